Source: an optimization exercise on an open RTL-to-GDS flow (aim: a short achievable clock period and few clock cycles). Production flows keep margins and buffers that such runs may drop. Where RTL was checked, it was by simulation tests only, not by an equivalence proof against the original. Runs are listed by start time; runs that overlapped did not see each other's results, and the first one shown may already differ from the original design. Some runs may be left out. An edit can pass the tests and still lose a function that they never use. Function not checked in runs 3 and 4: the RTL went through the layout flow alone. Power figures rest on the tool's default switching activity, not on a simulated workload.

$ cat design.v
module multiply(
    input clk, rstn,
    input [31:0] a, b,
    output [31:0] c
);
    assign c = a *b;
endmodule
module ALU (
  input [5:0]  ALU_Control,
  input [31:0] operand_A,
  input [31:0] operand_B,
  output reg [31:0] ALU_result
);
always @(*) begin
  case (ALU_Control)
    (6'b000000)  : ALU_result <= operand_A + operand_B;
    (6'b000001)  : ALU_result <= operand_A - operand_B;
    (6'b001000)   : ALU_result <= operand_A | operand_B;
    (6'b000101)  : ALU_result <= operand_A ^ operand_B;
    (6'b001001)  : ALU_result <= operand_A & operand_B;
    (6'b000010)  : ALU_result <= operand_A << operand_B[4:0];
    (6'b000110)  : ALU_result <= operand_A >> operand_B[4:0];
    (6'b000111)  : ALU_result <= $signed(operand_A) >>> operand_B[4:0];
    (6'b011111)  : ALU_result <= operand_A;
    (6'b111111) : ALU_result <= operand_A;
    (6'b000011)  : ALU_result <= ({31'b0,$signed(operand_A)<$signed(operand_B)});
    (6'b000100) : ALU_result <= ({31'b0,$unsigned(operand_A)<$unsigned(operand_B)});
    (6'b101010)  : ALU_result <= operand_A + operand_B;
    default: ALU_result <= 32'b0; 
  endcase
end	  
endmodule
module mini_decoder (
    input [31:0] instruction,
    input [31:0] PC,
    output reg[31:0]PC_predict
);
 wire [6:0]opcode;
 wire[12:0] sb_imm_orig;
 wire[31:0] sb_imm_32;
 wire jump_flag;
 wire branch_flag;
 reg[31:0] imm;
 reg branch_loop;
wire[20:0] uj_imm;
wire[31:0] uj_imm_32;
assign opcode=instruction[6:0]; 
assign uj_imm = {instruction[31], instruction[19:12], instruction[20], instruction[30:21], 1'b0};
assign uj_imm_32 = { {11{uj_imm[20]}}, uj_imm};
assign sb_imm_orig = {instruction[31], instruction[7], instruction[30:25], instruction[11:8], 1'b0};
assign sb_imm_32 = { {19{sb_imm_orig[12]}}, sb_imm_orig}; 
assign jump_flag =(opcode==7'b1101111);
assign branch_flag = (opcode==7'b1100011);
always @(*) begin
    if (jump_flag) begin
      imm=uj_imm_32;
    end
    else if (branch_flag)begin
      imm=sb_imm_32;
    end
    else begin
      imm=32'b0;
    end
    if (sb_imm_32[31]==1'b1) begin
      branch_loop=1'b1;  
    end
    else begin
      branch_loop=1'b0;   
    end
    if (branch_flag && branch_loop || jump_flag) begin
        PC_predict=PC+imm;
    end
    else begin
        PC_predict=PC+4;
    end
end
endmodule
module branch_unit (
    input [5:0]ALU_Control,
    input [31:0] operand_A,
    input [31:0] operand_B,
    output reg branch_result
);
always @(*) begin
     case (ALU_Control)
        (6'b001110) : branch_result <=  ($unsigned(operand_A)<$unsigned(operand_B));
        (6'b001101)  : branch_result <= ($signed(operand_A)>=$signed(operand_B));
        (6'b001111) : branch_result <= ($unsigned(operand_A)>=$unsigned(operand_B));
        (6'b001010)  : branch_result <= (operand_A == operand_B);
        (6'b001011)  : branch_result <= (operand_A != operand_B);
        (6'b001100)  : branch_result <= ($signed(operand_A)<$signed(operand_B));
    default: branch_result<= 1'b0;
 endcase  
end
endmodule
module decoder (
  input [31:0] instruction,
  output [4:0] read_sel1,                    
  output [4:0] read_sel2,                    
  output [4:0] rd,                           
  output reg[31:0] imm32                       
);
wire [6:0] opcode;
wire [2:0] funct3;
wire[6:0]  s_imm_msb;
wire[4:0]  s_imm_lsb;
wire[19:0] u_imm;
wire[11:0] i_imm_orig;
wire[20:0] uj_imm;
wire[11:0] s_imm_orig;
wire[12:0] sb_imm_orig;
wire[4:0] shamt;
wire[31:0] sb_imm_32;
wire[31:0] u_imm_32;
wire[31:0] i_imm_32;
wire[31:0] s_imm_32;
wire[31:0] uj_imm_32;  
wire[31:0] shamt_32;
assign opcode = instruction[6:0];
assign funct3 = instruction[14:12];
assign read_sel2  = instruction[24:20];
assign read_sel1  = instruction[19:15];
assign rd = instruction[11:7]; 
assign s_imm_msb = instruction[31:25];
assign s_imm_lsb = instruction[11:7];
assign s_imm_orig = {s_imm_msb, s_imm_lsb};
assign s_imm_32 = { {20{s_imm_orig[11]}},s_imm_orig};  
assign i_imm_orig = instruction[31:20];
assign i_imm_32 = { {20{i_imm_orig[11]}}, i_imm_orig};  
assign u_imm = instruction[31:12];
assign u_imm_32 = {u_imm, 12'b000000000000}; 
assign sb_imm_orig = {instruction[31], instruction[7], instruction[30:25], instruction[11:8], 1'b0};
assign sb_imm_32 = { {19{sb_imm_orig[12]}}, sb_imm_orig}; 
assign shamt = instruction[24:20];
assign shamt_32 = {27'b000000000000000000000000000, shamt};
always @(*) begin
    case (opcode)
        7'b0010011: begin
            if (funct3 == 3'b001 || funct3 == 3'b101) begin
                imm32 = shamt_32;  
            end else begin
                imm32 = i_imm_32;  
            end
        end
        7'b0000011: imm32 = i_imm_32;  
        7'b0100011: imm32 = s_imm_32;  
        7'b1100011: imm32 = sb_imm_32;  
        7'b1100111: imm32 = i_imm_32;  
        7'b0010111: imm32 = u_imm_32;  
        7'b0110111: imm32 = u_imm_32;  
        default: imm32 = 0;  
    endcase
end
endmodule
module decode_stage(
    input clk,
    input rstn,
    input stall_all,    
    input [5:0]ALU_Control,
    input branch_op,
    input [31:0]PC,
    input [31:0]instruction,
    input wrEN_WB,
    input [4:0]Rd_WB,  
    input [31:0]RWrdata_WB,   
    input [4:0] Rd_Exec,
    input mem_wEn_Exec,
    input [4:0] Rd_Mem,
    input mem_wEn_Mem,
    input [31:0] Data_mem_Mem,
    input [31:0] ALU_output_Mem,
    input [6:0]opcode_Mem,   
    input [6:0]opcode_Exec,
    input [6:0]opcode_WB,
    output [31:0]Rdata1,
    output [31:0]Rdata2,
    output [31:0] imm32,     
    output [4:0] Rd_Dec,       
    output reg[1:0] forward_select_A_Dec,  
    output reg[1:0] forward_select_B_Dec,
    output reg npc_control,
    output reg [31:0]jump_target_PC,     
    output reg wait_signal_c  
);
reg [31:0]operand_A,operand_B;
wire[4:0] Rsrc1,Rsrc2;
reg [4:0] Rdst_in;
reg [31:0] RWrdata;
reg wrEn;
reg wait_signal;
reg [1:0] forward_select_A,forward_select_A_c;
reg [1:0] forward_select_B,forward_select_B_c;
reg jump_flag,branch_jump_flag;
reg [1:0]predict_result;
decoder decoder_unit (
      .instruction(instruction),  
      .read_sel1(Rsrc1),      
      .read_sel2(Rsrc2),       
      .rd(Rd_Dec), 
      .imm32(imm32)            
   );
RegFile RF(
        .AddrA(Rsrc1), 
        .DataOutA(Rdata1), 
	      .AddrB(Rsrc2), 
        .DataOutB(Rdata2), 
	      .AddrW(Rdst_in), 
        .DataInW(RWrdata), 
        .WenW(wrEn),   
        .CLK(clk)
        );  
branch_unit branch_unit(
  .ALU_Control(ALU_Control),
  .operand_A(operand_A),
  .operand_B(operand_B),
  .branch_result(branch_result)
);
always @(*) begin
  Rdst_in=Rd_WB;
  RWrdata=RWrdata_WB;
  wrEn=wrEN_WB;
end 
always @(posedge clk or negedge rstn) begin
  if (!rstn) begin
    wait_signal<=1'b0;
    forward_select_A<=2'b00;
    forward_select_B<=2'b00;
  end
  else if (!stall_all) begin
    wait_signal<=wait_signal_c;
    forward_select_A<=forward_select_A_c;
    forward_select_B<=forward_select_B_c;
  end
end
always @(*) begin
    forward_select_A_c=2'b00;
    forward_select_B_c=2'b00;
    wait_signal_c=1'b0;
    operand_A=32'b0;
    operand_B=32'b0;
    jump_target_PC=32'b0;
    jump_flag=1'b0; 
    branch_jump_flag=1'b0;
    npc_control=1'b0;
    forward_select_A_Dec=2'b0;
    forward_select_B_Dec=2'b0;
    predict_result=2'b0;
  if (branch_op==1'b1 || ALU_Control==6'b111111)  begin  
    if (wait_signal==1'b0) begin 
      if (Rd_Exec!= 5'b0 && Rd_Exec==Rsrc1 && mem_wEn_Exec==1'b1 && opcode_Exec!=7'b1100011 ) begin  
          wait_signal_c=1'b1;
          forward_select_A_c=2'b10;  
      end
      else if (Rd_Mem!=5'b0 && Rd_Mem==Rsrc1 && mem_wEn_Mem==1'b1 && opcode_Mem!=7'b1100011) begin  
            wait_signal_c=1'b1;
            forward_select_A_c=2'b01;    
      end
      else if (Rd_WB!=5'b0 && Rd_WB==Rsrc1 && wrEN_WB==1'b0 && opcode_WB!=7'b1100011 && opcode_WB!=7'b0100011) begin
            wait_signal_c=1'b1;
            forward_select_A_c=2'b11;
      end
      else begin
        operand_A=Rdata1;
      end
      if (Rd_Exec!= 5'b0 && Rd_Exec==Rsrc2 && mem_wEn_Exec==1'b1 && opcode_Exec!=7'b1100011 ) begin
          wait_signal_c=1'b1;
          forward_select_B_c=2'b10;  
      end
      else if (Rd_Mem!=5'b0 && Rd_Mem==Rsrc2 && mem_wEn_Mem==1'b1 && opcode_Mem!=7'b1100011 ) begin
            wait_signal_c=1'b1;
            forward_select_B_c=2'b01;
      end
      else if (Rd_WB!=5'b0 && Rd_WB==Rsrc2 && wrEN_WB==1'b0 && opcode_WB!=7'b1100011 && opcode_WB!=7'b0100011) begin
            wait_signal_c=1'b1;
            forward_select_B_c=2'b11;
      end
      else begin
        operand_B=Rdata2;
      end
    end
    else if (wait_signal==1'b1)begin  
      wait_signal_c=1'b0;
      if (forward_select_A==2'b11) begin
          operand_A=Rdata1;
      end
      else if(forward_select_A==2'b01) begin   
          operand_A=RWrdata_WB;   
      end
      else if (forward_select_A==2'b10) begin  
        if(opcode_Mem==7'b0000011)
          operand_A=Data_mem_Mem;    
        else
          operand_A=ALU_output_Mem;    
      end
      else begin
        operand_A=Rdata1;     
      end
      if (forward_select_B==2'b11) begin
          operand_B=Rdata2;
      end
      else if(forward_select_B==2'b01) begin   
          operand_B=RWrdata_WB;   
      end
      else if (forward_select_B==2'b10) begin  
        if(opcode_Mem==7'b0000011)
          operand_B=Data_mem_Mem;    
        else
          operand_B=ALU_output_Mem;    
      end
      else begin
        operand_B=Rdata2;      
      end
    end
    if (wait_signal_c==1'b0) begin 
      if (imm32[31]==1'b1) begin   
        if (branch_result==1'b1) begin   
          predict_result=2'b11; 
        end
        else if (branch_result==1'b0) begin  
          predict_result=2'b01;
        end
      end
      else if (imm32[31]==1'b0) begin   
        if (branch_result==1'b1) begin   
          predict_result=2'b10;
        end
        else if (branch_result==1'b0) begin  
            predict_result=2'b11; 
        end
      end
      else begin
        predict_result=2'b0;
      end
      if (ALU_Control == 6'b111111) begin   
        jump_target_PC=operand_A+imm32;
        branch_jump_flag=1'b0;
        jump_flag=1'b1;
      end
      else if (branch_op==1'b1) begin     
        if (predict_result==2'b01) begin
          jump_target_PC=PC+4;
          branch_jump_flag=1'b1;
        end
        else if (predict_result==2'b10) begin
          jump_target_PC=PC + imm32;
          branch_jump_flag=1'b1;
        end
        else begin
          jump_target_PC=32'b0;  
          branch_jump_flag=1'b0;
        end
        jump_flag=1'b0;
      end
      else begin
        jump_target_PC=32'b0;
        jump_flag=1'b0;
        branch_jump_flag=1'b0;
      end
      if (jump_flag||branch_jump_flag) begin    
          npc_control=1'b1;
      end
      else begin
          npc_control=1'b0; 
      end
    end
  end
  else begin 
    if (Rd_Exec!= 5'b0 && Rd_Exec==Rsrc1 && mem_wEn_Exec==1'b1 && opcode_Exec!=7'b1100011)  begin 
            forward_select_A_Dec=2'b10;  
    end
    else if (Rd_Mem!=5'b0 && Rd_Mem==Rsrc1 && mem_wEn_Mem==1'b1 && opcode_Mem!=7'b1100011 ) begin  
            forward_select_A_Dec=2'b01;   
    end
    else 
      forward_select_A_Dec=2'b00;   
    if (Rd_Exec!= 5'b0 && Rd_Exec==Rsrc2 && mem_wEn_Exec==1'b1 && opcode_Exec!=7'b1100011) begin
            forward_select_B_Dec=2'b10;    
    end
    else if (Rd_Mem!=5'b0 && Rd_Mem==Rsrc2 && mem_wEn_Mem==1'b1 && opcode_Mem!=7'b1100011) begin  
          forward_select_B_Dec=2'b01;    
    end
    else 
      forward_select_B_Dec=2'b00;     
  end
end
endmodule
module execution(
  input [1:0] op_A_sel,
  input op_B_sel,
  input [5:0]ALU_Control,
  input [31:0] Rdata1,  
  input [31:0] Rdata2_in,  
  input [31:0] imm32,
  input [31:0] PC, 
  input [1:0] forward_select_A,
  input [1:0] forward_select_B,
  input [31:0]instruction_Exec,
  input [31:0]RWrdata_WB,
  input [31:0]Data_mem_Mem,
  input [31:0] ALU_output_Mem,
  input [6:0]opcode_Mem,
  output reg[31:0]Rdata2_out,
  output [6:0] opcode_Exec,
  output [31:0] ALU_result
);
reg [31:0] operand_A;  
reg [31:0] operand_B;   
  wire [31:0] mul_result;
  wire [31:0] ALU_result_temp;
assign opcode_Exec = instruction_Exec[6:0];
ALU ALU_inst (
  .ALU_Control(ALU_Control),  
  .operand_A(operand_A),      
  .operand_B(operand_B),      
  .ALU_result(ALU_result_temp)     
);
multiply mul_inst (
  .a(operand_A),
  .b(operand_B),
  .c(mul_result)
);
assign ALU_result = (ALU_Control == 6'b110011)? mul_result : ALU_result_temp;
always @(*) begin
  if(forward_select_A==2'b01 && op_A_sel==2'b00) begin
    operand_A=RWrdata_WB;   
  end
  else if (forward_select_A==2'b10 && op_A_sel==2'b00) begin
    if(opcode_Mem==7'b0000011)
      operand_A=Data_mem_Mem;    
    else
      operand_A=ALU_output_Mem;    
  end
  else begin
    case (op_A_sel)
      2'b00: operand_A=Rdata1;
      2'b01: operand_A=PC;   
      2'b10:  operand_A=PC + 32'd4;  
      2'b11: operand_A=32'b0; 
      default: operand_A=32'b0; 
    endcase
  end
  if (op_B_sel==1'b1) begin
      operand_B=imm32;
  end 
  else begin
    if(forward_select_B==2'b01) begin
      operand_B=RWrdata_WB;  
    end
    else if (forward_select_B==2'b10) begin
      if (opcode_Mem==7'b0000011)
        operand_B=Data_mem_Mem;
      else 
        operand_B=ALU_output_Mem;
    end
    else begin
        operand_B=Rdata2_in;
    end
  end
  if(ALU_Control==6'b101010) begin
     if(forward_select_B==2'b01) begin
      Rdata2_out=RWrdata_WB;  
    end
    else if (forward_select_B==2'b10) begin
      if (opcode_Mem==7'b0000011)
        Rdata2_out=Data_mem_Mem;
      else 
        Rdata2_out=ALU_output_Mem;
    end
    else begin
        Rdata2_out=Rdata2_in;
    end
  end
  else begin
    Rdata2_out=32'b0;
  end
end
endmodule
module ifetch(
    input npc_control,
    input IF_stall,
    input [31:0] branch_pc,   
    input rst,
    input clk,
    input [31:0] imem_rdata,
    output [31:0] instruction,
    output [31:0]PC,
    output halt
);
    reg [31:0] PC_in;
    wire [31:0]PC_out;
    wire [31:0]InstWord;
    wire [6:0]opcode;
   assign InstWord = imem_rdata;
    mini_decoder mini_decoder(
        .instruction(InstWord),
        .PC(PC_in),
        .PC_predict(PC_out)
    );
   assign PC=PC_in;   
    always @ (negedge clk)begin
        if (!rst) begin
            PC_in <= 32'b0;
        end
        else if (npc_control) begin
            PC_in <= (IF_stall)?PC:branch_pc;  
        end
        else begin
            PC_in <= (IF_stall)?PC:PC_out;
        end
    end
    assign instruction=InstWord;
    assign opcode = InstWord[6:0];
    assign halt = !((opcode == 7'b0110011)||(opcode == 7'b0010011)||(opcode == 7'b0100011)||(opcode == 7'b0000011)
   ||(opcode == 7'b1100011)||(opcode == 7'b1100111) ||(opcode == 7'b1101111)||(opcode == 7'b0010111)||(opcode == 7'b0110111));
endmodule
module mem_access(
    input clk,
    input mem_wEn,          
    input load_extend_sign,  
    input branch_op,       
    input [1:0]MemSize,
    input [31:0] instruction_Mem,
    input [31:0] imm32,
    input [31:0] Rdata2,
    input [31:0]ALU_result,  
    input [31:0] dmem_rdata,
    output [31:0] dmem_addr,
    output [31:0] dmem_wdata,
    output [1:0] dmem_size,
    output dmem_we,
    output [31:0]DataWord,
    output [6:0] opcode_Mem
);
assign opcode_Mem = instruction_Mem[6:0];
assign dmem_addr = ALU_result;
assign dmem_wdata = Rdata2;
assign dmem_size = MemSize;
assign dmem_we = !mem_wEn;
DataMem DMEM(
    .Addr(ALU_result), 
    .Size(MemSize), 
    .load_extend_sign(load_extend_sign),
    .RData(dmem_rdata), 
    .DataOut(DataWord)
    );
endmodule
module DataMem(Addr, Size, load_extend_sign, RData, DataOut);
   input [31:0] Addr;
   input [1:0] 	Size; 
   input load_extend_sign;  
   input [31:0] RData;   
   output reg[31:0] DataOut;
   wire [7:0] ByteB;
   wire [15:0] HalfB;
   assign ByteB = RData[8*Addr[1:0] +: 8];
   assign HalfB = Addr[1] ? RData[31:16] : RData[15:0];
always @ (*) begin
    if (Size == 2'b00 && load_extend_sign == 1'b1) begin
        DataOut = {{24{ByteB[7]}}, ByteB};
    end else if (Size == 2'b00 && load_extend_sign == 1'b0) begin
        DataOut = {24'b0, ByteB};
    end else if (Size == 2'b01 && load_extend_sign == 1'b1) begin
        DataOut = {{16{HalfB[15]}}, HalfB};
    end else if (Size == 2'b01 && load_extend_sign == 1'b0) begin
        DataOut = {16'b0, HalfB};
    end else begin
        DataOut = RData;
    end
end
endmodule  
module RegFile(AddrA, DataOutA,
	       AddrB, DataOutB,
	       AddrW, DataInW, WenW, CLK);
   input [4:0] AddrA, AddrB, AddrW;
   output [31:0] DataOutA, DataOutB;
   reg [31:0] DataOutA, DataOutB;   
   input [31:0]  DataInW;
   input 	 WenW, CLK;
   reg [31:0] 	 Mem[0:31];
   always @ * begin
      DataOutA = (AddrA == 0) ? 32'h00000000 : Mem[AddrA];
      DataOutB = (AddrB == 0) ? 32'h00000000 : Mem[AddrB]; 
   end
   always @ (negedge CLK) begin
     if (!WenW) begin
       Mem[AddrW] <= DataInW;
     end
      Mem[0] <= 0;  
   end
endmodule  
module write_back(
    input wb_sel,
    input [31:0] ALU_result,
    input [31:0]DataWord,
    input [31:0]instruction_WB,
    output [31:0]RWrdata,
    output [6:0] opcode_WB
);
assign RWrdata = (wb_sel)? DataWord:ALU_result;  
assign opcode_WB = instruction_WB[6:0];
endmodule
module control  (
  input [31:0] instruction,
  output reg wEn,    
  output reg [1:0] op_A_sel,                  
  output reg op_B_sel,                       
  output reg [5:0] ALU_Control,               
  output reg branch_op,                        
  output reg mem_wEn,
  output reg [1:0]MemSize,
  output reg load_extend_sign,
  output reg wb_sel
);
wire [6:0] opcode;
wire [6:0] funct7;
wire [2:0] funct3;
assign opcode = instruction[6:0];
assign funct7 = instruction[31:25];
assign funct3 = instruction[14:12];
always @(*) begin 
  wEn <= 1;
  op_A_sel <= 2'b00;
  op_B_sel <= 0;
  ALU_Control <= 6'b000000;
  branch_op <= 0;
  mem_wEn <= 1;
  MemSize <= 2'b00;
  load_extend_sign <= 1'b0;
  wb_sel <= 0;
  case (opcode) 
    7'b0110011: begin  
    branch_op <= 0;
    mem_wEn <= 1;
    op_A_sel <= 2'b00;  
    op_B_sel <= 0;  
    wb_sel <= 0;  
    wEn <= 0;
        case (funct3)
              3'b000 : begin
                  if (funct7 == 7'b0000000) begin 
                          ALU_Control <= 6'b000000;
                  end else if (funct7==7'b0100000) begin
                          ALU_Control <= 6'b000001;      
                  end else if (funct7==7'b0000001) begin
                          ALU_Control <= 6'b110011;
                  end
              end
              3'b001: ALU_Control<=6'b000010;  
              3'b010: ALU_Control<=6'b000011; 
              3'b011: ALU_Control<=6'b000100; 
              3'b100: ALU_Control<=6'b000101; 
              3'b101: begin
                  if(funct7==7'b0000000)begin
                      ALU_Control<=6'b000110;  
                  end
                  else if (funct7==7'b0100000) begin
                      ALU_Control<=6'b000111;  
                  end
              end
              3'b110:ALU_Control<=6'b001000; 
              3'b111:ALU_Control<=6'b001001; 
              default: ALU_Control<=6'b000000;
        endcase
    end 		  
  7'b0010011: begin  
    branch_op <= 0;
    mem_wEn <= 1;
    op_A_sel <= 2'b00; 
    op_B_sel <= 1;  
    wb_sel <= 0;
    wEn <= 0;
        case (funct3)
          3'b000: ALU_Control <= 6'b000000;
          3'b001:ALU_Control <=6'b000010;
          3'b010: ALU_Control<=6'b000011;
          3'b011: ALU_Control<=6'b000100;
          3'b100: ALU_Control<=6'b000101;
          3'b101: begin
              if (funct7 == 7'b0000000) begin 
              ALU_Control <= 6'b000110;  
              end else if(funct7==7'b0100000) begin 
              ALU_Control <= 6'b000111;  
              end
          end
          3'b110: ALU_Control <= 6'b001000;
          3'b111: ALU_Control <= 6'b001001;
          default: ALU_Control<=6'b000000;
        endcase
  end
      7'b0000011: begin  
    branch_op <= 0;
    mem_wEn <= 1;  
    op_A_sel <= 2'b00;
    op_B_sel <= 1;
    wb_sel <= 1;
    wEn <= 0;   
    ALU_Control <= 6'b000000;
    case (funct3)
      3'b000 :begin MemSize<=2'b00; load_extend_sign<= 1'b1; end 
      3'b001 : begin MemSize<=2'b01; load_extend_sign<= 1'b1; end  
      3'b010 : begin MemSize<= 2'b10; load_extend_sign<=1'b1; end 
      3'b100:begin MemSize<=2'b00;load_extend_sign<= 1'b0; end 
      3'b101:begin MemSize<=2'b01;load_extend_sign<= 1'b0; end 
      default: begin MemSize<=2'b00;load_extend_sign<= 1'b0; end
    endcase
  end 
      7'b0100011: begin  
    branch_op <= 0;
    mem_wEn <= 0;  
    op_A_sel <= 2'b00;  
    op_B_sel <= 1;   
    wb_sel <= 0;
    wEn <= 1;
    ALU_Control <= 6'b101010;
    case (funct3)
      3'b000: MemSize<=2'b00;  
      3'b001: MemSize<=2'b01;  
      3'b010: MemSize<=2'b10;  
      default: MemSize<=2'b11;
    endcase
  end
      7'b1100011 : begin  
      branch_op <= 1;    
      mem_wEn <= 1;
      op_A_sel <= 2'b00;   
      op_B_sel <= 0;   
      wb_sel <= 0;
      wEn <= 1;
      case (funct3)
          3'b000 : ALU_Control<=6'b001010;
          3'b001: ALU_Control<=6'b001011;
          3'b100: ALU_Control<=6'b001100;
          3'b101 : ALU_Control<=6'b001101;
          3'b110 : ALU_Control<=6'b001110;
          3'b111: ALU_Control<=6'b001111;
      endcase
  end
  7'b1100111: begin  
    branch_op <= 0;
    mem_wEn <= 1;
    op_A_sel <= 2'b10;  
    op_B_sel <= 0;   
    wb_sel <= 0;
    wEn <= 0;
    ALU_Control <= 6'b111111;  
  end
  7'b1101111: begin  
    branch_op <= 0;
    mem_wEn <= 1;
    op_A_sel <= 2'b10;   
    op_B_sel <= 0;  
    wb_sel <= 0;
    wEn <= 0;
    ALU_Control <= 6'b011111;  
  end
  7'b0010111: begin  
    mem_wEn <= 1;
    op_A_sel <= 2'b01;  
    op_B_sel <= 1;  
    wb_sel <= 0;
    wEn <= 0;
    ALU_Control <=6'b000000;   
  end
  7'b0110111 : begin  
    branch_op <= 0;
    mem_wEn <= 1;
    op_A_sel <= 2'b11;  
    op_B_sel <= 1;      
    wb_sel <= 0;
    wEn <= 0;
    ALU_Control <= 6'b000000;  
  end
  endcase 
end	 
endmodule
module pipeline_top (
    input clk, rstn,
    output reg halt_out,
    output [31:0] imem_addr,
    input [31:0] imem_rdata,
    output [31:0] dmem_addr,
    output [31:0] dmem_wdata,
    output [1:0] dmem_size,
    output dmem_we,
    input [31:0] dmem_rdata
);
wire stall_all, stall_IF, stall_Dec, stall_Exec;   
wire flush_all, flush_IF, flush_Dec;  
wire wait_signal_Dec;   
wire IF_stall;  
wire [31:0] PC_IF,PC_Dec_out;
reg [31:0] PC_Dec_in,PC_Exec_in;
wire [31:0] Instruction_IF; 
reg [31:0] Instruction_Dec,Instruction_Exec,Instruction_Mem,Instruction_WB;
wire [31:0]Imm_Dec;
reg [31:0] Imm_Mem,Imm_Exec;   
wire [31:0]A_Dec,B_Dec;
reg [31:0] A_Exec;   
reg [31:0] B_Exec;   
wire [31:0]Rdata1_Dec;
reg [31:0] Rdata1_Exec;
wire [31:0]Rdata2_Dec,Rdata2_Exec_out;
reg [31:0] Rdata2_Exec_in,Rdata2_Mem;
wire [4:0]Rd_Dec;
reg [4:0] Rd_Exec,Rd_Mem,Rd_WB;  
wire [31:0]ALU_output_Exec;
reg [31:0] ALU_output_Mem, ALU_output_WB;
wire [31:0]Data_mem_Mem;
reg  [31:0]  Data_mem_WB;
wire [31:0] RWrdata_WB;
wire wrEn_Dec;
reg wrEn_Exec,wrEn_Mem,wrEN_WB;
wire [1:0]op_A_sel_Dec;
reg [1:0]op_A_sel_Exec;
wire op_B_sel_Dec;
reg op_B_sel_Exec;
wire [5:0]ALU_Control_Dec;
reg [5:0]ALU_Control_Exec;
wire branch_op_Dec;
reg branch_op_Exec,branch_op_Mem;
wire mem_wEn_Dec;
reg mem_wEn_Exec,mem_wEn_Mem;
wire [1:0] MemSize_Dec;
reg [1:0]MemSize_Exec,MemSize_Mem;
wire load_extend_sign_Dec;
reg load_extend_sign_Exec,load_extend_sign_Mem;
wire wb_sel_Dec;
reg wb_sel_Exec,wb_sel_Mem,wb_sel_WB;
wire [6:0] opcode_Exec,opcode_Mem,opcode_WB;
wire npc_control_Dec;   
wire [1:0]forward_select_A_Dec,forward_select_B_Dec;
reg [1:0] forward_select_A_Exec,forward_select_B_Exec;
wire halt_IF;
reg halt_Dec,halt_Exec,halt_Mem,halt_WB;
wire stall_hazard_if, stall_hazard_dec, stall_hazard_ex;
assign stall_IF=stall_Dec||halt_IF||stall_hazard_if;
assign stall_Dec=wait_signal_Dec||stall_hazard_dec;   
assign imem_addr = PC_IF;
assign stall_Exec = stall_hazard_ex;
assign IF_stall=stall_IF||stall_all;
ifetch IF (
    .clk(clk),
    .rst(rstn),    
    .IF_stall(IF_stall),
    .imem_rdata(imem_rdata),
    .branch_pc(PC_Dec_out),    
    .npc_control(npc_control_Dec), 
    .instruction(Instruction_IF), 
    .PC (PC_IF),
    .halt(halt_IF)
    );
control Control(
    .instruction(Instruction_Dec),
    .wEn(wrEn_Dec),
    .op_A_sel(op_A_sel_Dec),
    .op_B_sel(op_B_sel_Dec),
    .ALU_Control(ALU_Control_Dec),
    .branch_op(branch_op_Dec),
    .mem_wEn(mem_wEn_Dec),
    .MemSize(MemSize_Dec),
    .load_extend_sign(load_extend_sign_Dec),
    .wb_sel(wb_sel_Dec)
);
decode_stage Dec (
    .clk(clk),
    .rstn(rstn),
    .stall_all(stall_all),
    .ALU_Control(ALU_Control_Dec),
    .branch_op(branch_op_Dec),
    .PC(PC_Dec_in),
    .instruction(Instruction_Dec),
    .wrEN_WB(wrEN_WB),
    .Rd_WB(Rd_WB),    
    .RWrdata_WB(RWrdata_WB),
    .Rd_Exec(Rd_Exec),
    .mem_wEn_Exec(mem_wEn_Exec),
    .Rd_Mem(Rd_Mem),
    .mem_wEn_Mem(mem_wEn_Mem),
    .Data_mem_Mem(Data_mem_Mem),
    .ALU_output_Mem(ALU_output_Mem),
    .opcode_Mem(opcode_Mem),
    .opcode_Exec(opcode_Exec),
    .opcode_WB(opcode_WB),
    .Rdata1(Rdata1_Dec),
    .Rdata2(Rdata2_Dec),
    .imm32(Imm_Dec),
    .Rd_Dec(Rd_Dec),
    .forward_select_A_Dec(forward_select_A_Dec),
    .forward_select_B_Dec(forward_select_B_Dec),
    .npc_control(npc_control_Dec),
    .jump_target_PC(PC_Dec_out),
    .wait_signal_c(wait_signal_Dec)
);
execution Exec (
    .op_A_sel(op_A_sel_Exec),
    .op_B_sel(op_B_sel_Exec),
    .ALU_Control(ALU_Control_Exec),
    .Rdata1(Rdata1_Exec),
    .Rdata2_in(Rdata2_Exec_in),
    .imm32(Imm_Exec),
    .PC(PC_Exec_in),
    .forward_select_A(forward_select_A_Exec),
    .forward_select_B(forward_select_B_Exec),
    .instruction_Exec(Instruction_Exec),
    .RWrdata_WB(RWrdata_WB),
    .Data_mem_Mem(Data_mem_Mem),
    .ALU_output_Mem(ALU_output_Mem),
    .opcode_Mem(opcode_Mem),
    .Rdata2_out(Rdata2_Exec_out),
    .ALU_result(ALU_output_Exec),
    .opcode_Exec(opcode_Exec)
    );
mem_access Mem(
    .clk(clk),
    .mem_wEn(mem_wEn_Mem),
    .load_extend_sign(load_extend_sign_Mem),
    .branch_op(branch_op_Mem),
    .MemSize(MemSize_Mem),
    .instruction_Mem(Instruction_Mem),
    .imm32(Imm_Mem),
    .Rdata2(Rdata2_Mem),
    .ALU_result(ALU_output_Mem),
    .dmem_rdata(dmem_rdata),
    .dmem_addr(dmem_addr),
    .dmem_wdata(dmem_wdata),
    .dmem_size(dmem_size),
    .dmem_we(dmem_we),
    .DataWord(Data_mem_Mem),
    .opcode_Mem(opcode_Mem)
);
assign stall_all = 1'b0;
assign stall_hazard_dec = 1'b0;
assign stall_hazard_if = 1'b0;
assign stall_hazard_ex = 1'b0;
write_back WB(
    .wb_sel(wb_sel_WB),
    .ALU_result(ALU_output_WB),
    .DataWord(Data_mem_WB),
    .instruction_WB(Instruction_WB),
    .RWrdata(RWrdata_WB),
    .opcode_WB(opcode_WB)
);
always @(posedge clk or negedge rstn) begin 
    if (!rstn) begin
        halt_Dec<=1'b0;
        halt_Exec<=1'b0;
        halt_Mem<=1'b0;
        halt_WB<=1'b0;
        halt_out<=1'b0;
        wrEn_Exec<=1'b1;
        wrEn_Mem<=1'b1;
        wrEN_WB<=1'b1;
        ALU_Control_Exec<=6'b0;
        branch_op_Exec<=1'b0;
        branch_op_Mem<=1'b0;
        mem_wEn_Exec<=1'b1;
        mem_wEn_Mem<=1'b1;
        MemSize_Exec<=2'b0;
        MemSize_Mem<=2'b0;
        load_extend_sign_Exec<=1'b0;
        load_extend_sign_Mem<=1'b0;
        wb_sel_Exec<=1'b0;
        wb_sel_Mem<=1'b0;
        wb_sel_WB<=1'b0;
        PC_Dec_in <= 32'b0;
        Instruction_Dec <= 32'b0;
        Instruction_Exec<=32'b0;
        Instruction_Mem<=32'b0;
        Instruction_WB<=32'b0;
        PC_Exec_in <= 32'b0;
        A_Exec <= 32'b0;
        Rdata1_Exec<=32'b0;
        Rdata2_Exec_in<=32'b0;
        B_Exec <= 32'b0;
        Imm_Exec <= 32'b0;
        Rd_Exec <= 32'b0;
        op_A_sel_Exec<=2'b0;
        op_B_sel_Exec<=1'b0;
        forward_select_A_Exec<=2'b0;
        forward_select_B_Exec<=2'b0;
        ALU_output_Mem <= 32'b0;
        Rdata2_Mem<=32'b0;
        Rd_Mem<=32'b0;   
        Data_mem_WB <= 32'b0;
        ALU_output_WB <= 32'b0;
        Rd_WB<=32'b0;   
    end
    else begin
        halt_Dec<=halt_IF;
        halt_Exec<=halt_Dec;
        halt_Mem<=halt_Exec;
        halt_WB<=halt_Mem;
        halt_out<=halt_WB;
        wrEn_Exec<=(stall_all | stall_Dec)? wrEn_Exec : wrEn_Dec;
        ALU_Control_Exec<=(stall_all | stall_Dec)? ALU_Control_Exec : ALU_Control_Dec;
        branch_op_Exec<=(stall_all | stall_Dec)? branch_op_Exec : branch_op_Dec;
        mem_wEn_Exec<=(stall_all | stall_Dec)? mem_wEn_Exec : mem_wEn_Dec;
        MemSize_Exec<=(stall_all | stall_Dec)? MemSize_Exec : MemSize_Dec;
        load_extend_sign_Exec<=(stall_all | stall_Dec)? load_extend_sign_Exec : load_extend_sign_Dec;
        wb_sel_Exec<=(stall_all | stall_Dec)? wb_sel_Exec : wb_sel_Dec;
        op_A_sel_Exec<=(stall_all | stall_Dec)?op_A_sel_Exec:op_A_sel_Dec;
        op_B_sel_Exec<=(stall_all | stall_Dec)?op_B_sel_Exec:op_B_sel_Dec;
        PC_Exec_in<=(stall_all | stall_Dec)?PC_Exec_in:PC_Dec_in;
        forward_select_A_Exec<=(stall_all | stall_Dec)?forward_select_A_Exec:forward_select_A_Dec;
        forward_select_B_Exec<=(stall_all | stall_Dec)? forward_select_B_Exec:forward_select_B_Dec;
        wrEn_Mem<=(stall_all | stall_Exec)? wrEn_Mem : wrEn_Exec;  
        branch_op_Mem<=(stall_all | stall_Exec)? branch_op_Mem : branch_op_Exec;
        mem_wEn_Mem<=(stall_all | stall_Exec)? mem_wEn_Mem : mem_wEn_Exec;
        MemSize_Mem<=(stall_all | stall_Exec)? MemSize_Mem : MemSize_Exec;
        load_extend_sign_Mem<=(stall_all | stall_Exec)? load_extend_sign_Mem : load_extend_sign_Exec;
        wb_sel_Mem<=(stall_all | stall_Exec)? wb_sel_Mem : wb_sel_Exec;
        wb_sel_WB<=(stall_all)? wb_sel_WB : wb_sel_Mem;
        wrEn_Mem<=(stall_all)? wrEn_Mem : wrEn_Exec;  
        PC_Dec_in <= (stall_all | stall_IF)? PC_Dec_in : PC_IF;
        Instruction_Dec <= (stall_all | stall_IF)? Instruction_Dec : Instruction_IF;
        PC_Exec_in <= (stall_all | stall_Dec)? PC_Exec_in : PC_Dec_in;
        A_Exec <= (stall_all | stall_Dec)? A_Exec : A_Dec;
        B_Exec <= (stall_all | stall_Dec)? B_Exec : B_Dec;
        Rdata1_Exec<= (stall_all | stall_Dec)? Rdata1_Exec : Rdata1_Dec;
        Rdata2_Exec_in<= (stall_all | stall_Dec)? Rdata2_Exec_in : Rdata2_Dec;
        Imm_Exec <= (stall_all | stall_Dec)? Imm_Exec : Imm_Dec;
        Rd_Exec <= (stall_all | stall_Dec)? Rd_Exec : Rd_Dec;
        Instruction_Exec<=(stall_all | stall_Dec)?Instruction_Exec:Instruction_Dec;
        if (!stall_all && stall_Dec) begin
            wrEn_Exec<=1'b1;
            mem_wEn_Exec<=1'b1;
            Rd_Exec<=5'b0;
            Instruction_Exec<=32'b0;
            forward_select_A_Exec<=2'b00;
            forward_select_B_Exec<=2'b00;
        end
        ALU_output_Mem <= (stall_all | stall_Exec)? ALU_output_Mem : ALU_output_Exec;
        Rdata2_Mem<= (stall_all | stall_Exec)? Rdata2_Mem : Rdata2_Exec_out;
        Rd_Mem<= (stall_all | stall_Exec)? Rd_Mem : Rd_Exec;   
        Instruction_Mem<=(stall_all | stall_Exec)? Instruction_Mem:Instruction_Exec;
        Data_mem_WB <= (stall_all)? Data_mem_WB : Data_mem_Mem;
        ALU_output_WB <= (stall_all)? ALU_output_WB : ALU_output_Mem;
        Rd_WB<= (stall_all)? Rd_WB : Rd_Mem;  
        wrEN_WB<= (stall_all)? wrEN_WB : wrEn_Mem;
        Instruction_WB<=(stall_all)? Instruction_WB:Instruction_Mem;
    end
end
endmodule
$ cat run.sh
#!/bin/bash
# synth_recipe.tcl (not shown) runs the flow's synth.tcl, then flattens the netlist and writes it again
# the make line also repeats each setting of config.mk as NAME=value (left out here)
make -C /OpenROAD-flow-scripts/flow DESIGN_CONFIG=/design/flow/config.mk WORK_HOME=/design/flow/orfs CLKGATE_MAP_FILE= SYNTH_SCRIPT=/design/flow/synth_recipe.tcl finish
$ cat config.mk
export PLATFORM = sky130hd
export DESIGN_NAME = pipeline_top
export DESIGN_NICKNAME = pipeline_top
export VERILOG_FILES = /design/flow/design.v
export SDC_FILE = /design/flow/constraint.sdc
export NUM_CORES = 4
export LEC_CHECK = 0
export CAP_MARGIN = 20
export CORE_MARGIN = 2
export CORE_UTILIZATION = 40
export SLEW_MARGIN = 20
$ cat constraint.sdc
create_clock -name core_clock -period 30.0 [get_ports {clk}]
set_input_delay 6.0000 -clock core_clock [delete_from_list [all_inputs] [get_ports {clk}]]
set_output_delay 6.0000 -clock core_clock [all_outputs]
set_load 0.01 [all_outputs]
==> impl_metrics.yaml, run 1 <==
setup_path:
  r2r-end: "IF.PC_in[30]"
  worstPathArrival_ns: 13.58
  critPathKind: "in2reg"
  crit_family: "compound AO/OA/AOI/OAI gates"
  r2r-start: "Instruction_Dec[16]"
  critPathMostFrequentCell: "o21a_1"
  r2r_cells: 30
  cp_num_buf_inv: 2
  cpPeakStageDelay_ns: 0.82
  crit_slowest_cell: "a21boi_0"
  r2r_setup_slack_ns: 5.25
  crit_fanout: 12
  critical_path.endpoint_type: "flop"
  worstPathRequired_ns: 15.66
  critPathLaunchType: "input pin"
layout:
  multiInputGateArea_um2: 53400
  nets: 10400
  areaGrowthSynthToFinish_pct: 16.0
  seqCellArea_um2: 40300
  final_cells: 12900
  n_fill_cell: 22300
  drive_gt1_share_pct: 14.6
grt:
  antenna_found_initial: 23
  grt_max_degree: 138
  grt_pass1_wl_mm: 594
  grt-ovfl-total: 0
  grt_usage_pct: 33.7
  grt_pass1_vias: 81300
clocking:
  path_clk_slew_ns: 0.06
  cts_tree: "built"
  hold_buffers: 0
  cts_root_buf: "clkbuf_16"
  cts_resized: 0
  h-tree-depth: 4
  numCtsBuffers: 164
  post_cts_buffers: 0
  cts.sinks: 1416
  clkLatencyLatePin_ns: 0.84
  clockBufferDepth: 3
yosys:
  ys_async_sr_fraction_pct: 27.7
  synthFlopType: "edfxtp_1"
  ys_top_cells_by_area: "edfxtp_1 (31%), mux4_2 (13%), dfrtp_1 (9.9%)"
  yosysTopAreaCellShare_pct: 30.5
  yosysSeqAreaShare_pct: 41.2
  synth.distinct_cells: 128
  yosysWarningCount: 12
  ys_ff_latch: 1416
  syn_inst: 8513
  synth_area_um2: 97600
  post-synth-top-area-cell: "edfxtp_1"
  synth_edf_count: 992
  synth.avg_cell_area_um2: 11.5
floorplan:
  num_rows: 181
  initial_core_util_pct: 40.2
  core-area_um2: 243000
  io_pins: 166
  die_x_um: 498
  chipHeight_um: 498
  dieArea_um2: 248000
placed_design:
  io_buffers: 165
  place_ws_ns: 1.54
  place.gp.congestion: 1.01
  dp.cells: 11600
  dp_hpwl_mm: 299
timing:
  slew_headroom_pct: 15.0
  hold_viol_final: 0
  fin_skew_ns: 0.0961
  post-route-worst-setup-slack_ns: 2.08
  timing.setup.tns_ns: 0
  finalSetupViolations: 0
  rsz0062_at_grt: "no"
  tightest_slew_ns: 1.27
  slew_viol_final: 0
routing:
  wl_per_cell_um: 32.9
  via_per_inst: 6.15
  drtPass1Iterations: 6
  drt_iter0_drc: 8609
  postRouteAntennaNets: 0
  drc_errors: 0
  wirelength_mm: 424
  vias: 79300
worst_hold_path:
  hold_path.class: "reg2reg"
  hold-path-endpoint: "wrEn_Mem"
  min-delay-start: "wrEn_Exec"
  hold_depth: 0
flow_run:
  drv_cap: 0
outcome:
  status: "no timing/DRC/antenna violations"
-- final cells by class --
type / count / area share, %
inverter: 564 / 1.88
clock inverter: 1136 / 4.68
timing repair buffer: 419 / 3.24
clock buffer: 186 / 3.86
multi-input combinational: 5967 / 47.2
sequential: 1416 / 35.6
antenna: 10 / 0.0221
tap: 3202 / 3.54
-- cell families (layout without fill, tap and decap cells) --
group,Yosys count,in the layout,synth area share (%)
AO/OA/AOI/OAI,1720,1720,11.7
buffers and inverters,1130,2305,4.53
flip-flops,1416,1416,41.2
multiplexers,867,867,16.5
AND/OR/NAND/NOR,2357,2357,10.6
XOR/XNOR,254,254,2.38
adder cells (fa/ha/maj),769,769,13.0
other,0,10,0
-- registers in the layout (all words and copies together), names as in the netlist, 5 cells and up --
signal and flops:
PC_Exec_in 32, ALU_output_Mem 32, Instruction_Dec 32, ALU_Control_Exec 6
Instruction_Mem 7, Rdata2_Mem 32, Instruction_WB 6, ALU_output_WB 32
Data_mem_WB 32, Instruction_Exec 7, IF.PC_in 32, Imm_Exec 32
Rd_WB 5, Rd_Exec 5, Rdata2_Exec_in 32, Rd_Mem 5
Rdata1_Exec 32, PC_Dec_in 32, Dec.RF.Mem 992
-- layout by cell type (no fill, tap or decap), types with 38 or more instances in the layout --
cell type and count:
dfrtp_1 375, mux4_2 583, and2_1 70, clkbuf_16 169, a211oi_1 67, clkdlybuf4s50_1 164, o211ai_1 60, nor2b_1 38
o21ai_0 405, inv_1 1580, fa_1 413, xor2_1 73, ha_1 354, a221oi_1 57, o221ai_1 47, a31oi_1 46
nor3_1 103, a21oi_1 399, mux2i_1 177, mux2_2 98, o22ai_1 86, nand2b_1 55, buf_4 245, nor2_1 714
nand3_1 98, a22o_1 48, xnor2_1 172, edfxtp_1 992, o21a_1 41, nand2_1 975, a21o_1 106, a22oi_1 53
nand4_1 60
-- how the worst max path moves through the flow --
| stage | slack [ns] | start | to | cells past startpoint |
|---|---|---|---|---|
| 5_1_grt | 1.76 | dmem_rdata[15] | IF.PC_in[30] | 32 |
| 2_1_floorplan | 3.51 | dmem_rdata[25] | IF.PC_in[30] | 30 |
| 3_5_place_dp | 1.54 | dmem_rdata[24] | IF.PC_in[30] | 31 |
| 3_3_place_gp | 1.54 | dmem_rdata[24] | IF.PC_in[30] | 31 |
| 6_report | 2.08 | dmem_rdata[24] | IF.PC_in[30] | 31 |
| 4_1_cts | 2.30 | dmem_rdata[24] | IF.PC_in[30] | 31 |
-- metal layers --
metal	global-route usage, %	routed length (µm)	up-vias
li1	-	-	33400
met1	39.3	154000	40600
met2	55.9	206000	4285
met3	6.79	32200	1018
met4	23.1	32400	16
met5	0	100	-
-- synthesized netlist by cell type, types with 106 or more instances --
cell type and number:
mux4_2 583, a21o_1 106, inv_1 539, o21ai_0 410, mux2i_1 181, buf_1 108, nor2_1 750, a21oi_1 403
ha_1 354, fa_1 413, xnor2_1 173, nand2_1 977, clkbuf_1 374, dfrtp_1 387, edfxtp_1 992, nor3_1 107
-- metrics by stage --
step	hold slack, ns	utilization (%)	area [µm²]
4_1_cts	0.332	46.6	113000
3_3_place_gp	0.332	42.6	103000
3_5_place_dp	0.336	42.6	103000
2_1_floorplan	0.331	-	97600
5_1_grt	0.328	46.6	113000
6_report	0.336	46.6	113000
Testbench counts, summed over its fixed seeds: cycles 43,507.
Power of run 1 is left out: the tool's default activity adds up to more than one toggle a clock period on the data nets, which glitch-free logic cannot reach.
## Run 2: large edit since run 1, in outline
design.v: 1043 -> 1384 lines; modules unchanged: 0
  mul_tree: new, 946 lines, shown in part
  mul_final: new, 200 lines
  pipeline_top: edited, 268 -> 238 lines
  removed: multiply, ALU, mini_decoder, branch_unit, decoder, decode_stage, execution, ifetch, mem_access, DataMem, RegFile, write_back, control
==> module mul_tree as of run 2, first 4 of 946 lines <==
module mul_tree (
  input [31:0] a, b,
  output [127:0] rows
);
==> module mul_final as of run 2 <==
module mul_final (
  input [127:0] rows,
  output [31:0] p
);
  wire t1, t2, t3, t4, t5, t6, t7, t8, t9, t10, t11, t12, t13, t14, t15, t16, t17, t18, t19, t20, t21, t22, t23, t24, t25, t26, t27, t28, t29, t30, t31, t32, t33, t34, t35, t36, t37, t38, t39, t40, t41, t42, t43, t44, t45, t46, t47, t48, t49, t50, t51, t52, t53, t54, t55, t56, t57, t58, t59, t60, t61, t62, t63, t64, t65, t66, t67, t68, t69, t70, t71, t72, t73, t74, t75, t76, t77, t78, t79, t80, t81, t82, t83, t84, t85, t86, t87, t88, t89, t90, t91, t92, t93, t94, t95, t96, t97, t98, t99, t100, t101, t102, t103, t104, t105, t106, t107, t108, t109, t110, t111, t112, t113, t114, t115, t116, t117, t118, t119, t120, t121, t122, t123, t124, t125, t126, t127, t128;
  assign t1 = rows[0] ^ rows[32];
  assign t2 = rows[0] & rows[32];
  assign t3 = rows[1] ^ rows[33] ^ rows[65];
  assign t4 = (rows[1] & rows[33]) | (rows[1] & rows[65]) | (rows[33] & rows[65]);
  assign t5 = rows[2] ^ rows[34] ^ rows[66];
  assign t6 = (rows[2] & rows[34]) | (rows[2] & rows[66]) | (rows[34] & rows[66]);
  assign t7 = rows[3] ^ rows[35] ^ rows[67];
  assign t8 = (rows[3] & rows[35]) | (rows[3] & rows[67]) | (rows[35] & rows[67]);
  assign t9 = rows[4] ^ rows[36] ^ rows[68];
  assign t10 = (rows[4] & rows[36]) | (rows[4] & rows[68]) | (rows[36] & rows[68]);
  assign t11 = rows[5] ^ rows[37] ^ rows[69];
  assign t12 = (rows[5] & rows[37]) | (rows[5] & rows[69]) | (rows[37] & rows[69]);
  assign t13 = rows[6] ^ rows[38] ^ rows[70];
  assign t14 = (rows[6] & rows[38]) | (rows[6] & rows[70]) | (rows[38] & rows[70]);
  assign t15 = rows[7] ^ rows[39] ^ rows[71];
  assign t16 = (rows[7] & rows[39]) | (rows[7] & rows[71]) | (rows[39] & rows[71]);
  assign t17 = rows[8] ^ rows[40] ^ rows[72];
  assign t18 = (rows[8] & rows[40]) | (rows[8] & rows[72]) | (rows[40] & rows[72]);
  assign t19 = rows[9] ^ rows[41] ^ rows[73];
  assign t20 = (rows[9] & rows[41]) | (rows[9] & rows[73]) | (rows[41] & rows[73]);
  assign t21 = rows[10] ^ rows[42] ^ rows[74];
  assign t22 = (rows[10] & rows[42]) | (rows[10] & rows[74]) | (rows[42] & rows[74]);
  assign t23 = rows[11] ^ rows[43] ^ rows[75];
  assign t24 = (rows[11] & rows[43]) | (rows[11] & rows[75]) | (rows[43] & rows[75]);
  assign t25 = rows[12] ^ rows[44] ^ rows[76];
  assign t26 = (rows[12] & rows[44]) | (rows[12] & rows[76]) | (rows[44] & rows[76]);
  assign t27 = rows[13] ^ rows[45] ^ rows[77];
  assign t28 = (rows[13] & rows[45]) | (rows[13] & rows[77]) | (rows[45] & rows[77]);
  assign t29 = rows[14] ^ rows[46] ^ rows[78];
  assign t30 = (rows[14] & rows[46]) | (rows[14] & rows[78]) | (rows[46] & rows[78]);
  assign t31 = rows[15] ^ rows[47] ^ rows[79];
  assign t32 = (rows[15] & rows[47]) | (rows[15] & rows[79]) | (rows[47] & rows[79]);
  assign t33 = rows[16] ^ rows[48] ^ rows[80];
  assign t34 = (rows[16] & rows[48]) | (rows[16] & rows[80]) | (rows[48] & rows[80]);
  assign t35 = rows[17] ^ rows[49] ^ rows[81];
  assign t36 = (rows[17] & rows[49]) | (rows[17] & rows[81]) | (rows[49] & rows[81]);
  assign t37 = rows[18] ^ rows[50] ^ rows[82];
  assign t38 = (rows[18] & rows[50]) | (rows[18] & rows[82]) | (rows[50] & rows[82]);
  assign t39 = rows[19] ^ rows[51] ^ rows[83];
  assign t40 = (rows[19] & rows[51]) | (rows[19] & rows[83]) | (rows[51] & rows[83]);
  assign t41 = rows[20] ^ rows[52] ^ rows[84];
  assign t42 = (rows[20] & rows[52]) | (rows[20] & rows[84]) | (rows[52] & rows[84]);
  assign t43 = rows[21] ^ rows[53] ^ rows[85];
  assign t44 = (rows[21] & rows[53]) | (rows[21] & rows[85]) | (rows[53] & rows[85]);
  assign t45 = rows[22] ^ rows[54] ^ rows[86];
  assign t46 = (rows[22] & rows[54]) | (rows[22] & rows[86]) | (rows[54] & rows[86]);
  assign t47 = rows[23] ^ rows[55] ^ rows[87];
  assign t48 = (rows[23] & rows[55]) | (rows[23] & rows[87]) | (rows[55] & rows[87]);
  assign t49 = rows[24] ^ rows[56] ^ rows[88];
  assign t50 = (rows[24] & rows[56]) | (rows[24] & rows[88]) | (rows[56] & rows[88]);
  assign t51 = rows[25] ^ rows[57] ^ rows[89];
  assign t52 = (rows[25] & rows[57]) | (rows[25] & rows[89]) | (rows[57] & rows[89]);
  assign t53 = rows[26] ^ rows[58] ^ rows[90];
  assign t54 = (rows[26] & rows[58]) | (rows[26] & rows[90]) | (rows[58] & rows[90]);
  assign t55 = rows[27] ^ rows[59] ^ rows[91];
  assign t56 = (rows[27] & rows[59]) | (rows[27] & rows[91]) | (rows[59] & rows[91]);
  assign t57 = rows[28] ^ rows[60] ^ rows[92];
  assign t58 = (rows[28] & rows[60]) | (rows[28] & rows[92]) | (rows[60] & rows[92]);
  assign t59 = rows[29] ^ rows[61] ^ rows[93];
  assign t60 = (rows[29] & rows[61]) | (rows[29] & rows[93]) | (rows[61] & rows[93]);
  assign t61 = rows[30] ^ rows[62] ^ rows[94];
  assign t62 = (rows[30] & rows[62]) | (rows[30] & rows[94]) | (rows[62] & rows[94]);
  assign t63 = rows[31] ^ rows[63] ^ rows[95];
  assign t64 = (rows[31] & rows[63]) | (rows[31] & rows[95]) | (rows[63] & rows[95]);
  assign t65 = t1 ^ rows[64];
  assign t66 = t1 & rows[64];
  assign t67 = t3 ^ rows[97] ^ t2;
  assign t68 = (t3 & rows[97]) | (t3 & t2) | (rows[97] & t2);
  assign t69 = t5 ^ rows[98] ^ t4;
  assign t70 = (t5 & rows[98]) | (t5 & t4) | (rows[98] & t4);
  assign t71 = t7 ^ rows[99] ^ t6;
  assign t72 = (t7 & rows[99]) | (t7 & t6) | (rows[99] & t6);
  assign t73 = t9 ^ rows[100] ^ t8;
  assign t74 = (t9 & rows[100]) | (t9 & t8) | (rows[100] & t8);
  assign t75 = t11 ^ rows[101] ^ t10;
  assign t76 = (t11 & rows[101]) | (t11 & t10) | (rows[101] & t10);
  assign t77 = t13 ^ rows[102] ^ t12;
  assign t78 = (t13 & rows[102]) | (t13 & t12) | (rows[102] & t12);
  assign t79 = t15 ^ rows[103] ^ t14;
  assign t80 = (t15 & rows[103]) | (t15 & t14) | (rows[103] & t14);
  assign t81 = t17 ^ rows[104] ^ t16;
  assign t82 = (t17 & rows[104]) | (t17 & t16) | (rows[104] & t16);
  assign t83 = t19 ^ rows[105] ^ t18;
  assign t84 = (t19 & rows[105]) | (t19 & t18) | (rows[105] & t18);
  assign t85 = t21 ^ rows[106] ^ t20;
  assign t86 = (t21 & rows[106]) | (t21 & t20) | (rows[106] & t20);
  assign t87 = t23 ^ rows[107] ^ t22;
  assign t88 = (t23 & rows[107]) | (t23 & t22) | (rows[107] & t22);
  assign t89 = t25 ^ rows[108] ^ t24;
  assign t90 = (t25 & rows[108]) | (t25 & t24) | (rows[108] & t24);
  assign t91 = t27 ^ rows[109] ^ t26;
  assign t92 = (t27 & rows[109]) | (t27 & t26) | (rows[109] & t26);
  assign t93 = t29 ^ rows[110] ^ t28;
  assign t94 = (t29 & rows[110]) | (t29 & t28) | (rows[110] & t28);
  assign t95 = t31 ^ rows[111] ^ t30;
  assign t96 = (t31 & rows[111]) | (t31 & t30) | (rows[111] & t30);
  assign t97 = t33 ^ rows[112] ^ t32;
  assign t98 = (t33 & rows[112]) | (t33 & t32) | (rows[112] & t32);
  assign t99 = t35 ^ rows[113] ^ t34;
  assign t100 = (t35 & rows[113]) | (t35 & t34) | (rows[113] & t34);
  assign t101 = t37 ^ rows[114] ^ t36;
  assign t102 = (t37 & rows[114]) | (t37 & t36) | (rows[114] & t36);
  assign t103 = t39 ^ rows[115] ^ t38;
  assign t104 = (t39 & rows[115]) | (t39 & t38) | (rows[115] & t38);
  assign t105 = t41 ^ rows[116] ^ t40;
  assign t106 = (t41 & rows[116]) | (t41 & t40) | (rows[116] & t40);
  assign t107 = t43 ^ rows[117] ^ t42;
  assign t108 = (t43 & rows[117]) | (t43 & t42) | (rows[117] & t42);
  assign t109 = t45 ^ rows[118] ^ t44;
  assign t110 = (t45 & rows[118]) | (t45 & t44) | (rows[118] & t44);
  assign t111 = t47 ^ rows[119] ^ t46;
  assign t112 = (t47 & rows[119]) | (t47 & t46) | (rows[119] & t46);
  assign t113 = t49 ^ rows[120] ^ t48;
  assign t114 = (t49 & rows[120]) | (t49 & t48) | (rows[120] & t48);
  assign t115 = t51 ^ rows[121] ^ t50;
  assign t116 = (t51 & rows[121]) | (t51 & t50) | (rows[121] & t50);
  assign t117 = t53 ^ rows[122] ^ t52;
  assign t118 = (t53 & rows[122]) | (t53 & t52) | (rows[122] & t52);
  assign t119 = t55 ^ rows[123] ^ t54;
  assign t120 = (t55 & rows[123]) | (t55 & t54) | (rows[123] & t54);
  assign t121 = t57 ^ rows[124] ^ t56;
  assign t122 = (t57 & rows[124]) | (t57 & t56) | (rows[124] & t56);
  assign t123 = t59 ^ rows[125] ^ t58;
  assign t124 = (t59 & rows[125]) | (t59 & t58) | (rows[125] & t58);
  assign t125 = t61 ^ rows[126] ^ t60;
  assign t126 = (t61 & rows[126]) | (t61 & t60) | (rows[126] & t60);
  assign t127 = t63 ^ rows[127] ^ t62;
  assign t128 = (t63 & rows[127]) | (t63 & t62) | (rows[127] & t62);
  wire [31:0] x, y;
  assign x[0] = t65;
  assign y[0] = rows[96];
  assign x[1] = t67;
  assign y[1] = t66;
  assign x[2] = t69;
  assign y[2] = t68;
  assign x[3] = t71;
  assign y[3] = t70;
  assign x[4] = t73;
  assign y[4] = t72;
  assign x[5] = t75;
  assign y[5] = t74;
  assign x[6] = t77;
  assign y[6] = t76;
  assign x[7] = t79;
  assign y[7] = t78;
  assign x[8] = t81;
  assign y[8] = t80;
  assign x[9] = t83;
  assign y[9] = t82;
  assign x[10] = t85;
  assign y[10] = t84;
  assign x[11] = t87;
  assign y[11] = t86;
  assign x[12] = t89;
  assign y[12] = t88;
  assign x[13] = t91;
  assign y[13] = t90;
  assign x[14] = t93;
  assign y[14] = t92;
  assign x[15] = t95;
  assign y[15] = t94;
  assign x[16] = t97;
  assign y[16] = t96;
  assign x[17] = t99;
  assign y[17] = t98;
  assign x[18] = t101;
  assign y[18] = t100;
  assign x[19] = t103;
  assign y[19] = t102;
  assign x[20] = t105;
  assign y[20] = t104;
  assign x[21] = t107;
  assign y[21] = t106;
  assign x[22] = t109;
  assign y[22] = t108;
  assign x[23] = t111;
  assign y[23] = t110;
  assign x[24] = t113;
  assign y[24] = t112;
  assign x[25] = t115;
  assign y[25] = t114;
  assign x[26] = t117;
  assign y[26] = t116;
  assign x[27] = t119;
  assign y[27] = t118;
  assign x[28] = t121;
  assign y[28] = t120;
  assign x[29] = t123;
  assign y[29] = t122;
  assign x[30] = t125;
  assign y[30] = t124;
  assign x[31] = t127;
  assign y[31] = t126;
  assign p = x + y;
endmodule
==> module pipeline_top as of run 2 <==
module pipeline_top (
    input clk, rstn,
    output reg halt_out,
    output [31:0] imem_addr,
    input [31:0] imem_rdata,
    output [31:0] dmem_addr,
    output [31:0] dmem_wdata,
    output [1:0] dmem_size,
    output dmem_we,
    input [31:0] dmem_rdata
);
reg  [9:0]  pc_f;
reg         v_d;
reg  [31:0] ir_d;
reg  [9:0]  pc_d;
reg         v_e, wr_e, ld_e, st_e, mul_e, br_e, halt_e;
reg  [4:0]  rd_e;
reg  [31:0] a_e, b_e, imm_e, res_d_e;
reg         fa_m_e, fa_w_e, fb_m_e, fb_w_e;
reg         bimm_e;           
reg         use_res_d_e;      
reg         sub_e, sra_e;
reg  [2:0]  f3_e;             
reg  [2:0]  bf3_e;            
reg         chk_e;            
reg         pred_e;           
reg  [9:0]  alt_e;            
reg         wr_m, ld_m, mul_m, we_m;
reg  [4:0]  rd_m;
reg  [31:0] res_m, sd_m;
reg  [2:0]  f3_m;
reg  [127:0] rows_m;
reg         wr_w, ld_w;
reg  [4:0]  rd_w;
reg  [31:0] res_w, ld_raw_w;
reg  [2:0]  f3_w;
reg  [1:0]  al_w;
reg  [31:0] rf [1:31];
reg         stopped;          
reg  [31:0] ld_val_w;
always @(*) begin
    case (f3_w[1:0])
        2'b00: begin
            case (al_w)
                2'd0: ld_val_w[7:0] = ld_raw_w[7:0];
                2'd1: ld_val_w[7:0] = ld_raw_w[15:8];
                2'd2: ld_val_w[7:0] = ld_raw_w[23:16];
                default: ld_val_w[7:0] = ld_raw_w[31:24];
            endcase
            ld_val_w[31:8] = {24{~f3_w[2] & ld_val_w[7]}};
        end
        2'b01: begin
            ld_val_w[15:0] = al_w[1] ? ld_raw_w[31:16] : ld_raw_w[15:0];
            ld_val_w[31:16] = {16{~f3_w[2] & ld_val_w[15]}};
        end
        default: ld_val_w = ld_raw_w;
    endcase
end
wire [31:0] wb_w = ld_w ? ld_val_w : res_w;
always @(posedge clk) begin
    if (wr_w) rf[rd_w] <= wb_w;
end
wire [6:0] op_d = ir_d[6:0];
wire [2:0] f3_d = ir_d[14:12];
wire [4:0] rs1_d = ir_d[19:15];
wire [4:0] rs2_d = ir_d[24:20];
wire [4:0] rd_d = ir_d[11:7];
wire is_op_d    = op_d == 7'b0110011;
wire is_opi_d   = op_d == 7'b0010011;
wire is_st_d    = op_d == 7'b0100011;
wire is_ld_d    = op_d == 7'b0000011;
wire is_br_d    = op_d == 7'b1100011;
wire is_jalr_d  = op_d == 7'b1100111;
wire is_jal_d   = op_d == 7'b1101111;
wire is_auipc_d = op_d == 7'b0010111;
wire is_lui_d   = op_d == 7'b0110111;
wire is_halt_d  = ~(is_op_d | is_opi_d | is_st_d | is_ld_d | is_br_d | is_jalr_d |
                    is_jal_d | is_auipc_d | is_lui_d);
wire is_mul_d   = is_op_d & ir_d[25];
wire use1_d = is_op_d | is_opi_d | is_st_d | is_ld_d | is_br_d | is_jalr_d;
wire use2_d = is_op_d | is_st_d | is_br_d;
wire wr_d   = (is_op_d | is_opi_d | is_ld_d | is_jalr_d | is_jal_d | is_auipc_d | is_lui_d) &
              (rd_d != 5'd0);
wire [31:0] immI = {{20{ir_d[31]}}, ir_d[31:20]};
wire [31:0] immS = {{20{ir_d[31]}}, ir_d[31:25], ir_d[11:7]};
wire [31:0] immU = {ir_d[31:12], 12'b0};
wire e_wr_now = v_e & wr_e;
wire m_late   = ld_m | mul_m;               
wire m1_e = e_wr_now & (rd_e == rs1_d);
wire m2_e = e_wr_now & (rd_e == rs2_d);
wire m1_m = wr_m & (rd_m == rs1_d);
wire m2_m = wr_m & (rd_m == rs2_d);
wire m1_w = wr_w & (rd_w == rs1_d);
wire m2_w = wr_w & (rd_w == rs2_d);
wire [31:0] rf1 = (rs1_d == 5'd0) ? 32'b0 : rf[rs1_d];
wire [31:0] rf2 = (rs2_d == 5'd0) ? 32'b0 : rf[rs2_d];
wire [31:0] a_d = (m1_m & ~m_late) ? res_m : m1_w ? wb_w : rf1;
wire [31:0] b_d = (m2_m & ~m_late) ? res_m : m2_w ? wb_w : rf2;
wire rdy1_d = ~m1_e & ~(m1_m & m_late);
wire rdy2_d = ~m2_e & ~(m2_m & m_late);
wire lu_stall = v_e & wr_e & (ld_e | mul_e) & ((use1_d & m1_e) | (use2_d & m2_e));
wire eq_d  = a_d == b_d;
wire lt_d  = $signed(a_d) < $signed(b_d);
wire ltu_d = a_d < b_d;
wire cond_d = f3_d[2] ? ((f3_d[1] ? ltu_d : lt_d) ^ f3_d[0]) : (eq_d ^ f3_d[0]);
wire [9:0] pc1_d   = pc_d + 10'd1;
wire [9:0] brtgt_d = pc_d + {ir_d[7], ir_d[30:25], ir_d[11:9]};
wire [9:0] jtgt_d  = pc_d + {ir_d[19:12], ir_d[20], ir_d[30:22]};
wire [11:0] jrsum_d = a_d[11:0] + ir_d[31:20];
wire [9:0] jrtgt_d = jrsum_d[11:2];
wire br_rdy_d  = rdy1_d & rdy2_d;
wire br_pred_d = ir_d[31];                          
wire br_take_d = br_rdy_d ? cond_d : br_pred_d;
wire jr_wait_d = is_jalr_d & ~rdy1_d;
wire e_mis;
wire d_ok      = v_d & ~e_mis & ~stopped;
wire d_stall   = d_ok & (lu_stall | jr_wait_d);
wire d_go      = d_ok & ~d_stall;              
wire d_redir   = d_go & ((is_br_d & br_take_d) | is_jal_d | is_jalr_d);
wire [9:0] d_tgt = is_jalr_d ? jrtgt_d : is_jal_d ? jtgt_d : brtgt_d;
wire d_halt    = d_go & is_halt_d;
wire [31:0] a_x = fa_m_e ? res_m : fa_w_e ? wb_w : a_e;
wire [31:0] b_x = fb_m_e ? res_m : fb_w_e ? wb_w : b_e;
wire [31:0] bo_x = bimm_e ? imm_e : b_x;
wire [31:0] sum_x = a_x + (sub_e ? ~bo_x : bo_x) + {31'b0, sub_e};
wire        lt_x  = $signed(a_x) < $signed(bo_x);
wire        ltu_x = a_x < bo_x;
wire [31:0] sll_x = a_x << bo_x[4:0];
wire [31:0] srl_x = $signed({sra_e & a_x[31], a_x}) >>> bo_x[4:0];
reg  [31:0] alu_x;
always @(*) begin
    case (f3_e)
        3'd0: alu_x = sum_x;
        3'd1: alu_x = sll_x;
        3'd2: alu_x = {31'b0, lt_x};
        3'd3: alu_x = {31'b0, ltu_x};
        3'd4: alu_x = a_x ^ bo_x;
        3'd5: alu_x = srl_x;
        3'd6: alu_x = a_x | bo_x;
        default: alu_x = a_x & bo_x;
    endcase
end
wire [31:0] res_x = use_res_d_e ? res_d_e : alu_x;
wire eq_x  = a_x == b_x;
wire blt_x = $signed(a_x) < $signed(b_x);
wire bltu_x = a_x < b_x;
wire cond_x = bf3_e[2] ? ((bf3_e[1] ? bltu_x : blt_x) ^ bf3_e[0]) : (eq_x ^ bf3_e[0]);
assign e_mis = v_e & chk_e & (cond_x != pred_e);
wire [127:0] rows_x;
mul_tree MT (.a(a_x), .b(b_x), .rows(rows_x));
wire [31:0] prod_m;
mul_final MF (.rows(rows_m), .p(prod_m));
assign dmem_addr  = res_m;
assign dmem_wdata = sd_m;
assign dmem_size  = f3_m[1:0];
assign dmem_we    = we_m;
assign imem_addr  = {20'b0, pc_f, 2'b00};
always @(posedge clk or negedge rstn) begin
    if (!rstn) begin
        pc_f <= 10'd0;
        v_d <= 1'b0;
        ir_d <= 32'b0;
        pc_d <= 10'd0;
        v_e <= 1'b0; wr_e <= 1'b0; ld_e <= 1'b0; st_e <= 1'b0; mul_e <= 1'b0;
        br_e <= 1'b0; halt_e <= 1'b0; chk_e <= 1'b0; pred_e <= 1'b0;
        rd_e <= 5'd0;
        fa_m_e <= 1'b0; fa_w_e <= 1'b0; fb_m_e <= 1'b0; fb_w_e <= 1'b0;
        wr_m <= 1'b0; ld_m <= 1'b0; mul_m <= 1'b0; we_m <= 1'b0; rd_m <= 5'd0;
        wr_w <= 1'b0; ld_w <= 1'b0; rd_w <= 5'd0;
        stopped <= 1'b0;
        halt_out <= 1'b0;
    end else begin
        if (e_mis) begin
            pc_f <= alt_e;
            v_d <= 1'b0;
        end else if (stopped | d_halt) begin
            v_d <= 1'b0;
        end else if (d_stall) begin
        end else if (d_redir) begin
            pc_f <= d_tgt;
            v_d <= 1'b0;
        end else begin
            pc_f <= pc_f + 10'd1;
            ir_d <= imem_rdata;
            pc_d <= pc_f;
            v_d <= 1'b1;
        end
        if (d_halt) stopped <= 1'b1;
        v_e    <= d_go;
        wr_e   <= d_go & wr_d;
        ld_e   <= d_go & is_ld_d;
        st_e   <= d_go & is_st_d;
        mul_e  <= d_go & is_mul_d;
        br_e   <= d_go & is_br_d;
        halt_e <= d_go & is_halt_d;
        chk_e  <= d_go & is_br_d & ~br_rdy_d;
        pred_e <= br_pred_d;
        rd_e   <= rd_d;
        fa_m_e <= d_go & use1_d & m1_e;
        fa_w_e <= d_go & use1_d & ~m1_e & m1_m & m_late;
        fb_m_e <= d_go & use2_d & m2_e;
        fb_w_e <= d_go & use2_d & ~m2_e & m2_m & m_late;
        wr_m  <= v_e & wr_e;
        ld_m  <= v_e & ld_e;
        mul_m <= v_e & mul_e;
        we_m  <= v_e & st_e;
        rd_m  <= rd_e;
        wr_w <= wr_m;
        ld_w <= ld_m;
        rd_w <= rd_m;
        halt_out <= halt_out | (v_e & halt_e) |
                    (d_halt & ~(v_e & st_e));
    end
end
always @(posedge clk) begin
    a_e <= a_d;
    b_e <= b_d;
    imm_e <= is_st_d ? immS : immI;
    res_d_e <= is_lui_d ? immU :
               is_auipc_d ? {ir_d[31:12], pc_d, 2'b00} :
               {20'b0, pc1_d, 2'b00};
    use_res_d_e <= is_lui_d | is_auipc_d | is_jal_d | is_jalr_d;
    bimm_e <= ~(is_op_d | is_br_d);
    sub_e <= is_op_d & ir_d[30] & (f3_d == 3'd0);
    sra_e <= ir_d[30];
    f3_e <= (is_ld_d | is_st_d) ? 3'd0 : f3_d;
    bf3_e <= f3_d;
    alt_e <= br_pred_d ? pc1_d : brtgt_d;
    res_m <= res_x;
    sd_m <= b_x;
    f3_m <= bf3_e;
    rows_m <= rows_x;
    res_w <= mul_m ? prod_m : res_m;
    ld_raw_w <= dmem_rdata;
    f3_w <= f3_m;
    al_w <= res_m[1:0];
end
endmodule
==> run 2 against run 1 <==
  * Still clean
  * Synthesized cell count is 15% lower
  * Clock skew shrank 0.037 ns
  * Setup slack improved by 19 ns
  * Sequential cell count increased by 47
  * Sequential share of layout area increased by 4.7 points
  * Design area is 13% lower
  * Global-route usage shrank 3.9 points
  * Routed wire length is 21% lower
  * Utilization is 1.3 points lower
  * Worst hold slack improved by 0.015 ns
  * Largest cell class unchanged
==> impl_metrics.yaml, run 2 <==
grt:
  grt-ovfl-total: 0
  grt_pass1_wl_mm: 476
  antenna_found_initial: 12
  grt_usage_pct: 29.8
  grt_max_degree: 99
  grt_pass1_vias: 64500
timing:
  slew_headroom_pct: 20.8
  rsz0062_at_grt: "no"
  post-route-worst-setup-slack_ns: 20.74
  fin_skew_ns: 0.0591
  period_needed_ns: 9.26
  tightest_slew_ns: 1.19
  finalSetupViolations: 0
  timing.setup.tns_ns: 0
  hold_viol_final: 0
  slew_viol_final: 0
  fin_crit_sh_pct: 30.9
  max_freq_mhz: 108
setup_path:
  critPathLaunchType: "flop"
  crit_fanout: 39
  r2r_cells: 24
  path_cells: "buf_4, buf_4, buf_4, buf_4, mux4_2, a21oi_1, a31oi_1, nor2_1, nor3_1, a21oi_1, o21ai_0, ha_1, and4_1, nand4bb_1, or4_1, a211o_1, nor4bb_1, a211o_1, mux2_4, nor3_4, nor3_2, nor2_4, buf_4, mux2_1"
  critPathKind: "reg2reg"
  cpPeakStageDelay_ns: 0.77
  critPathMostFrequentCell: "buf_4"
  critical_path.endpoint_type: "flop"
  r2r_setup_slack_ns: 20.74
  worstPathRequired_ns: 30.69
  worstPathArrival_ns: 9.95
  crit_slowest_cell: "buf_4"
layout:
  largestRegisters: "rf x992, rows_m x122"
  multiInputGateArea_um2: 44600
  n_fill_cell: 19500
  seqCellArea_um2: 39700
  top_register: "rf"
  final_util_pct: 45.3
  mostFrequentLayoutCells: "edfxtp_1 (992), nor2_1 (747), inv_1 (516)"
  final_design_area_no_fill_um2: 98500
  drive_gt1_share_pct: 16.1
  nets: 8098
  final_common_cell: "edfxtp_1"
  areaGrowthSynthToFinish_pct: 12.3
  largest_register_ffs: 992
clocking:
  clkLatencyLatePin_ns: 0.86
  h-tree-depth: 4
  cts.sinks: 1463
  clockBufferDepth: 3
  cts_resized: 0
  hold_buffers: 0
  numCtsBuffers: 163
  cts_tree: "built"
  cts_root_buf: "clkbuf_16"
  post_cts_buffers: 0
  path_clk_slew_ns: 0.06
routing:
  drc_errors: 0
  drt_iter0_drc: 8102
  postRouteAntennaNets: 0
  wirelength_mm: 337
  drtPass1Iterations: 6
  vias: 64600
  wl_per_cell_um: 32.6
  via_per_inst: 6.26
yosys:
  yosysMostFrequentCell: "edfxtp_1"
  post-synth-top-area-cell: "edfxtp_1"
  synthFlopType: "edfxtp_1"
  yosys-top-cells-count: "edfxtp_1 (992), nor2_1 (791), inv_1 (517), mux4_2 (429), nand2_1 (428)"
  yosysSeqAreaShare_pct: 45.2
  yosysWarningCount: 1
  syn_inst: 7273
  synth_area_um2: 87800
  ys_async_sr_fraction_pct: 6.02
  synth_edf_count: 992
  synth.distinct_cells: 99
  ys_ff_latch: 1463
  yosysTopAreaCellShare_pct: 33.9
  ys_top_cells_by_area: "edfxtp_1 (34%), mux4_2 (11%), fa_1 (9.4%)"
  synth.avg_cell_area_um2: 12.1
floorplan:
  dieArea_um2: 223000
  chipHeight_um: 472
  die_x_um: 472
  io_pins: 166
  initial_core_util_pct: 40.3
  core-area_um2: 218000
  num_rows: 171
worst_hold_path:
  hold_path.class: "reg2reg"
  hold_depth: 0
placed_design:
  place_ws_ns: 20.69
  io_buffers: 143
  place.gp.congestion: 1.03
  placed_area_um2: 93100
  dp_hpwl_mm: 224
flow_run:
  drv_cap: 0
outcome:
  status: "no timing/DRC/antenna violations"
run 2: changes by cell type after synthesis, sizes merged, moves of 115 or more:
cell,before,now
dfrtp,387,88
dfxtp,32,383
mux2i,182,307
mux4,584,429
nand2,977,428
o21ai,429,314
run 2: logic make-up after synthesis:
kind of cell	Yosys count	share of synthesized area, %
xor gates and xnor gates	200	2.03
and+or+nand+nor	1629	8.03
AOI/OAI and AO/OA	1348	9.94
adders and majority gates	700	13.5
other	1	0.00427
DFF	1463	45.2
buffers and inverters	1042	4.80
muxes	890	16.5
run 2: final cells by class:
type                       instances  area share [%]
clock buffer                     201            4.41
tap                             2854            3.62
clock inverter                    95            1.07
antenna                            7          0.0178
timing repair buffer             379            3.29
multi-input combinational       4789            45.3
sequential                      1463            40.3
inverter                         536            2.04
run 2: path summary, 6_finish.rpt:
| kind | startpoint | end |
|---|---|---|
| worst min register to register | f3_m[1] | f3_w[1] |
| worst max register to register | ir_d[15] | pc_d[4] |
| max in group asynchronous | rstn | ir_d[15] |
| worst max-delay path | ir_d[15] | pc_d[4] |
| min in group asynchronous | rstn | pc_d[8] |
| worst min-delay path | f3_m[1] | f3_w[1] |
run 2: worst max-delay path: cells and delay by family, from the launching register on:
kind	cells	cell delay (ns)
buffers and inverters	5	2.99
and+or+nand+nor	9	2.26
AOI/OAI and AO/OA	6	1.36
muxes	3	1.31
DFF	1	0.76
adders and majority gates	1	0.36
run 2: metal layers:
layer / global-route usage [%] / wire length [µm] / part of all wire (%) / vias to the layer above
li1: - / - / - / 26600
met1: 37.6 / 125000 / 37 / 33000
met2: 46.6 / 154000 / 46 / 4029
met3: 6.55 / 33400 / 9.9 / 996
met4: 18.4 / 24700 / 7.3 / 10
met5: 0 / 69 / 0.020 / -
run 2: per-stage QoR:
step	std cells	hold slack, ns
floorplan	7294	0.310
global placement	10000	0.340
detailed placement	10000	0.339
CTS	10300	0.353
global route	10300	0.370
finish	10300	0.351
Testbench counts for the RTL of run 2, summed over its fixed seeds: cycles 45,736.
Power of run 2 is not shown: the default activity estimate is doubtful for this run.
==> run 3, diff against run 2 <==
--- a/design.v
+++ b/design.v
@@ -1156,55 +1156,73 @@
     input [31:0] dmem_rdata
 );
-reg  [9:0]  pc_f;
+reg  [9:0]  pc_f;             
+reg  [9:0]  ia_f;             
 reg         v_d;
 reg  [31:0] ir_d;
 reg  [9:0]  pc_d;
-reg         v_e, wr_e, ld_e, st_e, mul_e, br_e, halt_e;
+reg         pt_d;             
+reg  [31:1] sel1_d, sel2_d;   
+reg         v_e, wr_e, ld_e, st_e, mul_e, halt_e;
 reg  [4:0]  rd_e;
 reg  [31:0] a_e, b_e, imm_e, res_d_e;
-reg         fa_m_e, fa_w_e, fb_m_e, fb_w_e;
+reg         fa_w_e, fb_w_e;   
 reg         bimm_e;           
-reg         use_res_d_e;      
+reg         early_e;          
 reg         sub_e, sra_e;
+reg         add_e;            
 reg  [2:0]  f3_e;             
-reg  [2:0]  bf3_e;            
+reg  [2:0]  mf3_e;            
 reg         chk_e;            
 reg         pred_e;           
 reg  [9:0]  alt_e;            
-reg         wr_m, ld_m, mul_m, we_m;
+reg         wr_m, ld_m, mul_m;
+reg         we_m;             
 reg  [4:0]  rd_m;
-reg  [31:0] res_m, sd_m;
+reg  [31:0] res_m;
+reg  [31:0] da_m;             
+reg  [31:0] sd_m;             
+reg  [1:0]  ds_m;             
 reg  [2:0]  f3_m;
 reg  [127:0] rows_m;
-reg         wr_w, ld_w;
+reg         wr_w;
 reg  [4:0]  rd_w;
-reg  [31:0] res_w, ld_raw_w;
-reg  [2:0]  f3_w;
-reg  [1:0]  al_w;
+reg  [31:0] res_w;
 reg  [31:0] rf [1:31];
 reg         stopped;          
-reg  [31:0] ld_val_w;
-always @(*) begin
-    case (f3_w[1:0])
-        2'b00: begin
-            case (al_w)
-                2'd0: ld_val_w[7:0] = ld_raw_w[7:0];
-                2'd1: ld_val_w[7:0] = ld_raw_w[15:8];
-                2'd2: ld_val_w[7:0] = ld_raw_w[23:16];
-                default: ld_val_w[7:0] = ld_raw_w[31:24];
-            endcase
-            ld_val_w[31:8] = {24{~f3_w[2] & ld_val_w[7]}};
-        end
-        2'b01: begin
-            ld_val_w[15:0] = al_w[1] ? ld_raw_w[31:16] : ld_raw_w[15:0];
-            ld_val_w[31:16] = {16{~f3_w[2] & ld_val_w[15]}};
-        end
-        default: ld_val_w = ld_raw_w;
-    endcase
-end
-wire [31:0] wb_w = ld_w ? ld_val_w : res_w;
+integer r, k;
+wire [31:0] wb_w = res_w;
 always @(posedge clk) begin
     if (wr_w) rf[rd_w] <= wb_w;
 end
+wire [31:0] a_x = fa_w_e ? wb_w : a_e;
+wire [31:0] b_x = fb_w_e ? wb_w : b_e;
+wire [31:0] bo_x = bimm_e ? imm_e : b_x;
+wire [31:0] q_x = sub_e ? ~bo_x : bo_x;     
+wire [31:0] sum_x = a_x + q_x + {31'b0, sub_e};
+wire        lt_x  = $signed(a_x) < $signed(bo_x);
+wire        ltu_x = a_x < bo_x;
+wire [31:0] sll_x = a_x << bo_x[4:0];
+wire [31:0] srl_x = $signed({sra_e & a_x[31], a_x}) >>> bo_x[4:0];
+reg  [31:0] alu_x;
+always @(*) begin
+    case (f3_e)
+        3'd0: alu_x = sum_x;
+        3'd1: alu_x = sll_x;
+        3'd2: alu_x = {31'b0, lt_x};
+        3'd3: alu_x = {31'b0, ltu_x};
+        3'd4: alu_x = a_x ^ bo_x;
+        3'd5: alu_x = srl_x;
+        3'd6: alu_x = a_x | bo_x;
+        default: alu_x = a_x & bo_x;
+    endcase
+end
+wire [31:0] res_x = early_e ? res_d_e : alu_x;
+wire eq_x   = a_x == b_x;
+wire blt_x  = $signed(a_x) < $signed(b_x);
+wire bltu_x = a_x < b_x;
+wire cond_x = mf3_e[2] ? ((mf3_e[1] ? bltu_x : blt_x) ^ mf3_e[0]) : (eq_x ^ mf3_e[0]);
+wire e_mis  = v_e & chk_e & (cond_x != pred_e);
+wire [127:0] rows_x;
+mul_tree MT (.a(a_x), .b(b_x), .rows(rows_x));
 wire [6:0] op_d = ir_d[6:0];
 wire [2:0] f3_d = ir_d[14:12];
@@ -1231,105 +1249,127 @@
 wire [31:0] immS = {{20{ir_d[31]}}, ir_d[31:25], ir_d[11:7]};
 wire [31:0] immU = {ir_d[31:12], 12'b0};
-wire e_wr_now = v_e & wr_e;
-wire m_late   = ld_m | mul_m;               
-wire m1_e = e_wr_now & (rd_e == rs1_d);
-wire m2_e = e_wr_now & (rd_e == rs2_d);
+wire m_late = ld_m | mul_m;                 
+wire e_slow = ~early_e;                     
+wire m1_e = v_e & wr_e & (rd_e == rs1_d);
+wire m2_e = v_e & wr_e & (rd_e == rs2_d);
 wire m1_m = wr_m & (rd_m == rs1_d);
 wire m2_m = wr_m & (rd_m == rs2_d);
 wire m1_w = wr_w & (rd_w == rs1_d);
 wire m2_w = wr_w & (rd_w == rs2_d);
-wire [31:0] rf1 = (rs1_d == 5'd0) ? 32'b0 : rf[rs1_d];
-wire [31:0] rf2 = (rs2_d == 5'd0) ? 32'b0 : rf[rs2_d];
-wire [31:0] a_d = (m1_m & ~m_late) ? res_m : m1_w ? wb_w : rf1;
-wire [31:0] b_d = (m2_m & ~m_late) ? res_m : m2_w ? wb_w : rf2;
-wire rdy1_d = ~m1_e & ~(m1_m & m_late);
-wire rdy2_d = ~m2_e & ~(m2_m & m_late);
-wire lu_stall = v_e & wr_e & (ld_e | mul_e) & ((use1_d & m1_e) | (use2_d & m2_e));
-wire eq_d  = a_d == b_d;
-wire lt_d  = $signed(a_d) < $signed(b_d);
-wire ltu_d = a_d < b_d;
+reg  [31:0] rf1, rf2;
+always @(*) begin
+    rf1 = 32'b0;
+    rf2 = 32'b0;
+    for (r = 1; r < 32; r = r + 1) begin
+        rf1 = rf1 | (rf[r] & {32{sel1_d[r]}});
+        rf2 = rf2 | (rf[r] & {32{sel2_d[r]}});
+    end
+end
+wire [31:0] f1_d = m1_e ? res_d_e : m1_m ? res_m : m1_w ? wb_w : rf1;
+wire [31:0] f2_d = m2_e ? res_d_e : m2_m ? res_m : m2_w ? wb_w : rf2;
+wire ok1_d = ~(m1_e & e_slow) & ~(~m1_e & m1_m & m_late);
+wire ok2_d = ~(m2_e & e_slow) & ~(~m2_e & m2_m & m_late);
+wire [31:0] a_d = (m1_e & e_slow) ? res_x : f1_d;
+wire [31:0] b_d = (m2_e & e_slow) ? res_x : f2_d;
+wire d_wait = (use1_d & m1_e & (ld_e | mul_e)) | (use2_d & m2_e & (ld_e | mul_e)) |
+              (is_jalr_d & ~ok1_d);
+wire eq_d  = f1_d == f2_d;
+wire lt_d  = $signed(f1_d) < $signed(f2_d);
+wire ltu_d = f1_d < f2_d;
 wire cond_d = f3_d[2] ? ((f3_d[1] ? ltu_d : lt_d) ^ f3_d[0]) : (eq_d ^ f3_d[0]);
+wire        s1_d = m1_e & e_slow & ~m2_e;    
+wire        s2_d = m2_e & e_slow & ~m1_e;
+wire [31:0] so_d = s1_d ? f2_d : f1_d;      
+wire [31:0] sx_d = a_x ^ q_x ^ so_d;        
+wire [31:0] sm_d = (a_x & q_x) | (a_x & sx_d) | (q_x & sx_d);
+wire        seq_d = (sx_d[0] == sub_e) & (sx_d[31:1] == sm_d[30:0]);
+wire        sok_d = (s1_d | s2_d) & add_e & ~f3_d[2];
+wire rs_same_d = rs1_d == rs2_d;
+wire br_fast_d = (ok1_d & ok2_d) | sok_d | rs_same_d;
+wire br_cond_d = rs_same_d ? (f3_d[2] ? f3_d[0] : ~f3_d[0]) :
+                 (ok1_d & ok2_d) ? cond_d : (seq_d ^ f3_d[0]);
+wire br_pred_d = ir_d[31];                          
+wire br_take_d = br_fast_d ? br_cond_d : br_pred_d;
 wire [9:0] pc1_d   = pc_d + 10'd1;
 wire [9:0] brtgt_d = pc_d + {ir_d[7], ir_d[30:25], ir_d[11:9]};
 wire [9:0] jtgt_d  = pc_d + {ir_d[19:12], ir_d[20], ir_d[30:22]};
-wire [11:0] jrsum_d = a_d[11:0] + ir_d[31:20];
+wire [11:0] jrsum_d = f1_d[11:0] + ir_d[31:20];
 wire [9:0] jrtgt_d = jrsum_d[11:2];
-wire br_rdy_d  = rdy1_d & rdy2_d;
-wire br_pred_d = ir_d[31];                          
-wire br_take_d = br_rdy_d ? cond_d : br_pred_d;
-wire jr_wait_d = is_jalr_d & ~rdy1_d;
-wire e_mis;
-wire d_ok      = v_d & ~e_mis & ~stopped;
-wire d_stall   = d_ok & (lu_stall | jr_wait_d);
-wire d_go      = d_ok & ~d_stall;              
-wire d_redir   = d_go & ((is_br_d & br_take_d) | is_jal_d | is_jalr_d);
-wire [9:0] d_tgt = is_jalr_d ? jrtgt_d : is_jal_d ? jtgt_d : brtgt_d;
-wire d_halt    = d_go & is_halt_d;
-wire [31:0] a_x = fa_m_e ? res_m : fa_w_e ? wb_w : a_e;
-wire [31:0] b_x = fb_m_e ? res_m : fb_w_e ? wb_w : b_e;
-wire [31:0] bo_x = bimm_e ? imm_e : b_x;
-wire [31:0] sum_x = a_x + (sub_e ? ~bo_x : bo_x) + {31'b0, sub_e};
-wire        lt_x  = $signed(a_x) < $signed(bo_x);
-wire        ltu_x = a_x < bo_x;
-wire [31:0] sll_x = a_x << bo_x[4:0];
-wire [31:0] srl_x = $signed({sra_e & a_x[31], a_x}) >>> bo_x[4:0];
-reg  [31:0] alu_x;
+wire take_d = is_jal_d | is_jalr_d | (is_br_d & br_take_d);
+wire d_ok    = v_d & ~e_mis & ~stopped;
+wire d_stall = v_d & ~stopped & d_wait;         
+wire d_go    = d_ok & ~d_wait;                  
+wire d_redir = d_go & (is_jalr_d | (take_d ^ pt_d));
+wire d_halt  = d_go & is_halt_d;
+wire d_end   = v_d & ~stopped & ~d_wait & is_halt_d;    
+wire [6:0] op_f  = imem_rdata[6:0];
+wire       jal_f = op_f == 7'b1101111;
+wire       bb_f  = (op_f == 7'b1100011) & imem_rdata[31];
+wire [9:0] jt_f  = pc_f + {imem_rdata[19:12], imem_rdata[20], imem_rdata[30:22]};
+wire [9:0] bt_f  = pc_f + {imem_rdata[7], imem_rdata[30:25], imem_rdata[11:9]};
+wire       pt_f  = jal_f | bb_f;
+wire [31:0] prod_m;
+mul_final MF (.rows(rows_m), .p(prod_m));
+reg  [31:0] ld_val_m;
 always @(*) begin
-    case (f3_e)
-        3'd0: alu_x = sum_x;
-        3'd1: alu_x = sll_x;
-        3'd2: alu_x = {31'b0, lt_x};
-        3'd3: alu_x = {31'b0, ltu_x};
-        3'd4: alu_x = a_x ^ bo_x;
-        3'd5: alu_x = srl_x;
-        3'd6: alu_x = a_x | bo_x;
-        default: alu_x = a_x & bo_x;
+    case (f3_m[1:0])
+        2'b00: begin
+            case (res_m[1:0])
+                2'd0: ld_val_m[7:0] = dmem_rdata[7:0];
+                2'd1: ld_val_m[7:0] = dmem_rdata[15:8];
+                2'd2: ld_val_m[7:0] = dmem_rdata[23:16];
+                default: ld_val_m[7:0] = dmem_rdata[31:24];
+            endcase
+            ld_val_m[31:8] = {24{~f3_m[2] & ld_val_m[7]}};
+        end
+        2'b01: begin
+            ld_val_m[15:0] = res_m[1] ? dmem_rdata[31:16] : dmem_rdata[15:0];
+            ld_val_m[31:16] = {16{~f3_m[2] & ld_val_m[15]}};
+        end
+        default: ld_val_m = dmem_rdata;
     endcase
 end
-wire [31:0] res_x = use_res_d_e ? res_d_e : alu_x;
-wire eq_x  = a_x == b_x;
-wire blt_x = $signed(a_x) < $signed(b_x);
-wire bltu_x = a_x < b_x;
-wire cond_x = bf3_e[2] ? ((bf3_e[1] ? bltu_x : blt_x) ^ bf3_e[0]) : (eq_x ^ bf3_e[0]);
-assign e_mis = v_e & chk_e & (cond_x != pred_e);
-wire [127:0] rows_x;
-mul_tree MT (.a(a_x), .b(b_x), .rows(rows_x));
-wire [31:0] prod_m;
-mul_final MF (.rows(rows_m), .p(prod_m));
-assign dmem_addr  = res_m;
+assign dmem_addr  = da_m;
 assign dmem_wdata = sd_m;
-assign dmem_size  = f3_m[1:0];
+assign dmem_size  = ds_m;
 assign dmem_we    = we_m;
-assign imem_addr  = {20'b0, pc_f, 2'b00};
+assign imem_addr  = {20'b0, ia_f, 2'b00};
+wire       f_hold = d_stall | stopped | d_end;
+wire [9:0] pc_seq = jal_f ? jt_f : bb_f ? bt_f : pc_f + 10'd1;
+wire [9:0] br_t_nxt = pt_d ? pc_seq : brtgt_d;
+wire [9:0] br_n_nxt = pt_d ? pc1_d : pc_seq;
+wire [9:0] oth_nxt = (v_d & is_jalr_d) ? jrtgt_d : (v_d & is_jal_d & ~pt_d) ? jtgt_d : pc_seq;
+wire [9:0] pc_nxt = e_mis ? alt_e : (v_d & is_br_d) ? (br_take_d ? br_t_nxt : br_n_nxt) : oth_nxt;
 always @(posedge clk or negedge rstn) begin
     if (!rstn) begin
         pc_f <= 10'd0;
+        ia_f <= 10'd0;
         v_d <= 1'b0;
         ir_d <= 32'b0;
         pc_d <= 10'd0;
+        pt_d <= 1'b0;
+        sel1_d <= 31'b0;
+        sel2_d <= 31'b0;
         v_e <= 1'b0; wr_e <= 1'b0; ld_e <= 1'b0; st_e <= 1'b0; mul_e <= 1'b0;
-        br_e <= 1'b0; halt_e <= 1'b0; chk_e <= 1'b0; pred_e <= 1'b0;
+        halt_e <= 1'b0; chk_e <= 1'b0;
         rd_e <= 5'd0;
-        fa_m_e <= 1'b0; fa_w_e <= 1'b0; fb_m_e <= 1'b0; fb_w_e <= 1'b0;
+        fa_w_e <= 1'b0; fb_w_e <= 1'b0;
         wr_m <= 1'b0; ld_m <= 1'b0; mul_m <= 1'b0; we_m <= 1'b0; rd_m <= 5'd0;
-        wr_w <= 1'b0; ld_w <= 1'b0; rd_w <= 5'd0;
+        wr_w <= 1'b0; rd_w <= 5'd0;
         stopped <= 1'b0;
         halt_out <= 1'b0;
     end else begin
-        if (e_mis) begin
-            pc_f <= alt_e;
-            v_d <= 1'b0;
-        end else if (stopped | d_halt) begin
-            v_d <= 1'b0;
-        end else if (d_stall) begin
-        end else if (d_redir) begin
-            pc_f <= d_tgt;
-            v_d <= 1'b0;
-        end else begin
-            pc_f <= pc_f + 10'd1;
+        if (e_mis | ~f_hold) pc_f <= pc_nxt;
+        if (e_mis | ~d_stall) ia_f <= pc_nxt;
+        if (~f_hold) begin
             ir_d <= imem_rdata;
             pc_d <= pc_f;
-            v_d <= 1'b1;
+            pt_d <= pt_f;
+            for (r = 1; r < 32; r = r + 1) begin
+                sel1_d[r] <= imem_rdata[19:15] == r;
+                sel2_d[r] <= imem_rdata[24:20] == r;
+            end
         end
+        v_d <= e_mis ? 1'b0 : f_hold ? (v_d & ~stopped & ~d_end) : ~d_redir;
         if (d_halt) stopped <= 1'b1;
         v_e    <= d_go;
@@ -1338,12 +1378,8 @@
         st_e   <= d_go & is_st_d;
         mul_e  <= d_go & is_mul_d;
-        br_e   <= d_go & is_br_d;
         halt_e <= d_go & is_halt_d;
-        chk_e  <= d_go & is_br_d & ~br_rdy_d;
-        pred_e <= br_pred_d;
+        chk_e  <= d_go & is_br_d & ~br_fast_d;
         rd_e   <= rd_d;
-        fa_m_e <= d_go & use1_d & m1_e;
         fa_w_e <= d_go & use1_d & ~m1_e & m1_m & m_late;
-        fb_m_e <= d_go & use2_d & m2_e;
         fb_w_e <= d_go & use2_d & ~m2_e & m2_m & m_late;
         wr_m  <= v_e & wr_e;
@@ -1353,5 +1389,4 @@
         rd_m  <= rd_e;
         wr_w <= wr_m;
-        ld_w <= ld_m;
         rd_w <= rd_m;
         halt_out <= halt_out | (v_e & halt_e) |
@@ -1365,20 +1400,23 @@
     res_d_e <= is_lui_d ? immU :
                is_auipc_d ? {ir_d[31:12], pc_d, 2'b00} :
-               {20'b0, pc1_d, 2'b00};
-    use_res_d_e <= is_lui_d | is_auipc_d | is_jal_d | is_jalr_d;
-    bimm_e <= ~(is_op_d | is_br_d);
+               {19'b0, pc_d + 11'd1, 2'b00};
+    early_e <= is_lui_d | is_auipc_d | is_jal_d | is_jalr_d;
+    bimm_e <= ~is_op_d;
     sub_e <= is_op_d & ir_d[30] & (f3_d == 3'd0);
+    add_e <= (is_op_d | is_opi_d) & (f3_d == 3'd0) & ~is_mul_d;
     sra_e <= ir_d[30];
     f3_e <= (is_ld_d | is_st_d) ? 3'd0 : f3_d;
-    bf3_e <= f3_d;
+    mf3_e <= f3_d;
+    pred_e <= br_pred_d;
     alt_e <= br_pred_d ? pc1_d : brtgt_d;
     res_m <= res_x;
-    sd_m <= b_x;
-    f3_m <= bf3_e;
+    if (v_e & (ld_e | st_e)) da_m <= res_x;
+    if (v_e & st_e) begin
+        sd_m <= b_x;
+        ds_m <= mf3_e[1:0];
+    end
+    f3_m <= mf3_e;
     rows_m <= rows_x;
-    res_w <= mul_m ? prod_m : res_m;
-    ld_raw_w <= dmem_rdata;
-    f3_w <= f3_m;
-    al_w <= res_m[1:0];
+    res_w <= ld_m ? ld_val_m : mul_m ? prod_m : res_m;
 end
 endmodule
==> flow/run.sh (new file) <==
#!/bin/bash
# The standard layout, with fast buffers (instead of the default pick, a delay
# cell) on the input and output ports. make's output goes to make.log here.
set -euo pipefail
bash standard.sh finish "BUFFER_PORTS_ARGS=-buffer_cell sky130_fd_sc_hd__buf_4" > make.log 2>&1
==> standard.sh (new file) <==
#!/bin/bash
# synth_recipe.tcl (not shown) runs the flow's synth.tcl, then flattens the netlist and writes it again
# the make line also repeats each setting of config.mk as NAME=value (left out here)
make -C /OpenROAD-flow-scripts/flow DESIGN_CONFIG=/design/flow/config.mk WORK_HOME=/design/flow/orfs CLKGATE_MAP_FILE= SYNTH_SCRIPT=/design/flow/synth_recipe.tcl "${@:-finish}"
removed: run.sh
==> run 3 against run 2 <==
  * Routed wire length is 28% higher
  * Cell count rose by 6.7%
  * Critical path type is now in2reg
  * Worst hold slack gained 0.084 ns
  * Global-route usage grew 7.8 points
  * First-iteration DRC count rose by 96%
  * Critical path depth down 5
  * Utilization rose by 0.25 points
  * Synthesized cell count rose by 8.7%
  * Largest cell class unchanged
  * Design area grew 0.35%
  * Highest routed layer unchanged
  * Maximum frequency is 7.2% higher
  * Area after synthesis is 0.38% lower
  * Non-clock buffer count rose by 74
==> impl_metrics.yaml, run 3 <==
yosys:
  syn_inst: 7903
  synth_area_um2: 87400
  synth.area.mux_share_pct: 2.75
  synth_edf_count: 1058
  yosys.area_share.simple_pct: 10.2
  yosys-top-cells-count: "edfxtp_1 (1058), nor2_1 (799), nand2_1 (567), inv_1 (498), fa_1 (444)"
  synthFlopType: "edfxtp_1"
  ys_top_cells_by_area: "edfxtp_1 (36%), fa_1 (10%), dfxtp_1 (7.2%)"
  synth.distinct_cells: 96
  synth_xor_area_share_pct: 2.44
  post-synth-top-area-cell: "edfxtp_1"
  ys_async_sr_fraction_pct: 10.3
  ys_ff_latch: 1530
  synth-compound-area-share_pct: 17.5
  yosysWarningCount: 1
  synth_top_family_by_area: "compound AO/OA/AOI/OAI gates"
  synth.avg_cell_area_um2: 11.1
  yosysMostFrequentCell: "edfxtp_1"
  yosysTopAreaCellShare_pct: 36.3
  synthAdderAreaFrac_pct: 14.4
  yosysSeqAreaShare_pct: 48.0
layout:
  nets: 8808
  final_design_area_no_fill_um2: 98900
  drive_gt1_share_pct: 11.7
  largest_register_ffs: 992
  largestRegisters: "rf x992, rows_m x122"
  top_register: "rf"
  final_util_pct: 45.5
  final_cells: 11000
  final_common_cell: "edfxtp_1"
  mostFrequentLayoutCells: "edfxtp_1 (1058), nor2_1 (765), nand2_1 (566)"
  areaGrowthSynthToFinish_pct: 13.1
clocking:
  clockBufferDepth: 3
  cts_root_buf: "clkbuf_16"
  cts_tree: "built"
  cts.sinks: 1530
  clkLatencyLatePin_ns: 0.88
  hold_buffers: 0
  numCtsBuffers: 167
  path_clk_slew_ns: 0.06
  h-tree-depth: 4
  cts_resized: 0
  post_cts_buffers: 0
grt:
  grt_usage_pct: 37.6
  gr-usage-met1_pct: 49.8
  grt_pass1_vias: 73100
  grt_max_degree: 133
  antenna_found_initial: 21
  use_met3_pct: 16.0
  grt_busiest_layer: "met2"
  use_met2_pct: 50.3
  grt-ovfl-total: 0
  grt_pass1_wl_mm: 583
setup_path:
  critPathMostFrequentCell: "a21oi_1"
  crit_family: "compound AO/OA/AOI/OAI gates"
  r2r_cells: 20
  path_cells: "buf_4, nor2b_1, nand4_1, nand2b_1, ha_1, fa_1, a21oi_1, nor2_1, nor2_1, o21bai_1, a21oi_1, o21bai_1, a21oi_1, xnor2_1, mux2_2, nand2_1, o211ai_1, nand4b_1, o31ai_1"
  worstPathRequired_ns: 30.75
  cpPeakStageDelay_ns: 0.45
  critPathLaunchType: "input pin"
  critPathKind: "in2reg"
  critical_path_depth: 19
  crit_fanout: 5
  worstPathArrival_ns: 9.39
  critical_path.endpoint_type: "flop"
  crit_slowest_cell: "fa_1"
  cp_num_buf_inv: 1
timing:
  rsz0062_at_grt: "no"
  hold_ws_ns: 0.435
  slew_headroom_pct: 11.1
  hold_viol_final: 0
  slew_viol_final: 0
  max_freq_mhz: 116
  finalSetupViolations: 0
  post-route-worst-setup-slack_ns: 21.36
  period_needed_ns: 8.64
  timing.setup.tns_ns: 0
  tightest_slew_ns: 1.32
  fin_crit_sh_pct: 28.8
  fin_skew_ns: 0.0781
floorplan:
  io_pins: 166
  dieArea_um2: 222000
  die_x_um: 472
  chipHeight_um: 472
  initial_core_util_pct: 40.3
  core-area_um2: 217000
  num_rows: 171
worst_hold_path:
  hold_depth: 0
  hold_path.class: "reg2reg"
placed_design:
  io_buffers: 143
  place_ws_ns: 20.51
  dp.cells: 10700
  dp_hpwl_mm: 271
  place.gp.congestion: 1.03
  placed_area_um2: 93100
routing:
  wirelength_mm: 431
  wl_per_cell_um: 39.1
  drc_errors: 0
  vias: 76800
  drtPass1Iterations: 12
  drt_iter0_drc: 15900
  postRouteAntennaNets: 0
  via_per_inst: 6.97
flow_run:
  drv_cap: 0
pwr:
  power_density_nw_per_um2: 112
  p_total_mw: 11.1
  power_leakage_nw: 37.9
  ir_drop_v: 0.0000876
outcome:
  status: "no timing/DRC/antenna violations"
[run 3: cell types whose count changed after synthesis, moves of 73 or more]
cell      delta
mux2_2      -82
a21oi_1     -73
clkbuf_1    +87
a221oi_1   +205
mux4_2     -429
nand2_1    +139
nand4_1    +129
mux2i_1    -109
a22o_1     +237
a22oi_1    +352
[run 3: final timing paths]
check / startpoint / endpoint / slack, ns
setup / recovery: imem_rdata[4] / pc_f[8] / 21.36
hold / removal: rd_m[3] / rd_w[3] / 0.44
setup reg to reg: fb_w_e / da_m[30] / 21.39
hold reg to reg: rd_m[3] / rd_w[3] / 0.44
max in group asynchronous: rstn / sel1_d[30] / 22.96
min in group asynchronous: rstn / ia_f[6] / 5.06
[run 3: kinds of logic after synthesis]
family,count (synthesis)
buffers and inverters,1050
DFF,1530
muxes,233
and+or+nand+nor,1994
other,1
xor gates and xnor gates,244
AOI/OAI and AO/OA,2111
adders and majority gates,740
[run 3: worst register-to-register path: cells and delay by family (launching register included)]
family,cells,cell delay (ns)
buf+inv,4,1.81
mux,2,0.58
flops,1,0.86
simple gates,4,1.63
compound gates,9,3.12
fa+ha+maj,1,0.29
[run 3: layout make-up]
class                           count  area, µm²
Fill cell                       19900     118000
Multi-Input combinational cell   5344      42100
Sequential cell                  1530      42100
Clock buffer                      217       4500
Tap cell                         2854       3570
Timing Repair Buffer              453       3410
Inverter                          507       1900
Clock inverter                     99       1250
Antenna cell                       10       25.0
[run 3: report_power, final]
group / internal, mW / total, mW / switching (mW)
logic: 2.08 / 5.97 / 3.89
clock network: 1.23 / 2.18 / 0.949
registers: 2.70 / 2.95 / 0.248
total: 6.01 / 11.1 / 5.08
[run 3: routing by layer]
metal,up-vias,share of wire [%]
met5,-,0.038
met3,1817,18
met1,37700,36
met4,16,7.9
met2,7856,38
li1,29400,-
==> run 4, diff against run 3 <==
--- a/design.v
+++ b/design.v
@@ -1,7 +1,7 @@
 module mul_tree (
   input [31:0] a, b,
-  output [127:0] rows
+  output [191:0] rows
 );
-  wire t1, t2, t3, t4, t5, t6, t7, t8, t9, t10, t11, t12, t13, t14, t15, t16, t17, t18, t19, t20, t21, t22, t23, t24, t25, t26, t27, t28, t29, t30, t31, t32, t33, t34, t35, t36, t37, t38, t39, t40, t41, t42, t43, t44, t45, t46, t47, t48, t49, t50, t51, t52, t53, t54, t55, t56, t57, t58, t59, t60, t61, t62, t63, t64, t65, t66, t67, t68, t69, t70, t71, t72, t73, t74, t75, t76, t77, t78, t79, t80, t81, t82, t83, t84, t85, t86, t87, t88, t89, t90, t91, t92, t93, t94, t95, t96, t97, t98, t99, t100, t101, t102, t103, t104, t105, t106, t107, t108, t109, t110, t111, t112, t113, t114, t115, t116, t117, t118, t119, t120, t121, t122, t123, t124, t125, t126, t127, t128, t129, t130, t131, t132, t133, t134, t135, t136, t137, t138, t139, t140, t141, t142, t143, t144, t145, t146, t147, t148, t149, t150, t151, t152, t153, t154, t155, t156, t157, t158, t159, t160, t161, t162, t163, t164, t165, t166, t167, t168, t169, t170, t171, t172, t173, t174, t175, t176, t177, t178, t179, t180, t181, t182, t183, t184, t185, t186, t187, t188, t189, t190, t191, t192, t193, t194, t195, t196, t197, t198, t199, t200, t201, t202, t203, t204, t205, t206, t207, t208, t209, t210, t211, t212, t213, t214, t215, t216, t217, t218, t219, t220, t221, t222, t223, t224, t225, t226, t227, t228, t229, t230, t231, t232, t233, t234, t235, t236, t237, t238, t239, t240, t241, t242, t243, t244, t245, t246, t247, t248, t249, t250, t251, t252, t253, t254, t255, t256, t257, t258, t259, t260, t261, t262, t263, t264, t265, t266, t267, t268, t269, t270, t271, t272, t273, t274, t275, t276, t277, t278, t279, t280, t281, t282, t283, t284, t285, t286, t287, t288, t289, t290, t291, t292, t293, t294, t295, t296, t297, t298, t299, t300, t301, t302, t303, t304, t305, t306, t307, t308, t309, t310, t311, t312, t313, t314, t315, t316, t317, t318, t319, t320, t321, t322, t323, t324, t325, t326, t327, t328, t329, t330, t331, t332, t333, t334, t335, t336, t337, t338, t339, t340, t341, t342, t343, t344, t345, t346, t347, t348, t349, t350, t351, t352, t353, t354, t355, t356, t357, t358, t359, t360, t361, t362, t363, t364, t365, t366, t367, t368, t369, t370, t371, t372, t373, t374, t375, t376, t377, t378, t379, t380, t381, t382, t383, t384, t385, t386, t387, t388, t389, t390, t391, t392, t393, t394, t395, t396, t397, t398, t399, t400, t401, t402, t403, t404, t405, t406, t407, t408, t409, t410, t411, t412, t413, t414, t415, t416, t417, t418, t419, t420, t421, t422, t423, t424, t425, t426, t427, t428, t429, t430, t431, t432, t433, t434, t435, t436, t437, t438, t439, t440, t441, t442, t443, t444, t445, t446, t447, t448, t449, t450, t451, t452, t453, t454, t455, t456, t457, t458, t459, t460, t461, t462, t463, t464, t465, t466, t467, t468, t469, t470, t471, t472, t473, t474, t475, t476, t477, t478, t479, t480, t481, t482, t483, t484, t485, t486, t487, t488, t489, t490, t491, t492, t493, t494, t495, t496, t497, t498, t499, t500, t501, t502, t503, t504, t505, t506, t507, t508, t509, t510, t511, t512, t513, t514, t515, t516, t517, t518, t519, t520, t521, t522, t523, t524, t525, t526, t527, t528, t529, t530, t531, t532, t533, t534, t535, t536, t537, t538, t539, t540, t541, t542, t543, t544, t545, t546, t547, t548, t549, t550, t551, t552, t553, t554, t555, t556, t557, t558, t559, t560, t561, t562, t563, t564, t565, t566, t567, t568, t569, t570, t571, t572, t573, t574, t575, t576, t577, t578, t579, t580, t581, t582, t583, t584, t585, t586, t587, t588, t589, t590, t591, t592, t593, t594, t595, t596, t597, t598, t599, t600, t601, t602, t603, t604, t605, t606, t607, t608, t609, t610, t611, t612, t613, t614, t615, t616, t617, t618, t619, t620, t621, t622, t623, t624, t625, t626, t627, t628, t629, t630, t631, t632, t633, t634, t635, t636, t637, t638, t639, t640, t641, t642, t643, t644, t645, t646, t647, t648, t649, t650, t651, t652, t653, t654, t655, t656, t657, t658, t659, t660, t661, t662, t663, t664, t665, t666, t667, t668, t669, t670, t671, t672, t673, t674, t675, t676, t677, t678, t679, t680, t681, t682, t683, t684, t685, t686, t687, t688, t689, t690, t691, t692, t693, t694, t695, t696, t697, t698, t699, t700, t701, t702, t703, t704, t705, t706, t707, t708, t709, t710, t711, t712, t713, t714, t715, t716, t717, t718, t719, t720, t721, t722, t723, t724, t725, t726, t727, t728, t729, t730, t731, t732, t733, t734, t735, t736, t737, t738, t739, t740, t741, t742, t743, t744, t745, t746, t747, t748, t749, t750, t751, t752, t753, t754, t755, t756, t757, t758, t759, t760, t761, t762, t763, t764, t765, t766, t767, t768, t769, t770, t771, t772, t773, t774, t775, t776, t777, t778, t779, t780, t781, t782, t783, t784, t785, t786, t787, t788, t789, t790, t791, t792, t793, t794, t795, t796, t797, t798, t799, t800, t801, t802, t803, t804, t805, t806, t807, t808, t809, t810, t811, t812;
+  wire t1, t2, t3, t4, t5, t6, t7, t8, t9, t10, t11, t12, t13, t14, t15, t16, t17, t18, t19, t20, t21, t22, t23, t24, t25, t26, t27, t28, t29, t30, t31, t32, t33, t34, t35, t36, t37, t38, t39, t40, t41, t42, t43, t44, t45, t46, t47, t48, t49, t50, t51, t52, t53, t54, t55, t56, t57, t58, t59, t60, t61, t62, t63, t64, t65, t66, t67, t68, t69, t70, t71, t72, t73, t74, t75, t76, t77, t78, t79, t80, t81, t82, t83, t84, t85, t86, t87, t88, t89, t90, t91, t92, t93, t94, t95, t96, t97, t98, t99, t100, t101, t102, t103, t104, t105, t106, t107, t108, t109, t110, t111, t112, t113, t114, t115, t116, t117, t118, t119, t120, t121, t122, t123, t124, t125, t126, t127, t128, t129, t130, t131, t132, t133, t134, t135, t136, t137, t138, t139, t140, t141, t142, t143, t144, t145, t146, t147, t148, t149, t150, t151, t152, t153, t154, t155, t156, t157, t158, t159, t160, t161, t162, t163, t164, t165, t166, t167, t168, t169, t170, t171, t172, t173, t174, t175, t176, t177, t178, t179, t180, t181, t182, t183, t184, t185, t186, t187, t188, t189, t190, t191, t192, t193, t194, t195, t196, t197, t198, t199, t200, t201, t202, t203, t204, t205, t206, t207, t208, t209, t210, t211, t212, t213, t214, t215, t216, t217, t218, t219, t220, t221, t222, t223, t224, t225, t226, t227, t228, t229, t230, t231, t232, t233, t234, t235, t236, t237, t238, t239, t240, t241, t242, t243, t244, t245, t246, t247, t248, t249, t250, t251, t252, t253, t254, t255, t256, t257, t258, t259, t260, t261, t262, t263, t264, t265, t266, t267, t268, t269, t270, t271, t272, t273, t274, t275, t276, t277, t278, t279, t280, t281, t282, t283, t284, t285, t286, t287, t288, t289, t290, t291, t292, t293, t294, t295, t296, t297, t298, t299, t300, t301, t302, t303, t304, t305, t306, t307, t308, t309, t310, t311, t312, t313, t314, t315, t316, t317, t318, t319, t320, t321, t322, t323, t324, t325, t326, t327, t328, t329, t330, t331, t332, t333, t334, t335, t336, t337, t338, t339, t340, t341, t342, t343, t344, t345, t346, t347, t348, t349, t350, t351, t352, t353, t354, t355, t356, t357, t358, t359, t360, t361, t362, t363, t364, t365, t366, t367, t368, t369, t370, t371, t372, t373, t374, t375, t376, t377, t378, t379, t380, t381, t382, t383, t384, t385, t386, t387, t388, t389, t390, t391, t392, t393, t394, t395, t396, t397, t398, t399, t400, t401, t402, t403, t404, t405, t406, t407, t408, t409, t410, t411, t412, t413, t414, t415, t416, t417, t418, t419, t420, t421, t422, t423, t424, t425, t426, t427, t428, t429, t430, t431, t432, t433, t434, t435, t436, t437, t438, t439, t440, t441, t442, t443, t444, t445, t446, t447, t448, t449, t450, t451, t452, t453, t454, t455, t456, t457, t458, t459, t460, t461, t462, t463, t464, t465, t466, t467, t468, t469, t470, t471, t472, t473, t474, t475, t476, t477, t478, t479, t480, t481, t482, t483, t484, t485, t486, t487, t488, t489, t490, t491, t492, t493, t494, t495, t496, t497, t498, t499, t500, t501, t502, t503, t504, t505, t506, t507, t508, t509, t510, t511, t512, t513, t514, t515, t516, t517, t518, t519, t520, t521, t522, t523, t524, t525, t526, t527, t528, t529, t530, t531, t532, t533, t534, t535, t536, t537, t538, t539, t540, t541, t542, t543, t544, t545, t546, t547, t548, t549, t550, t551, t552, t553, t554, t555, t556, t557, t558, t559, t560, t561, t562, t563, t564, t565, t566, t567, t568, t569, t570, t571, t572, t573, t574, t575, t576, t577, t578, t579, t580, t581, t582, t583, t584, t585, t586, t587, t588, t589, t590, t591, t592, t593, t594, t595, t596, t597, t598, t599, t600, t601, t602, t603, t604, t605, t606, t607, t608, t609, t610, t611, t612, t613, t614, t615, t616, t617, t618, t619, t620, t621, t622, t623, t624, t625, t626, t627, t628, t629, t630, t631, t632, t633, t634, t635, t636, t637, t638, t639, t640, t641, t642, t643, t644, t645, t646, t647, t648, t649, t650, t651, t652, t653, t654, t655, t656, t657, t658, t659, t660, t661, t662, t663, t664, t665, t666, t667, t668, t669, t670, t671, t672, t673, t674, t675, t676, t677, t678, t679, t680, t681, t682, t683, t684, t685, t686, t687, t688, t689, t690, t691, t692, t693, t694, t695, t696, t697, t698, t699, t700, t701, t702;
   assign t1 = (a[28] & b[0]) ^ (a[27] & b[1]);
   assign t2 = (a[28] & b[0]) & (a[27] & b[1]);
@@ -706,441 +706,521 @@
   assign t701 = t540 ^ t542 ^ t544;
   assign t702 = (t540 & t542) | (t540 & t544) | (t542 & t544);
-  assign t703 = (a[4] & b[0]) ^ (a[3] & b[1]);
-  assign t704 = (a[4] & b[0]) & (a[3] & b[1]);
-  assign t705 = (a[5] & b[0]) ^ (a[4] & b[1]) ^ (a[3] & b[2]);
-  assign t706 = ((a[5] & b[0]) & (a[4] & b[1])) | ((a[5] & b[0]) & (a[3] & b[2])) | ((a[4] & b[1]) & (a[3] & b[2]));
-  assign t707 = (a[2] & b[3]) ^ (a[1] & b[4]);
-  assign t708 = (a[2] & b[3]) & (a[1] & b[4]);
-  assign t709 = t553 ^ (a[4] & b[2]) ^ (a[3] & b[3]);
-  assign t710 = (t553 & (a[4] & b[2])) | (t553 & (a[3] & b[3])) | ((a[4] & b[2]) & (a[3] & b[3]));
-  assign t711 = (a[2] & b[4]) ^ (a[1] & b[5]) ^ (a[0] & b[6]);
-  assign t712 = ((a[2] & b[4]) & (a[1] & b[5])) | ((a[2] & b[4]) & (a[0] & b[6])) | ((a[1] & b[5]) & (a[0] & b[6]));
-  assign t713 = t555 ^ t557 ^ (a[2] & b[5]);
-  assign t714 = (t555 & t557) | (t555 & (a[2] & b[5])) | (t557 & (a[2] & b[5]));
-  assign t715 = (a[1] & b[6]) ^ (a[0] & b[7]) ^ t554;
-  assign t716 = ((a[1] & b[6]) & (a[0] & b[7])) | ((a[1] & b[6]) & t554) | ((a[0] & b[7]) & t554);
-  assign t717 = t559 ^ t561 ^ t563;
-  assign t718 = (t559 & t561) | (t559 & t563) | (t561 & t563);
-  assign t719 = (a[0] & b[8]) ^ t556 ^ t558;
-  assign t720 = ((a[0] & b[8]) & t556) | ((a[0] & b[8]) & t558) | (t556 & t558);
-  assign t721 = t565 ^ t567 ^ t569;
-  assign t722 = (t565 & t567) | (t565 & t569) | (t567 & t569);
-  assign t723 = t560 ^ t562 ^ t564;
-  assign t724 = (t560 & t562) | (t560 & t564) | (t562 & t564);
-  assign t725 = t571 ^ t573 ^ t575;
-  assign t726 = (t571 & t573) | (t571 & t575) | (t573 & t575);
-  assign t727 = t566 ^ t568 ^ t570;
-  assign t728 = (t566 & t568) | (t566 & t570) | (t568 & t570);
-  assign t729 = t577 ^ t579 ^ t581;
-  assign t730 = (t577 & t579) | (t577 & t581) | (t579 & t581);
-  assign t731 = t572 ^ t574 ^ t576;
-  assign t732 = (t572 & t574) | (t572 & t576) | (t574 & t576);
-  assign t733 = t583 ^ t585 ^ t587;
-  assign t734 = (t583 & t585) | (t583 & t587) | (t585 & t587);
-  assign t735 = t578 ^ t580 ^ t582;
-  assign t736 = (t578 & t580) | (t578 & t582) | (t580 & t582);
-  assign t737 = t589 ^ t591 ^ t593;
-  assign t738 = (t589 & t591) | (t589 & t593) | (t591 & t593);
-  assign t739 = t584 ^ t586 ^ t588;
-  assign t740 = (t584 & t586) | (t584 & t588) | (t586 & t588);
-  assign t741 = t595 ^ t597 ^ t599;
-  assign t742 = (t595 & t597) | (t595 & t599) | (t597 & t599);
-  assign t743 = t590 ^ t592 ^ t594;
-  assign t744 = (t590 & t592) | (t590 & t594) | (t592 & t594);
-  assign t745 = t601 ^ t603 ^ t605;
-  assign t746 = (t601 & t603) | (t601 & t605) | (t603 & t605);
-  assign t747 = t596 ^ t598 ^ t600;
-  assign t748 = (t596 & t598) | (t596 & t600) | (t598 & t600);
-  assign t749 = t607 ^ t609 ^ t611;
-  assign t750 = (t607 & t609) | (t607 & t611) | (t609 & t611);
-  assign t751 = t602 ^ t604 ^ t606;
-  assign t752 = (t602 & t604) | (t602 & t606) | (t604 & t606);
-  assign t753 = t613 ^ t615 ^ t617;
-  assign t754 = (t613 & t615) | (t613 & t617) | (t615 & t617);
-  assign t755 = t608 ^ t610 ^ t612;
-  assign t756 = (t608 & t610) | (t608 & t612) | (t610 & t612);
-  assign t757 = t619 ^ t621 ^ t623;
-  assign t758 = (t619 & t621) | (t619 & t623) | (t621 & t623);
-  assign t759 = t614 ^ t616 ^ t618;
-  assign t760 = (t614 & t616) | (t614 & t618) | (t616 & t618);
-  assign t761 = t625 ^ t627 ^ t629;
-  assign t762 = (t625 & t627) | (t625 & t629) | (t627 & t629);
-  assign t763 = t620 ^ t622 ^ t624;
-  assign t764 = (t620 & t622) | (t620 & t624) | (t622 & t624);
-  assign t765 = t631 ^ t633 ^ t635;
-  assign t766 = (t631 & t633) | (t631 & t635) | (t633 & t635);
-  assign t767 = t626 ^ t628 ^ t630;
-  assign t768 = (t626 & t628) | (t626 & t630) | (t628 & t630);
-  assign t769 = t637 ^ t639 ^ t641;
-  assign t770 = (t637 & t639) | (t637 & t641) | (t639 & t641);
-  assign t771 = t632 ^ t634 ^ t636;
-  assign t772 = (t632 & t634) | (t632 & t636) | (t634 & t636);
-  assign t773 = t643 ^ t645 ^ t647;
-  assign t774 = (t643 & t645) | (t643 & t647) | (t645 & t647);
-  assign t775 = t638 ^ t640 ^ t642;
-  assign t776 = (t638 & t640) | (t638 & t642) | (t640 & t642);
-  assign t777 = t649 ^ t651 ^ t653;
-  assign t778 = (t649 & t651) | (t649 & t653) | (t651 & t653);
-  assign t779 = t644 ^ t646 ^ t648;
-  assign t780 = (t644 & t646) | (t644 & t648) | (t646 & t648);
-  assign t781 = t655 ^ t657 ^ t659;
-  assign t782 = (t655 & t657) | (t655 & t659) | (t657 & t659);
-  assign t783 = t650 ^ t652 ^ t654;
-  assign t784 = (t650 & t652) | (t650 & t654) | (t652 & t654);
-  assign t785 = t661 ^ t663 ^ t665;
-  assign t786 = (t661 & t663) | (t661 & t665) | (t663 & t665);
-  assign t787 = t656 ^ t658 ^ t660;
-  assign t788 = (t656 & t658) | (t656 & t660) | (t658 & t660);
-  assign t789 = t667 ^ t669 ^ t671;
-  assign t790 = (t667 & t669) | (t667 & t671) | (t669 & t671);
-  assign t791 = t662 ^ t664 ^ t666;
-  assign t792 = (t662 & t664) | (t662 & t666) | (t664 & t666);
-  assign t793 = t673 ^ t675 ^ t677;
-  assign t794 = (t673 & t675) | (t673 & t677) | (t675 & t677);
-  assign t795 = t668 ^ t670 ^ t672;
-  assign t796 = (t668 & t670) | (t668 & t672) | (t670 & t672);
-  assign t797 = t679 ^ t681 ^ t683;
-  assign t798 = (t679 & t681) | (t679 & t683) | (t681 & t683);
-  assign t799 = t674 ^ t676 ^ t678;
-  assign t800 = (t674 & t676) | (t674 & t678) | (t676 & t678);
-  assign t801 = t685 ^ t687 ^ t689;
-  assign t802 = (t685 & t687) | (t685 & t689) | (t687 & t689);
-  assign t803 = t680 ^ t682 ^ t684;
-  assign t804 = (t680 & t682) | (t680 & t684) | (t682 & t684);
-  assign t805 = t691 ^ t693 ^ t695;
-  assign t806 = (t691 & t693) | (t691 & t695) | (t693 & t695);
-  assign t807 = t686 ^ t688 ^ t690;
-  assign t808 = (t686 & t688) | (t686 & t690) | (t688 & t690);
-  assign t809 = t697 ^ t699 ^ t701;
-  assign t810 = (t697 & t699) | (t697 & t701) | (t699 & t701);
-  assign t811 = t692 ^ t694 ^ t696;
-  assign t812 = (t692 & t694) | (t692 & t696) | (t694 & t696);
   assign rows[0] = (a[0] & b[0]);
   assign rows[1] = (a[1] & b[0]);
   assign rows[2] = (a[2] & b[0]);
   assign rows[3] = (a[3] & b[0]);
-  assign rows[4] = t703;
-  assign rows[5] = t705;
-  assign rows[6] = t709;
-  assign rows[7] = t713;
-  assign rows[8] = t717;
-  assign rows[9] = t721;
-  assign rows[10] = t725;
-  assign rows[11] = t729;
-  assign rows[12] = t733;
-  assign rows[13] = t737;
-  assign rows[14] = t741;
-  assign rows[15] = t745;
-  assign rows[16] = t749;
-  assign rows[17] = t753;
-  assign rows[18] = t757;
-  assign rows[19] = t761;
-  assign rows[20] = t765;
-  assign rows[21] = t769;
-  assign rows[22] = t773;
-  assign rows[23] = t777;
-  assign rows[24] = t781;
-  assign rows[25] = t785;
-  assign rows[26] = t789;
-  assign rows[27] = t793;
-  assign rows[28] = t797;
-  assign rows[29] = t801;
-  assign rows[30] = t805;
-  assign rows[31] = t809;
+  assign rows[4] = (a[4] & b[0]);
+  assign rows[5] = (a[5] & b[0]);
+  assign rows[6] = t553;
+  assign rows[7] = t555;
+  assign rows[8] = t559;
+  assign rows[9] = t565;
+  assign rows[10] = t571;
+  assign rows[11] = t577;
+  assign rows[12] = t583;
+  assign rows[13] = t589;
+  assign rows[14] = t595;
+  assign rows[15] = t601;
+  assign rows[16] = t607;
+  assign rows[17] = t613;
+  assign rows[18] = t619;
+  assign rows[19] = t625;
+  assign rows[20] = t631;
+  assign rows[21] = t637;
+  assign rows[22] = t643;
+  assign rows[23] = t649;
+  assign rows[24] = t655;
+  assign rows[25] = t661;
+  assign rows[26] = t667;
+  assign rows[27] = t673;
+  assign rows[28] = t679;
+  assign rows[29] = t685;
+  assign rows[30] = t691;
+  assign rows[31] = t697;
   assign rows[32] = 1'b0;
   assign rows[33] = (a[0] & b[1]);
   assign rows[34] = (a[1] & b[1]);
   assign rows[35] = (a[2] & b[1]);
-  assign rows[36] = (a[2] & b[2]);
-  assign rows[37] = t707;
-  assign rows[38] = t711;
-  assign rows[39] = t715;
-  assign rows[40] = t719;
-  assign rows[41] = t723;
-  assign rows[42] = t727;
-  assign rows[43] = t731;
-  assign rows[44] = t735;
-  assign rows[45] = t739;
-  assign rows[46] = t743;
-  assign rows[47] = t747;
-  assign rows[48] = t751;
-  assign rows[49] = t755;
-  assign rows[50] = t759;
-  assign rows[51] = t763;
-  assign rows[52] = t767;
-  assign rows[53] = t771;
-  assign rows[54] = t775;
-  assign rows[55] = t779;
-  assign rows[56] = t783;
-  assign rows[57] = t787;
-  assign rows[58] = t791;
-  assign rows[59] = t795;
-  assign rows[60] = t799;
-  assign rows[61] = t803;
-  assign rows[62] = t807;
-  assign rows[63] = t811;
+  assign rows[36] = (a[3] & b[1]);
+  assign rows[37] = (a[4] & b[1]);
+  assign rows[38] = (a[4] & b[2]);
+  assign rows[39] = t557;
+  assign rows[40] = t561;
+  assign rows[41] = t567;
+  assign rows[42] = t573;
+  assign rows[43] = t579;
+  assign rows[44] = t585;
+  assign rows[45] = t591;
+  assign rows[46] = t597;
+  assign rows[47] = t603;
+  assign rows[48] = t609;
+  assign rows[49] = t615;
+  assign rows[50] = t621;
+  assign rows[51] = t627;
+  assign rows[52] = t633;
+  assign rows[53] = t639;
+  assign rows[54] = t645;
+  assign rows[55] = t651;
+  assign rows[56] = t657;
+  assign rows[57] = t663;
+  assign rows[58] = t669;
+  assign rows[59] = t675;
+  assign rows[60] = t681;
+  assign rows[61] = t687;
+  assign rows[62] = t693;
+  assign rows[63] = t699;
   assign rows[64] = 1'b0;
   assign rows[65] = 1'b0;
   assign rows[66] = (a[0] & b[2]);
   assign rows[67] = (a[1] & b[2]);
-  assign rows[68] = (a[1] & b[3]);
-  assign rows[69] = (a[0] & b[5]);
-  assign rows[70] = t706;
-  assign rows[71] = t710;
-  assign rows[72] = t714;
-  assign rows[73] = t718;
-  assign rows[74] = t722;
-  assign rows[75] = t726;
-  assign rows[76] = t730;
-  assign rows[77] = t734;
-  assign rows[78] = t738;
-  assign rows[79] = t742;
-  assign rows[80] = t746;
-  assign rows[81] = t750;
-  assign rows[82] = t754;
-  assign rows[83] = t758;
-  assign rows[84] = t762;
-  assign rows[85] = t766;
-  assign rows[86] = t770;
-  assign rows[87] = t774;
-  assign rows[88] = t778;
-  assign rows[89] = t782;
-  assign rows[90] = t786;
-  assign rows[91] = t790;
-  assign rows[92] = t794;
-  assign rows[93] = t798;
-  assign rows[94] = t802;
-  assign rows[95] = t806;
+  assign rows[68] = (a[2] & b[2]);
+  assign rows[69] = (a[3] & b[2]);
+  assign rows[70] = (a[3] & b[3]);
+  assign rows[71] = (a[2] & b[5]);
+  assign rows[72] = t563;
+  assign rows[73] = t569;
+  assign rows[74] = t575;
+  assign rows[75] = t581;
+  assign rows[76] = t587;
+  assign rows[77] = t593;
+  assign rows[78] = t599;
+  assign rows[79] = t605;
+  assign rows[80] = t611;
+  assign rows[81] = t617;
+  assign rows[82] = t623;
+  assign rows[83] = t629;
+  assign rows[84] = t635;
+  assign rows[85] = t641;
+  assign rows[86] = t647;
+  assign rows[87] = t653;
+  assign rows[88] = t659;
+  assign rows[89] = t665;
+  assign rows[90] = t671;
+  assign rows[91] = t677;
+  assign rows[92] = t683;
+  assign rows[93] = t689;
+  assign rows[94] = t695;
+  assign rows[95] = t701;
   assign rows[96] = 1'b0;
   assign rows[97] = 1'b0;
   assign rows[98] = 1'b0;
   assign rows[99] = (a[0] & b[3]);
-  assign rows[100] = (a[0] & b[4]);
-  assign rows[101] = t704;
-  assign rows[102] = t708;
-  assign rows[103] = t712;
-  assign rows[104] = t716;
-  assign rows[105] = t720;
-  assign rows[106] = t724;
-  assign rows[107] = t728;
-  assign rows[108] = t732;
-  assign rows[109] = t736;
-  assign rows[110] = t740;
-  assign rows[111] = t744;
-  assign rows[112] = t748;
-  assign rows[113] = t752;
-  assign rows[114] = t756;
-  assign rows[115] = t760;
-  assign rows[116] = t764;
-  assign rows[117] = t768;
-  assign rows[118] = t772;
-  assign rows[119] = t776;
-  assign rows[120] = t780;
-  assign rows[121] = t784;
-  assign rows[122] = t788;
-  assign rows[123] = t792;
-  assign rows[124] = t796;
-  assign rows[125] = t800;
-  assign rows[126] = t804;
-  assign rows[127] = t808;
+  assign rows[100] = (a[1] & b[3]);
+  assign rows[101] = (a[2] & b[3]);
+  assign rows[102] = (a[2] & b[4]);
+  assign rows[103] = (a[1] & b[6]);
+  assign rows[104] = (a[0] & b[8]);
+  assign rows[105] = t560;
+  assign rows[106] = t566;
+  assign rows[107] = t572;
+  assign rows[108] = t578;
+  assign rows[109] = t584;
+  assign rows[110] = t590;
+  assign rows[111] = t596;
+  assign rows[112] = t602;
+  assign rows[113] = t608;
+  assign rows[114] = t614;
+  assign rows[115] = t620;
+  assign rows[116] = t626;
+  assign rows[117] = t632;
+  assign rows[118] = t638;
+  assign rows[119] = t644;
+  assign rows[120] = t650;
+  assign rows[121] = t656;
+  assign rows[122] = t662;
+  assign rows[123] = t668;
+  assign rows[124] = t674;
+  assign rows[125] = t680;
+  assign rows[126] = t686;
+  assign rows[127] = t692;
+  assign rows[128] = 1'b0;
+  assign rows[129] = 1'b0;
+  assign rows[130] = 1'b0;
+  assign rows[131] = 1'b0;
+  assign rows[132] = (a[0] & b[4]);
+  assign rows[133] = (a[1] & b[4]);
+  assign rows[134] = (a[1] & b[5]);
+  assign rows[135] = (a[0] & b[7]);
+  assign rows[136] = t556;
+  assign rows[137] = t562;
+  assign rows[138] = t568;
+  assign rows[139] = t574;
+  assign rows[140] = t580;
+  assign rows[141] = t586;
+  assign rows[142] = t592;
+  assign rows[143] = t598;
+  assign rows[144] = t604;
+  assign rows[145] = t610;
+  assign rows[146] = t616;
+  assign rows[147] = t622;
+  assign rows[148] = t628;
+  assign rows[149] = t634;
+  assign rows[150] = t640;
+  assign rows[151] = t646;
+  assign rows[152] = t652;
+  assign rows[153] = t658;
+  assign rows[154] = t664;
+  assign rows[155] = t670;
+  assign rows[156] = t676;
+  assign rows[157] = t682;
+  assign rows[158] = t688;
+  assign rows[159] = t694;
+  assign rows[160] = 1'b0;
+  assign rows[161] = 1'b0;
+  assign rows[162] = 1'b0;
+  assign rows[163] = 1'b0;
+  assign rows[164] = 1'b0;
+  assign rows[165] = (a[0] & b[5]);
+  assign rows[166] = (a[0] & b[6]);
+  assign rows[167] = t554;
+  assign rows[168] = t558;
+  assign rows[169] = t564;
+  assign rows[170] = t570;
+  assign rows[171] = t576;
+  assign rows[172] = t582;
+  assign rows[173] = t588;
+  assign rows[174] = t594;
+  assign rows[175] = t600;
+  assign rows[176] = t606;
+  assign rows[177] = t612;
+  assign rows[178] = t618;
+  assign rows[179] = t624;
+  assign rows[180] = t630;
+  assign rows[181] = t636;
+  assign rows[182] = t642;
+  assign rows[183] = t648;
+  assign rows[184] = t654;
+  assign rows[185] = t660;
+  assign rows[186] = t666;
+  assign rows[187] = t672;
+  assign rows[188] = t678;
+  assign rows[189] = t684;
+  assign rows[190] = t690;
+  assign rows[191] = t696;
 endmodule
 module mul_final (
-  input [127:0] rows,
+  input [191:0] rows,
   output [31:0] p
 );
-  wire t1, t2, t3, t4, t5, t6, t7, t8, t9, t10, t11, t12, t13, t14, t15, t16, t17, t18, t19, t20, t21, t22, t23, t24, t25, t26, t27, t28, t29, t30, t31, t32, t33, t34, t35, t36, t37, t38, t39, t40, t41, t42, t43, t44, t45, t46, t47, t48, t49, t50, t51, t52, t53, t54, t55, t56, t57, t58, t59, t60, t61, t62, t63, t64, t65, t66, t67, t68, t69, t70, t71, t72, t73, t74, t75, t76, t77, t78, t79, t80, t81, t82, t83, t84, t85, t86, t87, t88, t89, t90, t91, t92, t93, t94, t95, t96, t97, t98, t99, t100, t101, t102, t103, t104, t105, t106, t107, t108, t109, t110, t111, t112, t113, t114, t115, t116, t117, t118, t119, t120, t121, t122, t123, t124, t125, t126, t127, t128;
-  assign t1 = rows[0] ^ rows[32];
-  assign t2 = rows[0] & rows[32];
+  wire t1, t2, t3, t4, t5, t6, t7, t8, t9, t10, t11, t12, t13, t14, t15, t16, t17, t18, t19, t20, t21, t22, t23, t24, t25, t26, t27, t28, t29, t30, t31, t32, t33, t34, t35, t36, t37, t38, t39, t40, t41, t42, t43, t44, t45, t46, t47, t48, t49, t50, t51, t52, t53, t54, t55, t56, t57, t58, t59, t60, t61, t62, t63, t64, t65, t66, t67, t68, t69, t70, t71, t72, t73, t74, t75, t76, t77, t78, t79, t80, t81, t82, t83, t84, t85, t86, t87, t88, t89, t90, t91, t92, t93, t94, t95, t96, t97, t98, t99, t100, t101, t102, t103, t104, t105, t106, t107, t108, t109, t110, t111, t112, t113, t114, t115, t116, t117, t118, t119, t120, t121, t122, t123, t124, t125, t126, t127, t128, t129, t130, t131, t132, t133, t134, t135, t136, t137, t138, t139, t140, t141, t142, t143, t144, t145, t146, t147, t148, t149, t150, t151, t152, t153, t154, t155, t156, t157, t158, t159, t160, t161, t162, t163, t164, t165, t166, t167, t168, t169, t170, t171, t172, t173, t174, t175, t176, t177, t178, t179, t180, t181, t182, t183, t184, t185, t186, t187, t188, t189, t190, t191, t192, t193, t194, t195, t196, t197, t198, t199, t200, t201, t202, t203, t204, t205, t206, t207, t208, t209, t210, t211, t212, t213, t214, t215, t216, t217, t218, t219, t220, t221, t222, t223, t224, t225, t226, t227, t228, t229, t230, t231, t232, t233, t234, t235, t236, t237, t238, t239, t240, t241, t242, t243, t244, t245, t246, t247, t248, t249, t250, t251, t252, t253, t254;
+  assign t1 = rows[0] ^ rows[32] ^ rows[64];
+  assign t2 = (rows[0] & rows[32]) | (rows[0] & rows[64]) | (rows[32] & rows[64]);
   assign t3 = rows[1] ^ rows[33] ^ rows[65];
   assign t4 = (rows[1] & rows[33]) | (rows[1] & rows[65]) | (rows[33] & rows[65]);
-  assign t5 = rows[2] ^ rows[34] ^ rows[66];
-  assign t6 = (rows[2] & rows[34]) | (rows[2] & rows[66]) | (rows[34] & rows[66]);
-  assign t7 = rows[3] ^ rows[35] ^ rows[67];
-  assign t8 = (rows[3] & rows[35]) | (rows[3] & rows[67]) | (rows[35] & rows[67]);
-  assign t9 = rows[4] ^ rows[36] ^ rows[68];
-  assign t10 = (rows[4] & rows[36]) | (rows[4] & rows[68]) | (rows[36] & rows[68]);
-  assign t11 = rows[5] ^ rows[37] ^ rows[69];
-  assign t12 = (rows[5] & rows[37]) | (rows[5] & rows[69]) | (rows[37] & rows[69]);
-  assign t13 = rows[6] ^ rows[38] ^ rows[70];
-  assign t14 = (rows[6] & rows[38]) | (rows[6] & rows[70]) | (rows[38] & rows[70]);
-  assign t15 = rows[7] ^ rows[39] ^ rows[71];
-  assign t16 = (rows[7] & rows[39]) | (rows[7] & rows[71]) | (rows[39] & rows[71]);
-  assign t17 = rows[8] ^ rows[40] ^ rows[72];
-  assign t18 = (rows[8] & rows[40]) | (rows[8] & rows[72]) | (rows[40] & rows[72]);
-  assign t19 = rows[9] ^ rows[41] ^ rows[73];
-  assign t20 = (rows[9] & rows[41]) | (rows[9] & rows[73]) | (rows[41] & rows[73]);
-  assign t21 = rows[10] ^ rows[42] ^ rows[74];
-  assign t22 = (rows[10] & rows[42]) | (rows[10] & rows[74]) | (rows[42] & rows[74]);
-  assign t23 = rows[11] ^ rows[43] ^ rows[75];
-  assign t24 = (rows[11] & rows[43]) | (rows[11] & rows[75]) | (rows[43] & rows[75]);
-  assign t25 = rows[12] ^ rows[44] ^ rows[76];
-  assign t26 = (rows[12] & rows[44]) | (rows[12] & rows[76]) | (rows[44] & rows[76]);
-  assign t27 = rows[13] ^ rows[45] ^ rows[77];
-  assign t28 = (rows[13] & rows[45]) | (rows[13] & rows[77]) | (rows[45] & rows[77]);
-  assign t29 = rows[14] ^ rows[46] ^ rows[78];
-  assign t30 = (rows[14] & rows[46]) | (rows[14] & rows[78]) | (rows[46] & rows[78]);
-  assign t31 = rows[15] ^ rows[47] ^ rows[79];
-  assign t32 = (rows[15] & rows[47]) | (rows[15] & rows[79]) | (rows[47] & rows[79]);
-  assign t33 = rows[16] ^ rows[48] ^ rows[80];
-  assign t34 = (rows[16] & rows[48]) | (rows[16] & rows[80]) | (rows[48] & rows[80]);
-  assign t35 = rows[17] ^ rows[49] ^ rows[81];
-  assign t36 = (rows[17] & rows[49]) | (rows[17] & rows[81]) | (rows[49] & rows[81]);
-  assign t37 = rows[18] ^ rows[50] ^ rows[82];
-  assign t38 = (rows[18] & rows[50]) | (rows[18] & rows[82]) | (rows[50] & rows[82]);
-  assign t39 = rows[19] ^ rows[51] ^ rows[83];
-  assign t40 = (rows[19] & rows[51]) | (rows[19] & rows[83]) | (rows[51] & rows[83]);
-  assign t41 = rows[20] ^ rows[52] ^ rows[84];
-  assign t42 = (rows[20] & rows[52]) | (rows[20] & rows[84]) | (rows[52] & rows[84]);
-  assign t43 = rows[21] ^ rows[53] ^ rows[85];
-  assign t44 = (rows[21] & rows[53]) | (rows[21] & rows[85]) | (rows[53] & rows[85]);
-  assign t45 = rows[22] ^ rows[54] ^ rows[86];
-  assign t46 = (rows[22] & rows[54]) | (rows[22] & rows[86]) | (rows[54] & rows[86]);
-  assign t47 = rows[23] ^ rows[55] ^ rows[87];
-  assign t48 = (rows[23] & rows[55]) | (rows[23] & rows[87]) | (rows[55] & rows[87]);
-  assign t49 = rows[24] ^ rows[56] ^ rows[88];
-  assign t50 = (rows[24] & rows[56]) | (rows[24] & rows[88]) | (rows[56] & rows[88]);
-  assign t51 = rows[25] ^ rows[57] ^ rows[89];
-  assign t52 = (rows[25] & rows[57]) | (rows[25] & rows[89]) | (rows[57] & rows[89]);
-  assign t53 = rows[26] ^ rows[58] ^ rows[90];
-  assign t54 = (rows[26] & rows[58]) | (rows[26] & rows[90]) | (rows[58] & rows[90]);
-  assign t55 = rows[27] ^ rows[59] ^ rows[91];
-  assign t56 = (rows[27] & rows[59]) | (rows[27] & rows[91]) | (rows[59] & rows[91]);
-  assign t57 = rows[28] ^ rows[60] ^ rows[92];
-  assign t58 = (rows[28] & rows[60]) | (rows[28] & rows[92]) | (rows[60] & rows[92]);
-  assign t59 = rows[29] ^ rows[61] ^ rows[93];
-  assign t60 = (rows[29] & rows[61]) | (rows[29] & rows[93]) | (rows[61] & rows[93]);
-  assign t61 = rows[30] ^ rows[62] ^ rows[94];
-  assign t62 = (rows[30] & rows[62]) | (rows[30] & rows[94]) | (rows[62] & rows[94]);
-  assign t63 = rows[31] ^ rows[63] ^ rows[95];
-  assign t64 = (rows[31] & rows[63]) | (rows[31] & rows[95]) | (rows[63] & rows[95]);
-  assign t65 = t1 ^ rows[64];
-  assign t66 = t1 & rows[64];
-  assign t67 = t3 ^ rows[97] ^ t2;
-  assign t68 = (t3 & rows[97]) | (t3 & t2) | (rows[97] & t2);
-  assign t69 = t5 ^ rows[98] ^ t4;
-  assign t70 = (t5 & rows[98]) | (t5 & t4) | (rows[98] & t4);
-  assign t71 = t7 ^ rows[99] ^ t6;
-  assign t72 = (t7 & rows[99]) | (t7 & t6) | (rows[99] & t6);
-  assign t73 = t9 ^ rows[100] ^ t8;
-  assign t74 = (t9 & rows[100]) | (t9 & t8) | (rows[100] & t8);
-  assign t75 = t11 ^ rows[101] ^ t10;
-  assign t76 = (t11 & rows[101]) | (t11 & t10) | (rows[101] & t10);
-  assign t77 = t13 ^ rows[102] ^ t12;
-  assign t78 = (t13 & rows[102]) | (t13 & t12) | (rows[102] & t12);
-  assign t79 = t15 ^ rows[103] ^ t14;
-  assign t80 = (t15 & rows[103]) | (t15 & t14) | (rows[103] & t14);
-  assign t81 = t17 ^ rows[104] ^ t16;
-  assign t82 = (t17 & rows[104]) | (t17 & t16) | (rows[104] & t16);
-  assign t83 = t19 ^ rows[105] ^ t18;
-  assign t84 = (t19 & rows[105]) | (t19 & t18) | (rows[105] & t18);
-  assign t85 = t21 ^ rows[106] ^ t20;
-  assign t86 = (t21 & rows[106]) | (t21 & t20) | (rows[106] & t20);
-  assign t87 = t23 ^ rows[107] ^ t22;
-  assign t88 = (t23 & rows[107]) | (t23 & t22) | (rows[107] & t22);
-  assign t89 = t25 ^ rows[108] ^ t24;
-  assign t90 = (t25 & rows[108]) | (t25 & t24) | (rows[108] & t24);
-  assign t91 = t27 ^ rows[109] ^ t26;
-  assign t92 = (t27 & rows[109]) | (t27 & t26) | (rows[109] & t26);
-  assign t93 = t29 ^ rows[110] ^ t28;
-  assign t94 = (t29 & rows[110]) | (t29 & t28) | (rows[110] & t28);
-  assign t95 = t31 ^ rows[111] ^ t30;
-  assign t96 = (t31 & rows[111]) | (t31 & t30) | (rows[111] & t30);
-  assign t97 = t33 ^ rows[112] ^ t32;
-  assign t98 = (t33 & rows[112]) | (t33 & t32) | (rows[112] & t32);
-  assign t99 = t35 ^ rows[113] ^ t34;
-  assign t100 = (t35 & rows[113]) | (t35 & t34) | (rows[113] & t34);
-  assign t101 = t37 ^ rows[114] ^ t36;
-  assign t102 = (t37 & rows[114]) | (t37 & t36) | (rows[114] & t36);
-  assign t103 = t39 ^ rows[115] ^ t38;
-  assign t104 = (t39 & rows[115]) | (t39 & t38) | (rows[115] & t38);
-  assign t105 = t41 ^ rows[116] ^ t40;
-  assign t106 = (t41 & rows[116]) | (t41 & t40) | (rows[116] & t40);
-  assign t107 = t43 ^ rows[117] ^ t42;
-  assign t108 = (t43 & rows[117]) | (t43 & t42) | (rows[117] & t42);
-  assign t109 = t45 ^ rows[118] ^ t44;
-  assign t110 = (t45 & rows[118]) | (t45 & t44) | (rows[118] & t44);
-  assign t111 = t47 ^ rows[119] ^ t46;
-  assign t112 = (t47 & rows[119]) | (t47 & t46) | (rows[119] & t46);
-  assign t113 = t49 ^ rows[120] ^ t48;
-  assign t114 = (t49 & rows[120]) | (t49 & t48) | (rows[120] & t48);
-  assign t115 = t51 ^ rows[121] ^ t50;
-  assign t116 = (t51 & rows[121]) | (t51 & t50) | (rows[121] & t50);
-  assign t117 = t53 ^ rows[122] ^ t52;
-  assign t118 = (t53 & rows[122]) | (t53 & t52) | (rows[122] & t52);
-  assign t119 = t55 ^ rows[123] ^ t54;
-  assign t120 = (t55 & rows[123]) | (t55 & t54) | (rows[123] & t54);
-  assign t121 = t57 ^ rows[124] ^ t56;
-  assign t122 = (t57 & rows[124]) | (t57 & t56) | (rows[124] & t56);
-  assign t123 = t59 ^ rows[125] ^ t58;
-  assign t124 = (t59 & rows[125]) | (t59 & t58) | (rows[125] & t58);
-  assign t125 = t61 ^ rows[126] ^ t60;
-  assign t126 = (t61 & rows[126]) | (t61 & t60) | (rows[126] & t60);
-  assign t127 = t63 ^ rows[127] ^ t62;
-  assign t128 = (t63 & rows[127]) | (t63 & t62) | (rows[127] & t62);
+  assign t5 = rows[97] ^ rows[129];
+  assign t6 = rows[97] & rows[129];
+  assign t7 = rows[2] ^ rows[34] ^ rows[66];
+  assign t8 = (rows[2] & rows[34]) | (rows[2] & rows[66]) | (rows[34] & rows[66]);
+  assign t9 = rows[98] ^ rows[130] ^ rows[162];
+  assign t10 = (rows[98] & rows[130]) | (rows[98] & rows[162]) | (rows[130] & rows[162]);
+  assign t11 = rows[3] ^ rows[35] ^ rows[67];
+  assign t12 = (rows[3] & rows[35]) | (rows[3] & rows[67]) | (rows[35] & rows[67]);
+  assign t13 = rows[99] ^ rows[131] ^ rows[163];
+  assign t14 = (rows[99] & rows[131]) | (rows[99] & rows[163]) | (rows[131] & rows[163]);
+  assign t15 = rows[4] ^ rows[36] ^ rows[68];
+  assign t16 = (rows[4] & rows[36]) | (rows[4] & rows[68]) | (rows[36] & rows[68]);
+  assign t17 = rows[100] ^ rows[132] ^ rows[164];
+  assign t18 = (rows[100] & rows[132]) | (rows[100] & rows[164]) | (rows[132] & rows[164]);
+  assign t19 = rows[5] ^ rows[37] ^ rows[69];
+  assign t20 = (rows[5] & rows[37]) | (rows[5] & rows[69]) | (rows[37] & rows[69]);
+  assign t21 = rows[101] ^ rows[133] ^ rows[165];
+  assign t22 = (rows[101] & rows[133]) | (rows[101] & rows[165]) | (rows[133] & rows[165]);
+  assign t23 = rows[6] ^ rows[38] ^ rows[70];
+  assign t24 = (rows[6] & rows[38]) | (rows[6] & rows[70]) | (rows[38] & rows[70]);
+  assign t25 = rows[102] ^ rows[134] ^ rows[166];
+  assign t26 = (rows[102] & rows[134]) | (rows[102] & rows[166]) | (rows[134] & rows[166]);
+  assign t27 = rows[7] ^ rows[39] ^ rows[71];
+  assign t28 = (rows[7] & rows[39]) | (rows[7] & rows[71]) | (rows[39] & rows[71]);
+  assign t29 = rows[103] ^ rows[135] ^ rows[167];
+  assign t30 = (rows[103] & rows[135]) | (rows[103] & rows[167]) | (rows[135] & rows[167]);
+  assign t31 = rows[8] ^ rows[40] ^ rows[72];
+  assign t32 = (rows[8] & rows[40]) | (rows[8] & rows[72]) | (rows[40] & rows[72]);
+  assign t33 = rows[104] ^ rows[136] ^ rows[168];
+  assign t34 = (rows[104] & rows[136]) | (rows[104] & rows[168]) | (rows[136] & rows[168]);
+  assign t35 = rows[9] ^ rows[41] ^ rows[73];
+  assign t36 = (rows[9] & rows[41]) | (rows[9] & rows[73]) | (rows[41] & rows[73]);
+  assign t37 = rows[105] ^ rows[137] ^ rows[169];
+  assign t38 = (rows[105] & rows[137]) | (rows[105] & rows[169]) | (rows[137] & rows[169]);
+  assign t39 = rows[10] ^ rows[42] ^ rows[74];
+  assign t40 = (rows[10] & rows[42]) | (rows[10] & rows[74]) | (rows[42] & rows[74]);
+  assign t41 = rows[106] ^ rows[138] ^ rows[170];
+  assign t42 = (rows[106] & rows[138]) | (rows[106] & rows[170]) | (rows[138] & rows[170]);
+  assign t43 = rows[11] ^ rows[43] ^ rows[75];
+  assign t44 = (rows[11] & rows[43]) | (rows[11] & rows[75]) | (rows[43] & rows[75]);
+  assign t45 = rows[107] ^ rows[139] ^ rows[171];
+  assign t46 = (rows[107] & rows[139]) | (rows[107] & rows[171]) | (rows[139] & rows[171]);
+  assign t47 = rows[12] ^ rows[44] ^ rows[76];
+  assign t48 = (rows[12] & rows[44]) | (rows[12] & rows[76]) | (rows[44] & rows[76]);
+  assign t49 = rows[108] ^ rows[140] ^ rows[172];
+  assign t50 = (rows[108] & rows[140]) | (rows[108] & rows[172]) | (rows[140] & rows[172]);
+  assign t51 = rows[13] ^ rows[45] ^ rows[77];
+  assign t52 = (rows[13] & rows[45]) | (rows[13] & rows[77]) | (rows[45] & rows[77]);
+  assign t53 = rows[109] ^ rows[141] ^ rows[173];
+  assign t54 = (rows[109] & rows[141]) | (rows[109] & rows[173]) | (rows[141] & rows[173]);
+  assign t55 = rows[14] ^ rows[46] ^ rows[78];
+  assign t56 = (rows[14] & rows[46]) | (rows[14] & rows[78]) | (rows[46] & rows[78]);
+  assign t57 = rows[110] ^ rows[142] ^ rows[174];
+  assign t58 = (rows[110] & rows[142]) | (rows[110] & rows[174]) | (rows[142] & rows[174]);
+  assign t59 = rows[15] ^ rows[47] ^ rows[79];
+  assign t60 = (rows[15] & rows[47]) | (rows[15] & rows[79]) | (rows[47] & rows[79]);
+  assign t61 = rows[111] ^ rows[143] ^ rows[175];
+  assign t62 = (rows[111] & rows[143]) | (rows[111] & rows[175]) | (rows[143] & rows[175]);
+  assign t63 = rows[16] ^ rows[48] ^ rows[80];
+  assign t64 = (rows[16] & rows[48]) | (rows[16] & rows[80]) | (rows[48] & rows[80]);
+  assign t65 = rows[112] ^ rows[144] ^ rows[176];
+  assign t66 = (rows[112] & rows[144]) | (rows[112] & rows[176]) | (rows[144] & rows[176]);
+  assign t67 = rows[17] ^ rows[49] ^ rows[81];
+  assign t68 = (rows[17] & rows[49]) | (rows[17] & rows[81]) | (rows[49] & rows[81]);
+  assign t69 = rows[113] ^ rows[145] ^ rows[177];
+  assign t70 = (rows[113] & rows[145]) | (rows[113] & rows[177]) | (rows[145] & rows[177]);
+  assign t71 = rows[18] ^ rows[50] ^ rows[82];
+  assign t72 = (rows[18] & rows[50]) | (rows[18] & rows[82]) | (rows[50] & rows[82]);
+  assign t73 = rows[114] ^ rows[146] ^ rows[178];
+  assign t74 = (rows[114] & rows[146]) | (rows[114] & rows[178]) | (rows[146] & rows[178]);
+  assign t75 = rows[19] ^ rows[51] ^ rows[83];
+  assign t76 = (rows[19] & rows[51]) | (rows[19] & rows[83]) | (rows[51] & rows[83]);
+  assign t77 = rows[115] ^ rows[147] ^ rows[179];
+  assign t78 = (rows[115] & rows[147]) | (rows[115] & rows[179]) | (rows[147] & rows[179]);
+  assign t79 = rows[20] ^ rows[52] ^ rows[84];
+  assign t80 = (rows[20] & rows[52]) | (rows[20] & rows[84]) | (rows[52] & rows[84]);
+  assign t81 = rows[116] ^ rows[148] ^ rows[180];
+  assign t82 = (rows[116] & rows[148]) | (rows[116] & rows[180]) | (rows[148] & rows[180]);
+  assign t83 = rows[21] ^ rows[53] ^ rows[85];
+  assign t84 = (rows[21] & rows[53]) | (rows[21] & rows[85]) | (rows[53] & rows[85]);
+  assign t85 = rows[117] ^ rows[149] ^ rows[181];
+  assign t86 = (rows[117] & rows[149]) | (rows[117] & rows[181]) | (rows[149] & rows[181]);
+  assign t87 = rows[22] ^ rows[54] ^ rows[86];
+  assign t88 = (rows[22] & rows[54]) | (rows[22] & rows[86]) | (rows[54] & rows[86]);
+  assign t89 = rows[118] ^ rows[150] ^ rows[182];
+  assign t90 = (rows[118] & rows[150]) | (rows[118] & rows[182]) | (rows[150] & rows[182]);
+  assign t91 = rows[23] ^ rows[55] ^ rows[87];
+  assign t92 = (rows[23] & rows[55]) | (rows[23] & rows[87]) | (rows[55] & rows[87]);
+  assign t93 = rows[119] ^ rows[151] ^ rows[183];
+  assign t94 = (rows[119] & rows[151]) | (rows[119] & rows[183]) | (rows[151] & rows[183]);
+  assign t95 = rows[24] ^ rows[56] ^ rows[88];
+  assign t96 = (rows[24] & rows[56]) | (rows[24] & rows[88]) | (rows[56] & rows[88]);
+  assign t97 = rows[120] ^ rows[152] ^ rows[184];
+  assign t98 = (rows[120] & rows[152]) | (rows[120] & rows[184]) | (rows[152] & rows[184]);
+  assign t99 = rows[25] ^ rows[57] ^ rows[89];
+  assign t100 = (rows[25] & rows[57]) | (rows[25] & rows[89]) | (rows[57] & rows[89]);
+  assign t101 = rows[121] ^ rows[153] ^ rows[185];
+  assign t102 = (rows[121] & rows[153]) | (rows[121] & rows[185]) | (rows[153] & rows[185]);
+  assign t103 = rows[26] ^ rows[58] ^ rows[90];
+  assign t104 = (rows[26] & rows[58]) | (rows[26] & rows[90]) | (rows[58] & rows[90]);
+  assign t105 = rows[122] ^ rows[154] ^ rows[186];
+  assign t106 = (rows[122] & rows[154]) | (rows[122] & rows[186]) | (rows[154] & rows[186]);
+  assign t107 = rows[27] ^ rows[59] ^ rows[91];
+  assign t108 = (rows[27] & rows[59]) | (rows[27] & rows[91]) | (rows[59] & rows[91]);
+  assign t109 = rows[123] ^ rows[155] ^ rows[187];
+  assign t110 = (rows[123] & rows[155]) | (rows[123] & rows[187]) | (rows[155] & rows[187]);
+  assign t111 = rows[28] ^ rows[60] ^ rows[92];
+  assign t112 = (rows[28] & rows[60]) | (rows[28] & rows[92]) | (rows[60] & rows[92]);
+  assign t113 = rows[124] ^ rows[156] ^ rows[188];
+  assign t114 = (rows[124] & rows[156]) | (rows[124] & rows[188]) | (rows[156] & rows[188]);
+  assign t115 = rows[29] ^ rows[61] ^ rows[93];
+  assign t116 = (rows[29] & rows[61]) | (rows[29] & rows[93]) | (rows[61] & rows[93]);
+  assign t117 = rows[125] ^ rows[157] ^ rows[189];
+  assign t118 = (rows[125] & rows[157]) | (rows[125] & rows[189]) | (rows[157] & rows[189]);
+  assign t119 = rows[30] ^ rows[62] ^ rows[94];
+  assign t120 = (rows[30] & rows[62]) | (rows[30] & rows[94]) | (rows[62] & rows[94]);
+  assign t121 = rows[126] ^ rows[158] ^ rows[190];
+  assign t122 = (rows[126] & rows[158]) | (rows[126] & rows[190]) | (rows[158] & rows[190]);
+  assign t123 = rows[31] ^ rows[63] ^ rows[95];
+  assign t124 = (rows[31] & rows[63]) | (rows[31] & rows[95]) | (rows[63] & rows[95]);
+  assign t125 = rows[127] ^ rows[159] ^ rows[191];
+  assign t126 = (rows[127] & rows[159]) | (rows[127] & rows[191]) | (rows[159] & rows[191]);
+  assign t127 = t1 ^ rows[96];
+  assign t128 = t1 & rows[96];
+  assign t129 = t3 ^ t5 ^ rows[161];
+  assign t130 = (t3 & t5) | (t3 & rows[161]) | (t5 & rows[161]);
+  assign t131 = t7 ^ t9 ^ t4;
+  assign t132 = (t7 & t9) | (t7 & t4) | (t9 & t4);
+  assign t133 = t11 ^ t13 ^ t8;
+  assign t134 = (t11 & t13) | (t11 & t8) | (t13 & t8);
+  assign t135 = t15 ^ t17 ^ t12;
+  assign t136 = (t15 & t17) | (t15 & t12) | (t17 & t12);
+  assign t137 = t19 ^ t21 ^ t16;
+  assign t138 = (t19 & t21) | (t19 & t16) | (t21 & t16);
+  assign t139 = t23 ^ t25 ^ t20;
+  assign t140 = (t23 & t25) | (t23 & t20) | (t25 & t20);
+  assign t141 = t27 ^ t29 ^ t24;
+  assign t142 = (t27 & t29) | (t27 & t24) | (t29 & t24);
+  assign t143 = t31 ^ t33 ^ t28;
+  assign t144 = (t31 & t33) | (t31 & t28) | (t33 & t28);
+  assign t145 = t35 ^ t37 ^ t32;
+  assign t146 = (t35 & t37) | (t35 & t32) | (t37 & t32);
+  assign t147 = t39 ^ t41 ^ t36;
+  assign t148 = (t39 & t41) | (t39 & t36) | (t41 & t36);
+  assign t149 = t43 ^ t45 ^ t40;
+  assign t150 = (t43 & t45) | (t43 & t40) | (t45 & t40);
+  assign t151 = t47 ^ t49 ^ t44;
+  assign t152 = (t47 & t49) | (t47 & t44) | (t49 & t44);
+  assign t153 = t51 ^ t53 ^ t48;
+  assign t154 = (t51 & t53) | (t51 & t48) | (t53 & t48);
+  assign t155 = t55 ^ t57 ^ t52;
+  assign t156 = (t55 & t57) | (t55 & t52) | (t57 & t52);
+  assign t157 = t59 ^ t61 ^ t56;
+  assign t158 = (t59 & t61) | (t59 & t56) | (t61 & t56);
+  assign t159 = t63 ^ t65 ^ t60;
+  assign t160 = (t63 & t65) | (t63 & t60) | (t65 & t60);
+  assign t161 = t67 ^ t69 ^ t64;
+  assign t162 = (t67 & t69) | (t67 & t64) | (t69 & t64);
+  assign t163 = t71 ^ t73 ^ t68;
+  assign t164 = (t71 & t73) | (t71 & t68) | (t73 & t68);
+  assign t165 = t75 ^ t77 ^ t72;
+  assign t166 = (t75 & t77) | (t75 & t72) | (t77 & t72);
+  assign t167 = t79 ^ t81 ^ t76;
+  assign t168 = (t79 & t81) | (t79 & t76) | (t81 & t76);
+  assign t169 = t83 ^ t85 ^ t80;
+  assign t170 = (t83 & t85) | (t83 & t80) | (t85 & t80);
+  assign t171 = t87 ^ t89 ^ t84;
+  assign t172 = (t87 & t89) | (t87 & t84) | (t89 & t84);
+  assign t173 = t91 ^ t93 ^ t88;
+  assign t174 = (t91 & t93) | (t91 & t88) | (t93 & t88);
+  assign t175 = t95 ^ t97 ^ t92;
+  assign t176 = (t95 & t97) | (t95 & t92) | (t97 & t92);
+  assign t177 = t99 ^ t101 ^ t96;
+  assign t178 = (t99 & t101) | (t99 & t96) | (t101 & t96);
+  assign t179 = t103 ^ t105 ^ t100;
+  assign t180 = (t103 & t105) | (t103 & t100) | (t105 & t100);
+  assign t181 = t107 ^ t109 ^ t104;
+  assign t182 = (t107 & t109) | (t107 & t104) | (t109 & t104);
+  assign t183 = t111 ^ t113 ^ t108;
+  assign t184 = (t111 & t113) | (t111 & t108) | (t113 & t108);
+  assign t185 = t115 ^ t117 ^ t112;
+  assign t186 = (t115 & t117) | (t115 & t112) | (t117 & t112);
+  assign t187 = t119 ^ t121 ^ t116;
+  assign t188 = (t119 & t121) | (t119 & t116) | (t121 & t116);
+  assign t189 = t123 ^ t125 ^ t120;
+  assign t190 = (t123 & t125) | (t123 & t120) | (t125 & t120);
+  assign t191 = t127 ^ rows[128];
+  assign t192 = t127 & rows[128];
+  assign t193 = t129 ^ t2 ^ t128;
+  assign t194 = (t129 & t2) | (t129 & t128) | (t2 & t128);
+  assign t195 = t131 ^ t6 ^ t130;
+  assign t196 = (t131 & t6) | (t131 & t130) | (t6 & t130);
+  assign t197 = t133 ^ t10 ^ t132;
+  assign t198 = (t133 & t10) | (t133 & t132) | (t10 & t132);
+  assign t199 = t135 ^ t14 ^ t134;
+  assign t200 = (t135 & t14) | (t135 & t134) | (t14 & t134);
+  assign t201 = t137 ^ t18 ^ t136;
+  assign t202 = (t137 & t18) | (t137 & t136) | (t18 & t136);
+  assign t203 = t139 ^ t22 ^ t138;
+  assign t204 = (t139 & t22) | (t139 & t138) | (t22 & t138);
+  assign t205 = t141 ^ t26 ^ t140;
+  assign t206 = (t141 & t26) | (t141 & t140) | (t26 & t140);
+  assign t207 = t143 ^ t30 ^ t142;
+  assign t208 = (t143 & t30) | (t143 & t142) | (t30 & t142);
+  assign t209 = t145 ^ t34 ^ t144;
+  assign t210 = (t145 & t34) | (t145 & t144) | (t34 & t144);
+  assign t211 = t147 ^ t38 ^ t146;
+  assign t212 = (t147 & t38) | (t147 & t146) | (t38 & t146);
+  assign t213 = t149 ^ t42 ^ t148;
+  assign t214 = (t149 & t42) | (t149 & t148) | (t42 & t148);
+  assign t215 = t151 ^ t46 ^ t150;
+  assign t216 = (t151 & t46) | (t151 & t150) | (t46 & t150);
+  assign t217 = t153 ^ t50 ^ t152;
+  assign t218 = (t153 & t50) | (t153 & t152) | (t50 & t152);
+  assign t219 = t155 ^ t54 ^ t154;
+  assign t220 = (t155 & t54) | (t155 & t154) | (t54 & t154);
+  assign t221 = t157 ^ t58 ^ t156;
+  assign t222 = (t157 & t58) | (t157 & t156) | (t58 & t156);
+  assign t223 = t159 ^ t62 ^ t158;
+  assign t224 = (t159 & t62) | (t159 & t158) | (t62 & t158);
+  assign t225 = t161 ^ t66 ^ t160;
+  assign t226 = (t161 & t66) | (t161 & t160) | (t66 & t160);
+  assign t227 = t163 ^ t70 ^ t162;
+  assign t228 = (t163 & t70) | (t163 & t162) | (t70 & t162);
+  assign t229 = t165 ^ t74 ^ t164;
+  assign t230 = (t165 & t74) | (t165 & t164) | (t74 & t164);
+  assign t231 = t167 ^ t78 ^ t166;
+  assign t232 = (t167 & t78) | (t167 & t166) | (t78 & t166);
+  assign t233 = t169 ^ t82 ^ t168;
+  assign t234 = (t169 & t82) | (t169 & t168) | (t82 & t168);
+  assign t235 = t171 ^ t86 ^ t170;
+  assign t236 = (t171 & t86) | (t171 & t170) | (t86 & t170);
+  assign t237 = t173 ^ t90 ^ t172;
+  assign t238 = (t173 & t90) | (t173 & t172) | (t90 & t172);
+  assign t239 = t175 ^ t94 ^ t174;
+  assign t240 = (t175 & t94) | (t175 & t174) | (t94 & t174);
+  assign t241 = t177 ^ t98 ^ t176;
+  assign t242 = (t177 & t98) | (t177 & t176) | (t98 & t176);
+  assign t243 = t179 ^ t102 ^ t178;
+  assign t244 = (t179 & t102) | (t179 & t178) | (t102 & t178);
+  assign t245 = t181 ^ t106 ^ t180;
+  assign t246 = (t181 & t106) | (t181 & t180) | (t106 & t180);
+  assign t247 = t183 ^ t110 ^ t182;
+  assign t248 = (t183 & t110) | (t183 & t182) | (t110 & t182);
+  assign t249 = t185 ^ t114 ^ t184;
+  assign t250 = (t185 & t114) | (t185 & t184) | (t114 & t184);
+  assign t251 = t187 ^ t118 ^ t186;
+  assign t252 = (t187 & t118) | (t187 & t186) | (t118 & t186);
+  assign t253 = t189 ^ t122 ^ t188;
+  assign t254 = (t189 & t122) | (t189 & t188) | (t122 & t188);
   wire [31:0] x, y;
-  assign x[0] = t65;
-  assign y[0] = rows[96];
-  assign x[1] = t67;
-  assign y[1] = t66;
-  assign x[2] = t69;
-  assign y[2] = t68;
-  assign x[3] = t71;
-  assign y[3] = t70;
-  assign x[4] = t73;
-  assign y[4] = t72;
-  assign x[5] = t75;
-  assign y[5] = t74;
-  assign x[6] = t77;
-  assign y[6] = t76;
-  assign x[7] = t79;
-  assign y[7] = t78;
-  assign x[8] = t81;
-  assign y[8] = t80;
-  assign x[9] = t83;
-  assign y[9] = t82;
-  assign x[10] = t85;
-  assign y[10] = t84;
-  assign x[11] = t87;
-  assign y[11] = t86;
-  assign x[12] = t89;
-  assign y[12] = t88;
-  assign x[13] = t91;
-  assign y[13] = t90;
-  assign x[14] = t93;
-  assign y[14] = t92;
-  assign x[15] = t95;
-  assign y[15] = t94;
-  assign x[16] = t97;
-  assign y[16] = t96;
-  assign x[17] = t99;
-  assign y[17] = t98;
-  assign x[18] = t101;
-  assign y[18] = t100;
-  assign x[19] = t103;
-  assign y[19] = t102;
-  assign x[20] = t105;
-  assign y[20] = t104;
-  assign x[21] = t107;
-  assign y[21] = t106;
-  assign x[22] = t109;
-  assign y[22] = t108;
-  assign x[23] = t111;
-  assign y[23] = t110;
-  assign x[24] = t113;
-  assign y[24] = t112;
-  assign x[25] = t115;
-  assign y[25] = t114;
-  assign x[26] = t117;
-  assign y[26] = t116;
-  assign x[27] = t119;
-  assign y[27] = t118;
-  assign x[28] = t121;
-  assign y[28] = t120;
-  assign x[29] = t123;
-  assign y[29] = t122;
-  assign x[30] = t125;
-  assign y[30] = t124;
-  assign x[31] = t127;
-  assign y[31] = t126;
+  assign x[0] = t191;
+  assign y[0] = rows[160];
+  assign x[1] = t193;
+  assign y[1] = t192;
+  assign x[2] = t195;
+  assign y[2] = t194;
+  assign x[3] = t197;
+  assign y[3] = t196;
+  assign x[4] = t199;
+  assign y[4] = t198;
+  assign x[5] = t201;
+  assign y[5] = t200;
+  assign x[6] = t203;
+  assign y[6] = t202;
+  assign x[7] = t205;
+  assign y[7] = t204;
+  assign x[8] = t207;
+  assign y[8] = t206;
+  assign x[9] = t209;
+  assign y[9] = t208;
+  assign x[10] = t211;
+  assign y[10] = t210;
+  assign x[11] = t213;
+  assign y[11] = t212;
+  assign x[12] = t215;
+  assign y[12] = t214;
+  assign x[13] = t217;
+  assign y[13] = t216;
+  assign x[14] = t219;
+  assign y[14] = t218;
+  assign x[15] = t221;
+  assign y[15] = t220;
+  assign x[16] = t223;
+  assign y[16] = t222;
+  assign x[17] = t225;
+  assign y[17] = t224;
+  assign x[18] = t227;
+  assign y[18] = t226;
+  assign x[19] = t229;
+  assign y[19] = t228;
+  assign x[20] = t231;
+  assign y[20] = t230;
+  assign x[21] = t233;
+  assign y[21] = t232;
+  assign x[22] = t235;
+  assign y[22] = t234;
+  assign x[23] = t237;
+  assign y[23] = t236;
+  assign x[24] = t239;
+  assign y[24] = t238;
+  assign x[25] = t241;
+  assign y[25] = t240;
+  assign x[26] = t243;
+  assign y[26] = t242;
+  assign x[27] = t245;
+  assign y[27] = t244;
+  assign x[28] = t247;
+  assign y[28] = t246;
+  assign x[29] = t249;
+  assign y[29] = t248;
+  assign x[30] = t251;
+  assign y[30] = t250;
+  assign x[31] = t253;
+  assign y[31] = t252;
   assign p = x + y;
 endmodule
@@ -1158,4 +1238,7 @@
 reg  [9:0]  pc_f;             
 reg  [9:0]  ia_f;             
+reg         lc_v;
+reg  [4:0]  lc_rd;
+reg  [11:0] lc_val;
 reg         v_d;
 reg  [31:0] ir_d;
@@ -1163,7 +1246,9 @@
 reg         pt_d;             
 reg  [31:1] sel1_d, sel2_d;   
+reg         eq1e, eq1m, eq1w, eq2e, eq2m, eq2w;
 reg         v_e, wr_e, ld_e, st_e, mul_e, halt_e;
 reg  [4:0]  rd_e;
 reg  [31:0] a_e, b_e, imm_e, res_d_e;
+reg  [31:0] ma_e, mb_e;       
 reg         fa_w_e, fb_w_e;   
 reg         bimm_e;           
@@ -1184,5 +1269,5 @@
 reg  [1:0]  ds_m;             
 reg  [2:0]  f3_m;
-reg  [127:0] rows_m;
+reg  [191:0] rows_m;
 reg         wr_w;
 reg  [4:0]  rd_w;
@@ -1223,6 +1308,8 @@
 wire cond_x = mf3_e[2] ? ((mf3_e[1] ? bltu_x : blt_x) ^ mf3_e[0]) : (eq_x ^ mf3_e[0]);
 wire e_mis  = v_e & chk_e & (cond_x != pred_e);
-wire [127:0] rows_x;
-mul_tree MT (.a(a_x), .b(b_x), .rows(rows_x));
+wire [191:0] rows_x;
+wire [31:0] ma_x = fa_w_e ? wb_w : ma_e;
+wire [31:0] mb_x = fb_w_e ? wb_w : mb_e;
+mul_tree MT (.a(ma_x), .b(mb_x), .rows(rows_x));
 wire [6:0] op_d = ir_d[6:0];
 wire [2:0] f3_d = ir_d[14:12];
@@ -1251,10 +1338,10 @@
 wire m_late = ld_m | mul_m;                 
 wire e_slow = ~early_e;                     
-wire m1_e = v_e & wr_e & (rd_e == rs1_d);
-wire m2_e = v_e & wr_e & (rd_e == rs2_d);
-wire m1_m = wr_m & (rd_m == rs1_d);
-wire m2_m = wr_m & (rd_m == rs2_d);
-wire m1_w = wr_w & (rd_w == rs1_d);
-wire m2_w = wr_w & (rd_w == rs2_d);
+wire m1_e = v_e & eq1e;
+wire m2_e = v_e & eq2e;
+wire m1_m = eq1m;
+wire m2_m = eq2m;
+wire m1_w = eq1w;
+wire m2_w = eq2w;
 reg  [31:0] rf1, rf2;
 always @(*) begin
@@ -1281,8 +1368,9 @@
 wire        s2_d = m2_e & e_slow & ~m1_e;
 wire [31:0] so_d = s1_d ? f2_d : f1_d;      
-wire [31:0] sx_d = a_x ^ q_x ^ so_d;        
-wire [31:0] sm_d = (a_x & q_x) | (a_x & sx_d) | (q_x & sx_d);
+wire [31:0] qe_d = (bimm_e ? imm_e : b_e) ^ {32{sub_e}};
+wire [31:0] sx_d = a_e ^ qe_d ^ so_d;       
+wire [31:0] sm_d = (a_e & qe_d) | (a_e & sx_d) | (qe_d & sx_d);
 wire        seq_d = (sx_d[0] == sub_e) & (sx_d[31:1] == sm_d[30:0]);
-wire        sok_d = (s1_d | s2_d) & add_e & ~f3_d[2];
+wire        sok_d = (s1_d | s2_d) & add_e & ~f3_d[2] & ~fa_w_e & ~fb_w_e;
 wire rs_same_d = rs1_d == rs2_d;
 wire br_fast_d = (ok1_d & ok2_d) | sok_d | rs_same_d;
@@ -1300,13 +1388,17 @@
 wire d_stall = v_d & ~stopped & d_wait;         
 wire d_go    = d_ok & ~d_wait;                  
-wire d_redir = d_go & (is_jalr_d | (take_d ^ pt_d));
+wire jr_ok   = pt_d & (jrtgt_d == pc_f);            
+wire d_redir = d_go & (is_jalr_d ? ~jr_ok : (take_d ^ pt_d));
 wire d_halt  = d_go & is_halt_d;
 wire d_end   = v_d & ~stopped & ~d_wait & is_halt_d;    
-wire [6:0] op_f  = imem_rdata[6:0];
-wire       jal_f = op_f == 7'b1101111;
-wire       bb_f  = (op_f == 7'b1100011) & imem_rdata[31];
-wire [9:0] jt_f  = pc_f + {imem_rdata[19:12], imem_rdata[20], imem_rdata[30:22]};
-wire [9:0] bt_f  = pc_f + {imem_rdata[7], imem_rdata[30:25], imem_rdata[11:9]};
-wire       pt_f  = jal_f | bb_f;
+wire        d_const = v_d & ~stopped & (is_lui_d | is_auipc_d) & (rd_d != 5'd0);
+wire        d_kill  = v_d & ~stopped & wr_d & (rd_d == lc_rd);
+wire        lk_v    = d_const | (lc_v & ~d_kill);
+wire [4:0]  lk_rd   = d_const ? rd_d : lc_rd;
+wire [11:0] lk_val  = d_const ? (is_auipc_d ? {pc_d, 2'b00} : 12'd0) : lc_val;
+wire [9:0]  pc_seq;            
+wire        pt_f;              
+fpred FP (.pc(pc_f), .ins(imem_rdata), .lk_v(lk_v), .lk_rd(lk_rd), .lk_val(lk_val),
+          .nxt(pc_seq), .taken(pt_f));
 wire [31:0] prod_m;
 mul_final MF (.rows(rows_m), .p(prod_m));
@@ -1336,13 +1428,17 @@
 assign imem_addr  = {20'b0, ia_f, 2'b00};
 wire       f_hold = d_stall | stopped | d_end;
-wire [9:0] pc_seq = jal_f ? jt_f : bb_f ? bt_f : pc_f + 10'd1;
-wire [9:0] br_t_nxt = pt_d ? pc_seq : brtgt_d;
-wire [9:0] br_n_nxt = pt_d ? pc1_d : pc_seq;
-wire [9:0] oth_nxt = (v_d & is_jalr_d) ? jrtgt_d : (v_d & is_jal_d & ~pt_d) ? jtgt_d : pc_seq;
-wire [9:0] pc_nxt = e_mis ? alt_e : (v_d & is_br_d) ? (br_take_d ? br_t_nxt : br_n_nxt) : oth_nxt;
+wire       d_brv   = v_d & is_br_d;
+wire       d_jrmis = v_d & is_jalr_d & ~jr_ok;
+wire       d_jmis  = v_d & is_jal_d & ~pt_d;
+wire       use_seq = ~e_mis & (d_brv ? (br_take_d == pt_d) : ~(d_jrmis | d_jmis));
+wire [9:0] oth_nxt = e_mis ? alt_e : d_brv ? (pt_d ? pc1_d : brtgt_d) : d_jrmis ? jrtgt_d : jtgt_d;
+wire [9:0] pc_nxt  = use_seq ? pc_seq : oth_nxt;
 always @(posedge clk or negedge rstn) begin
     if (!rstn) begin
         pc_f <= 10'd0;
         ia_f <= 10'd0;
+        lc_v <= 1'b0;
+        lc_rd <= 5'd0;
+        lc_val <= 12'd0;
         v_d <= 1'b0;
         ir_d <= 32'b0;
@@ -1351,4 +1447,6 @@
         sel1_d <= 31'b0;
         sel2_d <= 31'b0;
+        eq1e <= 1'b0; eq1m <= 1'b0; eq1w <= 1'b0;
+        eq2e <= 1'b0; eq2m <= 1'b0; eq2w <= 1'b0;
         v_e <= 1'b0; wr_e <= 1'b0; ld_e <= 1'b0; st_e <= 1'b0; mul_e <= 1'b0;
         halt_e <= 1'b0; chk_e <= 1'b0;
@@ -1366,4 +1464,10 @@
             pc_d <= pc_f;
             pt_d <= pt_f;
+            eq1e <= wr_d & (rd_d == imem_rdata[19:15]);
+            eq2e <= wr_d & (rd_d == imem_rdata[24:20]);
+            eq1m <= v_e & wr_e & (rd_e == imem_rdata[19:15]);
+            eq2m <= v_e & wr_e & (rd_e == imem_rdata[24:20]);
+            eq1w <= wr_m & (rd_m == imem_rdata[19:15]);
+            eq2w <= wr_m & (rd_m == imem_rdata[24:20]);
             for (r = 1; r < 32; r = r + 1) begin
                 sel1_d[r] <= imem_rdata[19:15] == r;
@@ -1371,6 +1475,19 @@
             end
         end
+        if (f_hold) begin
+            eq1e <= 1'b0;
+            eq2e <= 1'b0;
+            eq1m <= m1_e;
+            eq2m <= m2_e;
+            eq1w <= m1_m;
+            eq2w <= m2_m;
+        end
         v_d <= e_mis ? 1'b0 : f_hold ? (v_d & ~stopped & ~d_end) : ~d_redir;
         if (d_halt) stopped <= 1'b1;
+        if (d_go) begin
+            lc_v <= lk_v;
+            lc_rd <= lk_rd;
+            lc_val <= lk_val;
+        end
         v_e    <= d_go;
         wr_e   <= d_go & wr_d;
@@ -1396,4 +1513,8 @@
 always @(posedge clk) begin
     a_e <= a_d;
+    if (is_mul_d) begin
+        ma_e <= a_d;
+        mb_e <= b_d;
+    end
     b_e <= b_d;
     imm_e <= is_st_d ? immS : immI;
@@ -1411,12 +1532,31 @@
     alt_e <= br_pred_d ? pc1_d : brtgt_d;
     res_m <= res_x;
-    if (v_e & (ld_e | st_e)) da_m <= res_x;
-    if (v_e & st_e) begin
-        sd_m <= b_x;
-        ds_m <= mf3_e[1:0];
-    end
-    f3_m <= mf3_e;
+    da_m <= sum_x;                  
+    sd_m <= b_x;
+    ds_m <= mf3_e[1:0];
+    f3_m <= ld_e ? mf3_e : 3'd0;
     rows_m <= rows_x;
     res_w <= ld_m ? ld_val_m : mul_m ? prod_m : res_m;
 end
 endmodule
+module fpred (
+    input  [9:0]  pc,
+    input  [31:0] ins,
+    input         lk_v,
+    input  [4:0]  lk_rd,
+    input  [11:0] lk_val,
+    output [9:0]  nxt,
+    output        taken
+);
+wire [6:0]  op  = ins[6:0];
+wire        jal = op == 7'b1101111;
+wire        bb  = (op == 7'b1100011) & ins[31];
+wire        jr  = (op == 7'b1100111) & lk_v & (ins[19:15] == lk_rd);
+wire [9:0]  jt  = pc + {ins[19:12], ins[20], ins[30:22]};
+wire [9:0]  bt  = pc + {ins[7], ins[30:25], ins[11:9]};
+wire [11:0] js  = lk_val + ins[31:20];
+wire [9:0]  p1  = pc + 10'd1;
+assign nxt = ({10{jal}} & jt) | ({10{bb}} & bt) | ({10{jr}} & js[11:2]) |
+             ({10{~(jal | bb | jr)}} & p1);
+assign taken = jal | bb | jr;
+endmodule
--- a/config.mk
+++ b/config.mk
@@ -8,4 +8,6 @@
 export CAP_MARGIN = 20
 export CORE_MARGIN = 2
-export CORE_UTILIZATION = 40
+export CORE_UTILIZATION = 60
+export GPL_TIMING_DRIVEN = 1
 export SLEW_MARGIN = 20
+export SYNTH_HIERARCHICAL = 1
==> run 4 against run 3 <==
  * Cell count is 2.0% higher
  * Sequential share of layout area is 0.23 points lower
  * Clock power is 8% higher
  * Clock skew is 0.019 ns lower
==> impl_metrics.yaml, run 4 <==
routing:
  vias: 82800
  via_per_inst: 7.37
  postRouteAntennaNets: 0
  wirelength_mm: 422
  drc_errors: 0
  wl_per_cell_um: 37.5
  drtPass1Iterations: 14
  drt_iter0_drc: 17200
clocking:
  hold_buffers: 0
  path_clk_slew_ns: 0.06
  clockBufferDepth: 3
  cts.sinks: 1688
  cts_tree: "built"
  post_cts_buffers: 0
  clkLatencyLatePin_ns: 0.90
  cts_root_buf: "clkbuf_16"
  cts_resized: 0
  numCtsBuffers: 178
  h-tree-depth: 4
yosys:
  synth.distinct_cells: 113
  post-synth-top-area-cell: "edfxtp_1"
  synth_area_um2: 97600
  yosysWarningCount: 7
  yosysMostFrequentCell: "edfxtp_1"
  ys_ff_latch: 1688
  yosys-top-cells-count: "edfxtp_1 (1056), inv_1 (860), nand2_1 (654), clkbuf_1 (482), fa_1 (457)"
  synth_edf_count: 1056
  syn_inst: 8990
  synthFlopType: "edfxtp_1"
  ys_async_sr_fraction_pct: 10.7
  yosysSeqAreaShare_pct: 46.4
  synth.avg_cell_area_um2: 10.9
  yosysTopAreaCellShare_pct: 32.5
  ys_top_cells_by_area: "edfxtp_1 (32%), fa_1 (9.4%), dfxtp_1 (9.2%)"
floorplan:
  dieArea_um2: 166000
  chipHeight_um: 407
  core-area_um2: 162000
  initial_core_util_pct: 60.2
  num_rows: 148
  die_x_um: 407
  io_pins: 166
layout:
  final_common_cell: "edfxtp_1"
  largestRegisters: "rf x992, rows_m x192"
  drive_gt1_share_pct: 11.9
  mostFrequentLayoutCells: "edfxtp_1 (1056), inv_1 (859), nand2_1 (653)"
  nets: 9709
  largest_register_ffs: 992
  final_cells: 11200
  top_register: "rf"
  final_design_area_no_fill_um2: 107000
  areaGrowthSynthToFinish_pct: 9.79
setup_path:
  crit_family: "compound AO/OA/AOI/OAI gates"
  cpPeakStageDelay_ns: 1.08
  critPathKind: "reg2reg"
  path_cells: "buf_4, a22o_1, a221oi_1, nand4_1, o32ai_1, o211ai_1, o21ai_0, inv_1, a21oi_1, fa_1, xnor2_1, nor4_1, nand4_1, nor4_1, nand2b_1, mux2i_2, mux2i_4, a2111oi_2, nor3_1, buf_4, mux2i_1, a21oi_1"
  r2r-start: "sel1_d[3]"
  startpoint: "sel1_d[3]"
  critical_path.endpoint_type: "flop"
  cp_num_buf_inv: 3
  worstPathRequired_ns: 30.72
  critPathLaunchType: "flop"
  crit_slowest_cell: "o32ai_1"
  crit_fanout: 19
  worstPathArrival_ns: 8.37
pwr:
  power_leakage_nw: 42.0
  power_density_nw_per_um2: 89.1
  ir_drop_v: 0.000114
timing:
  tightest_slew_ns: 1.33
  slew_headroom_pct: 11.2
  timing.setup.tns_ns: 0
  fin_crit_sh_pct: 25.5
  max_freq_mhz: 131
  period_needed_ns: 7.65
  hold_viol_final: 0
  fin_skew_ns: 0.0591
  rsz0062_at_grt: "no"
  finalSetupViolations: 0
  slew_viol_final: 0
  hold_ws_ns: 0.454
grt:
  grt_usage_pct: 49.8
  grt_pass1_vias: 79100
  grt_pass1_wl_mm: 585
  antenna_found_initial: 27
  grt_max_degree: 133
  grt-ovfl-total: 0
placed_design:
  io_buffers: 143
  dp_hpwl_mm: 267
  dp.cells: 10900
  placed_area_um2: 101000
  place.gp.congestion: 1.04
flow_run:
  drv_cap: 0
worst_hold_path:
  min-delay-start: "rd_e[1]"
  hold_path.class: "reg2reg"
outcome:
  status: "no timing/DRC/antenna violations"
[run 4: changes by cell type after synthesis, moves of 128 or more]
cell / previous run / this run
nor2_1: 799 / 295
o21ai_0: 302 / 430
dfxtp_1: 315 / 451
buf_4: 23 / 185
inv_1: 498 / 860
and2_1: 35 / 379
[run 4: metrics by stage]
| stage | worst slack [ns] | util [%] | power, mW |
|---|---|---|---|
| 2_1_floorplan | 22.06 | - | 5.43 |
| 3_3_place_gp | 21.52 | 62.1 | 6.98 |
| 3_5_place_dp | 21.54 | 62.1 | 7.01 |
| 4_1_cts | 22.45 | 66.0 | 9.34 |
| 5_1_grt | 22.27 | 66.0 | 9.81 |
| 6_report | 22.35 | 66.1 | 9.55 |
[run 4: per-module statistics from Yosys (local to each module, per instance)]
module | cells inside | copies in the design
fpred | 217 | 1
pipeline_top | 6714 | 1
mul_tree | 1423 | 1
mul_final | 636 | 1
[run 4: final timing paths]
path | slack, ns | end | depth (start not counted)
worst max-delay path | 22.35 | pc_f[5] | 22
worst min-delay path | 0.45 | rd_m[1] | 0
worst max register to register | 22.35 | pc_f[5] | 22
worst min register to register | 0.45 | rd_m[1] | 0
max in group asynchronous | 23.08 | sel1_d[13] | 2
min in group asynchronous | 5.15 | ir_d[10] | 1
[run 4: cell type report]
class | count | area (µm²)
antenna | 16 | 40.0
clock buffer | 217 | 4890
clock inverter | 117 | 1330
fill | 12600 | 55000
inverter | 865 | 3250
multi-input combinational | 5722 | 46300
sequential | 1688 | 45400
tap | 2175 | 2720
timing repair buffer | 434 | 3270
[run 4: logic make-up after synthesis]
logic type | Yosys count | synth area share (%)
compound gates | 2408 | 17.6
xor+xnor | 332 | 3.06
fa+ha+maj | 754 | 13.2
buf+inv | 1615 | 7.00
flops | 1688 | 46.4
mux | 291 | 3.15
other cells | 2 | 0.00769
simple gates | 1900 | 9.68
[run 4: power by group]
part | total (mW) | internal (mW) | switching [mW]
sequential | 3.18 | 2.87 | 0.314
combinational | 4.02 | 1.36 | 2.66
clock | 2.35 | 1.33 | 1.02
total | 9.55 | 5.56 | 3.99
[run 4: layer usage]
layer  track usage, %  routed length (µm)  up-vias  share of wire, %
li1                 -                   -    32100                 -
met1             62.9              141000    39800                34
met2             68.8              167000     8424                40
met3             23.7               75900     2362                18
met4             30.4               36200       32               8.6
met5             2.41                 734        -              0.17
==> run 5, diff against run 4 <==
--- a/design.v
+++ b/design.v
@@ -1241,4 +1241,7 @@
 reg  [4:0]  lc_rd;
 reg  [11:0] lc_val;
+reg         kc_v;
+reg  [4:0]  kc_rd;
+reg  [31:0] kc_val;
 reg         v_d;
 reg  [31:0] ir_d;
@@ -1377,5 +1380,5 @@
 wire br_cond_d = rs_same_d ? (f3_d[2] ? f3_d[0] : ~f3_d[0]) :
                  (ok1_d & ok2_d) ? cond_d : (seq_d ^ f3_d[0]);
-wire br_pred_d = ir_d[31];                          
+wire br_pred_d = pt_d;                              
 wire br_take_d = br_fast_d ? br_cond_d : br_pred_d;
 wire [9:0] pc1_d   = pc_d + 10'd1;
@@ -1399,5 +1402,13 @@
 wire [9:0]  pc_seq;            
 wire        pt_f;              
+wire        d_addi  = v_d & ~stopped & is_opi_d & (f3_d == 3'd0) & (rd_d != 5'd0);
+wire        d_kset  = d_addi & ((rs1_d == 5'd0) | (kc_v & (rs1_d == kc_rd)));
+wire        d_kkill = v_d & ~stopped & wr_d & (rd_d == kc_rd);
+wire        kk_v    = d_kset | (kc_v & ~d_kkill);
+wire [4:0]  kk_rd   = d_kset ? rd_d : kc_rd;
+wire [31:0] kk_val  = d_kset ? (((rs1_d == 5'd0) ? 32'd0 : kc_val) + immI) : kc_val;
+wire        kk_zero = kk_val == 32'd0;
 fpred FP (.pc(pc_f), .ins(imem_rdata), .lk_v(lk_v), .lk_rd(lk_rd), .lk_val(lk_val),
+          .kk_v(kk_v), .kk_rd(kk_rd), .kk_zero(kk_zero), .kk_neg(kk_val[31]),
           .nxt(pc_seq), .taken(pt_f));
 wire [31:0] prod_m;
@@ -1437,8 +1448,10 @@
     if (!rstn) begin
         pc_f <= 10'd0;
-        ia_f <= 10'd0;
         lc_v <= 1'b0;
         lc_rd <= 5'd0;
         lc_val <= 12'd0;
+        kc_v <= 1'b0;
+        kc_rd <= 5'd0;
+        kc_val <= 32'd0;
         v_d <= 1'b0;
         ir_d <= 32'b0;
@@ -1453,11 +1466,9 @@
         rd_e <= 5'd0;
         fa_w_e <= 1'b0; fb_w_e <= 1'b0;
-        wr_m <= 1'b0; ld_m <= 1'b0; mul_m <= 1'b0; we_m <= 1'b0; rd_m <= 5'd0;
+        wr_m <= 1'b0; ld_m <= 1'b0; mul_m <= 1'b0; rd_m <= 5'd0;
         wr_w <= 1'b0; rd_w <= 5'd0;
         stopped <= 1'b0;
-        halt_out <= 1'b0;
     end else begin
         if (e_mis | ~f_hold) pc_f <= pc_nxt;
-        if (e_mis | ~d_stall) ia_f <= pc_nxt;
         if (~f_hold) begin
             ir_d <= imem_rdata;
@@ -1489,4 +1500,7 @@
             lc_rd <= lk_rd;
             lc_val <= lk_val;
+            kc_v <= kk_v;
+            kc_rd <= kk_rd;
+            kc_val <= kk_val;
         end
         v_e    <= d_go;
@@ -1503,8 +1517,17 @@
         ld_m  <= v_e & ld_e;
         mul_m <= v_e & mul_e;
-        we_m  <= v_e & st_e;
         rd_m  <= rd_e;
         wr_w <= wr_m;
         rd_w <= rd_m;
+    end
+end
+always @(posedge clk) begin
+    if (!rstn) begin
+        ia_f <= 10'd0;
+        we_m <= 1'b0;
+        halt_out <= 1'b0;
+    end else begin
+        if (e_mis | ~d_stall) ia_f <= pc_nxt;
+        we_m <= v_e & st_e;
         halt_out <= halt_out | (v_e & halt_e) |
                     (d_halt & ~(v_e & st_e));
@@ -1546,4 +1569,8 @@
     input  [4:0]  lk_rd,
     input  [11:0] lk_val,
+    input         kk_v,
+    input  [4:0]  kk_rd,
+    input         kk_zero,
+    input         kk_neg,
     output [9:0]  nxt,
     output        taken
@@ -1551,5 +1578,8 @@
 wire [6:0]  op  = ins[6:0];
 wire        jal = op == 7'b1101111;
-wire        bb  = (op == 7'b1100011) & ins[31];
+wire        br  = op == 7'b1100011;
+wire        kn  = kk_v & (ins[19:15] == kk_rd) & (ins[24:20] == 5'd0) & ~ins[13];
+wire        kt  = (ins[14] ? kk_neg : kk_zero) ^ ins[12];
+wire        bb  = br & (kn ? kt : ins[31]);
 wire        jr  = (op == 7'b1100111) & lk_v & (ins[19:15] == lk_rd);
 wire [9:0]  jt  = pc + {ins[19:12], ins[20], ins[30:22]};
==> run 5 against run 4 <==
  * Clock skew rose by 0.012 ns
  * First-iteration DRC count is 3.9% higher
  * Still clean on timing, DRC and antenna
  * Routed wire length rose by 2.1%
  * Clock-buffer cell count grew 17
  * Maximum frequency is 5.8% lower
  * Total power down 6.9%
  * Design area up 3.1%
  * Utilization barely moved
  * Die area rose by 3.5%
  * Via count increased by 4.5%
  * Critical path type unchanged
  * Global-route usage shrank 0.66 points
  * Area after synthesis up 3.5%
==> impl_metrics.yaml, run 5 <==
outcome:
  status: "no timing/DRC/antenna violations"
setup_path:
  critical_path.endpoint_type: "flop"
  worstPathRequired_ns: 30.76
  startpoint: "sel2_d[6]"
  r2r_setup_slack_ns: 21.88
  crit_fanout: 19
  r2r-start: "sel2_d[6]"
  critPathLaunchType: "flop"
  crit_end: "pc_f[8]"
  r2r_cells: 21
  worstPathArrival_ns: 8.88
  critPathKind: "reg2reg"
  r2r-end: "pc_f[8]"
layout:
  top_register: "rf"
  mostFrequentLayoutCells: "edfxtp_1 (1056), inv_1 (885), nand2_1 (839)"
  nets: 10300
  areaGrowthSynthToFinish_pct: 9.33
  drive_gt1_share_pct: 10.6
  largestRegisters: "rf x992, rows_m x192"
  largest_register_ffs: 992
  final_common_cell: "edfxtp_1"
pwr:
  power_leakage_nw: 44.0
  switching_power_mw: 3.57
  intPower_mw: 5.33
  ir_drop_v: 0.0000858
  combPwrFrac_pct: 38.9
  power_density_nw_per_um2: 80.5
  sw_frac_of_total_pct: 40.1
  pwr-share-clk_pct: 26.1
  seqPwrFrac_pct: 35.0
routing:
  postRouteAntennaNets: 0
  vias: 86500
  via_per_inst: 7.32
  drc_errors: 0
  wirelength_mm: 431
  drt_iter0_drc: 17800
  drtPass1Iterations: 22
  wl_per_cell_um: 36.5
placed_design:
  io_buffers: 143
  place.gp.congestion: 1.03
  dp_hpwl_mm: 275
timing:
  hold_ws_ns: 0.400
  fin_skew_ns: 0.0714
  slew_headroom_pct: 11.9
  hold_viol_final: 0
  fin_crit_sh_pct: 27.1
  timing.setup.tns_ns: 0
  slew_viol_final: 0
  period_needed_ns: 8.12
  tightest_slew_ns: 1.31
  rsz0062_at_grt: "no"
  max_freq_mhz: 123
  finalSetupViolations: 0
clocking:
  cts_tree: "built"
  hold_buffers: 0
  post_cts_buffers: 0
  cts_root_buf: "clkbuf_16"
  cts.sinks: 1727
  numCtsBuffers: 181
  cts_resized: 0
  path_clk_slew_ns: 0.06
  clkLatencyLatePin_ns: 0.89
  h-tree-depth: 4
  clockBufferDepth: 3
yosys:
  synth_top_family_by_area: "compound AO/OA/AOI/OAI gates"
  yosysWarningCount: 7
  synth_xor_area_share_pct: 3.29
  yosysMostFrequentCell: "edfxtp_1"
  ys_ff_latch: 1727
  yosysSeqAreaShare_pct: 45.7
  synthFlopType: "edfxtp_1"
  synthAdderAreaFrac_pct: 13.2
  synth.distinct_cells: 111
  post-synth-top-area-cell: "edfxtp_1"
  synth-compound-area-share_pct: 17.4
  synth.area.mux_share_pct: 2.67
  synth_edf_count: 1056
  yosysTopAreaCellShare_pct: 31.4
  syn_inst: 9526
  yosys.area_share.simple_pct: 10.9
  ys_top_cells_by_area: "edfxtp_1 (31%), dfxtp_1 (9.2%), fa_1 (9.1%)"
  yosys-top-cells-count: "edfxtp_1 (1056), inv_1 (888), nand2_1 (842), o21ai_0 (511), clkbuf_1 (490)"
  ys_async_sr_fraction_pct: 12.0
  synth_area_um2: 101000
  synth.avg_cell_area_um2: 10.6
grt:
  grt_pass1_wl_mm: 600
  grt-ovfl-total: 0
  grt_pass1_vias: 82500
  grt_usage_pct: 49.2
  grt_max_degree: 107
  antenna_found_initial: 36
floorplan:
  chipHeight_um: 414
  num_rows: 150
  die_x_um: 414
  io_pins: 166
  core-area_um2: 167000
  dieArea_um2: 172000
  initial_core_util_pct: 60.4
worst_hold_path:
  hold_path.class: "reg2reg"
flow_run:
  drv_cap: 0
run 5: final cells by class:
class	count	area (µm²)
clock inverters	105	1090
fillers	13100	56800
multi-input cells	6185	48700
well taps	2204	2760
repair buffers	442	3330
flip-flops and latches	1727	46300
diodes	24	60.1
clock buffers	234	4940
inverters	891	3340
run 5: per-layer routing:
metal | part of all wire (%) | GRT usage [%] | up-vias
li1 | - | - | 33900
met1 | 34 | 61.3 | 41400
met2 | 40 | 67.8 | 8422
met3 | 17 | 21.8 | 2625
met4 | 9.8 | 34.7 | 32
met5 | 0.087 | 1.33 | -
run 5: cells by family (layout without fill, tap and decap cells):
kind of cell,Yosys count,in the layout
other cells,2,61
xor+xnor,375,375
compound gates,2488,2488
simple gates,2234,2234
buf+inv,1649,1672
flops,1727,1727
mux,259,259
fa+ha+maj,792,792
run 5: worst max-delay path, cell delays in order, from the launching register on:
cell and delay (ns):
dfrtp_2 0.83, buf_4 0.50, a22o_1 0.28, a221oi_1 0.21
nand4_1 0.18, o32ai_1 1.01, o211ai_1 0.19, o21ai_0 0.24
mux2_2 0.27, fa_1 0.43, xor2_1 0.34, nand4_1 0.16
or4_1 0.41, nor4_1 0.31, nand2b_1 0.09, mux2i_1 0.51
nor3_1 0.13, xnor2_1 0.19, a41oi_1 0.69, nand2_2 0.44
and3_1 0.29, o31ai_1 0.23
run 5: Yosys stat by module (local to each module, per instance):
module | flops+latches | cell area, µm² | times used
fpred | 0 | 1680 | 1
mul_final | 0 | 5180 | 1
mul_tree | 0 | 12200 | 1
pipeline_top | 1727 | 82000 | 1
run 5: metrics by stage:
stage | instances | utilization, % | setup WS [ns] | total power, mW | area, µm²
after floorplan | 9561 | - | 22.11 | 5.06 | 101000
after global placement | 11400 | 62.4 | 21.34 | 6.39 | 104000
after detailed placement | 11400 | 62.4 | 21.41 | 6.43 | 104000
after CTS | 11800 | 66.0 | 22.30 | 8.71 | 110000
after global routing | 11800 | 66.0 | 21.68 | 9.15 | 110000
final | 11800 | 66.1 | 21.88 | 8.89 | 110000
run 5: worst min-delay path by stage:
stage | from | end | cells after the start
2_1_floorplan | pt_d | pred_e | 0
3_3_place_gp | ir_d[12] | mf3_e[0] | 0
3_5_place_dp | ir_d[12] | mf3_e[0] | 0
4_1_cts | ir_d[12] | mf3_e[0] | 0
5_1_grt | ir_d[12] | mf3_e[0] | 0
6_report | ir_d[12] | mf3_e[0] | 0
run 5: power by group through the flow:
stage	Sequential [mW]	Clock (mW)	Combinational, mW
global route	3.12	2.40	3.63
CTS	3.10	2.31	3.30
finish	3.11	2.32	3.46
global placement	3.14	0	3.24
floorplan	3.16	0	1.89
detailed placement	3.15	0	3.28
Testbench counts for the RTL of run 5, summed over its fixed seeds: cycles 40,375.
==> run 6, diff against run 5 <==
--- a/design.v
+++ b/design.v
@@ -1400,5 +1400,5 @@
 wire [4:0]  lk_rd   = d_const ? rd_d : lc_rd;
 wire [11:0] lk_val  = d_const ? (is_auipc_d ? {pc_d, 2'b00} : 12'd0) : lc_val;
-wire [9:0]  pc_seq;            
+wire [9:0]  pc_nxt, ia_nxt;    
 wire        pt_f;              
 wire        d_addi  = v_d & ~stopped & is_opi_d & (f3_d == 3'd0) & (rd_d != 5'd0);
@@ -1411,5 +1411,6 @@
 fpred FP (.pc(pc_f), .ins(imem_rdata), .lk_v(lk_v), .lk_rd(lk_rd), .lk_val(lk_val),
           .kk_v(kk_v), .kk_rd(kk_rd), .kk_zero(kk_zero), .kk_neg(kk_val[31]),
-          .nxt(pc_seq), .taken(pt_f));
+          .use_p(use_p), .oth_p(oth_p), .use_i(use_i), .oth_i(oth_i),
+          .nxt_p(pc_nxt), .nxt_i(ia_nxt), .taken(pt_f));
 wire [31:0] prod_m;
 mul_final MF (.rows(rows_m), .p(prod_m));
@@ -1444,5 +1445,10 @@
 wire       use_seq = ~e_mis & (d_brv ? (br_take_d == pt_d) : ~(d_jrmis | d_jmis));
 wire [9:0] oth_nxt = e_mis ? alt_e : d_brv ? (pt_d ? pc1_d : brtgt_d) : d_jrmis ? jrtgt_d : jtgt_d;
-wire [9:0] pc_nxt  = use_seq ? pc_seq : oth_nxt;
+wire       en_p    = e_mis | ~f_hold;
+wire       en_i    = e_mis | ~d_stall;
+wire       use_p   = use_seq & en_p;
+wire [9:0] oth_p   = en_p ? oth_nxt : pc_f;
+wire       use_i   = rstn & use_seq & en_i;
+wire [9:0] oth_i   = ~rstn ? 10'd0 : en_i ? oth_nxt : ia_f;
 always @(posedge clk or negedge rstn) begin
     if (!rstn) begin
@@ -1470,5 +1476,5 @@
         stopped <= 1'b0;
     end else begin
-        if (e_mis | ~f_hold) pc_f <= pc_nxt;
+        pc_f <= pc_nxt;
         if (~f_hold) begin
             ir_d <= imem_rdata;
@@ -1523,10 +1529,9 @@
 end
 always @(posedge clk) begin
+    ia_f <= ia_nxt;                 
     if (!rstn) begin
-        ia_f <= 10'd0;
         we_m <= 1'b0;
         halt_out <= 1'b0;
     end else begin
-        if (e_mis | ~d_stall) ia_f <= pc_nxt;
         we_m <= v_e & st_e;
         halt_out <= halt_out | (v_e & halt_e) |
@@ -1573,5 +1578,10 @@
     input         kk_zero,
     input         kk_neg,
-    output [9:0]  nxt,
+    input         use_p,       
+    input  [9:0]  oth_p,
+    input         use_i,       
+    input  [9:0]  oth_i,
+    output [9:0]  nxt_p,
+    output [9:0]  nxt_i,
     output        taken
 );
@@ -1587,6 +1597,8 @@
 wire [11:0] js  = lk_val + ins[31:20];
 wire [9:0]  p1  = pc + 10'd1;
-assign nxt = ({10{jal}} & jt) | ({10{bb}} & bt) | ({10{jr}} & js[11:2]) |
+wire [9:0]  nxt = ({10{jal}} & jt) | ({10{bb}} & bt) | ({10{jr}} & js[11:2]) |
              ({10{~(jal | bb | jr)}} & p1);
 assign taken = jal | bb | jr;
+assign nxt_p = use_p ? nxt : oth_p;
+assign nxt_i = use_i ? nxt : oth_i;
 endmodule
--- a/config.mk
+++ b/config.mk
@@ -6,8 +6,9 @@
 export NUM_CORES = 4
 export LEC_CHECK = 0
-export CAP_MARGIN = 20
+export CAP_MARGIN = 40
 export CORE_MARGIN = 2
-export CORE_UTILIZATION = 60
+export CORE_UTILIZATION = 45
+export GPL_ROUTABILITY_DRIVEN = 1
 export GPL_TIMING_DRIVEN = 1
-export SLEW_MARGIN = 20
+export SLEW_MARGIN = 40
 export SYNTH_HIERARCHICAL = 1
==> run 6 against run 5 <==
  * Design area grew 2.2%
  * Clock-buffer cell count decreased by 7
  * Non-clock buffer count fell by 4
  * First-iteration DRC count decreased by 8.6%
  * Area after synthesis grew 0.63%
  * Utilization is 16 points lower
  * Worst hold slack better by 0.045 ns
  * Cell count grew 6.6%
  * Total power rose by 12%
  * Critical endpoint is now ia_f[4]
  * Highest routed layer unchanged
==> impl_metrics.yaml, run 6 <==
layout:
  drive_gt1_share_pct: 11.6
  largest_register_ffs: 992
  n_fill_cell: 20100
  multiInputGateArea_um2: 49600
  mostFrequentLayoutCells: "edfxtp_1 (1056), inv_1 (886), nand2_1 (688)"
  seqCellArea_um2: 46300
  areaGrowthSynthToFinish_pct: 11.0
  final_common_cell: "edfxtp_1"
  nets: 10300
  largestRegisters: "rf x992, rows_m x192"
  top_register: "rf"
clocking:
  post_cts_buffers: 0
  hold_buffers: 0
  path_clk_slew_ns: 0.06
  clkLatencyLatePin_ns: 0.88
  cts_tree: "built"
  h-tree-depth: 4
  clockBufferDepth: 3
  cts_root_buf: "clkbuf_16"
  cts.sinks: 1727
  cts_resized: 0
  numCtsBuffers: 186
timing:
  slew_headroom_pct: 27.9
  timing.setup.tns_ns: 0
  finalSetupViolations: 0
  tightest_slew_ns: 1.08
  max_freq_mhz: 125
  period_needed_ns: 7.99
  rsz0062_at_grt: "no"
  hold_viol_final: 0
  fin_skew_ns: 0.0567
  slew_viol_final: 0
  fin_crit_sh_pct: 26.6
yosys:
  yosys-top-cells-count: "edfxtp_1 (1056), inv_1 (888), nand2_1 (690), clkbuf_1 (495), dfxtp_1 (464)"
  synth_area_um2: 102000
  synth.avg_cell_area_um2: 10.7
  yosysWarningCount: 7
  ys_top_cells_by_area: "edfxtp_1 (31%), dfxtp_1 (9.1%), fa_1 (9.0%)"
  post-synth-top-area-cell: "edfxtp_1"
  ys_ff_latch: 1727
  yosysSeqAreaShare_pct: 45.4
  yosysMostFrequentCell: "edfxtp_1"
  yosysTopAreaCellShare_pct: 31.2
  ys_async_sr_fraction_pct: 12.0
  synth.distinct_cells: 108
  synth_edf_count: 1056
  syn_inst: 9517
  synthFlopType: "edfxtp_1"
setup_path:
  critPathKind: "reg2reg"
  critPathLaunchType: "flop"
  worstPathArrival_ns: 8.78
  critical_path.endpoint_type: "flop"
  r2r_cells: 23
  critPathMostFrequentCell: "buf_4"
  cpPeakStageDelay_ns: 0.93
  critical_path_depth: 23
  cp_num_buf_inv: 5
  crit_family: "compound AO/OA/AOI/OAI gates"
  crit_fanout: 21
  worstPathRequired_ns: 30.78
  crit_slowest_cell: "dfrtp_2"
  path_cells: "buf_4, inv_1, buf_4, o32ai_1, o211ai_1, o21ai_0, inv_1, ha_1, a21o_1, a21o_1, a211oi_1, o21ai_0, a221oi_1, a21boi_0, mux2i_1, nor3_1, o31ai_2, xor2_1, xor2_1, a211oi_2, buf_4, nor2_1, a31oi_1"
grt:
  grt_max_degree: 120
  antenna_found_initial: 28
  grt_pass1_wl_mm: 624
  grt_pass1_vias: 82400
  grt-ovfl-total: 0
  grt_usage_pct: 38.4
pwr:
  power_density_nw_per_um2: 88.3
  ir_drop_v: 0.0000663
  power_leakage_nw: 44.6
  p_total_mw: 9.97
routing:
  drtPass1Iterations: 11
  drc_errors: 0
  drt_iter0_drc: 16300
  wirelength_mm: 452
  vias: 85300
  via_per_inst: 6.77
  wl_per_cell_um: 35.9
  postRouteAntennaNets: 0
floorplan:
  chipHeight_um: 479
  initial_core_util_pct: 45.3
  die_x_um: 479
  core-area_um2: 225000
  num_rows: 174
  dieArea_um2: 230000
  io_pins: 166
worst_hold_path:
  hold_depth: 0
  hold_path.class: "reg2reg"
placed_design:
  io_buffers: 143
  dp_hpwl_mm: 285
  place.gp.congestion: 1.01
flow_run:
  drv_cap: 0
outcome:
  status: "no timing/DRC/antenna violations"
run 6: changes by cell type after synthesis, moves of 37 or more:
cell      previous run  this run
a21oi_1            358       395
a221oi_1           325       287
a22o_1             320       261
a22oi_1            342       457
mux2i_1            184       244
nand2_1            842       690
o211ai_1           105        60
o21ai_0            511       420
run 6: logic make-up (layout without fill, tap and decap cells):
group	after synthesis	in the layout	synth area share (%)
AOI/OAI and AO/OA	2437	2437	16.9
xor gates and xnor gates	373	373	3.27
adders and majority gates	792	792	13.1
buffers and inverters	1650	1683	6.80
DFF	1727	1727	45.4
muxes	358	358	3.68
other	2	53	0.00739
and+or+nand+nor	2178	2178	10.8
run 6: cell type report:
type	instances	share of cell area [%]
inverter	896	2.98
timing repair buffer	438	3.13
tap	2992	3.32
multi-input combinational	6175	43.9
antenna	16	0.0355
clock inverter	122	1.18
sequential	1727	41.0
clock buffer	227	4.45
run 6: modules after synthesis, one instance, submodules excluded:
module	cells inside	area, µm²
fpred	277	1950
pipeline_top	7181	82300
mul_tree	1423	12200
mul_final	636	5180
run 6: through the flow:
stage / instance area, µm² / utilization (%) / instances / setup WS (ns) / hold WS, ns
global route: 113000 / 50.2 / 12600 / 22.13 / 0.463
CTS: 113000 / 50.1 / 12600 / 22.29 / 0.447
floorplan: 102000 / - / 9552 / 22.16 / 0.344
finish: 113000 / 50.2 / 12600 / 22.01 / 0.446
detailed placement: 106000 / 47.3 / 12200 / 21.42 / 0.434
global placement: 106000 / 47.1 / 12200 / 21.52 / 0.433
run 6: path summary, 6_finish.rpt:
path | slack (ns) | end | start
max | 22.01 | ia_f[4] | eq1w
min | 0.45 | rd_m[3] | rd_e[3]
max reg2reg | 22.01 | ia_f[4] | eq1w
min reg2reg | 0.45 | rd_m[3] | rd_e[3]
max in group asynchronous | 23.65 | sel2_d[3] | rstn
min in group asynchronous | 5.13 | ir_d[7] | rstn
run 6: routing by layer:
| metal | global-route usage (%) | vias up | wire length (µm) |
|---|---|---|---|
| met4 | 23.8 | 14 | 37000 |
| met1 | 49.0 | 41800 | 163000 |
| met3 | 15.3 | 2013 | 69200 |
| met5 | 0 | - | 178 |
| li1 | - | 34000 | - |
| met2 | 54.2 | 7495 | 183000 |
run 6: worst reg2reg max path, stage by stage (launching register included):
cell      delay, ns
dfrtp_2        0.93
buf_4          0.62
inv_1          0.52
buf_4          0.50
o32ai_1        0.66
o211ai_1       0.17
o21ai_0        0.29
inv_1          0.23
ha_1           0.36
a21o_1         0.16
a21o_1         0.18
a211oi_1       0.40
o21ai_0        0.15
a221oi_1       0.29
a21boi_0       0.27
mux2i_1        0.26
nor3_1         0.10
o31ai_2        0.52
xor2_1         0.37
xor2_1         0.17
a211oi_2       0.25
buf_4          0.28
nor2_1         0.11
a31oi_1        0.14
run 6: power breakdown:
group	internal [mW]	switching, mW
registers	2.93	0.270
clock network	1.37	1.05
logic	1.44	2.92
Testbench counts for the RTL of run 6, summed over its fixed seeds: cycles 40,375.
==> run 7, diff against run 6 <==
--- a/design.v
+++ b/design.v
@@ -1241,4 +1241,5 @@
 reg  [4:0]  lc_rd;
 reg  [11:0] lc_val;
+reg  [11:0] jv_d;             
 reg         kc_v;
 reg  [4:0]  kc_rd;
@@ -1391,5 +1392,5 @@
 wire d_stall = v_d & ~stopped & d_wait;         
 wire d_go    = d_ok & ~d_wait;                  
-wire jr_ok   = pt_d & (jrtgt_d == pc_f);            
+wire jr_ok   = pt_d & (f1_d[11:0] == jv_d);         
 wire d_redir = d_go & (is_jalr_d ? ~jr_ok : (take_d ^ pt_d));
 wire d_halt  = d_go & is_halt_d;
@@ -1464,4 +1465,5 @@
         pc_d <= 10'd0;
         pt_d <= 1'b0;
+        jv_d <= 12'd0;
         sel1_d <= 31'b0;
         sel2_d <= 31'b0;
@@ -1481,4 +1483,5 @@
             pc_d <= pc_f;
             pt_d <= pt_f;
+            jv_d <= lk_val;
             eq1e <= wr_d & (rd_d == imem_rdata[19:15]);
             eq2e <= wr_d & (rd_d == imem_rdata[24:20]);
==> run 7 against run 6 <==
  * Non-clock buffer count rose by 27
  * Clock power is 2% lower
  * Critical path depth down 1
  * Global-route usage rose by 1.1 points
  * Utilization shrank 0.17 points
  * Cell count is 1.6% higher
  * Critical endpoint unchanged
  * Highest routed layer unchanged
==> impl_metrics.yaml, run 7 <==
outcome:
  status: "no timing/DRC/antenna violations"
timing:
  slew_viol_final: 0
  rsz0062_at_grt: "no"
  slew_headroom_pct: 28.3
  hold_ws_ns: 0.438
  hold_viol_final: 0
  finalSetupViolations: 0
  fin_skew_ns: 0.0617
  tightest_slew_ns: 1.07
  post-route-worst-setup-slack_ns: 22.40
  timing.setup.tns_ns: 0
  fin_crit_sh_pct: 25.3
  max_freq_mhz: 132
  period_needed_ns: 7.60
setup_path:
  critical_path.endpoint_type: "flop"
  critical_path_depth: 22
  cpPeakStageDelay_ns: 0.76
  cp_num_buf_inv: 3
  r2r-end: "ia_f[4]"
  r2r-start: "sel2_d[26]"
  worstPathRequired_ns: 30.70
  crit_family: "compound AO/OA/AOI/OAI gates"
  path_cells: "buf_4, buf_4, a22o_1, a221oi_1, nand3_1, or4_1, a221oi_1, mux2i_1, fa_1, xor2_1, nand4_1, nor4_1, nand4_1, a211oi_2, nor3_1, o21ai_0, mux2_2, a221oi_1, nor2_1, buf_4, nor2_1, a31oi_1"
  critPathLaunchType: "flop"
  r2r_setup_slack_ns: 22.40
  critPathKind: "reg2reg"
  crit_fanout: 20
  r2r_cells: 22
  crit_slowest_cell: "or4_1"
  worstPathArrival_ns: 8.31
routing:
  wl_per_cell_um: 36.6
  drc_errors: 0
  vias: 86800
  wirelength_mm: 468
  drt_iter0_drc: 15800
  drtPass1Iterations: 14
  postRouteAntennaNets: 0
  via_per_inst: 6.78
clocking:
  hold_buffers: 0
  cts.sinks: 1739
  h-tree-depth: 4
  cts_tree: "built"
  post_cts_buffers: 0
  cts_resized: 0
  cts_root_buf: "clkbuf_16"
  numCtsBuffers: 189
  clockBufferDepth: 3
  path_clk_slew_ns: 0.06
  clkLatencyLatePin_ns: 0.89
floorplan:
  num_rows: 175
  initial_core_util_pct: 45.2
  chipHeight_um: 481
  io_pins: 166
  core-area_um2: 227000
  die_x_um: 481
  dieArea_um2: 232000
pwr:
  power_density_nw_per_um2: 79.6
  power_leakage_nw: 45.7
  ir_drop_v: 0.0000642
placed_design:
  dp.cells: 12400
  place_ws_ns: 21.51
  place.gp.congestion: 0.984
  dp_hpwl_mm: 296
  io_buffers: 143
layout:
  largest_register_ffs: 992
  largestRegisters: "rf x992, rows_m x192"
  final_common_cell: "edfxtp_1"
  areaGrowthSynthToFinish_pct: 10.9
  drive_gt1_share_pct: 11.1
  final_util_pct: 50.1
  final_cells: 12800
  nets: 10500
  mostFrequentLayoutCells: "edfxtp_1 (1056), inv_1 (887), nand2_1 (822)"
  top_register: "rf"
grt:
  grt_pass1_wl_mm: 643
  antenna_found_initial: 25
  grt_usage_pct: 39.5
  grt-ovfl-total: 0
  grt_pass1_vias: 83300
  grt_max_degree: 106
yosys:
  yosysTopAreaCellShare_pct: 30.9
  synth.avg_cell_area_um2: 10.6
  synth_area_um2: 103000
  yosysSeqAreaShare_pct: 45.3
  yosysWarningCount: 7
  synth.distinct_cells: 103
  post-synth-top-area-cell: "edfxtp_1"
  ys_async_sr_fraction_pct: 12.6
  yosys-top-cells-count: "edfxtp_1 (1056), inv_1 (887), nand2_1 (826), clkbuf_1 (476)"
  yosysMostFrequentCell: "edfxtp_1"
  synth_edf_count: 1056
  ys_ff_latch: 1739
  synthFlopType: "edfxtp_1"
  ys_top_cells_by_area: "edfxtp_1 (31%), dfxtp_1 (9.1%), fa_1 (8.9%)"
  syn_inst: 9697
worst_hold_path:
  hold_depth: 0
  hold_path.class: "reg2reg"
  min-delay-start: "rd_e[0]"
  hold-path-endpoint: "rd_m[0]"
flow_run:
  drv_cap: 0
run 7: modules after synthesis, one instance, submodules excluded:
module,flip-flops and latches,area [µm²],cells inside
pipeline_top,1739,83200,7361
fpred,0,1950,277
mul_tree,0,12200,1423
mul_final,0,5180,636
run 7: worst max path at each step:
stage	from	to	slack [ns]
final	sel2_d[26]	ia_f[4]	22.40
after global routing	ir_d[19]	pc_f[9]	22.23
after CTS	imem_rdata[23]	pc_f[3]	22.45
after detailed placement	imem_rdata[23]	pc_f[3]	21.51
after global placement	rstn	sel1_d[4]	21.39
after floorplan	imem_rdata[25]	pc_f[7]	22.16
run 7: layout make-up:
cell class / count / area [µm²]
fill: 20300 / 113000
inverter: 890 / 3340
multi-input combinational: 6332 / 50000
sequential: 1739 / 46600
clock buffer: 236 / 5030
timing repair buffer: 465 / 3830
tap: 3009 / 3760
clock inverter: 108 / 1120
antenna: 18 / 45.0
run 7: worst register-to-register path, stage by stage, from the launching register on:
cell	delay (ns)
dfrtp_2	0.70
buf_4	0.38
buf_4	0.32
a22o_1	0.29
a221oi_1	0.21
nand3_1	0.09
or4_1	0.76
a221oi_1	0.56
mux2i_1	0.21
fa_1	0.56
xor2_1	0.34
nand4_1	0.14
nor4_1	0.28
nand4_1	0.22
a211oi_2	0.53
nor3_1	0.19
o21ai_0	0.29
mux2_2	0.38
a221oi_1	0.44
nor2_1	0.10
buf_4	0.23
nor2_1	0.17
a31oi_1	0.06
run 7: kinds of logic after synthesis:
family / share of synthesized area (%)
AO/OA/AOI/OAI: 17.1
XOR/XNOR: 3.08
adder cells (fa/ha/maj): 13.0
buffers and inverters: 6.79
flip-flops: 45.3
multiplexers: 3.43
other: 0.00732
AND/OR/NAND/NOR: 11.2
run 7: metrics by stage:
| stage | area, µm² | power, mW |
|---|---|---|
| 6_report | 114000 | 9.06 |
| 3_3_place_gp | 107000 | 6.54 |
| 5_1_grt | 114000 | 9.32 |
| 4_1_cts | 113000 | 8.91 |
| 2_1_floorplan | 103000 | 5.05 |
| 3_5_place_dp | 107000 | 6.58 |
run 7: power by group:
part	leakage [nW]	switching [mW]	internal [mW]
clock	2.99	1.04	1.32
sequential	16.3	0.218	2.92
combinational	26.4	2.41	1.16
run 7: metal layers:
metal	vias up	share of wire (%)	track usage (%)	routed length (µm)
met3	1955	15	14.3	69600
met5	-	0.047	0.435	222
met2	7586	40	55.6	189000
li1	34600	-	-	-
met4	14	7.8	23.2	36600
met1	42700	37	51.9	173000
Testbench counts for the RTL of run 7, summed over its fixed seeds: cycles 40,375.
==> run 8, diff against run 7 <==
--- a/config.mk
+++ b/config.mk
@@ -8,5 +8,5 @@
 export CAP_MARGIN = 40
 export CORE_MARGIN = 2
-export CORE_UTILIZATION = 45
+export CORE_UTILIZATION = 55
 export GPL_ROUTABILITY_DRIVEN = 1
 export GPL_TIMING_DRIVEN = 1
==> run 8 against run 7 <==
  * Still clean
  * Design area down 0.69%
  * Worst hold slack better by 0.019 ns
  * Area after synthesis unchanged
  * Non-clock buffer count unchanged
  * Maximum frequency down 3.7%
  * Sequential cell count unchanged
  * Routed wire length down 3.4%
  * Utilization up 11 points
  * Clock skew up 0.014 ns
  * First-iteration DRC count up 6.4%
  * Total power down 0.67%
  * Critical path type unchanged
  * Largest cell class unchanged
==> impl_metrics.yaml, run 8 <==
outcome:
  status: "no timing/DRC/antenna violations"
clocking:
  numCtsBuffers: 183
  cts.sinks: 1739
  hold_buffers: 0
  post_cts_buffers: 0
  path_clk_slew_ns: 0.06
  cts_tree: "built"
  h-tree-depth: 4
  cts_resized: 0
  clockBufferDepth: 3
  clkLatencyLatePin_ns: 0.89
  cts_root_buf: "clkbuf_16"
timing:
  max_freq_mhz: 127
  slew_viol_final: 0
  period_needed_ns: 7.89
  finalSetupViolations: 0
  slew_headroom_pct: 26.1
  rsz0062_at_grt: "no"
  hold_viol_final: 0
  fin_skew_ns: 0.0761
  timing.setup.tns_ns: 0
  post-route-worst-setup-slack_ns: 22.11
  fin_crit_sh_pct: 26.3
  tightest_slew_ns: 1.10
layout:
  mostFrequentLayoutCells: "edfxtp_1 (1056), inv_1 (887), nand2_1 (823)"
  areaGrowthSynthToFinish_pct: 10.1
  seqCellArea_um2: 46600
  nets: 10500
  multiInputGateArea_um2: 50000
  drive_gt1_share_pct: 10.9
  n_fill_cell: 15400
  largestRegisters: "rf x992, rows_m x192"
  largest_register_ffs: 992
  top_register: "rf"
  final_design_area_no_fill_um2: 113000
  final_common_cell: "edfxtp_1"
floorplan:
  num_rows: 158
  die_x_um: 436
  core-area_um2: 185000
  initial_core_util_pct: 55.3
  chipHeight_um: 436
  io_pins: 166
  dieArea_um2: 190000
pwr:
  pwr-share-clk_pct: 26.0
  ir_drop_v: 0.0000637
  power_density_nw_per_um2: 79.6
  combPwrFrac_pct: 38.9
  intPower_mw: 5.36
  seqPwrFrac_pct: 35.1
  sw_frac_of_total_pct: 40.5
  switching_power_mw: 3.64
  power_leakage_nw: 45.6
grt:
  grt_usage_pct: 46.5
  grt-ovfl-total: 0
  grt_pass1_wl_mm: 626
  grt_pass1_vias: 83600
  antenna_found_initial: 34
  grt_max_degree: 126
setup_path:
  r2r-start: "eq1w"
  worstPathArrival_ns: 8.61
  worstPathRequired_ns: 30.72
  critPathMostFrequentCell: "buf_4"
  critPathKind: "reg2reg"
  crit_slowest_cell: "buf_4"
  critical_path.endpoint_type: "flop"
  r2r-end: "pc_f[6]"
  r2r_setup_slack_ns: 22.11
  cp_num_buf_inv: 5
  critPathLaunchType: "flop"
  crit_fanout: 26
  r2r_cells: 22
  cpPeakStageDelay_ns: 0.66
  path_cells: "buf_4, buf_4, inv_1, buf_4, nor2_1, a211oi_1, o21ai_0, o21ai_0, fa_1, xnor2_1, nand4_1, nor4_1, nand4_1, a211oi_1, nor3_1, o21ai_0, mux2_2, a221oi_1, nor2_1, buf_4, nor2_1, a21oi_1"
  crit_family: "compound AO/OA/AOI/OAI gates"
placed_design:
  dp_hpwl_mm: 285
  place.gp.congestion: 1.02
  placed_area_um2: 107000
  io_buffers: 143
  place_ws_ns: 21.59
yosys:
  synth-compound-area-share_pct: 17.1
  yosysWarningCount: 7
  synth.distinct_cells: 103
  ys_async_sr_fraction_pct: 12.6
  synth.avg_cell_area_um2: 10.6
  post-synth-top-area-cell: "edfxtp_1"
  synthAdderAreaFrac_pct: 13.0
  synthFlopType: "edfxtp_1"
  yosysSeqAreaShare_pct: 45.3
  yosys.area_share.simple_pct: 11.2
  yosys-top-cells-count: "edfxtp_1 (1056), inv_1 (887), nand2_1 (826), clkbuf_1 (476)"
  syn_inst: 9697
  yosysTopAreaCellShare_pct: 30.9
  synth_top_family_by_area: "compound AO/OA/AOI/OAI gates"
  synth_xor_area_share_pct: 3.08
  ys_ff_latch: 1739
  yosysMostFrequentCell: "edfxtp_1"
  synth_edf_count: 1056
  synth.area.mux_share_pct: 3.43
  synth_area_um2: 103000
  ys_top_cells_by_area: "edfxtp_1 (31%), dfxtp_1 (9.1%), fa_1 (8.9%)"
routing:
  wirelength_mm: 452
  drtPass1Iterations: 15
  vias: 87400
  via_per_inst: 7.13
  postRouteAntennaNets: 0
  drc_errors: 0
  drt_iter0_drc: 16900
  wl_per_cell_um: 36.9
worst_hold_path:
  hold_depth: 0
  min-delay-start: "rd_e[3]"
  hold_path.class: "reg2reg"
  hold-path-endpoint: "rd_m[3]"
flow_run:
  drv_cap: 0
==> run 8: metal layers <==
layer | wire, µm | global-route usage, %
met4 | 38100 | 28.8
met5 | 497 | 1.46
met2 | 181000 | 64.6
met3 | 73100 | 19.4
met1 | 159000 | 59.8
==> run 8: per-stage QoR <==
step                hold slack [ns]  std cells  power (mW)  utilization [%]
CTS                           0.453      12200        8.83             60.8
finish                        0.457      12300        8.99             60.9
detailed placement            0.440      11900        6.51             57.5
floorplan                     0.345       9732        5.05                -
global route                  0.467      12300        9.25             60.9
global placement              0.437      11900        6.48             57.3
==> run 8: cell type report <==
type                       instances  area share (%)
clock inverter                    94           0.994
sequential                      1739            41.3
clock buffer                     250            4.44
multi-input combinational       6332            44.3
timing repair buffer             465            3.27
tap                             2480            2.75
antenna                           15          0.0332
inverter                         890            2.96
==> run 8: cell families (layout without fill, tap and decap cells) <==
kind of cell             count (synthesis)  after routing
multiplexers                           336            336
adder cells (fa/ha/maj)                792            792
AND/OR/NAND/NOR                       2309           2309
buffers and inverters                 1661           1699
other                                    2             52
XOR/XNOR                               358            358
flip-flops                            1739           1739
AO/OA/AOI/OAI                         2500           2500
==> run 8: modules after synthesis (local to each module, per instance) <==
module | flops+latches | times used | area [µm²]
mul_final | 0 | 1 | 5180
pipeline_top | 1739 | 1 | 83200
fpred | 0 | 1 | 1950
mul_tree | 0 | 1 | 12200
==> run 8: worst max path at each step <==
stage,cells past startpoint,start,to
3_3_place_gp,11,imem_rdata[9],pc_f[8]
4_1_cts,11,imem_rdata[9],pc_f[8]
6_report,22,eq1w,pc_f[6]
5_1_grt,22,sel2_d[28],pc_f[1]
2_1_floorplan,9,imem_rdata[25],pc_f[7]
3_5_place_dp,11,imem_rdata[9],pc_f[8]
==> run 8: power groups by stage <==
stage               Clock [mW]  Sequential (mW)  Combinational (mW)
CTS                       2.34             3.14                3.35
detailed placement           0             3.19                3.32
floorplan                    0             3.18                1.87
global placement             0             3.19                3.29
global route              2.43             3.16                3.66
finish                    2.34             3.16                3.50
==> run 9, diff against run 8 <==
--- a/config.mk
+++ b/config.mk
@@ -6,9 +6,9 @@
 export NUM_CORES = 4
 export LEC_CHECK = 0
-export CAP_MARGIN = 40
+export CAP_MARGIN = 65
 export CORE_MARGIN = 2
-export CORE_UTILIZATION = 55
+export CORE_UTILIZATION = 50
 export GPL_ROUTABILITY_DRIVEN = 1
 export GPL_TIMING_DRIVEN = 1
-export SLEW_MARGIN = 40
+export SLEW_MARGIN = 65
 export SYNTH_HIERARCHICAL = 1
==> run 9 against run 8 <==
  * Largest power group unchanged
  * Combinational power up 4%
  * Critical path depth down 11
  * Critical endpoint is now ia_f[8]
  * Via count about the same
==> impl_metrics.yaml, run 9 <==
outcome:
  status: "no timing/DRC/antenna violations"
timing:
  max_freq_mhz: 132
  slew_headroom_pct: 57.4
  rsz0062_at_grt: "no"
  timing.setup.tns_ns: 0
  fin_skew_ns: 0.0894
  fin_crit_sh_pct: 25.2
  finalSetupViolations: 0
  tightest_slew_ns: 0.640
  hold_viol_final: 0
  period_needed_ns: 7.55
  hold_ws_ns: 0.449
  slew_viol_final: 0
routing:
  wirelength_mm: 457
  vias: 87300
  drtPass1Iterations: 14
  wl_per_cell_um: 36.3
  drt_iter0_drc: 15600
  via_per_inst: 6.93
  postRouteAntennaNets: 0
  drc_errors: 0
layout:
  final_util_pct: 57.1
  drive_gt1_share_pct: 13.7
  largest_register_ffs: 992
  largestRegisters: "rf x992, rows_m x192"
  top_register: "rf"
  final_design_area_no_fill_um2: 117000
  nets: 10600
  final_common_cell: "edfxtp_1"
  n_fill_cell: 17300
  areaGrowthSynthToFinish_pct: 13.8
  mostFrequentLayoutCells: "edfxtp_1 (1056), inv_1 (886), nand2_1 (821)"
pwr:
  intPower_mw: 5.54
  sw_frac_of_total_pct: 40.1
  p_total_mw: 9.26
  pwr-share-clk_pct: 26.8
  power_leakage_nw: 47.0
  power_density_nw_per_um2: 79.3
  seqPwrFrac_pct: 34.0
  ir_drop_v: 0.0000646
  combPwrFrac_pct: 39.2
  switching_power_mw: 3.71
yosys:
  ys_ff_latch: 1739
  ys_async_sr_fraction_pct: 12.6
  synth_area_um2: 103000
  yosys-top-cells-count: "edfxtp_1 (1056), inv_1 (887), nand2_1 (826), clkbuf_1 (476)"
  ys_top_cells_by_area: "edfxtp_1 (31%), dfxtp_1 (9.1%), fa_1 (8.9%)"
  synth_edf_count: 1056
  post-synth-top-area-cell: "edfxtp_1"
  yosysTopAreaCellShare_pct: 30.9
  synth.distinct_cells: 103
  yosysSeqAreaShare_pct: 45.3
  yosysMostFrequentCell: "edfxtp_1"
  syn_inst: 9697
  yosysWarningCount: 7
  synthFlopType: "edfxtp_1"
  synth.avg_cell_area_um2: 10.6
flow_run:
  drv_cap: 0
clocking:
  clockBufferDepth: 3
  h-tree-depth: 4
  post_cts_buffers: 0
  clkLatencyLatePin_ns: 0.93
  cts_root_buf: "clkbuf_16"
  cts_resized: 0
  cts_tree: "built"
  hold_buffers: 0
  path_clk_slew_ns: 0.06
  cts.sinks: 1739
  numCtsBuffers: 188
floorplan:
  num_rows: 166
  initial_core_util_pct: 50.2
  dieArea_um2: 209000
  chipHeight_um: 457
  die_x_um: 457
  core-area_um2: 204000
  io_pins: 166
setup_path:
  worstPathRequired_ns: 30.76
  critPathKind: "in2reg"
  critPathLaunchType: "input pin"
  crit_family: "compound AO/OA/AOI/OAI gates"
  worstPathArrival_ns: 8.31
  path_cells: "buf_4, ha_1, inv_1, fa_1, nand2b_1, a211oi_1, nor2_1, o21ai_0, xor2_1, a221oi_2, a31oi_1"
  crit_slowest_cell: "a211oi_1"
  cp_num_buf_inv: 2
  cpPeakStageDelay_ns: 0.47
  r2r-end: "ia_f[8]"
  r2r_setup_slack_ns: 22.67
  r2r-start: "sel1_d[3]"
  r2r_cells: 23
  critical_path.endpoint_type: "flop"
  crit_fanout: 3
  startpoint: "imem_rdata[9]"
placed_design:
  io_buffers: 143
  place.gp.congestion: 1.01
  placed_area_um2: 109000
  dp_hpwl_mm: 302
worst_hold_path:
  hold_depth: 0
  min-delay-start: "rd_e[0]"
  hold_path.class: "reg2reg"
  hold-path-endpoint: "rd_m[0]"
grt:
  grt-ovfl-total: 0
  antenna_found_initial: 28
  grt_usage_pct: 42.8
  grt_max_degree: 62
  grt_pass1_vias: 84200
  grt_pass1_wl_mm: 635
run 9: per-stage QoR:
step | setup WS, ns | cells
global placement | 21.48 | 12100
detailed placement | 21.56 | 12200
finish | 22.45 | 12600
global route | 22.29 | 12600
CTS | 22.49 | 12500
floorplan | 22.16 | 9732
run 9: how the worst max path moves through the flow:
stage / end / slack [ns] / cells after the start
final: ia_f[8] / 22.45 / 11
after global routing: ia_f[8] / 22.29 / 11
after CTS: ia_f[8] / 22.49 / 11
after detailed placement: ia_f[8] / 21.56 / 11
after global placement: ia_f[8] / 21.48 / 11
after floorplan: pc_f[7] / 22.16 / 9
run 9: cell type report:
| cell class | instances | area (µm²) | area share [%] |
|---|---|---|---|
| multi-input combinational | 6332 | 51000 | 43.7 |
| sequential | 1739 | 46700 | 40.0 |
| timing repair buffer | 572 | 5780 | 4.95 |
| clock buffer | 232 | 5090 | 4.36 |
| tap | 2688 | 3360 | 2.88 |
| inverter | 890 | 3340 | 2.86 |
| clock inverter | 121 | 1450 | 1.24 |
| antenna | 19 | 47.5 | 0.0407 |
run 9: cell families (layout without fill, tap and decap cells):
family          count (synthesis)  in the layout  share of synthesized area [%]
xor+xnor                      358            358                           3.08
flops                        1739           1739                           45.3
compound gates               2500           2500                           17.1
buf+inv                      1661           1815                           6.79
mux                           336            336                           3.43
other cells                     2             56                        0.00732
simple gates                 2309           2309                           11.2
fa+ha+maj                     792            792                           13.0
run 9: Yosys stat by module (local to each module, per instance):
module	times used	flip-flops and latches
mul_tree	1	0
fpred	1	0
mul_final	1	0
pipeline_top	1	1739
run 9: power by group through the flow:
| stage | logic (mW) | registers [mW] | clock network [mW] |
|---|---|---|---|
| 2_1_floorplan | 1.87 | 3.18 | 0 |
| 5_1_grt | 3.81 | 3.15 | 2.57 |
| 4_1_cts | 3.47 | 3.14 | 2.48 |
| 3_5_place_dp | 3.45 | 3.18 | 0 |
| 3_3_place_gp | 3.30 | 3.18 | 0 |
| 6_report | 3.63 | 3.15 | 2.48 |
run 9: layer usage:
layer | vias up | global-route usage, % | part of all wire (%)
met1 | 42500 | 55.4 | 36
met3 | 2156 | 16.0 | 15
li1 | 34800 | - | -
met4 | 22 | 28.2 | 8.7
met5 | - | 0.276 | 0.059
met2 | 7792 | 59.8 | 40
==> run 10, diff against run 9 <==
--- a/config.mk
+++ b/config.mk
@@ -6,9 +6,9 @@
 export NUM_CORES = 4
 export LEC_CHECK = 0
-export CAP_MARGIN = 65
+export CAP_MARGIN = 80
 export CORE_MARGIN = 2
 export CORE_UTILIZATION = 50
 export GPL_ROUTABILITY_DRIVEN = 1
 export GPL_TIMING_DRIVEN = 1
-export SLEW_MARGIN = 65
+export SLEW_MARGIN = 80
 export SYNTH_HIERARCHICAL = 1
==> run 10 against run 9 <==
  * Total power increased by 8.2%
  * Sequential power barely moved
  * Clock-buffer cell count is 4 higher
  * Critical endpoint unchanged
==> impl_metrics.yaml, run 10 <==
routing:
  vias: 90000
  postRouteAntennaNets: 0
  drtPass1Iterations: 14
  via_per_inst: 6.90
  drt_iter0_drc: 15800
  drc_errors: 0
  wl_per_cell_um: 35.6
  wirelength_mm: 465
setup_path:
  critPathLaunchType: "flop"
  worstPathArrival_ns: 8.42
  worstPathRequired_ns: 30.75
  startpoint: "sel2_d[21]"
  crit_fanout: 14
  r2r_setup_slack_ns: 22.33
  r2r-start: "sel2_d[21]"
  critical_path.endpoint_type: "flop"
  r2r-end: "ia_f[8]"
  r2r_cells: 27
  critPathKind: "reg2reg"
floorplan:
  initial_core_util_pct: 50.2
  core-area_um2: 204000
  io_pins: 166
  dieArea_um2: 209000
  chipHeight_um: 457
  num_rows: 166
  die_x_um: 457
yosys:
  synth_area_um2: 103000
  ys_ff_latch: 1739
  synthFlopType: "edfxtp_1"
  yosysWarningCount: 7
  synth_xor_area_share_pct: 3.08
  synth-compound-area-share_pct: 17.1
  yosysTopAreaCellShare_pct: 30.9
  ys_top_cells_by_area: "edfxtp_1 (31%), dfxtp_1 (9.1%), fa_1 (8.9%)"
  yosysSeqAreaShare_pct: 45.3
  synth.avg_cell_area_um2: 10.6
  yosysMostFrequentCell: "edfxtp_1"
  synthAdderAreaFrac_pct: 13.0
  synth_top_family_by_area: "compound AO/OA/AOI/OAI gates"
  yosys-top-cells-count: "edfxtp_1 (1056), inv_1 (887), nand2_1 (826), clkbuf_1 (476)"
  yosys.area_share.simple_pct: 11.2
  syn_inst: 9697
  post-synth-top-area-cell: "edfxtp_1"
  synth_edf_count: 1056
  synth.area.mux_share_pct: 3.43
  synth.distinct_cells: 103
  ys_async_sr_fraction_pct: 12.6
timing:
  slew_viol_final: 0
  timing.setup.tns_ns: 0
  max_freq_mhz: 130
  rsz0062_at_grt: "no"
  hold_viol_final: 0
  finalSetupViolations: 0
  fin_crit_sh_pct: 25.6
  fin_skew_ns: 0.0959
  period_needed_ns: 7.67
  hold_ws_ns: 0.455
clocking:
  clkLatencyLatePin_ns: 0.93
  cts_tree: "built"
  cts.sinks: 1739
  h-tree-depth: 4
  cts_resized: 0
  hold_buffers: 0
  numCtsBuffers: 188
  path_clk_slew_ns: 0.06
  cts_root_buf: "clkbuf_16"
  post_cts_buffers: 0
  clockBufferDepth: 3
grt:
  antenna_found_initial: 29
  grt_usage_pct: 43.6
  grt_max_degree: 39
  use_met3_pct: 16.3
  grt_pass1_wl_mm: 649
  use_met2_pct: 61.3
  grt_pass1_vias: 87600
  grt_busiest_layer: "met2"
  grt-ovfl-total: 0
  gr-usage-met1_pct: 55.9
placed_design:
  place.gp.congestion: 1.01
  dp.cells: 12600
  io_buffers: 143
  dp_hpwl_mm: 335
layout:
  final_common_cell: "edfxtp_1"
  n_fill_cell: 16000
  nets: 11000
  drive_gt1_share_pct: 22.2
  largestRegisters: "rf x992, rows_m x192"
  areaGrowthSynthToFinish_pct: 25.3
  multiInputGateArea_um2: 55300
  largest_register_ffs: 992
  final_cells: 13000
  top_register: "rf"
  mostFrequentLayoutCells: "edfxtp_1 (1056), inv_1 (872), nand2_1 (810)"
  seqCellArea_um2: 46800
pwr:
  power_leakage_nw: 51.0
  p_total_mw: 10.0
  ir_drop_v: 0.0000681
  power_density_nw_per_um2: 77.9
outcome:
  status: "no timing/DRC/antenna violations"
worst_hold_path:
  hold_path.class: "reg2reg"
  hold_depth: 0
  hold-path-endpoint: "rd_m[0]"
  min-delay-start: "rd_e[0]"
flow_run:
  drv_cap: 0
[run 10: cell counts after synthesis]
Identical to the previous run, type by type.
[run 10: worst max-delay path, cell delays in order, from the launching register on]
cell and delay (ns):
dfrtp_4 0.60, buf_6 0.25, buf_6 0.25, a22o_1 0.22
a221oi_1 0.22, clkdlybuf4s50_1 0.56, nand3_1 0.07, or4_1 0.70
a221oi_1 0.36, buf_4 0.20, mux2i_1 0.09, fa_1 0.44
xor2_1 0.20, nand4_1 0.13, nor4_2 0.30, clkdlybuf4s25_1 0.35
nand4_1 0.23, and4b_1 0.45, nor3_2 0.09, o21ai_1 0.23
mux2_2 0.40, a221oi_4 0.22, clkdlybuf4s18_2 0.29, buf_1 0.16
nor2_4 0.06, buf_2 0.18, nor2_1 0.12, a31oi_1 0.06
[run 10: kinds of logic after synthesis]
logic type / after synthesis
xor+xnor: 358
simple gates: 2309
compound gates: 2500
fa+ha+maj: 792
mux: 336
other cells: 2
buf+inv: 1661
flops: 1739
[run 10: worst max path at each step]
stage                         end  slack [ns]  depth (start not counted)
final                     ia_f[8]       22.33                         27
after global routing      ia_f[8]       22.14                         28
after CTS                 ia_f[8]       22.46                         27
after detailed placement  pc_f[6]       21.63                         12
after global placement    ia_f[8]       21.48                         11
after floorplan           pc_f[7]       22.16                          9
[run 10: final cells by class]
type	instances	share of cell area [%]
inverters	890	2.61
clock buffers	236	3.92
flip-flops and latches	1739	36.4
multi-input cells	6332	43.0
diodes	15	0.0292
clock inverters	119	1.21
well taps	2688	2.62
repair buffers	1027	10.2
[run 10: power by group]
group          total [mW]  leakage (nW)  internal (mW)  switching [mW]
Combinational        4.37          31.6           1.66            2.71
Clock                2.49          3.17           1.42            1.07
Sequential           3.15          16.2           2.92           0.230
[run 10: modules after synthesis, one instance, submodules excluded]
module | area (µm²) | times used
fpred | 1950 | 1
mul_final | 5180 | 1
mul_tree | 12200 | 1
pipeline_top | 83200 | 1
[run 10: stage by stage]
step	area [µm²]	worst slack [ns]	util, %
6_report	129000	22.33	62.9
5_1_grt	129000	22.14	62.9
4_1_cts	127000	22.46	62.0
3_5_place_dp	120000	21.63	58.7
3_3_place_gp	107000	21.48	52.1
2_1_floorplan	103000	22.16	-
[run 10: per-layer routing]
layer / vias to the layer above / share of wire (%)
met3: 2236 / 15
met4: 20 / 8.8
li1: 35800 / -
met2: 8212 / 40
met1: 43700 / 35
met5: - / 0.048

==> static timing again, ports no longer ideal <==
The flow's constraints put no driver on any port. The routed layouts listed below were extracted and timed again, unchanged, in two steps.
Step 1, drivers: a clkbuf_16 drives clk and a buf_2 each remaining input, both assumed.
Step 2 times the ports against the registers' clock, not the clock port: input delays grow and output delays shrink by t, the midpoint of the rising clock arrivals with the driver on.
Three values: ideal ports, drivers, drivers and shift; two values: the first two.
| run | shift t [ns] | setup WS [ns] | slew at the worst register clock pin (ns) | pins driven straight from the clock port |
|---|---|---|---|---|
| run 2 | 0.931 | 20.739 / 20.739 / 20.739 | 0.07 / 0.07 | 1 |
| run 3 | 0.934 | 21.362 / 21.392 / 20.500 | 0.07 / 0.07 | 1 |
| run 4 | 0.956 | 22.350 / 22.350 / 21.529 | 0.07 / 0.07 | 1 |
| run 5 | 0.948 | 21.878 / 21.878 / 21.401 | 0.08 / 0.08 | 1 |
| run 6 | 0.958 | 22.005 / 22.005 / 21.405 | 0.07 / 0.07 | 1 |
| run 7 | 0.960 | 22.398 / 22.398 / 21.533 | 0.07 / 0.07 | 1 |
| run 8 | 0.949 | 22.108 / 22.108 / 21.512 | 0.07 / 0.07 | 1 |
| run 9 | 0.972 | 22.446 / 22.439 / 21.541 | 0.07 / 0.07 | 1 |
| run 10 | 0.978 | 22.329 / 22.329 / 21.595 | 0.07 / 0.07 | 1 |
After both steps every run listed still meets setup and hold. For run 9, which loses most, drivers alone change the setup slack by -0.007 ns; drivers and shift together by -0.905 ns.
